What follows belongs to an exercise in optimizing a design on an open flow for small area; a production flow would make more cautious choices.
At most, simulation tests tie the RTL to the original design; equivalence was not proved.
Runs are listed by start time; runs that overlapped did not see each other's results, and the first one shown may already differ from the original design.
Not every run is shown, and edits may drop behaviour that the tests do not exercise.
Only the layout flow was run in runs 2 to 4, 6 and 7; the RTL was not checked for function there.
Power figures rest on the tool's default switching activity, not on a simulated workload.

### flow/run.sh
#!/bin/bash
# synth_recipe.tcl (not shown) runs the flow's synth.tcl, then flattens the netlist and writes it again
# the make line also repeats each setting of config.mk as NAME=value (left out here)
make -C /OpenROAD-flow-scripts/flow DESIGN_CONFIG=/design/flow/config.mk WORK_HOME=/design/flow/orfs CLKGATE_MAP_FILE= SYNTH_SCRIPT=/design/flow/synth_recipe.tcl finish
### flow/config.mk
export PLATFORM = sky130hd
export DESIGN_NAME = FSd1
export DESIGN_NICKNAME = FSd1
export VERILOG_FILES = /design/flow/design.v
export SDC_FILE = /design/flow/constraint.sdc
export NUM_CORES = 4
export LEC_CHECK = 0
export CAP_MARGIN = 20
export CORE_MARGIN = 2
export CORE_UTILIZATION = 40
export SLEW_MARGIN = 20
### flow/constraint.sdc
create_clock -name core_clock -period 10.0 [get_ports {clk24M}]
set_input_delay 2.0000 -clock core_clock [delete_from_list [all_inputs] [get_ports {clk24M}]]
set_output_delay 2.0000 -clock core_clock [all_outputs]
set_load 0.01 [all_outputs]
### flow/design.v
module bin2bcd_unit(clk, rst, ModIn, ModOut, Q);
    input clk, rst, ModIn;
    output ModOut;
    output [3:0] Q;
    reg [3:0] bcd;
    assign Q = bcd;
    assign ModOut = (bcd >= 5)?(1'b1):(1'b0);
    always @(posedge clk) begin
        if (rst == 1'b1) bcd <= 4'b0000;
        else begin
            case (bcd) 
                4'b0000 : begin bcd <= {3'b000, ModIn}; end
                4'b0001 : begin bcd <= {3'b001, ModIn}; end
                4'b0010 : begin bcd <= {3'b010, ModIn}; end
                4'b0011 : begin bcd <= {3'b011, ModIn}; end
                4'b0100 : begin bcd <= {3'b100, ModIn}; end
                4'b0101 : begin bcd <= {3'b000, ModIn}; end
                4'b0110 : begin bcd <= {3'b001, ModIn}; end
                4'b0111 : begin bcd <= {3'b010, ModIn}; end
                4'b1000 : begin bcd <= {3'b011, ModIn}; end
                4'b1001 : begin bcd <= {3'b100, ModIn}; end
                default : begin bcd <= 4'b0000; end
            endcase
        end
    end
endmodule
module bin2bcd #(parameter Ndigit = 2)(clk, rst, in, out);
    input clk, rst;
    input in;
    output [Ndigit*4 - 1:0] out;
    wire [Ndigit:0] m;
    assign m[0] = in;
    generate
        genvar i;
        for (i = 0; i < Ndigit; i = i + 1) begin
            bin2bcd_unit d(clk, rst, m[i], m[i+1], out[i*4+3:i*4]);
        end
    endgenerate
endmodule
module TX8(clk, rst, data, txd, start, busy);
    input clk, rst, start;
    input [7:0] data;
    output      txd, busy;
    reg [11:0]   cnt;  
    reg [3:0]   n_bit;
    reg 	       r_busy;
    reg [10:0]   tdata;
    assign txd = tdata[0], busy = r_busy;
    always @(posedge clk) begin
        if (rst == 1'b1) begin
            cnt <= 0; n_bit <= 0;
            r_busy <= 0;
            tdata <= 11'b11111111111;   
        end
        else begin
            if (r_busy == 0 && start == 1) begin
                r_busy <= 1;
                tdata <= {2'b11, data, 1'b0};   
            end
            if (r_busy == 1) begin
                cnt <= cnt + 1;
                if (cnt == 208 - 1) begin
                    cnt <= 0;
                    n_bit <= n_bit + 1;
                    tdata[10:0] <= {1'b0, tdata[10:1]};   
                    if (n_bit == 10) begin   
                        r_busy <= 0;
                        n_bit <= 0;
                        cnt <= 0;
                        tdata <= 10'b1111111111;
                    end
                end
            end
        end
    end
endmodule
module RX8(clk, rst, rxd, data, ready);
    input clk, rst, rxd;
    output [7:0] data;
    output 	ready;
    reg [11:0]   cnt;  
    reg [3:0]   n_bit;
    reg [9:0]   rdata;
    reg [2:0]   rxdb0;  
    reg 	       rxdb;
    reg 	       r_ready;
    reg [7:0]   data;
    assign ready = r_ready;
    always @(rxdb0) begin
        case (rxdb0)
            3'b000 : rxdb <= 0;
            3'b001 : rxdb <= 0;
            3'b010 : rxdb <= 0;
            3'b011 : rxdb <= 1;
            3'b100 : rxdb <= 0;
            3'b101 : rxdb <= 1;
            3'b110 : rxdb <= 1;
            3'b111 : rxdb <= 1;
        endcase
    end
    always @(posedge clk) begin
        if (rst == 1'b1) begin
            cnt <= 0; n_bit <= 0;
            r_ready <= 0;
            rdata <= 0; rxdb0 <= 0;
            data <= 0;
        end
        else begin
            if (n_bit == 0 && rxd == 0) begin
                n_bit <= 1;
            end
            if (n_bit != 0) begin
                cnt <= cnt + 1;
                if (cnt == (208/4)-1) rxdb0[0] <= rxd;
                if (cnt == (208/2)-1) rxdb0[1] <= rxd;
                if (cnt == (208*3/4)-1) rxdb0[2] <= rxd;
                if (cnt == 208 - 1) begin
                    cnt <= 0;
                    n_bit <= n_bit + 1;
                    rdata[9:0] <= {rxdb, rdata[9:1]};
                    if (n_bit == 9) begin
                        r_ready <= 0;
                    end
                    if (n_bit == 10) begin
                        data <= rdata[9:2];
                        r_ready <= 1;
                        n_bit <= 0;
                        cnt <= 0;
                    end
                end
            end
        end
    end
endmodule
module FSd1 (clk24M, rst_n, mix_in, lo_out, mix_out, sig_in, TXD, RXD, led);
    input clk24M, rst_n;
    input [2:0] mix_in;
    input [2:0] sig_in;
    output[2:0] lo_out, mix_out;
    input RXD;
    output TXD;
    output [1:0] led;
    reg [11:0] lo_cnt[0:2];
    reg [11:0] lo_cycle[0:2];
    reg [2:0] r_lo;
    reg [11:0] raw_cnt[0:2], raw_cnt_work[0:2];
    reg [23:0] sig_cnt[0:2], sig_cnt_work[0:2];
    reg mix_in_p[0:2], sig_in_p[0:2];
    wire rst = ~rst_n;
    wire tx_busy, rx_ready;
    reg tx_start;
    wire [7:0] tx_data, rx_data;
    reg [7:0] tx_state;
    reg [4:0] data_b;
    reg [7:0] data_h;
    reg [1:0] rx_f_receiving;
    reg [5:0] rx_byte;
    reg [11:0] r_lo_cycle;
    reg [3:0] rx_data_b;
    reg f_send;
    reg [1:0] r_lo_channel;
    wire w_txd;
    reg f_tx_data_ready;
    reg [5:0] bcd_conversion_count;
    wire [31:0] bcd_out;
    reg [31:0] bcd_out_reg;
    reg bcd_in;
    reg f_bcd_data_ready, f_bcd_converting;
    reg [2:0] bcd_state;
    reg [23:0] bcd_in_data;
    wire bcd_rst;
    reg f_send_frame;
    RX8 irx8(clk24M, rst, RXD, rx_data, rx_ready);
    TX8 itx8(clk24M, rst, tx_data, w_txd, tx_start, tx_busy);
    assign TXD = (f_send_frame == 1)?(w_txd):(1'b1);
    bin2bcd #(.Ndigit(8)) i0(clk24M, bcd_rst, bcd_in, bcd_out);  
    assign bcd_rst = (f_bcd_converting == 1)?(0):(1);
    integer i;
    always @(posedge clk24M) begin
        for (i = 0; i < 3; i = i + 1) begin
            if (rst == 1'b1) begin
                lo_cnt[i] <= 0; lo_cycle[i] <= 100;
                raw_cnt[i] <= 0; raw_cnt_work[i] <= 0; mix_in_p[i] <= mix_in[i];
                sig_cnt[i] <= 0; sig_cnt_work[i] <= 0; sig_in_p[i] <= sig_in[i];
                r_lo[i] <= 1'b0;
            end
            else begin
                lo_cnt[i] <= lo_cnt[i] + 1;
                if (lo_cnt[i] == lo_cycle[i] - 1) begin  
                    r_lo[i] <= 1'b1; lo_cnt[i] <= 0;
                end
                else if (lo_cnt[i] == lo_cycle[i]/2 - 1) r_lo[i] <= 1'b0;
                if (mix_in_p[i] == 0 && mix_in[i] == 1) begin
                    raw_cnt[i] <= raw_cnt_work[i];
                    raw_cnt_work[i] <= 0;
                end
                else raw_cnt_work[i] <= raw_cnt_work[i] + 1;
                mix_in_p[i] <= mix_in[i];
                if (sig_in_p[i] == 0 && sig_in[i] == 1) begin
                    sig_cnt[i] <= sig_cnt_work[i];
                    sig_cnt_work[i] <= 0;
                end
                else sig_cnt_work[i] <= sig_cnt_work[i] + 1;
                sig_in_p[i] <= sig_in[i];
            end
        end
        if (rst == 1'b1) begin
            tx_start <= 0; tx_state <= 0; data_b <= 0;
            rx_f_receiving <= 0; rx_byte <= 0;
            f_send <= 0; f_send_frame <= 0;
            f_tx_data_ready <= 0; bcd_conversion_count <= 0;
            f_bcd_data_ready <= 0; bcd_state <= 0;
            bcd_in_data <= 0; f_bcd_converting <= 0;
            bcd_out_reg <= 0; bcd_in <= 0;
        end
        else begin  
        if (f_bcd_data_ready == 0 && f_bcd_converting == 0) begin
            f_bcd_converting <= 1;
            case (bcd_state)
                0  : bcd_in_data <= {12'h000, raw_cnt[0]};
                1  : bcd_in_data <= {12'h000, raw_cnt[1]};
                2  : bcd_in_data <= {12'h000, raw_cnt[2]};
                3  : bcd_in_data <= sig_cnt[0];
                4  : bcd_in_data <= sig_cnt[1];
                5  : bcd_in_data <= sig_cnt[2];
                default: bcd_in_data <= 0;
            endcase
        end
        else if (f_bcd_converting == 1) begin
            if (bcd_conversion_count <= 23) bcd_in <= bcd_in_data[23 - bcd_conversion_count];
            else bcd_in <= 0;
            if (bcd_conversion_count == 25) begin
                bcd_out_reg <= bcd_out;
                bcd_conversion_count <= 0;
                f_bcd_converting <= 0;
                f_bcd_data_ready <= 1; 
                if (bcd_state == 5) bcd_state <= 0;
                else bcd_state <= bcd_state + 1;
            end
            else bcd_conversion_count <= bcd_conversion_count + 1;
        end
        if (tx_busy == 0 && tx_start == 0 && f_bcd_data_ready == 1) begin
            case (tx_state) 
                0  : data_b <= bcd_out_reg[15:12];
                1  : data_b <= bcd_out_reg[11: 8];
                2  : data_b <= bcd_out_reg[ 7: 4];
                3  : begin data_b <= bcd_out_reg[ 3: 0]; f_bcd_data_ready <= 0; end
                4  : data_b <= 5'h12;
                5  : data_b <= bcd_out_reg[15:12];
                6  : data_b <= bcd_out_reg[11: 8];
                7  : data_b <= bcd_out_reg[ 7: 4];
                8  : begin data_b <= bcd_out_reg[ 3: 0]; f_bcd_data_ready <= 0; end
                9  : data_b <= 5'h12;
                10 : data_b <= bcd_out_reg[15:12];
                11 : data_b <= bcd_out_reg[11: 8];
                12 : data_b <= bcd_out_reg[ 7: 4];
                13 : begin data_b <= bcd_out_reg[ 3: 0]; f_bcd_data_ready <= 0; end
                14 : data_b <= 5'h12;
                15 : data_b <= bcd_out_reg[31:28];
                16 : data_b <= bcd_out_reg[27:24];
                17 : data_b <= bcd_out_reg[23:20];
                18 : data_b <= bcd_out_reg[19:16];
                19 : data_b <= bcd_out_reg[15:12];
                20 : data_b <= bcd_out_reg[11: 8];
                21 : data_b <= bcd_out_reg[ 7: 4];
                22 : begin data_b <= bcd_out_reg[ 3: 0]; f_bcd_data_ready <= 0; end
                23 : data_b <= 5'h12;
                24 : data_b <= bcd_out_reg[31:28];
                25 : data_b <= bcd_out_reg[27:24];
                26 : data_b <= bcd_out_reg[23:20];
                27 : data_b <= bcd_out_reg[19:16];
                28 : data_b <= bcd_out_reg[15:12];
                29 : data_b <= bcd_out_reg[11: 8];
                30 : data_b <= bcd_out_reg[ 7: 4];
                31 : begin data_b <= bcd_out_reg[ 3: 0]; f_bcd_data_ready <= 0; end
                32 : data_b <= 5'h12;
                33 : data_b <= bcd_out_reg[31:28];
                34 : data_b <= bcd_out_reg[27:24];
                35 : data_b <= bcd_out_reg[23:20];
                36 : data_b <= bcd_out_reg[19:16];
                37 : data_b <= bcd_out_reg[15:12];
                38 : data_b <= bcd_out_reg[11: 8];
                39 : data_b <= bcd_out_reg[ 7: 4];
                40 : begin data_b <= bcd_out_reg[ 3: 0]; f_bcd_data_ready <= 0; end
                41 : data_b <= 5'h10;
                42  : data_b <= 5'h11;
            endcase
            if (tx_state == 42) begin
                tx_state <= 0;
                f_send_frame <= f_send;
            end
            else tx_state <= tx_state + 1;
            tx_start <= 1;
        end
        else tx_start <= 0;
        if (rx_f_receiving == 0 && rx_ready == 1) rx_f_receiving <= 1;
        if (rx_f_receiving == 1) begin
            rx_f_receiving <= 2;
            rx_byte <= rx_byte + 1;
            if (rx_byte == 0) begin
                if (rx_data == 8'h20) begin
                    f_send <= ~f_send;
                    rx_byte <= 0;
                end
                else r_lo_channel <= rx_data_b[1:0];
            end
            if (rx_byte == 1) r_lo_cycle[11:8] <= rx_data_b;
            if (rx_byte == 2) r_lo_cycle[7:4] <= rx_data_b;
            if (rx_byte == 3) r_lo_cycle[3:0] <= rx_data_b;
            if (rx_byte == 4) begin
                lo_cycle[r_lo_channel] <= r_lo_cycle;
                rx_byte <= 0;
            end
        end
        if (rx_f_receiving == 2 && rx_ready == 0) rx_f_receiving <= 0;
        end  
    end
    assign led[0] = (rx_byte == 1)?(1'b0):(1'b1);  
    assign led[1] = (rx_byte == 0)?(1'b1):(1'b0);  
    assign tx_data = data_h;
    always @(data_b) begin
        case (data_b) 
            5'h0 : data_h <= 8'h30;
            5'h1 : data_h <= 8'h31;
            5'h2 : data_h <= 8'h32;
            5'h3 : data_h <= 8'h33;
            5'h4 : data_h <= 8'h34;
            5'h5 : data_h <= 8'h35;
            5'h6 : data_h <= 8'h36;
            5'h7 : data_h <= 8'h37;
            5'h8 : data_h <= 8'h38;
            5'h9 : data_h <= 8'h39;
            5'ha : data_h <= 8'h41;
            5'hb : data_h <= 8'h42;
            5'hc : data_h <= 8'h43;
            5'hd : data_h <= 8'h44;
            5'he : data_h <= 8'h45;
            5'hf : data_h <= 8'h46;
            5'h10 : data_h <= 8'h0d;  
            5'h11 : data_h <= 8'h0a;  
            5'h12 : data_h <= 8'h2c;  
            default: data_h <= 8'h20;  
        endcase
    end
    always @(rx_data) begin 
        case (rx_data)
            8'h30 : rx_data_b <= 4'h0;
            8'h31 : rx_data_b <= 4'h1;
            8'h32 : rx_data_b <= 4'h2;
            8'h33 : rx_data_b <= 4'h3;
            8'h34 : rx_data_b <= 4'h4;
            8'h35 : rx_data_b <= 4'h5;
            8'h36 : rx_data_b <= 4'h6;
            8'h37 : rx_data_b <= 4'h7;
            8'h38 : rx_data_b <= 4'h8;
            8'h39 : rx_data_b <= 4'h9;
            8'h41 : rx_data_b <= 4'ha;  
            8'h42 : rx_data_b <= 4'hb;
            8'h43 : rx_data_b <= 4'hc;
            8'h44 : rx_data_b <= 4'hd;
            8'h45 : rx_data_b <= 4'he;
            8'h46 : rx_data_b <= 4'hf;
            8'h61 : rx_data_b <= 4'ha;  
            8'h62 : rx_data_b <= 4'hb;
            8'h63 : rx_data_b <= 4'hc;
            8'h64 : rx_data_b <= 4'hd;
            8'h65 : rx_data_b <= 4'he;
            8'h66 : rx_data_b <= 4'hf;
            default : rx_data_b <= 0;
        endcase
    end
    wire [2:0] w_mix_sig, w_mix_lo, w_mix_out;
    assign w_mix_sig = mix_in;
    assign w_mix_lo = r_lo;
    assign w_mix_out = w_mix_sig ^ w_mix_lo;
    assign mix_out = w_mix_out;
    assign lo_out = r_lo;
endmodule
==> flow_results.org, run 1 <==
** Cells and area
- In the final layout, the share of cells above drive strength 1 is 0.0602.
- From synthesis to final layout, the design area changed by 10.5%.
- Post-layout net count :: 2776
- Commonest non-fill, non-tap cell in the layout :: sky130_fd_sc_hd__nand2_1
- ANT cells :: 0
- The top cell types in the final layout, fill and taps aside, are 463 x sky130_fd_sc_hd__nand2_1, 456 x sky130_fd_sc_hd__dfxtp_1, 332 x sky130_fd_sc_hd__nor2_1.
- Layout filler cell count :: 5737
- Largest registers :: sig_cnt x72, sig_cnt_work x72
- Post-route design area :: between 20000 and 30000 µm²

** Route
- Routed signal wires occupy layers up through met4.
- Vias per Instance :: 5.33
- Total number of vias :: 18903
- For this block, wires on met1 add up to between 20 and 30 mm.
- For this block, the initial DRC count from the detailed router was 1151.
- Pre-antenna DRT Iters :: 7
- In the final routed layout, each cell accounts on average for roughly 15 µm.
- Wire segments on met3 add up to 2.20 mm in the final route.
- Wire length after detailed routing :: 53.3 mm
- The detail route stage leaves a number of antenna-violating nets equal to 0.
- Met2 wirelength from detailed routing :: 24.9 mm
- For this run, design rule violations remaining after detail routing come to 0.

** Logic synthesis
- Synthesized area :: 23700 µm²
- After synthesis the netlist holds a flip-flop and latch count of slightly above 500.
- Of all flip-flops after synthesis, the portion carrying an async set or reset was 0.
- The biggest area contributor in the post-synthesis netlist is sky130_fd_sc_hd__dfxtp_1.
- Mean cell area of the mapped netlist :: 8.47 µm²
- Top-area cell type share of the netlist area :: 0.386
- For this run, the number of Yosys warnings is 11.
- Top cells by area in the synthesized netlist :: sky130_fd_sc_hd__dfxtp_1 39%, sky130_fd_sc_hd__nand2_1 7.3%, sky130_fd_sc_hd__edfxtp_1 6.3%
- Main flop type after synthesis :: sky130_fd_sc_hd__dfxtp_1
- For this run, the register share of the synthesized area comes to 0.449.
- The number of nets in the synthesized netlist is 2844.
- Synthesis produced 2795 cells.
- Number of flops mapped to enable cells by yosys :: 50
- Yosys mapped the design onto 89 distinct sky130hd cell types.

** Setup path
- CP Data Required Time :: around 8.0 ns
- Data on the critical path arrives at its endpoint at 3.29 ns.
- Largest stage delay on the critical path :: 0.57 ns
- The worst setup path is launched from an input port.
- Largest fanout of any net on the critical path :: 4
- Category of cells accounting for the largest share of critical-path delay :: buffers and inverters
- Walking the worst path, the cells encountered are clkdlybuf4s50_1 -> xor2_1 -> clkdlybuf4s50_1.
- The worst setup path is captured at an output port.
- Among the stages of the critical path, the cell type that occurs most often is sky130_fd_sc_hd__clkdlybuf4s50_1.
- The largest individual stage delay along the critical path comes from the cell sky130_fd_sc_hd__clkdlybuf4s50_1.
- Total buffers and inverters traversed by the critical path :: 2
- Critical path class :: input port to output port

** Timing
- For the pin with the worst max-slew slack, the measured transition is around 1.0 ns.
- Setup violations remaining at the end of the flow were counted as 0.
- Final Skew :: 0.0192 ns
- Timing would allow up to 189 MHz.
- Of the available clock period, the critical path in the final layout requires 0.529.
- Unrepaired setup endpoints after global routing :: no
- Total Neg Setup Slack :: 0 ns
- The final count of pins violating max slew is 0.
- Number of endpoints with negative hold slack in the final report :: 0
- Relative slew slack :: 0.299
- Subtracting the final worst setup slack from the clock period gives 5.29 ns.

** Run
- Max Cap Viol :: 0

** Floorplanning
- Die width :: 247 µm
- Core Rows :: 89
- The die covers 61100 µm².
- From bottom edge to top edge, the die measures 247 µm.
- Core area :: between 50000 and 60000 µm²
- Initial standard-cell utilization of the core :: 0.403
- IO Count :: 18

** Global routing
- The first global-routing pass estimated 88.5 mm of wire.
- GRT Total Usage :: 0.173
- Entering global routing, the biggest net connects 140 pins.
- Via count of the first global-routing pass :: 17851
- The number of antenna violations at the first check in global routing is 0.
- Overflow after GRT :: 0

** Power
- Comb pwr share :: 0.026
- The analysis attributes to net switching a power of between 0.0009 and 0.001 W.
- LEAKAGE :: 9.00 nW
- Portion of total power attributed to the clock network :: 0.486
- Internal power comes to approximately 0.0033 W.
- Dividing total power by cell area gives a power density of 164 nW/µm².
- Of the total power, the share spent switching nets is 0.220.
- Across the VDD grid, the largest voltage drop is 160 µV.
- The share of total power dissipated in sequential elements is 0.488.

** CTS
- Number of buffers between clock root and the deepest sink :: 3
- Post-CTS setup buffers :: 0
- Clock-pin slew was measured on the worst setup and hold paths at around 0.060 ns.
- Total number of clock tree sinks :: 506
- CTS tree :: yes
- Depth of the CTS H-tree :: 2
- Counting the buffers created by CTS gives 56.
- Clock latency (worst-skew pair) :: 0.61 ns
- Clock tree synthesis selected as its root buffer the cell sky130_fd_sc_hd__clkbuf_16.
- Number of hold-repair buffers added at the cts stage :: 0
- Once the clock tree was built, the resizer swapped 0 gates to a different size.

** Place
- The congestion estimate from routability-driven global placement came to 0.893.
- IO Port Bufs :: 17
- Detailed Place HPWL :: 36.9 mm
- After detailed placement, the total cell area comes to about 24000 µm².

** Status
- The run finished with no timing, DRC or antenna violations.

** Worst hold path
- Worst min-delay path category :: flop to flop
-- cell type report --
| cell class | instances | area (µm²) | area share |
|---|---|---|---|
| timing repair buffer | 29 | 255 | 0.00975 |
| clock buffer | 84 | 1680 | 0.0643 |
| clock inverter | 19 | 208 | 0.00794 |
| inverter | 61 | 234 | 0.00894 |
| multi-input combinational | 2073 | 12200 | 0.466 |
| tap | 773 | 967 | 0.0370 |
| sequential | 506 | 10600 | 0.406 |
-- cell families (layout without fill, tap and decap cells) --
family          after synthesis  after routing  synth area share
buf+inv                     216            193            0.0360
xor+xnor                    242            242            0.0895
simple gates               1251           1251             0.248
mux                          58             58            0.0324
flops                       506            506             0.449
fa+ha+maj                    40             40            0.0211
compound gates              482            482             0.124
-- path summary, 6_finish.rpt --
| path | startpoint | endpoint | slack, ns | cells after the start |
|---|---|---|---|---|
| max | mix_in[1] | mix_out[1] | 4.71 | 3 |
| min | sig_cnt[1][7] | sig_cnt[1][7] | 0.45 | 2 |
| min reg2reg | sig_cnt[1][7] | sig_cnt[1][7] | 0.45 | 2 |
| max reg2reg | tx_state[3] | itx8.data[0] | 5.91 | 13 |
-- through the flow --
| step | utilization | power [W] | hold WS (ns) | setup slack, ns | cells |
|---|---|---|---|---|---|
| 2_1_floorplan | - | 0.00221 | 0.432 | 5.78 | 2795 |
| 3_3_place_gp | 0.413 | 0.00224 | 0.443 | 4.72 | 3442 |
| 3_5_place_dp | 0.413 | 0.00224 | 0.447 | 4.71 | 3442 |
| 4_1_cts | 0.445 | 0.00434 | 0.456 | 4.71 | 3545 |
| 5_1_grt | 0.445 | 0.00443 | 0.473 | 4.67 | 3545 |
| 6_report | 0.445 | 0.00428 | 0.451 | 4.71 | 3545 |
-- power by group through the flow --
stage	combinational, W	sequential, W	clock (W)
floorplan	0.0000923	0.00212	0
global placement	0.000109	0.00213	0
detailed placement	0.000112	0.00213	0
CTS	0.000112	0.00209	0.00214
global route	0.000125	0.00209	0.00222
finish	0.000111	0.00209	0.00208
-- worst reg2reg max path, cell delays in order, from the launching register on --
cell and delay, ns:
sky130_fd_sc_hd__dfxtp_1 0.91, sky130_fd_sc_hd__mux2_2 0.48, sky130_fd_sc_hd__a32oi_1 0.35, sky130_fd_sc_hd__a21oi_2 0.15, sky130_fd_sc_hd__or4_4 0.57, sky130_fd_sc_hd__o21ai_2 0.20, sky130_fd_sc_hd__a22oi_1 0.22, sky130_fd_sc_hd__nor2_1 0.22
sky130_fd_sc_hd__inv_1 0.10, sky130_fd_sc_hd__ha_1 0.28, sky130_fd_sc_hd__inv_1 0.08, sky130_fd_sc_hd__a21oi_1 0.05, sky130_fd_sc_hd__a311oi_1 0.27, sky130_fd_sc_hd__o21ai_1 0.10
-- metal layers --
metal / vias to the layer above / GRT usage
li1: 9480 / -
met1: 9025 / 0.230
met2: 315 / 0.290
met3: 83 / 0.0287
met4: 0 / 0.0440
met5: - / 0
-- synth_stat cells (15+ instances only) --
master / count
sky130_fd_sc_hd__nand4_1: 37
sky130_fd_sc_hd__edfxtp_1: 50
sky130_fd_sc_hd__nor3_1: 48
sky130_fd_sc_hd__nor3b_1: 17
sky130_fd_sc_hd__a22oi_1: 20
sky130_fd_sc_hd__nand3_1: 102
sky130_fd_sc_hd__mux2i_1: 29
sky130_fd_sc_hd__dfxtp_1: 456
sky130_fd_sc_hd__nor4_1: 15
sky130_fd_sc_hd__mux2_2: 15
sky130_fd_sc_hd__o211ai_1: 15
sky130_fd_sc_hd__nor2_1: 333
sky130_fd_sc_hd__and4_1: 22
sky130_fd_sc_hd__xnor2_1: 107
sky130_fd_sc_hd__a222oi_1: 24
sky130_fd_sc_hd__a21oi_1: 247
sky130_fd_sc_hd__ha_1: 40
sky130_fd_sc_hd__nor2b_1: 23
sky130_fd_sc_hd__nand2b_1: 32
sky130_fd_sc_hd__o21ai_0: 83
sky130_fd_sc_hd__or3_1: 24
sky130_fd_sc_hd__xor2_1: 135
sky130_fd_sc_hd__clkbuf_1: 133
sky130_fd_sc_hd__inv_1: 61
sky130_fd_sc_hd__and2_1: 26
sky130_fd_sc_hd__nand2_1: 463
sky130_fd_sc_hd__and3_1: 53
==> run 2, diff against run 1 <==
==> flow/design.v (replaced) <==
module FSd1 (clk24M, rst_n, mix_in, lo_out, mix_out, sig_in, TXD, RXD, led);
    input clk24M, rst_n;
    input [2:0] mix_in;
    input [2:0] sig_in;
    output [2:0] lo_out, mix_out;
    input RXD;
    output TXD;
    output [1:0] led;
    wire rst = ~rst_n;
    reg [11:0] r_lo_cycle;
    reg [1:0]  r_lo_channel;
    reg [2:0]  rx_byte;
    wire       lo_wr;
    wire [11:0] rc0, rc1, rc2;
    wire [23:0] sc0, sc1, sc2;
    wire [2:0]  lo;
    genvar gi;
    generate
        for (gi = 0; gi < 3; gi = gi + 1) begin : ch
            reg [11:0] lo_cnt, lo_cyc;
            reg        r_lo;
            reg        mp, sp;
            reg [11:0] rw, rc;
            reg [23:0] sw, sc;
            wire [12:0] inc = {1'b0, lo_cnt} + 13'd1;
            wire m1 = (inc == {1'b0, lo_cyc});
            wire m2 = (inc == {2'b00, lo_cyc[11:1]});
            always @(posedge clk24M) begin
                mp <= mix_in[gi];
                sp <= sig_in[gi];
                if (rst) begin
                    lo_cnt <= 12'd0; lo_cyc <= 12'd100; r_lo <= 1'b0;
                    rw <= 12'd0; rc <= 12'd0;
                    sw <= 24'd0; sc <= 24'd0;
                end else begin
                    lo_cnt <= m1 ? 12'd0 : inc[11:0];
                    if (m1) r_lo <= 1'b1;
                    else if (m2) r_lo <= 1'b0;
                    if (lo_wr && r_lo_channel == gi) lo_cyc <= r_lo_cycle;
                    if (!mp && mix_in[gi]) begin rc <= rw; rw <= 12'd0; end
                    else rw <= rw + 12'd1;
                    if (!sp && sig_in[gi]) begin sc <= sw; sw <= 24'd0; end
                    else sw <= sw + 24'd1;
                end
            end
            assign lo[gi] = r_lo;
        end
    endgenerate
    assign rc0 = ch[0].rc; assign rc1 = ch[1].rc; assign rc2 = ch[2].rc;
    assign sc0 = ch[0].sc; assign sc1 = ch[1].sc; assign sc2 = ch[2].sc;
    assign lo_out = lo;
    assign mix_out = mix_in ^ lo;
    reg [31:0] R;
    reg        conv, ready;
    reg [7:0]  cnt;    
    reg [3:0]  tph;    
    reg [2:0]  g;      
    reg [3:0]  p;      
    reg [3:0]  db;     
    reg        f_send, f_send_frame;
    wire idle = (tph == 4'd11);
    wire busy = (tph <= 4'd10);
    wire fire = idle && ready;
    function [3:0] a3(input [3:0] d, input en);
        a3 = (en && d >= 4'd5) ? d + 4'd3 : d;
    endfunction
    wire [4:0] k = cnt[4:0];
    wire en23 = k[4] | k[3];
    wire en45 = k[4];
    wire en6  = k[4] & k[2];
    wire [31:0] Rc = {R[31:28],
                      a3(R[27:24], en6),
                      a3(R[23:20], en45), a3(R[19:16], en45),
                      a3(R[15:12], en23), a3(R[11:8], en23),
                      a3(R[7:4], 1'b1), a3(R[3:0], 1'b1)};
    reg [23:0] val;
    always @(*) begin
        case (g)
            3'd0: val = {12'd0, rc0};
            3'd1: val = {12'd0, rc1};
            3'd2: val = {12'd0, rc2};
            3'd3: val = sc0;
            3'd4: val = sc1;
            default: val = sc2;
        endcase
    end
    reg [3:0] digit;
    always @(*) begin
        case (p[2:0])
            3'd0: digit = R[3:0];
            3'd1: digit = R[7:4];
            3'd2: digit = R[11:8];
            3'd3: digit = R[15:12];
            3'd4: digit = R[19:16];
            3'd5: digit = R[23:20];
            3'd6: digit = R[27:24];
            default: digit = R[31:28];
        endcase
    end
    always @(posedge clk24M) begin
        if (rst) begin
            conv <= 1'b0; ready <= 1'b0; cnt <= 8'd0; tph <= 4'd11;
            g <= 3'd0; p <= 4'd3; f_send_frame <= 1'b0;
        end else begin
            if (!ready && !conv) begin
                conv <= 1'b1;
                R <= {val, 8'd0};
            end else if (conv) begin
                if (cnt <= 8'd23) R <= {Rc[30:0], Rc[31]};
                if (cnt == 8'd25) begin
                    conv <= 1'b0;
                    ready <= 1'b1;
                end
            end
            if (busy) cnt <= (cnt == 8'd207) ? 8'd0 : cnt + 8'd1;
            else if (conv) cnt <= (cnt == 8'd25) ? 8'd0 : cnt + 8'd1;
            else cnt <= 8'd0;
            if (fire) tph <= 4'd15;
            else if (tph == 4'd15 || (busy && cnt == 8'd207)) tph <= tph + 4'd1;
            if (fire) begin
                if (!p[3]) begin
                    db <= digit;
                    if (p[2:0] == 3'd0) begin
                        ready <= 1'b0;
                        g <= (g == 3'd5) ? 3'd0 : g + 3'd1;
                        p <= 4'd8;
                    end else p <= p - 4'd1;
                end else if (!p[0]) begin
                    if (g == 3'd0) begin
                        db <= 4'd13;             
                        p <= 4'd9;
                    end else begin
                        db <= 4'd12;             
                        p <= (g[2] | (g[1] & g[0])) ? 4'd7 : 4'd3;
                    end
                end else begin
                    db <= 4'd10;                 
                    p <= 4'd3;
                    f_send_frame <= f_send;
                end
            end
        end
    end
    wire isdig = ~db[3] | (~db[2] & ~db[1]);
    wire [7:0] ch_bits = {2'b00, isdig | (db[3] & db[2] & ~db[0]), isdig, db};
    reg txd;
    always @(*) begin
        case (tph)
            4'd0: txd = 1'b0;
            4'd1: txd = ch_bits[0];
            4'd2: txd = ch_bits[1];
            4'd3: txd = ch_bits[2];
            4'd4: txd = ch_bits[3];
            4'd5: txd = ch_bits[4];
            4'd6: txd = ch_bits[5];
            4'd7: txd = ch_bits[6];
            4'd8: txd = ch_bits[7];
            default: txd = 1'b1;
        endcase
    end
    assign TXD = f_send_frame ? txd : 1'b1;
    reg [7:0] rcnt;
    reg [3:0] rnb;
    reg [7:0] rdat;
    reg       rs;
    reg       st1, st2;
    wire      rlast = rnb[3] & rnb[1];       
    always @(posedge clk24M) begin
        if (rst) begin
            rcnt <= 8'd0; rnb <= 4'd0; st1 <= 1'b0; st2 <= 1'b0;
        end else begin
            st1 <= 1'b0;
            st2 <= st1;
            if (rnb == 4'd0) begin
                if (!RXD) rnb <= 4'd1;
            end else begin
                rcnt <= rcnt + 8'd1;
                if (!rlast) begin
                    if (rcnt == 8'd51) rdat <= {RXD, rdat[7:1]};
                    if (rcnt == 8'd103) rs <= RXD;
                    if (rcnt == 8'd155) rdat[7] <= (rdat[7] & rs) | (rdat[7] & RXD) | (rs & RXD);
                end
                if (rcnt == 8'd207) begin
                    rcnt <= 8'd0;
                    rnb <= rnb + 4'd1;
                    if (rlast) begin
                        rnb <= 4'd0;
                        st1 <= 1'b1;
                    end
                end
            end
        end
    end
    reg [3:0] hex;
    always @(*) begin
        case (rdat)
            8'h30: hex = 4'h0; 8'h31: hex = 4'h1; 8'h32: hex = 4'h2; 8'h33: hex = 4'h3;
            8'h34: hex = 4'h4; 8'h35: hex = 4'h5; 8'h36: hex = 4'h6; 8'h37: hex = 4'h7;
            8'h38: hex = 4'h8; 8'h39: hex = 4'h9;
            8'h41: hex = 4'ha; 8'h42: hex = 4'hb; 8'h43: hex = 4'hc;
            8'h44: hex = 4'hd; 8'h45: hex = 4'he; 8'h46: hex = 4'hf;
            8'h61: hex = 4'ha; 8'h62: hex = 4'hb; 8'h63: hex = 4'hc;
            8'h64: hex = 4'hd; 8'h65: hex = 4'he; 8'h66: hex = 4'hf;
            default: hex = 4'h0;
        endcase
    end
    assign lo_wr = st2 && (rx_byte == 3'd4);
    always @(posedge clk24M) begin
        if (rst) begin
            rx_byte <= 3'd0; f_send <= 1'b0;
        end else if (st2) begin
            case (rx_byte)
                3'd0: begin
                    if (rdat == 8'h20) f_send <= ~f_send;
                    else begin
                        r_lo_channel <= hex[1:0];
                        rx_byte <= 3'd1;
                    end
                end
                3'd4: rx_byte <= 3'd0;
                default: begin
                    r_lo_cycle <= {r_lo_cycle[7:0], hex};
                    rx_byte <= rx_byte + 3'd1;
                end
            endcase
        end
    end
    assign led[0] = (rx_byte == 3'd1) ? 1'b0 : 1'b1;
    assign led[1] = (rx_byte == 3'd0) ? 1'b1 : 1'b0;
endmodule
--- a/flow/config.mk
+++ b/flow/config.mk
@@ -5,6 +5,7 @@
 export SDC_FILE = /design/flow/constraint.sdc
 export NUM_CORES = 4
 export LEC_CHECK = 0
+export ABC_AREA = 1
 export CAP_MARGIN = 20
 export CORE_MARGIN = 2
 export CORE_UTILIZATION = 40
==> run 2 against run 1 <==
Compared with the run above: non-clock buffer count shrank 2; worst setup slack gained 0.062 ns; clock skew shrank 0.0022 ns; final cell count shrank 11%; global-route usage grew 1.5 points; sequential power shrank 19%; register-to-register slack gained 0.82 ns; first-iteration DRC count grew 19%; largest power group unchanged; highest routed layer unchanged.
==> flow_results.org, run 2 <==
** Status
- Run status :: no timing/DRC/antenna violations (unchanged)

** Cells and area
- The number of nets in the layout is 2567 (was 2776).
- The antenna diode instance count came to 0 (unchanged).
- The layout cell share with drive strength beyond 1 came to 0.0591 (was 0.0602).
- Layout filler cell count :: 4571 (was 5737)
- Non-filler cells in the finished layout :: 3161 (was 3545)
- Top library cells by usage in the layout, fill and taps aside: 464 x sky130_fd_sc_hd__nand2_1, 346 x sky130_fd_sc_hd__nor2_1, 337 x sky130_fd_sc_hd__dfxtp_1 (was 463 x sky130_fd_sc_hd__nand2_1, 456 x sky130_fd_sc_hd__dfxtp_1, 332 x sky130_fd_sc_hd__nor2_1).
- Largest registers: ch.sc x72, ch.sw x72 (was sig_cnt x72, sig_cnt_work x72).
- Area overhead of the layout relative to synthesis :: 11.9% (was 10.5%)
- The most frequent standard cell in the layout excluding fill and tap cells is sky130_fd_sc_hd__nand2_1 (unchanged).

** Floorplanning
- The y dimension of the die is 220 µm (was 247 µm).
- Die width :: 220 µm (was 247 µm)
- Core Rows :: 79 (was 89)
- The initial standard-cell utilization of the core is 0.402 (was 0.403).
- The die outline area came to 48200 µm² (was 61100 µm²).
- Core area :: 46300 µm² (was 58800 µm²)
- The number of I/O pins is 18 (unchanged).

** Setup path
- Setup slack on the worst flop-to-flop path :: 6.73 ns (was 5.91 ns)
- The kind of critical path is input port to output port (unchanged).
- The highest fanout seen on the critical path came to 3 (was 4).
- The required time of the critical path is 8.00 ns (about the same).
- The category of the worst setup path launch point was an input port (unchanged).
- The endpoint arrival time on the critical path was 3.22 ns (was 3.29 ns).
- Category of the worst setup path capture point :: output port (unchanged)

** Route
- The via density per instance was 5.13 (was 5.33).
- Pre-antenna DRT Iters :: 6 (was 7)
- The number of design rule violations left after detail routing was 0 (unchanged).
- The via count is 16210 (was 18903).
- Violation count after the first detailed-route iteration :: 1371 (was 1151)
- Post-route ant nets :: 0 (unchanged)
- Average detailed-routed wire length per instance :: 14.3 µm (was 15.0 µm)
- Wire length after detailed routing :: 45.1 mm (was 53.3 mm)

** CTS
- Clock slew at reported path FFs :: 0.06 ns (about the same)
- CTS tree :: yes (unchanged)
- Number of resized instances in the post-cts repair step :: 0 (unchanged)
- Clock tree root driver cell :: sky130_fd_sc_hd__clkbuf_16 (unchanged)
- The cts-stage hold buffer count is 0 (unchanged).
- The number of levels in the clock H-tree was 2 (unchanged).
- Post-CTS setup buffers :: 0 (unchanged)
- The clock insertion delay at the later pin of the skew report is 0.57 ns (was 0.61 ns).
- Number of CTS-inserted buffers :: 46 (was 56)
- Total number of clock tree sinks :: 396 (was 506)
- The buffer depth of the longest clock path is 3 (unchanged).

** Global routing
- The overall track demand over capacity in global routing is 0.187 (was 0.173).
- Number of antenna violations at the first check in global routing :: 0 (unchanged)
- The total overflow reported by the global router came to 0 (unchanged).
- Maximum number of pins on one net before global-route repair :: 89 (was 140)
- Wire length of the first global-routing pass :: 74.6 mm (was 88.5 mm)
- The number of global-route vias before repair was 15019 (was 17851).

** Power
- Total power divided by cell area :: 170 nW/µm² (was 164 nW/µm²)
- Total design power :: 0.00353 W (was 0.00428 W)
- IR Drop Worst-Case VDD :: 155 µV (was 160 µV)
- The total leakage power was 7.98 nW (was 9.00 nW).

** Logic synthesis
- Number of flip-flops and latches in the synthesized netlist :: 396 (was 506)
- Top cells by area in the synthesized netlist: sky130_fd_sc_hd__dfxtp_1 36%, sky130_fd_sc_hd__edfxtp_1 9.5%, sky130_fd_sc_hd__nand2_1 9.4% (was sky130_fd_sc_hd__dfxtp_1 39%, sky130_fd_sc_hd__nand2_1 7.3%, sky130_fd_sc_hd__edfxtp_1 6.3%).
- Synthesized area :: 18600 µm² (was 23700 µm²)
- Fraction of synthesized cell area in xor and xnor cells :: 0.0160 (was 0.0895)
- Sequential share of the synthesized area :: 0.458 (was 0.449)
- Cell type contributing the most total cell area after synthesis :: sky130_fd_sc_hd__dfxtp_1 (unchanged)
- The Yosys warning count is 1 (was 11).
- Fraction of the mapped netlist area in adder cells :: 0.0249 (was 0.0211)
- Top cell types by occurrence after synthesis: 464 x sky130_fd_sc_hd__nand2_1, 352 x sky130_fd_sc_hd__nor2_1, 337 x sky130_fd_sc_hd__dfxtp_1, 284 x sky130_fd_sc_hd__inv_1, 256 x sky130_fd_sc_hd__o21ai_0 (was 463 x sky130_fd_sc_hd__nand2_1, 456 x sky130_fd_sc_hd__dfxtp_1, 333 x sky130_fd_sc_hd__nor2_1, 247 x sky130_fd_sc_hd__a21oi_1, 135 x sky130_fd_sc_hd__xor2_1).
- The multiplexer area fraction after synthesis is 0.000538 (was 0.0324).
- The share of async-settable or async-resettable flops after synthesis was 0 (unchanged).
- Number of flops mapped to enable cells by yosys :: 59 (was 50)
- Synthesized Nets :: 2561 (was 2844)
- The share of Yosys cell area claimed by the top area cell type was 0.363 (was 0.386).
- The simple-gate share of the synthesized area came to 0.264 (was 0.248).
- Main flop type after synthesis :: sky130_fd_sc_hd__dfxtp_1 (unchanged)
- Cells after Synth :: 2515 (was 2795)
- The most common cell in the netlist was sky130_fd_sc_hd__nand2_1 (unchanged).
- The largest family of logic cells by synthesized area is simple AND/OR/NAND/NOR gates (unchanged).
- The post-synthesis compound-gate area fraction was 0.163 (was 0.124).
- Mean cell area of the mapped netlist :: 7.39 µm² (was 8.47 µm²)
- Distinct cell type count after synthesis :: 57 (was 89)

** Timing
- Total Neg Setup Slack :: 0 ns (unchanged)
- Slew of the pin with the lowest slew margin :: 1.10 ns (was 1.04 ns)
- Unrepaired setup endpoints after global routing :: no (unchanged)
- The hold violation total from the final report is 0 (unchanged).
- The worst-case headroom to the max-slew limit came to 0.267 (was 0.299).
- Final Skew :: 0.0170 ns (was 0.0192 ns)
- The shortest clock period the worst path allows after layout came to 5.22 ns (was 5.29 ns).
- The setup-violating endpoint count in the final report is 0 (unchanged).
- The final count of pins violating max slew came to 0 (unchanged).
- Achievable frequency :: 191 MHz (was 189 MHz)
- The worst path setup slack after routing came to 4.78 ns (was 4.71 ns).
- The part of the cycle the worst path needs was 0.522 (was 0.529).

** Place
- The final RePlAce weighted congestion was 0.886 (was 0.893).
- Worst setup slack before clock tree synthesis :: 4.78 ns (was 4.71 ns)
- The estimated wirelength of the detail-placed design is 32.3 mm (was 36.9 mm).
- The number of buffers inserted by port buffering was 17 (unchanged).
- Number of placed cells counting well taps :: 3080 (was 3442)

** Run
- The number of maximum-capacitance constraint violations is 0 (unchanged).

** Worst hold path
- Worst min-delay path category :: flop to flop (unchanged)
run 2: changes by cell type after synthesis, sizes merged, moves of 32 or more:
cell | previous run | this run
clkbuf | 133 | 59
nor2 | 334 | 373
nand3 | 103 | 163
dfxtp | 456 | 337
nand2b | 32 | 0
o21ai | 86 | 259
and3 | 53 | 0
xnor2 | 107 | 11
xor2 | 135 | 23
a21oi | 248 | 210
inv | 61 | 288
run 2: stage by stage:
step                      utilization  area [µm²]  hold slack, ns
final                           0.450       20800           0.428
after global routing            0.450       20800           0.441
after CTS                       0.450       20800           0.426
after detailed placement        0.418       19300           0.404
after global placement          0.418       19300           0.419
after floorplan                     -       18600           0.390
run 2: worst paths after layout:
kind	depth (start not counted)	start	end
min	2	st1	st2
max	3	mix_in[0]	mix_out[0]
min reg2reg	2	st1	st2
max reg2reg	5	g[2]	R[9]
run 2: cells by family (layout without fill, tap and decap cells):
group,count (synthesis),in the layout
buf+inv,358,397
simple gates,1133,1133
mux,1,1
compound gates,556,556
flops,396,396
fa+ha+maj,37,37
xor+xnor,34,34
run 2: power by group:
| group | switching (W) | leakage, nW | internal (W) |
|---|---|---|---|
| registers | 0.0000368 | 3.30 | 0.00167 |
| logic | 0.000128 | 3.96 | 0.0000623 |
| clock network | 0.000664 | 0.725 | 0.000973 |
| total | 0.000828 | 7.98 | 0.00270 |
run 2: cell type report:
type                            instances  area, µm²  share of cell area
Clock inverter                         18        153             0.00734
Multi-Input combinational cell       1761       8720               0.419
Tap cell                              607        759              0.0365
Timing Repair Buffer                   27        243              0.0117
Inverter                              289       1080              0.0522
Clock buffer                           63       1320              0.0634
Sequential cell                       396       8520               0.410
run 2: routing by layer:
metal  global-route usage  routed length [µm]  vias up
met5                    0                   0        -
met4               0.0535                1080        0
met3               0.0290                1980       77
met2                0.316               20700      341
met1                0.248               21300     7413
li1                     -                   -     8379
run 2: worst max-delay path: stages:
cell and delay (ns):
sky130_fd_sc_hd__clkdlybuf4s50_1 0.51, sky130_fd_sc_hd__xor2_1 0.16, sky130_fd_sc_hd__clkdlybuf4s50_1 0.55
==> run 3, diff against run 2 <==
--- a/flow/config.mk
+++ b/flow/config.mk
@@ -9,4 +9,6 @@
 export CAP_MARGIN = 20
 export CORE_MARGIN = 2
 export CORE_UTILIZATION = 40
+export CTS_BUF_LIST = sky130_fd_sc_hd__clkbuf_4
+export CTS_CLUSTER_SIZE = 30
 export SLEW_MARGIN = 20
==> run 3 against run 2 <==
Compared with the run above: largest cell class unchanged; non-clock buffer count did not move; first-iteration DRC count shrank 0.80%; clock skew grew 0.049 ns; maximum frequency hardly changed; critical endpoint unchanged; clock power shrank 12%; sequential share of layout area is 0.15 points higher; sequential power is essentially flat; utilization down 0.16 points; final area down 0.36%; hold slack improved by 0.0096 ns.
==> flow_results.org, run 3 <==
** Logic synthesis
- The post-synthesis cell area was 18600 µm² (unchanged).
- The Yosys warning count was 1 (unchanged).
- The share of Yosys cell area claimed by the top area cell type was 0.363 (unchanged).
- The prevailing post-synth register cell is sky130_fd_sc_hd__dfxtp_1 (unchanged).
- Share of flip-flops with an asynchronous set or reset after synthesis :: 0 (unchanged)
- The post-synthesis cell type with the largest combined area is sky130_fd_sc_hd__dfxtp_1 (unchanged).
- The number of instances in the synthesized netlist was 2515 (unchanged).
- The total nets after synthesis was 2561 (unchanged).
- The sequential element share of the synthesized area came to 0.458 (unchanged).
- The number of distinct library cells after synthesis came to 57 (unchanged).
- The number of register bits inferred by synthesis came to 396 (unchanged).
- The most common cell in the netlist was sky130_fd_sc_hd__nand2_1 (unchanged).
- The number of enable-type register cells in the synthesized netlist is 59 (unchanged).
- Mean cell area of the mapped netlist :: 7.39 µm² (unchanged)
- Top cells by area in the synthesized netlist :: sky130_fd_sc_hd__dfxtp_1 36%, sky130_fd_sc_hd__edfxtp_1 9.5%, sky130_fd_sc_hd__nand2_1 9.4% (unchanged)
- Top cell types by occurrence after synthesis :: 464 x sky130_fd_sc_hd__nand2_1, 352 x sky130_fd_sc_hd__nor2_1, 337 x sky130_fd_sc_hd__dfxtp_1, 284 x sky130_fd_sc_hd__inv_1, 256 x sky130_fd_sc_hd__o21ai_0 (unchanged)

** Cells and area
- The most frequent standard cell in the layout excluding fill and tap cells is sky130_fd_sc_hd__nand2_1 (unchanged).
- Fraction of final layout cells with drive strength greater than 1 :: 0.0971 (was 0.0591)
- Util after Layout :: 0.448 (was 0.450)
- Layout filler cell count :: 4684 (was 4571)
- Largest registers: ch.sc x72, ch.sw x72 (unchanged).
- Post-layout net count :: 2626 (was 2567)
- Area overhead of the layout relative to synthesis :: 11.5% (was 11.9%)
- Top library cells by usage in the layout, fill and taps aside :: 464 x sky130_fd_sc_hd__nand2_1, 346 x sky130_fd_sc_hd__nor2_1, 337 x sky130_fd_sc_hd__dfxtp_1 (unchanged)

** Route
- Average detailed-routed wire length per instance :: 13.7 µm (was 14.3 µm)
- Total number of vias :: 16498 (was 16210)
- The routed wire length came to 45.0 mm (was 45.1 mm).
- Violation count after the first detailed-route iteration :: 1360 (was 1371)
- The remaining antenna violation count after routing was 0 (unchanged).
- The via density per instance came to 5.04 (was 5.13).
- The detailed-routing iteration count for the pre-antenna-repair pass was 5 (was 6).
- Post-route DRC violation count :: 0 (unchanged)

** Timing
- The worst-case headroom to the max-slew limit is 0.260 (was 0.267).
- Clock period minus final worst setup slack :: 5.23 ns (was 5.22 ns)
- Achievable frequency :: 191 MHz (about the same)
- Unrepaired setup endpoints after global routing :: no (unchanged)
- The setup TNS after final layout is 0 ns (unchanged).
- The worst clock skew was 0.0661 ns (was 0.0170 ns).
- Max-slew violation count :: 0 (unchanged)
- The hold slack was 0.438 ns (was 0.428 ns).
- Slew of the pin with the lowest slew margin :: 1.11 ns (was 1.10 ns)
- Post-route clock period utilization :: 0.523 (was 0.522)
- Setup violators final :: 0 (unchanged)
- Number of endpoints with negative hold slack in the final report :: 0 (unchanged)

** CTS
- The cts-stage hold buffer count was 0 (unchanged).
- The number of sinks on the clock net is 396 (unchanged).
- Number of resized instances in the post-cts repair step :: 0 (unchanged)
- The post-CTS setup repair buffer count is 0 (unchanged).
- The clock-pin slew on the worst setup and hold paths came to 0.07 ns (was 0.06 ns).
- The CTS buffer count was 105 (was 46).
- Clock tree root driver cell :: sky130_fd_sc_hd__clkbuf_4 (was sky130_fd_sc_hd__clkbuf_16)
- CTS tree :: yes (unchanged)
- Clock latency (worst-skew pair) :: 0.82 ns (was 0.57 ns)
- Number of buffers between clock root and the deepest sink :: 3 (unchanged)
- The number of levels in the clock H-tree was 3 (was 2).

** Setup path
- Slowest-stage cell, CP :: sky130_fd_sc_hd__clkdlybuf4s50_1 (unchanged)
- Category of cells accounting for the largest share of critical-path delay :: buffers and inverters (unchanged)
- Cell seen most often among critical-path stages :: sky130_fd_sc_hd__clkdlybuf4s50_1 (unchanged)
- The kind of end point of the critical path was an output port (unchanged).
- Total buffers and inverters traversed by the critical path :: 2 (unchanged)
- Critical path class :: input port to output port (unchanged)
- Critical Path Start Type :: input port (unchanged)
- Largest fanout of any net on the critical path :: 3 (unchanged)
- Cell-by-cell listing of the critical path :: clkdlybuf4s50_1 -> xor2_1 -> clkdlybuf4s50_1 (unchanged)
- The required time of the critical path is 8.00 ns (about the same).
- Data arrival time at the worst-slack endpoint :: 3.23 ns (was 3.22 ns)
- Largest stage delay on the critical path :: 0.55 ns (about the same)

** Worst hold path
- The worst min-delay path class was flop to flop (unchanged).

** Global routing
- Wire length of the first global-routing pass :: 75.1 mm (was 74.6 mm)
- The number of antenna violations at the first check in global routing was 2 (was 0).
- The overall track demand over capacity in global routing is 0.189 (was 0.187).
- The total overflow reported by the global router came to 0 (unchanged).
- The number of global-route vias before repair came to 15468 (was 15019).
- The largest net degree at the start of global routing came to 89 (unchanged).

** Floorplanning
- The floorplan core area is 46300 µm² (unchanged).
- Initial standard-cell utilization of the core :: 0.402 (unchanged)
- The y dimension of the die came to 220 µm (unchanged).
- The die outline area was 48200 µm² (unchanged).
- IO Count :: 18 (unchanged)
- Die width :: 220 µm (unchanged)
- Core Rows :: 79 (unchanged)

** Status
- Run status: no timing/DRC/antenna violations (unchanged).

** Power
- The ratio of total power to cell area came to 161 nW/µm² (was 170 nW/µm²).
- The worst-case vdd ir drop is 87.9 µV (was 155 µV).
- The total power is 0.00334 W (was 0.00353 W).
- LEAKAGE :: 8.10 nW (was 7.98 nW)

** Place
- Detailed Place HPWL :: 32.3 mm (unchanged)
- IO Port Bufs :: 17 (unchanged)
- Gp weighted congestion :: 0.886 (unchanged)

** Run
- The number of maximum-capacitance constraint violations was 0 (unchanged).
## run 3: cells by family (layout without fill, tap and decap cells)
family                   count (synthesis)  in the layout  share of synthesized area
other                                    0              3                          0
AO/OA/AOI/OAI                          556            556                      0.163
adder cells (fa/ha/maj)                 37             37                     0.0249
XOR/XNOR                                34             34                     0.0160
buffers and inverters                  358            509                     0.0742
AND/OR/NAND/NOR                       1133           1133                      0.264
flip-flops                             396            396                      0.458
multiplexers                             1              1                   0.000538
## run 3: metal layers
layer | part of all wire | track usage | wire [µm] | vias to the layer above
li1 | - | - | - | 8590
met1 | 0.47 | 0.244 | 21200 | 7449
met2 | 0.46 | 0.311 | 20600 | 363
met3 | 0.043 | 0.0378 | 1950 | 96
met4 | 0.029 | 0.0743 | 1310 | 0
met5 | 0 | 0 | 0 | -
## run 3: layout make-up
cell class	instances	area (µm²)	share of cell area
Inverter	289	1080	0.0523
Timing Repair Buffer	27	243	0.0117
Clock buffer	168	1260	0.0609
Multi-Input combinational cell	1761	8720	0.421
Tap cell	607	759	0.0366
Clock inverter	25	128	0.00616
Sequential cell	396	8520	0.411
Antenna cell	3	7.51	0.000362
## run 3: worst paths after layout
| kind | startpoint | end | slack [ns] | cells after the start |
|---|---|---|---|---|
| hold reg to reg | st1 | st2 | 0.44 | 2 |
| setup reg to reg | g[2] | R[11] | 6.68 | 5 |
| setup / recovery | mix_in[0] | mix_out[0] | 4.77 | 3 |
| hold / removal | st1 | st2 | 0.44 | 2 |
## run 3: report_power, final
| group | internal [W] | switching [W] |
|---|---|---|
| Sequential | 0.00167 | 0.0000367 |
| Clock | 0.000783 | 0.000665 |
| Combinational | 0.0000623 | 0.000128 |
| Total | 0.00251 | 0.000830 |
## run 3: through the flow
stage	worst slack, ns	instances	instance area, µm²
6_report	4.77	3276	20700
5_1_grt	4.70	3276	20700
4_1_cts	4.78	3273	20700
3_5_place_dp	4.78	3080	19300
3_3_place_gp	4.77	3080	19300
2_1_floorplan	5.49	2515	18600
## run 3: worst reg2reg max path: cells and delay by family (launching register included)
kind,cells,cell delay (ns)
and+or+nand+nor,1,0.87
AOI/OAI and AO/OA,2,0.55
buffers and inverters,2,0.89
DFF,1,0.72
==> run 4, diff against run 3 <==
--- a/flow/config.mk
+++ b/flow/config.mk
@@ -8,7 +8,8 @@
 export ABC_AREA = 1
 export CAP_MARGIN = 20
 export CORE_MARGIN = 2
-export CORE_UTILIZATION = 40
-export CTS_BUF_LIST = sky130_fd_sc_hd__clkbuf_4
+export CORE_UTILIZATION = 60
+export CTS_BUF_LIST = sky130_fd_sc_hd__clkbuf_16
+export CTS_CLUSTER_DIAMETER = 120
 export CTS_CLUSTER_SIZE = 30
 export SLEW_MARGIN = 20
==> run 4 against run 3 <==
Compared with the run above: die area decreased by 33%; clock power decreased by 43%; hold slack got worse by 0.0065 ns; global-route usage increased by 7.0 points; maximum frequency about the same; via count decreased by 2.1%; sequential cell count unchanged; clock-buffer cell count decreased by 151; final area decreased by 5.5%; first-iteration DRC count decreased by 16%; largest power group unchanged.
==> flow_results.org, run 4 <==
** Route
- Pre-antenna DRT Iters :: 5 (unchanged)
- Total number of vias :: 16152 (was 16498)
- Vias per Instance :: 5.58 (was 5.04)
- The routed length on met2 was 20.4 mm (was 20.6 mm).
- The remaining antenna violation count after routing is 0 (unchanged).
- Violation count after the first detailed-route iteration :: 1138 (was 1360)
- The met3 routed wirelength came to 1.47 mm (was 1.95 mm).
- Top metal layer carrying routed signals :: met4 (unchanged)
- The routed wire length came to 42.8 mm (was 45.0 mm).
- The average wire per cell in the routed design came to 14.8 µm (was 13.7 µm).
- Post-route DRC violation count :: 0 (unchanged)
- Routed metal-1 wire length :: 19.9 mm (was 21.2 mm)

** CTS
- Post-CTS setup buffers :: 0 (unchanged)
- The clock-pin slew on the worst setup and hold paths came to 0.11 ns (was 0.07 ns).
- The clock insertion delay at the later pin of the skew report was 0.53 ns (was 0.82 ns).
- Clock tree root driver cell :: sky130_fd_sc_hd__clkbuf_16 (was sky130_fd_sc_hd__clkbuf_4)
- The number of sinks on the clock net is 396 (unchanged).
- The post-cts repair resize count is 0 (unchanged).
- Number of hold-repair buffers added at the cts stage :: 0 (unchanged)
- Depth of the CTS H-tree :: 1 (was 3)
- Number of CTS-inserted buffers :: 17 (was 105)
- Number of buffers between clock root and the deepest sink :: 3 (unchanged)
- The TritonCTS clock tree was yes (unchanged).

** Worst hold path
- The worst min-delay path class is flop to flop (unchanged).
- The source of the worst hold timing path is st1 (unchanged).

** Global routing
- The largest net degree at the start of global routing is 100 (was 89).
- Wire length of the first global-routing pass :: 71.4 mm (was 75.1 mm)
- Via count of the first global-routing pass :: 14851 (was 15468)
- GRT Total Usage :: 0.259 (was 0.189)
- The number of antenna violations at the first check in global routing was 0 (was 2).
- The total overflow reported by the global router is 0 (unchanged).

** Cells and area
- Area of combinational cells with multiple inputs :: 8720 µm² (about the same)
- Top library cells by usage in the layout, fill and taps aside: 464 x sky130_fd_sc_hd__nand2_1, 348 x sky130_fd_sc_hd__nor2_1, 337 x sky130_fd_sc_hd__dfxtp_1 (was 464 x sky130_fd_sc_hd__nand2_1, 346 x sky130_fd_sc_hd__nor2_1, 337 x sky130_fd_sc_hd__dfxtp_1).
- Largest registers :: ch.sc x72, ch.sw x72 (unchanged)
- Commonest non-fill, non-tap cell in the layout :: sky130_fd_sc_hd__nand2_1 (unchanged)
- The number of nets in the layout was 2540 (was 2626).
- Post-route design area :: 19600 µm² (was 20700 µm²)
- Area overhead of the layout relative to synthesis :: 5.28% (was 11.5%)
- Storage element area :: 8520 µm² (unchanged)
- The count of fill cells added during filler insertion came to 2788 (was 4684).
- The layout cell share with drive strength beyond 1 is 0.0404 (was 0.0971).
- Non-filler cells in the finished layout :: 2895 (was 3276)
- ANT cells :: 0 (was 3)

** Run
- The number of maximum-capacitance constraint violations is 0 (unchanged).

** Setup path
- Cell-by-cell listing of the critical path: clkdlybuf4s50_1 -> xor2_1 -> clkdlybuf4s50_1 (unchanged).
- Largest fanout of any net on the critical path :: 3 (unchanged)
- The worst reg2reg path startpoint is g[2] (unchanged).
- The slowest library cell on the worst path was sky130_fd_sc_hd__clkdlybuf4s50_1 (unchanged).
- Total buffers and inverters traversed by the critical path :: 2 (unchanged)
- First element of the critical path :: mix_in[2] (was mix_in[0])
- The biggest cell delay along the critical path came to 0.56 ns (was 0.55 ns).
- The endpoint arrival time on the critical path was 3.23 ns (about the same).
- Critical Path Start Type :: input port (unchanged)
- The kind of critical path is input port to output port (unchanged).
- Category of the worst setup path capture point :: output port (unchanged)
- Category of cells accounting for the largest share of critical-path delay :: buffers and inverters (unchanged)
- Cell seen most often among critical-path stages :: sky130_fd_sc_hd__clkdlybuf4s50_1 (unchanged)
- The required time of the critical path came to 8.00 ns (about the same).

** Floorplanning
- The die outline area was 32400 µm² (was 48200 µm²).
- The number of I/O pins came to 18 (unchanged).
- The floorplan core area is 30600 µm² (was 46300 µm²).
- The y dimension of the die was 180 µm (was 220 µm).
- The count of standard-cell rows was 64 (was 79).
- Die width :: 180 µm (was 220 µm)
- The initial standard-cell utilization of the core is 0.608 (was 0.402).

** Timing
- The setup-violating endpoint count in the final report is 0 (unchanged).
- The hold slack is 0.431 ns (was 0.438 ns).
- Achievable frequency :: 191 MHz (about the same)
- The worst-case headroom to the max-slew limit is 0.264 (was 0.260).
- Unrepaired setup endpoints after global routing: no (unchanged).
- The part of the cycle the worst path needs was 0.523 (about the same).
- The setup TNS after final layout is 0 ns (unchanged).
- The final count of pins violating max slew was 0 (unchanged).
- Final Skew :: 0.0294 ns (was 0.0661 ns)
- The transition time of the tightest slew-check pin came to 1.10 ns (was 1.11 ns).
- The hold violation total from the final report was 0 (unchanged).
- Clock period minus final worst setup slack :: 5.23 ns (about the same)

** Logic synthesis
- Top cells by area in the synthesized netlist: sky130_fd_sc_hd__dfxtp_1 36%, sky130_fd_sc_hd__edfxtp_1 9.5%, sky130_fd_sc_hd__nand2_1 9.4% (unchanged).
- Synthesized Nets :: 2561 (unchanged)
- Mean cell area of the mapped netlist :: 7.39 µm² (unchanged)
- Synthesized area :: 18600 µm² (unchanged)
- Most instantiated library cell after synthesis :: sky130_fd_sc_hd__nand2_1 (unchanged)
- Distinct cell type count after synthesis :: 57 (unchanged)
- The share of Yosys cell area claimed by the top area cell type was 0.363 (unchanged).
- The prevailing post-synth register cell is sky130_fd_sc_hd__dfxtp_1 (unchanged).
- The sequential element share of the synthesized area is 0.458 (unchanged).
- Top cell types by occurrence after synthesis :: 464 x sky130_fd_sc_hd__nand2_1, 352 x sky130_fd_sc_hd__nor2_1, 337 x sky130_fd_sc_hd__dfxtp_1, 284 x sky130_fd_sc_hd__inv_1, 256 x sky130_fd_sc_hd__o21ai_0 (unchanged)
- The post-synthesis cell type with the largest combined area is sky130_fd_sc_hd__dfxtp_1 (unchanged).
- Share of flip-flops with an asynchronous set or reset after synthesis :: 0 (unchanged)
- Number of flops mapped to enable cells by yosys :: 59 (unchanged)
- Cells after Synth :: 2515 (unchanged)
- Yosys warning total :: 1 (unchanged)
- The number of register bits inferred by synthesis is 396 (unchanged).

** Place
- The number of buffers inserted by port buffering came to 17 (unchanged).
- Cell area after placement :: 19100 µm² (was 19300 µm²)
- Detailed Place HPWL :: 31.4 mm (was 32.3 mm)
- Number of placed cells counting well taps :: 2870 (was 3080)
- Gp weighted congestion :: 0.896 (was 0.886)

** Status
- Run status: no timing/DRC/antenna violations (unchanged).

** Power
- IR Drop Worst-Case VDD :: 138 µV (was 87.9 µV)
- The total leakage power came to 7.53 nW (was 8.10 nW).
- The ratio of total power to cell area was 139 nW/µm² (was 161 nW/µm²).
- The total power came to 0.00271 W (was 0.00334 W).
==> run 4: final cells by class <==
type                    count  share of cell area
inverters                 289              0.0554
repair buffers             29              0.0142
clock inverters             7             0.00294
well taps                 396              0.0253
multi-input cells        1761               0.445
clock buffers              17              0.0217
flip-flops and latches    396               0.435
==> run 4: worst min-delay path, delay by kind of cell (launching register included) <==
family,cells,cell delay (ns)
buffers and inverters,1,0.03
AND/OR/NAND/NOR,1,0.05
flip-flops,1,0.32
==> run 4: worst paths after layout <==
check,end,slack (ns),depth (start not counted)
setup / recovery,mix_out[2],4.77,3
hold / removal,st2,0.43,2
setup reg to reg,R[19],6.72,5
hold reg to reg,st2,0.43,2
==> run 4: per-layer routing <==
metal / vias up / global-route usage
met5: - / 0
met4: 0 / 0.0668
met3: 60 / 0.0196
met2: 295 / 0.454
met1: 7478 / 0.348
li1: 8319 / -
==> run 4: cell families after synthesis <==
logic type,share of synthesized area
AO/OA/AOI/OAI,0.163
XOR/XNOR,0.0160
adder cells (fa/ha/maj),0.0249
buffers and inverters,0.0742
flip-flops,0.458
multiplexers,0.000538
AND/OR/NAND/NOR,0.264
==> run 4: where the power goes <==
part	internal, W	leakage [nW]	total [W]	switching (W)
clock	0.000321	0.252	0.000821	0.000500
sequential	0.00167	3.30	0.00170	0.0000368
combinational	0.0000639	3.97	0.000191	0.000127
==> run 4: metrics by stage <==
stage	setup WS, ns	util
after floorplan	5.49	-
after global placement	4.79	0.623
after detailed placement	4.76	0.623
after CTS	4.76	0.639
after global routing	4.68	0.640
final	4.77	0.640
==> run 5, diff against run 4 <==
--- a/flow/design.v
+++ b/flow/design.v
@@ -7,6 +7,9 @@
     output TXD;
     output [1:0] led;
     wire rst = ~rst_n;
+    reg rst_d;
+    always @(posedge clk24M) rst_d <= rst;
+    wire [11:0] lo_cyc_d = rst ? 12'd100 : r_lo_cycle;
     reg [11:0] r_lo_cycle;
     reg [1:0]  r_lo_channel;
     reg [2:0]  rx_byte;
@@ -28,18 +31,19 @@
             always @(posedge clk24M) begin
                 mp <= mix_in[gi];
                 sp <= sig_in[gi];
+                if (rst || (lo_wr && r_lo_channel == gi)) lo_cyc <= lo_cyc_d;
+                if (rst_d || (!mp && mix_in[gi])) rc <= rw;
+                if (rst_d || (!sp && sig_in[gi])) sc <= sw;
                 if (rst) begin
-                    lo_cnt <= 12'd0; lo_cyc <= 12'd100; r_lo <= 1'b0;
-                    rw <= 12'd0; rc <= 12'd0;
-                    sw <= 24'd0; sc <= 24'd0;
+                    lo_cnt <= 12'd0; r_lo <= 1'b0;
+                    rw <= 12'd0; sw <= 24'd0;
                 end else begin
                     lo_cnt <= m1 ? 12'd0 : inc[11:0];
                     if (m1) r_lo <= 1'b1;
                     else if (m2) r_lo <= 1'b0;
-                    if (lo_wr && r_lo_channel == gi) lo_cyc <= r_lo_cycle;
-                    if (!mp && mix_in[gi]) begin rc <= rw; rw <= 12'd0; end
+                    if (!mp && mix_in[gi]) rw <= 12'd0;
                     else rw <= rw + 12'd1;
-                    if (!sp && sig_in[gi]) begin sc <= sw; sw <= 24'd0; end
+                    if (!sp && sig_in[gi]) sw <= 24'd0;
                     else sw <= sw + 24'd1;
                 end
             end
@@ -50,7 +54,7 @@
     assign sc0 = ch[0].sc; assign sc1 = ch[1].sc; assign sc2 = ch[2].sc;
     assign lo_out = lo;
     assign mix_out = mix_in ^ lo;
-    reg [31:0] R;
+    reg [28:0] R;
     reg        conv, ready;
     reg [7:0]  cnt;    
     reg [3:0]  tph;    
@@ -65,18 +69,18 @@
         a3 = (en && d >= 4'd5) ? d + 4'd3 : d;
     endfunction
     wire [4:0] k = cnt[4:0];
-    wire en23 = k[4] | k[3];
-    wire en45 = k[4];
-    wire en6  = k[4] & k[2];
-    wire [31:0] Rc = {R[31:28],
-                      a3(R[27:24], en6),
-                      a3(R[23:20], en45), a3(R[19:16], en45),
-                      a3(R[15:12], en23), a3(R[11:8], en23),
-                      a3(R[7:4], 1'b1), a3(R[3:0], 1'b1)};
+    wire [28:0] Rc = {R[28],
+                      a3(R[27:24], k[4] & k[2] & k[1] & k[0]),    
+                      a3(R[23:20], k[4] & (k[2] | (k[1] & k[0]))),  
+                      a3(R[19:16], k[4]),                         
+                      a3(R[15:12], k[4] | (k[3] & k[2])),         
+                      a3(R[11:8], k[4] | k[3]),                   
+                      a3(R[7:4], k[4] | k[3] | k[2]),             
+                      a3(R[3:0], 1'b1)};
     reg [23:0] val;
     always @(*) begin
         case (g)
-            3'd0: val = {12'd0, rc0};
+            3'd0: val = rst_d ? 24'd0 : {12'd0, rc0};
             3'd1: val = {12'd0, rc1};
             3'd2: val = {12'd0, rc2};
             3'd3: val = sc0;
@@ -94,7 +98,7 @@
             3'd4: digit = R[19:16];
             3'd5: digit = R[23:20];
             3'd6: digit = R[27:24];
-            default: digit = R[31:28];
+            default: digit = {3'd0, R[28]};
         endcase
     end
     always @(posedge clk24M) begin
@@ -104,9 +108,9 @@
         end else begin
             if (!ready && !conv) begin
                 conv <= 1'b1;
-                R <= {val, 8'd0};
+                R <= {val, 5'd0};
             end else if (conv) begin
-                if (cnt <= 8'd23) R <= {Rc[30:0], Rc[31]};
+                if (cnt <= 8'd23) R <= {Rc[27:0], Rc[28]};
                 if (cnt == 8'd25) begin
                     conv <= 1'b0;
                     ready <= 1'b1;
@@ -166,22 +170,21 @@
     reg       st1, st2;
     wire      rlast = rnb[3] & rnb[1];       
     always @(posedge clk24M) begin
+        rcnt <= (rst || rnb == 4'd0 || rcnt == 8'd207) ? 8'd0 : rcnt + 8'd1;
         if (rst) begin
-            rcnt <= 8'd0; rnb <= 4'd0; st1 <= 1'b0; st2 <= 1'b0;
+            rnb <= 4'd0; st1 <= 1'b0; st2 <= 1'b0;
         end else begin
             st1 <= 1'b0;
             st2 <= st1;
             if (rnb == 4'd0) begin
                 if (!RXD) rnb <= 4'd1;
             end else begin
-                rcnt <= rcnt + 8'd1;
                 if (!rlast) begin
                     if (rcnt == 8'd51) rdat <= {RXD, rdat[7:1]};
                     if (rcnt == 8'd103) rs <= RXD;
                     if (rcnt == 8'd155) rdat[7] <= (rdat[7] & rs) | (rdat[7] & RXD) | (rs & RXD);
                 end
                 if (rcnt == 8'd207) begin
-                    rcnt <= 8'd0;
                     rnb <= rnb + 4'd1;
                     if (rlast) begin
                         rnb <= 4'd0;
==> flow/flow/run.sh (new file) <==
#!/bin/bash
# Layout flow: the standard flow (standard.sh), with two synthesis changes
# that leave the registers as the standard synthesis makes them:
#  - ABC maps the logic with the area script in flow/abc_area.script
#    (a scripts folder that links every ORFS script but that one);
#  - adders are left to ABC as plain logic (ADDER_MAP_FILE empty).
set -euo pipefail
W=$PWD
mkdir -p "$W/scripts"
for f in "$FLOW_HOME"/scripts/*; do
  ln -sfn "$f" "$W/scripts/$(basename "$f")"
done
rm -f "$W/scripts/abc_area.script"
cp "$W/flow/abc_area.script" "$W/scripts/abc_area.script"
export SCRIPTS_DIR="$W/scripts"
bash standard.sh ADDER_MAP_FILE= synth > "$W/synth.log" 2>&1
bash standard.sh ADDER_MAP_FILE= finish > "$W/layout.log" 2>&1
==> flow/flow/abc_area.script (new file) <==
strash
&get -n
&deepsyn -T 30
&put
dch -f
amap
topo
dnsize -c
==> flow/standard.sh (new file) <==
#!/bin/bash
# synth_recipe.tcl (not shown) runs the flow's synth.tcl, then flattens the netlist and writes it again
# the make line also repeats each setting of config.mk as NAME=value (left out here)
make -C /OpenROAD-flow-scripts/flow DESIGN_CONFIG=/design/flow/config.mk WORK_HOME=/design/flow/orfs CLKGATE_MAP_FILE= SYNTH_SCRIPT=/design/flow/synth_recipe.tcl "${@:-finish}"
removed: flow/run.sh
==> run 5 against run 4 <==
Compared with the run above: clock power fell by 1%; worst setup slack got worse by 0.020 ns; largest cell class is now flip-flops and latches; register-to-register slack got worse by 0.47 ns; clock-buffer cell count did not move; highest routed layer unchanged.
==> flow_results.org, run 5 <==
** Status
- Run status :: no timing/DRC/antenna violations (unchanged)

** Setup path
- The kind of critical path is input port to output port (unchanged).
- The highest fanout seen on the critical path was 4 (was 3).
- The worst reg2reg path startpoint was ch[2].lo_cnt[0] (was g[2]).
- Worst r2r dst :: ch[2].lo_cnt[3] (was R[19])
- Critical Path Start Type :: input port (unchanged)
- Category of the worst setup path capture point :: output port (unchanged)
- CP Data Required Time :: 8.00 ns (about the same)
- The flop-to-flop setup slack is 6.25 ns (was 6.72 ns).
- The endpoint arrival time on the critical path was 3.25 ns (was 3.23 ns).
- The number of cells traversed by the worst register-to-register path was 19 (was 5).

** Floorplanning
- The number of I/O pins is 18 (unchanged).
- Core area :: 25300 µm² (was 30600 µm²)
- Die outline area :: 27100 µm² (was 32400 µm²)
- Core Rows :: 58 (was 64)
- The y dimension of the die is 165 µm (was 180 µm).
- The width of the chip came to 165 µm (was 180 µm).
- Initial standard-cell utilization of the core :: 0.614 (was 0.608)

** Logic synthesis
- Top cell types by occurrence after synthesis: 272 x sky130_fd_sc_hd__nor2_1, 200 x sky130_fd_sc_hd__edfxtp_1, 194 x sky130_fd_sc_hd__dfxtp_1, 157 x sky130_fd_sc_hd__clkinv_1, 135 x sky130_fd_sc_hd__nor3_1 (was 464 x sky130_fd_sc_hd__nand2_1, 352 x sky130_fd_sc_hd__nor2_1, 337 x sky130_fd_sc_hd__dfxtp_1, 284 x sky130_fd_sc_hd__inv_1, 256 x sky130_fd_sc_hd__o21ai_0).
- The total nets after synthesis is 1516 (was 2561).
- Sequential share of the synthesized area :: 0.638 (was 0.458)
- Top-area cell type share of the netlist area :: 0.387 (was 0.363)
- The most common cell in the netlist is sky130_fd_sc_hd__nor2_1 (was sky130_fd_sc_hd__nand2_1).
- The prevailing post-synth register cell is sky130_fd_sc_hd__edfxtp_1 (was sky130_fd_sc_hd__dfxtp_1).
- Cells after Synth :: 1507 (was 2515)
- The number of enable-type register cells in the synthesized netlist is 200 (was 59).
- The share of async-settable or async-resettable flops after synthesis came to 0 (unchanged).
- The Yosys warning count is 1 (unchanged).
- Synthesized area :: 15500 µm² (was 18600 µm²)
- Distinct cell type count after synthesis :: 43 (was 57)
- Top cells by area in the synthesized netlist :: sky130_fd_sc_hd__edfxtp_1 39%, sky130_fd_sc_hd__dfxtp_1 25%, sky130_fd_sc_hd__nor2_1 6.6% (was sky130_fd_sc_hd__dfxtp_1 36%, sky130_fd_sc_hd__edfxtp_1 9.5%, sky130_fd_sc_hd__nand2_1 9.4%)
- Mean cell area of the mapped netlist :: 10.3 µm² (was 7.39 µm²)
- The post-synthesis cell type with the largest combined area is sky130_fd_sc_hd__edfxtp_1 (was sky130_fd_sc_hd__dfxtp_1).
- The number of register bits inferred by synthesis was 394 (was 396).

** Route
- Violation count after the first detailed-route iteration :: 1184 (was 1138)
- The via density per instance is 5.87 (was 5.58).
- The routed wire length came to 31.3 mm (was 42.8 mm).
- The via count is 11150 (was 16152).
- The average wire per cell in the routed design came to 16.5 µm (was 14.8 µm).
- The number of design rule violations left after detail routing was 0 (unchanged).
- The remaining antenna violation count after routing is 0 (unchanged).
- Pre-antenna DRT Iters :: 7 (was 5)

** Run
- The number of maximum-capacitance constraint violations came to 0 (unchanged).

** Timing
- The part of the cycle the worst path needs is 0.525 (was 0.523).
- The worst-case headroom to the max-slew limit came to 0.277 (was 0.264).
- Final Skew :: 0.0367 ns (was 0.0294 ns)
- Number of endpoints with negative hold slack in the final report :: 0 (unchanged)
- Smallest hold slack :: 0.440 ns (was 0.431 ns)
- The fmax came to 190 MHz (was 191 MHz).
- Unrepaired setup endpoints after global routing :: no (unchanged)
- The transition time of the tightest slew-check pin came to 1.08 ns (was 1.10 ns).
- Setup violators final :: 0 (unchanged)
- The setup TNS after final layout was 0 ns (unchanged).
- Clock period minus final worst setup slack :: 5.25 ns (was 5.23 ns)
- Max-slew violation count :: 0 (unchanged)

** Cells and area
- Fraction of final layout cells with drive strength greater than 1 :: 0.0281 (was 0.0404)
- Post-route design area :: 16700 µm² (was 19600 µm²)
- Storage element area :: 9890 µm² (was 8520 µm²)
- The number of cells in the finished layout apart from fillers is 1898 (was 2895).
- The most frequent standard cell in the layout excluding fill and tap cells is sky130_fd_sc_hd__nor2_1 (was sky130_fd_sc_hd__nand2_1).
- Top library cells by usage in the layout, fill and taps aside: 271 x sky130_fd_sc_hd__nor2_1, 200 x sky130_fd_sc_hd__edfxtp_1, 194 x sky130_fd_sc_hd__dfxtp_1 (was 464 x sky130_fd_sc_hd__nand2_1, 348 x sky130_fd_sc_hd__nor2_1, 337 x sky130_fd_sc_hd__dfxtp_1).
- Layout filler cell count :: 2023 (was 2788)
- Area of combinational cells with multiple inputs :: 5050 µm² (was 8720 µm²)
- Util after Layout :: 0.663 (was 0.640)
- The antenna diode instance count came to 0 (unchanged).
- The synthesis-to-layout area growth was 8.00% (was 5.28%).
- The number of nets in the layout is 1566 (was 2540).
- Largest registers :: ch.sc x72, ch.sw x72 (unchanged)

** Place
- IO Port Bufs :: 17 (unchanged)
- The estimated wirelength of the detail-placed design was 22.4 mm (was 31.4 mm).
- The final RePlAce weighted congestion is 0.925 (was 0.896).
- Cell area after placement :: 16200 µm² (was 19100 µm²)
- The post-placement cell count was 1868 (was 2870).

** CTS
- The clock root buffer was sky130_fd_sc_hd__clkbuf_16 (unchanged).
- The post-CTS setup repair buffer count is 0 (unchanged).
- Total number of clock tree sinks :: 394 (was 396)
- The clock insertion delay at the later pin of the skew report came to 0.53 ns (about the same).
- The TritonCTS clock tree is yes (unchanged).
- Number of resized instances in the post-cts repair step :: 0 (unchanged)
- The buffer depth of the longest clock path is 3 (unchanged).
- The cts-stage hold buffer count was 0 (unchanged).
- The CTS buffer count came to 17 (unchanged).
- Clock slew at reported path FFs :: 0.11 ns (about the same)
- Depth of the CTS H-tree :: 1 (unchanged)

** Worst hold path
- The worst min-delay path class is flop to flop (unchanged).
- Worst min-delay path endpoint :: rcnt[0] (was st2)
- Hold path startpoint :: rcnt[0] (was st1)
- Worst hold path cell count :: 1 (was 2)

** Global routing
- GRT Total Usage :: 0.233 (was 0.259)
- Via count of the first global-routing pass :: 9954 (was 14851)
- The number of antenna violations at the first check in global routing came to 1 (was 0).
- The wire length of the first global-routing pass was 49.8 mm (was 71.4 mm).
- Overflow after GRT :: 0 (unchanged)
- Maximum number of pins on one net before global-route repair :: 40 (was 100)

** Power
- The worst-case vdd ir drop was 173 µV (was 138 µV).
- The ratio of total power to cell area is 176 nW/µm² (was 139 nW/µm²).
- LEAKAGE :: 5.86 nW (was 7.53 nW)
## run 5: cell count changes in the layout (fill, tap and decap cells not counted), sizes merged, moves of 89 or more
cell,delta
nor3,+93
clkinv,+156
a21oi,-177
nand3,-150
o21ai,-172
inv,-282
nand2,-383
edfxtp,+141
nor2,-101
and3,+89
dfxtp,-143
## run 5: worst max-delay path, cell delays in order
cell and delay, ns:
sky130_fd_sc_hd__clkdlybuf4s50_1 0.54, sky130_fd_sc_hd__nor2_1 0.05, sky130_fd_sc_hd__a21oi_1 0.11, sky130_fd_sc_hd__clkdlybuf4s50_1 0.54
## run 5: worst max-delay path by stage
stage	startpoint	endpoint	slack (ns)	depth (start not counted)
after floorplan	rst_n	R[0]	5.42	2
after global placement	mix_in[0]	mix_out[0]	4.77	4
after detailed placement	mix_in[1]	mix_out[1]	4.74	4
after CTS	mix_in[1]	mix_out[1]	4.74	4
after global routing	mix_in[0]	mix_out[0]	4.66	4
final	mix_in[1]	mix_out[1]	4.75	4
## run 5: kinds of logic (layout without fill, tap and decap cells)
| kind of cell | after synthesis | count (layout) | share of synthesized area |
|---|---|---|---|
| flops | 394 | 394 | 0.638 |
| buf+inv | 160 | 221 | 0.0395 |
| compound gates | 293 | 293 | 0.126 |
| simple gates | 659 | 659 | 0.196 |
| xor+xnor | 1 | 1 | 0.000565 |
## run 5: area by class of cell
| cell class | count | share of cell area |
|---|---|---|
| Clock inverter | 13 | 0.00478 |
| Timing Repair Buffer | 34 | 0.0178 |
| Inverter | 157 | 0.0352 |
| Sequential cell | 394 | 0.591 |
| Multi-Input combinational cell | 953 | 0.302 |
| Tap cell | 330 | 0.0247 |
| Clock buffer | 17 | 0.0254 |
## run 5: metrics by stage
stage | setup slack (ns) | total power, W
floorplan | 5.42 | 0.00207
global placement | 4.77 | 0.00216
detailed placement | 4.74 | 0.00217
CTS | 4.74 | 0.00296
global route | 4.66 | 0.00306
finish | 4.75 | 0.00295
## run 5: report_power, final
part	leakage (nW)	switching [W]	internal [W]	total, W
combinational	1.96	0.000188	0.0000951	0.000283
sequential	3.61	0.0000657	0.00179	0.00185
clock	0.284	0.000487	0.000323	0.000810
## run 5: metal layers
metal | global-route usage | vias to the layer above | part of all wire
li1 | - | 5606 | -
met1 | 0.357 | 5250 | 0.49
met2 | 0.360 | 261 | 0.43
met3 | 0.0309 | 33 | 0.059
met4 | 0.0455 | 0 | 0.015
met5 | 0 | - | 0
==> run 6, diff against run 5 <==
--- a/flow/design.v
+++ b/flow/design.v
@@ -65,18 +65,26 @@
     wire idle = (tph == 4'd11);
     wire busy = (tph <= 4'd10);
     wire fire = idle && ready;
-    function [3:0] a3(input [3:0] d, input en);
-        a3 = (en && d >= 4'd5) ? d + 4'd3 : d;
+    function [3:0] dd(input [3:0] d, input en);
+        reg g;
+        begin
+            g = en & (d[3] | (d[2] & (d[1] | d[0])));
+            dd = {g | d[3],
+                  g ? (d[3] & d[0]) : d[2],
+                  d[1] ^ (g & ~d[0]),
+                  d[0] ^ g};
+        end
     endfunction
     wire [4:0] k = cnt[4:0];
-    wire [28:0] Rc = {R[28],
-                      a3(R[27:24], k[4] & k[2] & k[1] & k[0]),    
-                      a3(R[23:20], k[4] & (k[2] | (k[1] & k[0]))),  
-                      a3(R[19:16], k[4]),                         
-                      a3(R[15:12], k[4] | (k[3] & k[2])),         
-                      a3(R[11:8], k[4] | k[3]),                   
-                      a3(R[7:4], k[4] | k[3] | k[2]),             
-                      a3(R[3:0], 1'b1)};
+    wire crot = conv && cnt <= 8'd23;    
+    wire [3:0] c0 = dd(R[3:0], crot);
+    wire [3:0] c1 = dd(R[7:4], crot & (k[4] | k[3] | k[2]));              
+    wire [3:0] c2 = dd(R[11:8], crot & (k[4] | k[3]));                   
+    wire [3:0] c3 = dd(R[15:12], crot & (k[4] | (k[3] & k[2])));         
+    wire [3:0] c4 = dd(R[19:16], crot & k[4]);                           
+    wire [3:0] c5 = dd(R[23:20], crot & k[4] & (k[2] | (k[1] & k[0])));  
+    wire [3:0] c6 = dd(R[27:24], crot & k[4] & k[2] & k[1] & k[0]);      
+    wire [28:0] Rn = {c6, c5, c4, c3, c2, c1, c0, R[28]};
     reg [23:0] val;
     always @(*) begin
         case (g)
@@ -88,19 +96,10 @@
             default: val = sc2;
         endcase
     end
-    reg [3:0] digit;
-    always @(*) begin
-        case (p[2:0])
-            3'd0: digit = R[3:0];
-            3'd1: digit = R[7:4];
-            3'd2: digit = R[11:8];
-            3'd3: digit = R[15:12];
-            3'd4: digit = R[19:16];
-            3'd5: digit = R[23:20];
-            3'd6: digit = R[27:24];
-            default: digit = {3'd0, R[28]};
-        endcase
-    end
+    wire raw = !g[2] && !(g[1] & g[0]);
+    wire [3:0] digit = raw ? R[15:12] : {R[2:0] & {3{p[2:0] != 3'd7}}, R[28]};
+    wire isdig = ~db[3] | (~db[2] & ~db[1]);
+    wire drot = tph == 4'd0 && cnt <= 8'd3 && isdig;
     always @(posedge clk24M) begin
         if (rst) begin
             conv <= 1'b0; ready <= 1'b0; cnt <= 8'd0; tph <= 4'd11;
@@ -109,8 +108,10 @@
             if (!ready && !conv) begin
                 conv <= 1'b1;
                 R <= {val, 5'd0};
-            end else if (conv) begin
-                if (cnt <= 8'd23) R <= {Rc[27:0], Rc[28]};
+            end else if (crot || drot) begin
+                R <= Rn;
+            end
+            if (conv) begin
                 if (cnt == 8'd25) begin
                     conv <= 1'b0;
                     ready <= 1'b1;
@@ -145,7 +146,6 @@
             end
         end
     end
-    wire isdig = ~db[3] | (~db[2] & ~db[1]);
     wire [7:0] ch_bits = {2'b00, isdig | (db[3] & db[2] & ~db[0]), isdig, db};
     reg txd;
     always @(*) begin
--- a/flow/flow/run.sh
+++ b/flow/flow/run.sh
@@ -3,7 +3,8 @@
 # that leave the registers as the standard synthesis makes them:
 #  - ABC maps the logic with the area script in flow/abc_area.script
 #    (a scripts folder that links every ORFS script but that one);
-#  - adders are left to ABC as plain logic (ADDER_MAP_FILE empty).
+#  - adders are left to ABC as plain logic (ADDER_MAP_FILE empty);
+# and the port buffers are the smallest buffer, sky130_fd_sc_hd__buf_1.
 set -euo pipefail
 W=$PWD
 mkdir -p "$W/scripts"
@@ -13,5 +14,6 @@
 rm -f "$W/scripts/abc_area.script"
 cp "$W/flow/abc_area.script" "$W/scripts/abc_area.script"
 export SCRIPTS_DIR="$W/scripts"
+export BUFFER_PORTS_ARGS="-buffer_cell sky130_fd_sc_hd__buf_1"
 bash standard.sh ADDER_MAP_FILE= synth > "$W/synth.log" 2>&1
 bash standard.sh ADDER_MAP_FILE= finish > "$W/layout.log" 2>&1
==> flow/config.mk (replaced) <==
export PLATFORM = sky130hd
export DESIGN_NAME = FSd1
export DESIGN_NICKNAME = FSd1
export VERILOG_FILES = /design/flow/design.v
export SDC_FILE = /design/flow/constraint.sdc
export NUM_CORES = 4
export LEC_CHECK = 0
export ABC_AREA = 1
export CAP_MARGIN = 0
export CORE_MARGIN = 2
export CORE_UTILIZATION = 60
export CTS_BUF_LIST = sky130_fd_sc_hd__clkbuf_8
export CTS_CLUSTER_DIAMETER = 100
export CTS_CLUSTER_SIZE = 16
export SLEW_MARGIN = 0
==> run 6 against run 5 <==
Compared with the run above: worst setup slack gained 0.68 ns; synthesized area shrank 0.73%; die area shrank 0.71%; critical endpoint is now mix_out[2].
==> flow_results.org, run 6 <==
** Status
- Run status :: no timing/DRC/antenna violations (unchanged)

** Setup path
- The required time of the critical path is 8.00 ns (about the same).
- The number of cells traversed by the worst register-to-register path came to 13 (was 19).
- Worst r2r dst :: ch[2].lo_cnt[7] (was ch[2].lo_cnt[3])
- Total buffers and inverters traversed by the critical path :: 2 (unchanged)
- The kind of critical path is input port to output port (unchanged).
- The kind of end point of the critical path was an output port (unchanged).
- The highest fanout seen on the critical path is 4 (unchanged).
- Cell-by-cell listing of the critical path: buf_1 -> nor2_1 -> a21oi_1 -> buf_1 (was clkdlybuf4s50_1 -> nor2_1 -> a21oi_1 -> clkdlybuf4s50_1).
- The biggest cell delay along the critical path came to 0.18 ns (was 0.54 ns).
- Worst R2R Start :: ch[2].lo_cnt[0] (unchanged)
- Critical Path Start Type :: input port (unchanged)
- The flop-to-flop setup slack is 6.05 ns (was 6.25 ns).
- The slowest library cell on the worst path is sky130_fd_sc_hd__a21oi_1 (was sky130_fd_sc_hd__clkdlybuf4s50_1).
- Category of cells accounting for the largest share of critical-path delay :: buffers and inverters (unchanged)
- Data arrival time at the worst-slack endpoint :: 2.57 ns (was 3.25 ns)
- The cell type with the highest occurrence count on the critical path is sky130_fd_sc_hd__buf_1 (was sky130_fd_sc_hd__clkdlybuf4s50_1).

** Logic synthesis
- The number of register bits inferred by synthesis came to 394 (unchanged).
- Top cells by area in the synthesized netlist: sky130_fd_sc_hd__edfxtp_1 39%, sky130_fd_sc_hd__dfxtp_1 25%, sky130_fd_sc_hd__nor2_1 6.3% (was sky130_fd_sc_hd__edfxtp_1 39%, sky130_fd_sc_hd__dfxtp_1 25%, sky130_fd_sc_hd__nor2_1 6.6%).
- The most common cell in the netlist is sky130_fd_sc_hd__nor2_1 (unchanged).
- The share of async-settable or async-resettable flops after synthesis came to 0 (unchanged).
- The number of distinct library cells after synthesis was 43 (unchanged).
- Cell type contributing the most total cell area after synthesis :: sky130_fd_sc_hd__edfxtp_1 (unchanged)
- The number of instances in the synthesized netlist came to 1477 (was 1507).
- The share of Yosys cell area claimed by the top area cell type is 0.390 (was 0.387).
- Number of flops mapped to enable cells by yosys :: 200 (unchanged)
- The total nets after synthesis is 1486 (was 1516).
- Yosys warning total :: 1 (unchanged)
- The average cell area after synthesis came to 10.4 µm² (was 10.3 µm²).
- Top cell types by occurrence after synthesis :: 257 x sky130_fd_sc_hd__nor2_1, 200 x sky130_fd_sc_hd__edfxtp_1, 194 x sky130_fd_sc_hd__dfxtp_1, 153 x sky130_fd_sc_hd__clkinv_1, 124 x sky130_fd_sc_hd__nor3_1 (was 272 x sky130_fd_sc_hd__nor2_1, 200 x sky130_fd_sc_hd__edfxtp_1, 194 x sky130_fd_sc_hd__dfxtp_1, 157 x sky130_fd_sc_hd__clkinv_1, 135 x sky130_fd_sc_hd__nor3_1)
- The sequential element share of the synthesized area is 0.642 (was 0.638).
- Main flop type after synthesis :: sky130_fd_sc_hd__edfxtp_1 (unchanged)
- Synthesized area :: 15400 µm² (was 15500 µm²)

** Timing
- The fmax came to 219 MHz (was 190 MHz).
- Relative slew slack :: 0.232 (was 0.277)
- The shortest clock period the worst path allows after layout was 4.57 ns (was 5.25 ns).
- Smallest hold slack :: 0.443 ns (was 0.440 ns)
- The transition time of the tightest slew-check pin was 1.14 ns (was 1.08 ns).
- Unrepaired setup endpoints after global routing: no (unchanged).
- The worst clock skew was 0.0230 ns (was 0.0367 ns).
- The setup TNS after final layout is 0 ns (unchanged).
- Post-route clock period utilization :: 0.457 (was 0.525)
- Number of endpoints with negative hold slack in the final report :: 0 (unchanged)
- Worst path setup slack after routing :: 5.43 ns (was 4.75 ns)
- The setup-violating endpoint count in the final report came to 0 (unchanged).
- The final count of pins violating max slew came to 0 (unchanged).

** Cells and area
- ANT cells :: 0 (unchanged)
- The number of cells in the finished layout apart from fillers came to 1895 (was 1898).
- The count of fill cells added during filler insertion was 2012 (was 2023).
- Top library cells by usage in the layout, fill and taps aside :: 257 x sky130_fd_sc_hd__nor2_1, 200 x sky130_fd_sc_hd__edfxtp_1, 194 x sky130_fd_sc_hd__dfxtp_1 (was 271 x sky130_fd_sc_hd__nor2_1, 200 x sky130_fd_sc_hd__edfxtp_1, 194 x sky130_fd_sc_hd__dfxtp_1)
- Area overhead of the layout relative to synthesis :: 7.38% (was 8.00%)
- Largest registers :: ch.sc x72, ch.sw x72 (unchanged)
- The layout cell share with drive strength beyond 1 was 0.0358 (was 0.0281).
- The number of nets in the layout came to 1552 (was 1566).
- Commonest non-fill, non-tap cell in the layout :: sky130_fd_sc_hd__nor2_1 (unchanged)

** Global routing
- GRT Total Usage :: 0.229 (was 0.233)
- The met3 capacity usage during global routing came to 0.0247 (was 0.0309).
- The met1 layer usage reported by global route was 0.327 (was 0.357).
- Number of antenna violations at the first check in global routing :: 0 (was 1)
- Wire length of the first global-routing pass :: 49.4 mm (was 49.8 mm)
- Overflow after GRT :: 0 (unchanged)
- The global routing met2 resource utilization came to 0.380 (was 0.360).
- Maximum number of pins on one net before global-route repair :: 38 (was 40)
- The global-route layer with the greatest usage is met2 (unchanged).
- The number of global-route vias before repair came to 10116 (was 9954).

** Floorplanning
- Die width :: 164 µm (was 165 µm)
- The initial standard-cell utilization of the core is 0.611 (was 0.614).
- Height of the chip :: 164 µm (was 165 µm)
- The number of I/O pins came to 18 (unchanged).
- Core area :: 25200 µm² (was 25300 µm²)
- Core Rows :: 58 (unchanged)
- The die outline area came to 27000 µm² (was 27100 µm²).

** CTS
- Post-CTS setup buffers :: 0 (unchanged)
- The cts-stage hold buffer count came to 0 (unchanged).
- Clock slew at reported path FFs :: 0.08 ns (was 0.11 ns)
- The CTS buffer count came to 28 (was 17).
- Depth of the CTS H-tree :: 1 (unchanged)
- The TritonCTS clock tree is yes (unchanged).
- The clock root buffer was sky130_fd_sc_hd__clkbuf_8 (was sky130_fd_sc_hd__clkbuf_16).
- Number of resized instances in the post-cts repair step :: 0 (unchanged)
- Clock latency (worst-skew pair) :: 0.59 ns (was 0.53 ns)
- The buffer depth of the longest clock path is 3 (unchanged).
- The number of sinks on the clock net is 394 (unchanged).

** Worst hold path
- The worst min-delay path class was flop to flop (unchanged).
- The hold-critical path endpoint is rcnt[0] (unchanged).
- Hold path startpoint :: rcnt[0] (unchanged)
- Worst hold path cell count :: 1 (unchanged)

** Power
- Total power divided by cell area :: 173 nW/µm² (was 176 nW/µm²)
- IR Drop Worst-Case VDD :: 136 µV (was 173 µV)
- The total power was 0.00285 W (was 0.00295 W).
- The total leakage power came to 5.88 nW (was 5.86 nW).

** Route
- Pre-antenna DRT Iters :: 5 (was 7)
- Total number of vias :: 10795 (was 11150)
- Post-route DRC violation count :: 0 (unchanged)
- Post-route ant nets :: 0 (unchanged)
- The average wire per cell in the routed design was 15.9 µm (was 16.5 µm).
- Violation count after the first detailed-route iteration :: 1047 (was 1184)
- Vias per Instance :: 5.70 (was 5.87)
- The routed wire length was 30.0 mm (was 31.3 mm).

** Place
- Number of placed cells counting well taps :: 1843 (was 1868)
- Worst setup slack before clock tree synthesis :: 5.46 ns (was 4.74 ns)
- IO Port Bufs :: 17 (unchanged)
- The estimated wirelength of the detail-placed design came to 21.5 mm (was 22.4 mm).
- Gp weighted congestion :: 0.827 (was 0.925)

** Run
- Max Cap Viol :: 0 (unchanged)
[run 6: worst max path at each step]
stage            endpoint       from  cells past startpoint  slack, ns
2_1_floorplan        R[0]      rst_n                      2       5.34
3_3_place_gp   mix_out[2]  mix_in[2]                      4       5.47
3_5_place_dp   mix_out[2]  mix_in[2]                      4       5.46
6_report       mix_out[2]  mix_in[2]                      4       5.43
4_1_cts        mix_out[2]  mix_in[2]                      4       5.46
5_1_grt        mix_out[2]  mix_in[2]                      4       5.39
[run 6: power by group]
part	leakage, nW	switching [W]	internal [W]
logic	1.94	0.000161	0.0000839
clock network	0.330	0.000493	0.000272
registers	3.61	0.0000585	0.00179
[run 6: kinds of logic (layout without fill, tap and decap cells)]
family	count (synthesis)	count (layout)	synth area share
AOI/OAI and AO/OA	275	275	0.120
xor gates and xnor gates	1	1	0.000569
buffers and inverters	156	244	0.0388
DFF	394	394	0.642
and+or+nand+nor	651	651	0.199
[run 6: routing by layer]
metal	part of all wire	vias up	routed length, µm
met1	0.47	5014	14000
met2	0.46	242	13800
li1	-	5503	-
met3	0.054	36	1620
met5	0	-	0
met4	0.022	0	647
[run 6: cell type report]
cell class	count	area, µm²	share of cell area
Clock buffer	29	399	0.0241
Clock inverter	23	91.3	0.00553
Inverter	153	574	0.0347
Multi-Input combinational cell	927	4930	0.298
Sequential cell	394	9890	0.598
Tap cell	330	413	0.0250
Timing Repair Buffer	39	229	0.0139
[run 6: stage by stage]
step	cell area, µm²	utilization
floorplan	15400	-
global placement	16000	0.637
detailed placement	16000	0.637
CTS	16500	0.656
global route	16500	0.656
finish	16500	0.656
==> run 7, diff against run 6 <==
--- a/flow/config.mk
+++ b/flow/config.mk
@@ -9,7 +9,7 @@
 export CAP_MARGIN = 0
 export CORE_MARGIN = 2
 export CORE_UTILIZATION = 60
-export CTS_BUF_LIST = sky130_fd_sc_hd__clkbuf_8
-export CTS_CLUSTER_DIAMETER = 100
-export CTS_CLUSTER_SIZE = 16
+export CTS_BUF_LIST = sky130_fd_sc_hd__clkbuf_16
+export CTS_CLUSTER_DIAMETER = 120
+export CTS_CLUSTER_SIZE = 30
 export SLEW_MARGIN = 0
==> run 7 against run 6 <==
Compared with the run above: via count down 0.42%; final area about the same; global-route usage down 0.22 points; clock power up 4.2%; register-to-register slack worse by 0.04 ns; combinational power about the same; hold slack worse by 0.020 ns; sequential share of layout area about the same; die area unchanged; critical path depth unchanged; worst setup slack better by 0.00076 ns; synthesized area unchanged; critical path type unchanged.
==> flow_results.org, run 7 <==
** Status
- Run status: no timing/DRC/antenna violations (unchanged).

** Setup path
- The slowest library cell on the worst path was sky130_fd_sc_hd__a21oi_1 (unchanged).
- The endpoint arrival time on the critical path is 2.57 ns (about the same).
- The cell type with the highest occurrence count on the critical path is sky130_fd_sc_hd__buf_1 (unchanged).
- The category of the worst setup path launch point was an input port (unchanged).
- The highest fanout seen on the critical path was 4 (unchanged).
- Cell-by-cell listing of the critical path :: buf_1 -> nor2_1 -> a21oi_1 -> buf_1 (unchanged)
- The biggest cell delay along the critical path is 0.18 ns (about the same).
- The top cell family by delay on the critical path was buffers and inverters (unchanged).
- CP Data Required Time :: 8.00 ns (about the same)
- The number of buffer and inverter instances along the worst setup path was 2 (unchanged).
- First element of the critical path :: mix_in[2] (unchanged)
- The kind of end point of the critical path is an output port (unchanged).
- The worst reg2reg path startpoint is ch[2].lo_cnt[0] (unchanged).
- The kind of critical path is input port to output port (unchanged).

** Route
- The via density per instance is 5.75 (was 5.70).
- Violation count after the first detailed-route iteration :: 999 (was 1047)
- The average wire per cell in the routed design is 16.0 µm (was 15.9 µm).
- Pre-antenna DRT Iters :: 7 (was 5)
- Post-route DRC violation count :: 0 (unchanged)
- The remaining antenna violation count after routing came to 0 (unchanged).
- Total number of vias :: 10750 (was 10795)
- Wire length after detailed routing :: 29.8 mm (was 30.0 mm)

** Logic synthesis
- Top cells by area in the synthesized netlist :: sky130_fd_sc_hd__edfxtp_1 39%, sky130_fd_sc_hd__dfxtp_1 25%, sky130_fd_sc_hd__nor2_1 6.3% (unchanged)
- Mean cell area of the mapped netlist :: 10.4 µm² (unchanged)
- The share of async-settable or async-resettable flops after synthesis came to 0 (unchanged).
- Synthesized area :: 15400 µm² (unchanged)
- The prevailing post-synth register cell was sky130_fd_sc_hd__edfxtp_1 (unchanged).
- Most instantiated library cell after synthesis :: sky130_fd_sc_hd__nor2_1 (unchanged)
- The post-synthesis cell type with the largest combined area is sky130_fd_sc_hd__edfxtp_1 (unchanged).
- Cells after Synth :: 1477 (unchanged)
- Yosys warning total :: 1 (unchanged)
- Top-area cell type share of the netlist area :: 0.390 (unchanged)
- The sequential element share of the synthesized area is 0.642 (unchanged).
- The total nets after synthesis was 1486 (unchanged).
- The number of enable-type register cells in the synthesized netlist was 200 (unchanged).
- The number of register bits inferred by synthesis came to 394 (unchanged).
- Top cell types by occurrence after synthesis :: 257 x sky130_fd_sc_hd__nor2_1, 200 x sky130_fd_sc_hd__edfxtp_1, 194 x sky130_fd_sc_hd__dfxtp_1, 153 x sky130_fd_sc_hd__clkinv_1, 124 x sky130_fd_sc_hd__nor3_1 (unchanged)
- The number of distinct library cells after synthesis is 43 (unchanged).

** CTS
- Number of hold-repair buffers added at the cts stage :: 0 (unchanged)
- Clock slew at reported path FFs :: 0.10 ns (was 0.08 ns)
- The post-CTS setup repair buffer count came to 0 (unchanged).
- The CTS buffer count is 17 (was 28).
- The clock insertion delay at the later pin of the skew report was 0.52 ns (was 0.59 ns).
- The post-cts repair resize count came to 0 (unchanged).
- The buffer depth of the longest clock path is 3 (unchanged).
- The number of sinks on the clock net was 394 (unchanged).
- CTS tree :: yes (unchanged)
- Clock tree root driver cell :: sky130_fd_sc_hd__clkbuf_16 (was sky130_fd_sc_hd__clkbuf_8)
- The number of levels in the clock H-tree came to 1 (unchanged).

** Global routing
- GRT Total Usage :: 0.227 (was 0.229)
- Maximum number of pins on one net before global-route repair :: 38 (unchanged)
- Overflow after GRT :: 0 (unchanged)
- The number of antenna violations at the first check in global routing came to 0 (unchanged).
- Wire length of the first global-routing pass :: 48.8 mm (was 49.4 mm)
- The number of global-route vias before repair is 9979 (was 10116).

** Cells and area
- Largest registers: ch.sc x72, ch.sw x72 (unchanged).
- ANT cells :: 0 (unchanged)
- The most frequent standard cell in the layout excluding fill and tap cells is sky130_fd_sc_hd__nor2_1 (unchanged).
- The synthesis-to-layout area growth is 7.35% (was 7.38%).
- Top library cells by usage in the layout, fill and taps aside :: 257 x sky130_fd_sc_hd__nor2_1, 200 x sky130_fd_sc_hd__edfxtp_1, 194 x sky130_fd_sc_hd__dfxtp_1 (unchanged)
- The number of nets in the layout was 1541 (was 1552).
- The count of fill cells added during filler insertion is 2003 (was 2012).
- The layout cell share with drive strength beyond 1 was 0.0286 (was 0.0358).

** Timing
- The setup-violating endpoint count in the final report was 0 (unchanged).
- Max-slew violation count :: 0 (unchanged)
- The fmax was 219 MHz (about the same).
- The hold slack was 0.423 ns (was 0.443 ns).
- Unrepaired setup endpoints after global routing: no (unchanged).
- The worst clock skew was 0.0344 ns (was 0.0230 ns).
- The setup TNS after final layout is 0 ns (unchanged).
- Slew of the pin with the lowest slew margin :: 1.13 ns (was 1.14 ns)
- The hold violation total from the final report came to 0 (unchanged).
- Post-route clock period utilization :: 0.457 (about the same)
- The shortest clock period the worst path allows after layout came to 4.57 ns (about the same).
- The worst-case headroom to the max-slew limit is 0.241 (was 0.232).

** Floorplanning
- Core Rows :: 58 (unchanged)
- The die outline area came to 27000 µm² (unchanged).
- The number of I/O pins came to 18 (unchanged).
- Die width :: 164 µm (unchanged)
- The y dimension of the die is 164 µm (unchanged).
- Core area :: 25200 µm² (unchanged)
- Initial standard-cell utilization of the core :: 0.611 (unchanged)

** Power
- The ratio of total power to cell area was 175 nW/µm² (was 173 nW/µm²).
- IR Drop Worst-Case VDD :: 165 µV (was 136 µV)
- LEAKAGE :: 5.81 nW (was 5.88 nW)

** Place
- The number of buffers inserted by port buffering was 17 (unchanged).
- Gp weighted congestion :: 0.827 (unchanged)
- The estimated wirelength of the detail-placed design is 21.5 mm (unchanged).

** Run
- Max Cap Viol :: 0 (unchanged)

** Worst hold path
- The worst min-delay path class is flop to flop (unchanged).
- The source of the worst hold timing path was ch[2].sw[22] (was rcnt[0]).
==> run 7: layout make-up <==
class | count | area, µm² | share of cell area
Inverter | 153 | 574 | 0.0348
Multi-Input combinational cell | 927 | 4930 | 0.299
Sequential cell | 394 | 9890 | 0.598
Clock inverter | 9 | 60.1 | 0.00363
Tap cell | 330 | 413 | 0.0250
Clock buffer | 17 | 425 | 0.0257
Timing Repair Buffer | 39 | 229 | 0.0139
==> run 7: cell families (layout without fill, tap and decap cells) <==
kind of cell | after synthesis | after routing | synth area share
AO/OA/AOI/OAI | 275 | 275 | 0.120
XOR/XNOR | 1 | 1 | 0.000569
buffers and inverters | 156 | 218 | 0.0388
flip-flops | 394 | 394 | 0.642
AND/OR/NAND/NOR | 651 | 651 | 0.199
==> run 7: per-layer routing <==
metal  track usage  vias to the layer above  share of wire
met5             0                        -              0
met4        0.0482                        0          0.019
met3        0.0215                       26          0.047
met2         0.379                      213           0.47
met1         0.325                     5036           0.47
li1              -                     5475              -
==> run 7: through the flow <==
step | instance area [µm²] | power [W] | cells | util | worst slack (ns)
2_1_floorplan | 15400 | 0.00204 | 1477 | - | 5.34
3_3_place_gp | 16000 | 0.00212 | 1843 | 0.637 | 5.47
3_5_place_dp | 16000 | 0.00212 | 1843 | 0.637 | 5.46
4_1_cts | 16500 | 0.00291 | 1869 | 0.656 | 5.46
5_1_grt | 16500 | 0.00301 | 1869 | 0.656 | 5.39
6_report | 16500 | 0.00289 | 1869 | 0.656 | 5.43
==> run 7: path summary, 6_finish.rpt <==
check / cells after the start / slack [ns] / to
setup / recovery: 4 / 5.43 / mix_out[2]
hold / removal: 0 / 0.42 / ch[2].sc[22]
setup reg to reg: 13 / 6.01 / ch[2].lo_cnt[7]
hold reg to reg: 0 / 0.42 / ch[2].sc[22]
==> run 7: power breakdown <==
group | total [W] | switching [W] | internal [W]
Sequential | 0.00184 | 0.0000584 | 0.00179
Clock | 0.000797 | 0.000478 | 0.000319
Combinational | 0.000246 | 0.000162 | 0.0000840
==> run 8, diff against run 7 <==
--- a/flow/design.v
+++ b/flow/design.v
@@ -55,7 +55,7 @@
     assign lo_out = lo;
     assign mix_out = mix_in ^ lo;
     reg [28:0] R;
-    reg        conv, ready;
+    reg        conv;
     reg [7:0]  cnt;    
     reg [3:0]  tph;    
     reg [2:0]  g;      
@@ -64,6 +64,8 @@
     reg        f_send, f_send_frame;
     wire idle = (tph == 4'd11);
     wire busy = (tph <= 4'd10);
+    wire start = rst_d || (tph == 4'd15 && p == 4'd8);
+    wire ready = !conv && !start;
     wire fire = idle && ready;
     function [3:0] dd(input [3:0] d, input en);
         reg g;
@@ -100,33 +102,28 @@
     wire [3:0] digit = raw ? R[15:12] : {R[2:0] & {3{p[2:0] != 3'd7}}, R[28]};
     wire isdig = ~db[3] | (~db[2] & ~db[1]);
     wire drot = tph == 4'd0 && cnt <= 8'd3 && isdig;
+    always @(posedge clk24M)
+        cnt <= (cnt == 8'd207 || (!busy && !conv)) ? 8'd0 : cnt + 8'd1;
     always @(posedge clk24M) begin
         if (rst) begin
-            conv <= 1'b0; ready <= 1'b0; cnt <= 8'd0; tph <= 4'd11;
+            conv <= 1'b0; tph <= 4'd11;
             g <= 3'd0; p <= 4'd3; f_send_frame <= 1'b0;
         end else begin
-            if (!ready && !conv) begin
+            if (start) begin
                 conv <= 1'b1;
                 R <= {val, 5'd0};
             end else if (crot || drot) begin
                 R <= Rn;
             end
             if (conv) begin
-                if (cnt == 8'd25) begin
-                    conv <= 1'b0;
-                    ready <= 1'b1;
-                end
-            end
-            if (busy) cnt <= (cnt == 8'd207) ? 8'd0 : cnt + 8'd1;
-            else if (conv) cnt <= (cnt == 8'd25) ? 8'd0 : cnt + 8'd1;
-            else cnt <= 8'd0;
+                if (cnt == 8'd25) conv <= 1'b0;
+            end
             if (fire) tph <= 4'd15;
             else if (tph == 4'd15 || (busy && cnt == 8'd207)) tph <= tph + 4'd1;
             if (fire) begin
                 if (!p[3]) begin
                     db <= digit;
                     if (p[2:0] == 3'd0) begin
-                        ready <= 1'b0;
                         g <= (g == 3'd5) ? 3'd0 : g + 3'd1;
                         p <= 4'd8;
                     end else p <= p - 4'd1;
@@ -163,34 +160,30 @@
         endcase
     end
     assign TXD = f_send_frame ? txd : 1'b1;
+    localparam [7:0] R0 = 8'h01, R51 = 8'h0a, R103 = 8'h86, R155 = 8'h77, R207 = 8'hab;
     reg [7:0] rcnt;
     reg [3:0] rnb;
     reg [7:0] rdat;
     reg       rs;
-    reg       st1, st2;
-    wire      rlast = rnb[3] & rnb[1];       
+    reg       st2;
+    wire      ridle = (rnb == 4'd0) || (rnb == 4'd11);
+    wire      rlast = (rnb == 4'd10);
     always @(posedge clk24M) begin
-        rcnt <= (rst || rnb == 4'd0 || rcnt == 8'd207) ? 8'd0 : rcnt + 8'd1;
+        rcnt <= (rst || ridle || rcnt == R207) ? R0 :
+                {rcnt[6:0], rcnt[7] ^ rcnt[5] ^ rcnt[4] ^ rcnt[3]};
         if (rst) begin
-            rnb <= 4'd0; st1 <= 1'b0; st2 <= 1'b0;
+            rnb <= 4'd0; st2 <= 1'b0;
         end else begin
-            st1 <= 1'b0;
-            st2 <= st1;
-            if (rnb == 4'd0) begin
-                if (!RXD) rnb <= 4'd1;
+            st2 <= (rnb == 4'd11);
+            if (ridle) begin
+                rnb <= RXD ? 4'd0 : 4'd1;
             end else begin
                 if (!rlast) begin
-                    if (rcnt == 8'd51) rdat <= {RXD, rdat[7:1]};
-                    if (rcnt == 8'd103) rs <= RXD;
-                    if (rcnt == 8'd155) rdat[7] <= (rdat[7] & rs) | (rdat[7] & RXD) | (rs & RXD);
-                end
-                if (rcnt == 8'd207) begin
-                    rnb <= rnb + 4'd1;
-                    if (rlast) begin
-                        rnb <= 4'd0;
-                        st1 <= 1'b1;
-                    end
-                end
+                    if (rcnt == R51) rdat <= {RXD, rdat[7:1]};
+                    if (rcnt == R103) rs <= RXD;
+                    if (rcnt == R155) rdat[7] <= (rdat[7] & rs) | (rdat[7] & RXD) | (rs & RXD);
+                end
+                if (rcnt == R207) rnb <= rnb + 4'd1;
             end
         end
     end
==> run 8 against run 7 <==
Compared with the run above: utilization is 0.10 points higher; die area hardly changed; non-clock buffer count is 2 higher; combinational power is 8.9% lower; total power is 1.6% lower; hold slack better by 0.0053 ns; first-iteration DRC count is 4.2% lower; via count is 1.6% lower; maximum frequency is 1.6% higher; sequential power hardly changed; largest power group unchanged; highest routed layer unchanged.
==> flow_results.org, run 8 <==
** Setup path
- The flop-to-flop setup slack came to 5.98 ns (was 6.01 ns).
- Category of the worst setup path capture point :: output port (unchanged)
- The required time of the critical path came to 8.00 ns (about the same).
- Largest stage delay on the critical path :: 0.17 ns (was 0.18 ns)
- The highest fanout seen on the critical path is 3 (was 4).
- Cell seen most often among critical-path stages :: sky130_fd_sc_hd__buf_1 (unchanged)
- Critical path class :: input port to output port (unchanged)
- Cell-by-cell listing of the critical path: buf_1 -> clkinv_1 -> o22ai_1 -> buf_1 (was buf_1 -> nor2_1 -> a21oi_1 -> buf_1).
- The endpoint arrival time on the critical path was 2.50 ns (was 2.57 ns).
- Critical Path Start Type :: input port (unchanged)
- Slowest-stage cell, CP :: sky130_fd_sc_hd__buf_1 (was sky130_fd_sc_hd__a21oi_1)

** Global routing
- The largest net degree at the start of global routing came to 33 (was 38).
- Number of antenna violations at the first check in global routing :: 0 (unchanged)
- Overflow after GRT :: 0 (unchanged)
- The number of global-route vias before repair is 9546 (was 9979).
- GRT Total Usage :: 0.221 (was 0.227)
- Wire length of the first global-routing pass :: 47.5 mm (was 48.8 mm)

** Logic synthesis
- The sequential element share of the synthesized area came to 0.640 (was 0.642).
- The share of Yosys cell area claimed by the top area cell type came to 0.390 (about the same).
- Yosys warning total :: 1 (unchanged)
- Top cell types by occurrence after synthesis: 265 x sky130_fd_sc_hd__nor2_1, 200 x sky130_fd_sc_hd__edfxtp_1, 192 x sky130_fd_sc_hd__dfxtp_1, 149 x sky130_fd_sc_hd__clkinv_1, 122 x sky130_fd_sc_hd__nor3_1 (was 257 x sky130_fd_sc_hd__nor2_1, 200 x sky130_fd_sc_hd__edfxtp_1, 194 x sky130_fd_sc_hd__dfxtp_1, 153 x sky130_fd_sc_hd__clkinv_1, 124 x sky130_fd_sc_hd__nor3_1).
- The number of distinct library cells after synthesis was 48 (was 43).
- Cell type contributing the most total cell area after synthesis :: sky130_fd_sc_hd__edfxtp_1 (unchanged)
- The number of register bits inferred by synthesis is 392 (was 394).
- Main flop type after synthesis :: sky130_fd_sc_hd__edfxtp_1 (unchanged)
- Cells after Synth :: 1475 (was 1477)
- Mean cell area of the mapped netlist :: 10.4 µm² (about the same)
- Share of flip-flops with an asynchronous set or reset after synthesis :: 0 (unchanged)
- Synthesized Nets :: 1484 (was 1486)
- Top cells by area in the synthesized netlist: sky130_fd_sc_hd__edfxtp_1 39%, sky130_fd_sc_hd__dfxtp_1 25%, sky130_fd_sc_hd__nor2_1 6.5% (was sky130_fd_sc_hd__edfxtp_1 39%, sky130_fd_sc_hd__dfxtp_1 25%, sky130_fd_sc_hd__nor2_1 6.3%).
- The most common cell in the netlist is sky130_fd_sc_hd__nor2_1 (unchanged).
- Number of flops mapped to enable cells by yosys :: 200 (unchanged)
- Synthesized area :: 15400 µm² (about the same)

** Power
- The ratio of total power to cell area came to 172 nW/µm² (was 175 nW/µm²).
- IR Drop Worst-Case VDD :: 155 µV (was 165 µV)
- LEAKAGE :: 5.87 nW (was 5.81 nW)

** Cells and area
- The synthesis-to-layout area growth came to 7.55% (was 7.35%).
- Largest registers :: ch.sc x72, ch.sw x72 (unchanged)
- Top library cells by usage in the layout, fill and taps aside: 265 x sky130_fd_sc_hd__nor2_1, 200 x sky130_fd_sc_hd__edfxtp_1, 192 x sky130_fd_sc_hd__dfxtp_1 (was 257 x sky130_fd_sc_hd__nor2_1, 200 x sky130_fd_sc_hd__edfxtp_1, 194 x sky130_fd_sc_hd__dfxtp_1).
- Post-layout net count :: 1541 (unchanged)
- Commonest non-fill, non-tap cell in the layout :: sky130_fd_sc_hd__nor2_1 (unchanged)
- Layout filler cell count :: 2064 (was 2003)
- The layout cell share with drive strength beyond 1 was 0.0311 (was 0.0286).
- The antenna diode instance count came to 0 (unchanged).

** Route
- The remaining antenna violation count after routing was 0 (unchanged).
- Violation count after the first detailed-route iteration :: 957 (was 999)
- Pre-antenna DRT Iters :: 7 (unchanged)
- Vias per Instance :: 5.65 (was 5.75)
- The average wire per cell in the routed design came to 15.8 µm (was 16.0 µm).
- Wire length after detailed routing :: 29.6 mm (was 29.8 mm)
- Total number of vias :: 10582 (was 10750)
- Post-route DRC violation count :: 0 (unchanged)

** Status
- Run status :: no timing/DRC/antenna violations (unchanged)

** Floorplanning
- The width of the chip is 164 µm (about the same).
- The count of standard-cell rows was 58 (unchanged).
- Die outline area :: 26900 µm² (was 27000 µm²)
- Initial standard-cell utilization of the core :: 0.611 (about the same)
- Height of the chip :: 164 µm (about the same)
- The number of I/O pins came to 18 (unchanged).
- Core area :: 25200 µm² (unchanged)

** Timing
- The setup TNS after final layout was 0 ns (unchanged).
- Slew of the pin with the lowest slew margin :: 1.24 ns (was 1.13 ns)
- Unrepaired setup endpoints after global routing: no (unchanged).
- Setup violators final :: 0 (unchanged)
- Number of endpoints with negative hold slack in the final report :: 0 (unchanged)
- Achievable frequency :: 222 MHz (was 219 MHz)
- The hold slack was 0.428 ns (was 0.423 ns).
- The shortest clock period the worst path allows after layout came to 4.50 ns (was 4.57 ns).
- Max-slew violation count :: 0 (unchanged)
- The worst clock skew came to 0.0392 ns (was 0.0344 ns).
- The part of the cycle the worst path needs came to 0.450 (was 0.457).
- Relative slew slack :: 0.170 (was 0.241)

** CTS
- The post-CTS setup repair buffer count came to 0 (unchanged).
- Clock tree root driver cell :: sky130_fd_sc_hd__clkbuf_16 (unchanged)
- The CTS buffer count was 17 (unchanged).
- Clock slew at reported path FFs :: 0.11 ns (was 0.10 ns)
- Depth of the CTS H-tree :: 1 (unchanged)
- Total number of clock tree sinks :: 392 (was 394)
- CTS tree :: yes (unchanged)
- Number of buffers between clock root and the deepest sink :: 3 (unchanged)
- The cts-stage hold buffer count came to 0 (unchanged).
- Clock latency (worst-skew pair) :: 0.52 ns (about the same)
- The post-cts repair resize count was 0 (unchanged).

** Place
- The final RePlAce weighted congestion is 0.810 (was 0.827).
- The number of buffers inserted by port buffering is 17 (unchanged).
- Detailed Place HPWL :: 21.3 mm (was 21.5 mm)

** Worst hold path
- Worst min-delay path category :: flop to flop (unchanged)

** Run
- The number of maximum-capacitance constraint violations was 0 (unchanged).
==> run 8: cell count changes after synthesis, moves of 4 or more <==
cell	before	now
sky130_fd_sc_hd__o22ai_1	33	22
sky130_fd_sc_hd__a22o_1	2	6
sky130_fd_sc_hd__nor2_1	257	265
sky130_fd_sc_hd__a22oi_1	11	3
sky130_fd_sc_hd__nand2_1	85	77
sky130_fd_sc_hd__o21ai_0	84	94
sky130_fd_sc_hd__a2111oi_0	19	13
sky130_fd_sc_hd__clkinv_1	153	149
==> run 8: cells by family after synthesis <==
kind of cell / count (synthesis) / synth area share
AO/OA/AOI/OAI: 281 / 0.123
XOR/XNOR: 5 / 0.00285
buffers and inverters: 152 / 0.0378
flip-flops: 392 / 0.640
AND/OR/NAND/NOR: 645 / 0.196
==> run 8: worst paths after layout <==
| path | cells after the start | startpoint | end |
|---|---|---|---|
| worst max-delay path | 4 | mix_in[1] | mix_out[1] |
| worst min-delay path | 0 | ch[1].rw[6] | ch[1].rc[6] |
| worst max register to register | 11 | tph[0] | g[2] |
| worst min register to register | 0 | ch[1].rw[6] | ch[1].rc[6] |
==> run 8: cell type report <==
type | instances | area (µm²) | area share
Clock buffer | 17 | 425 | 0.0257
Clock inverter | 13 | 80.1 | 0.00484
Inverter | 149 | 559 | 0.0338
Multi-Input combinational cell | 931 | 4980 | 0.301
Sequential cell | 392 | 9850 | 0.595
Tap cell | 330 | 413 | 0.0249
Timing Repair Buffer | 41 | 244 | 0.0147
==> run 8: power by group <==
part	switching [W]	internal [W]
sequential	0.0000506	0.00176
combinational	0.000151	0.0000728
clock	0.000482	0.000323
==> run 8: critical path: cells and delay by family <==
family                 cells  cell delay [ns]
buffers and inverters      3             0.39
AOI/OAI and AO/OA          1             0.11
==> run 8: through the flow <==
step           instance area, µm²   util  total power (W)  worst slack, ns  std cells
2_1_floorplan               15400      -          0.00200             5.47       1475
3_3_place_gp                16000  0.637          0.00207             5.52       1843
3_5_place_dp                16000  0.637          0.00207             5.49       1843
4_1_cts                     16600  0.657          0.00286             5.48       1873
5_1_grt                     16600  0.657          0.00295             5.43       1873
6_report                    16600  0.657          0.00284             5.50       1873
==> run 8: routing by layer <==
metal,share of wire,GRT usage,vias up
met3,0.040,0.0225,35
met2,0.46,0.367,186
met5,0,0,-
met4,0.016,0.0443,0
met1,0.48,0.319,4867
li1,-,-,5494
==> run 9, diff against run 8 <==
==> flow/flow/abc_area.script (replaced) <==
strash
&get -n
&deepsyn -T 30
&put
dch -f
amap
topo
stime -c
buffer -c
upsize -c
dnsize -c
==> run 9 against run 8 <==
Compared with the run above: still clean; maximum frequency shrank 3.1%; synthesized cell count rose by 2.2%; via count is 1.5% higher; critical path depth did not move; register-to-register slack improved by 0.50 ns; sequential cell count is the same; die area increased by 1.2%; total power grew 0.59%; clock power up 1%; worst setup slack got worse by 0.15 ns; sequential power hardly changed; critical path type unchanged.
==> flow_results.org, run 9 <==
** Cells and area
- The combined area of the multi-input logic cells was 5030 µm² (was 4980 µm²).
- The antenna diode instance count is 0 (unchanged).
- The post-route core utilization was 0.655 (was 0.657).
- Area overhead of the layout relative to synthesis :: 6.41% (was 7.55%)
- Largest registers: ch.sc x72, ch.sw x72 (unchanged).
- The number of cells in the finished layout apart from fillers was 1870 (was 1873).
- The number of nets in the layout was 1538 (was 1541).
- Layout filler cell count :: 2020 (was 2064)
- The most frequent standard cell in the layout excluding fill and tap cells is sky130_fd_sc_hd__nor2_1 (unchanged).
- Top library cells by usage in the layout, fill and taps aside: 265 x sky130_fd_sc_hd__nor2_1, 200 x sky130_fd_sc_hd__edfxtp_1, 192 x sky130_fd_sc_hd__dfxtp_1 (unchanged).
- Storage element area :: 9850 µm² (unchanged)
- Fraction of final layout cells with drive strength greater than 1 :: 0.0552 (was 0.0311)

** Route
- Total number of vias :: 10737 (was 10582)
- The number of design-rule violations left by the first detailed-router iteration came to 871 (was 957).
- The average wire per cell in the routed design is 16.7 µm (was 15.8 µm).
- The routed wire length was 31.3 mm (was 29.6 mm).
- The remaining antenna violation count after routing was 0 (unchanged).
- The via density per instance is 5.74 (was 5.65).
- Pre-antenna DRT Iters :: 6 (was 7)
- Post-route DRC violation count :: 0 (unchanged)

** Setup path
- The kind of critical path was input port to output port (unchanged).
- The biggest cell delay along the critical path was 0.30 ns (was 0.17 ns).
- Total buffers and inverters traversed by the critical path :: 2 (was 3)
- Slowest-stage cell, CP :: sky130_fd_sc_hd__buf_1 (unchanged)
- The number of cells on the critical path was 4 (unchanged).
- The highest fanout seen on the critical path is 4 (was 3).
- The required time of the critical path came to 8.00 ns (about the same).
- Cell-by-cell listing of the critical path :: buf_1 -> nor2_1 -> a21oi_1 -> buf_1 (was buf_1 -> clkinv_1 -> o22ai_1 -> buf_1)
- The endpoint arrival time on the critical path was 2.65 ns (was 2.50 ns).
- Cell seen most often among critical-path stages :: sky130_fd_sc_hd__buf_1 (unchanged)
- Worst R2R Start :: tph[0] (unchanged)
- First element of the critical path :: mix_in[0] (was mix_in[1])
- Setup slack on the worst flop-to-flop path :: 6.48 ns (was 5.98 ns)
- Category of the worst setup path capture point :: output port (unchanged)
- The top cell family by delay on the critical path is buffers and inverters (unchanged).
- The category of the worst setup path launch point is an input port (unchanged).
- Number of cells traversed by the worst register-to-register path :: 12 (was 11)

** Logic synthesis
- The number of enable-type register cells in the synthesized netlist was 200 (unchanged).
- The post-synthesis cell area was 15600 µm² (was 15400 µm²).
- The number of instances in the synthesized netlist was 1507 (was 1475).
- The share of async-settable or async-resettable flops after synthesis is 0 (unchanged).
- Yosys warning total :: 1 (unchanged)
- The average cell area after synthesis was 10.3 µm² (was 10.4 µm²).
- Top-area cell type share of the netlist area :: 0.385 (was 0.390)
- The total nets after synthesis was 1516 (was 1484).
- Distinct cell type count after synthesis :: 64 (was 48)
- Sequential share of the synthesized area :: 0.632 (was 0.640)
- Top cell types by occurrence after synthesis :: 265 x sky130_fd_sc_hd__nor2_1, 200 x sky130_fd_sc_hd__edfxtp_1, 192 x sky130_fd_sc_hd__dfxtp_1, 133 x sky130_fd_sc_hd__inv_1, 122 x sky130_fd_sc_hd__nor3_1 (was 265 x sky130_fd_sc_hd__nor2_1, 200 x sky130_fd_sc_hd__edfxtp_1, 192 x sky130_fd_sc_hd__dfxtp_1, 149 x sky130_fd_sc_hd__clkinv_1, 122 x sky130_fd_sc_hd__nor3_1)
- Cell type contributing the most total cell area after synthesis :: sky130_fd_sc_hd__edfxtp_1 (unchanged)
- Number of flip-flops and latches in the synthesized netlist :: 392 (unchanged)
- The prevailing post-synth register cell is sky130_fd_sc_hd__edfxtp_1 (unchanged).
- Top cells by area in the synthesized netlist :: sky130_fd_sc_hd__edfxtp_1 39%, sky130_fd_sc_hd__dfxtp_1 25%, sky130_fd_sc_hd__nor2_1 6.4% (was sky130_fd_sc_hd__edfxtp_1 39%, sky130_fd_sc_hd__dfxtp_1 25%, sky130_fd_sc_hd__nor2_1 6.5%)
- Most instantiated library cell after synthesis :: sky130_fd_sc_hd__nor2_1 (unchanged)

** Run
- Max Cap Viol :: 0 (unchanged)

** Place
- Gp weighted congestion :: 0.836 (was 0.810)
- The number of buffers inserted by port buffering is 17 (unchanged).
- Detailed Place HPWL :: 22.6 mm (was 21.3 mm)
- Number of placed cells counting well taps :: 1840 (was 1843)

** Global routing
- The number of antenna violations at the first check in global routing was 0 (unchanged).
- Maximum number of pins on one net before global-route repair :: 34 (was 33)
- Wire length of the first global-routing pass :: 50.7 mm (was 47.5 mm)
- Overflow after GRT :: 0 (unchanged)
- The number of global-route vias before repair is 9972 (was 9546).
- The overall track demand over capacity in global routing came to 0.235 (was 0.221).

** Power
- Switching power summed over all nets :: 0.000699 W (was 0.000684 W)
- Total design power :: 0.00286 W (was 0.00284 W)
- The clock network fraction of design power was 0.285 (was 0.284).
- LEAKAGE :: 6.49 nW (was 5.87 nW)
- The ratio of total power to cell area was 172 nW/µm² (about the same).
- The share of power burned in combinational logic was 0.081 (was 0.079).
- IR Drop Worst-Case VDD :: 136 µV (was 155 µV)
- Cell Int Power :: 0.00216 W (about the same)
- The power share of the sequential group is 0.635 (was 0.638).
- The switching share of total power was 0.245 (was 0.241).

** Timing
- The setup TNS after final layout is 0 ns (unchanged).
- The final count of pins violating max slew is 0 (unchanged).
- The setup-violating endpoint count in the final report is 0 (unchanged).
- Relative slew slack :: 0.230 (was 0.170)
- Unrepaired setup endpoints after global routing: no (unchanged).
- Final Skew :: 0.0381 ns (was 0.0392 ns)
- The hold violation total from the final report came to 0 (unchanged).
- Achievable frequency :: 215 MHz (was 222 MHz)
- The shortest clock period the worst path allows after layout was 4.65 ns (was 4.50 ns).
- Smallest hold slack :: 0.455 ns (was 0.428 ns)
- The transition time of the tightest slew-check pin was 1.16 ns (was 1.24 ns).
- The part of the cycle the worst path needs is 0.465 (was 0.450).

** CTS
- The clock-pin slew on the worst setup and hold paths was 0.11 ns (about the same).
- The buffer depth of the longest clock path came to 3 (unchanged).
- The number of levels in the clock H-tree is 1 (unchanged).
- CTS tree :: yes (unchanged)
- The CTS buffer count came to 17 (unchanged).
- The clock insertion delay at the later pin of the skew report came to 0.53 ns (was 0.52 ns).
- Clock tree root driver cell :: sky130_fd_sc_hd__clkbuf_16 (unchanged)
- The cts-stage hold buffer count is 0 (unchanged).
- Number of resized instances in the post-cts repair step :: 0 (unchanged)
- Post-CTS setup buffers :: 0 (unchanged)
- Total number of clock tree sinks :: 392 (unchanged)

** Floorplanning
- The number of I/O pins came to 18 (unchanged).
- The y dimension of the die came to 165 µm (was 164 µm).
- The count of standard-cell rows came to 58 (unchanged).
- The die outline area came to 27300 µm² (was 26900 µm²).
- The floorplan core area is 25300 µm² (was 25200 µm²).
- The width of the chip was 165 µm (was 164 µm).
- The initial standard-cell utilization of the core is 0.615 (was 0.611).

** Worst hold path
- The source of the worst hold timing path was r_lo_cycle[5] (was ch[1].rw[6]).
- The worst hold path stage count is 0 (unchanged).
- Worst min-delay path category :: flop to flop (unchanged)

** Status
- Run status :: no timing/DRC/antenna violations (unchanged)
[run 9: cells by family after synthesis]
| family | count (synthesis) | synth area share |
|---|---|---|
| buffers and inverters | 184 | 0.0459 |
| AND/OR/NAND/NOR | 645 | 0.195 |
| XOR/XNOR | 5 | 0.00281 |
| flip-flops | 392 | 0.632 |
| AO/OA/AOI/OAI | 281 | 0.124 |
[run 9: power by group through the flow]
| stage | Clock (W) | Sequential (W) | Combinational (W) |
|---|---|---|---|
| final | 0.000813 | 0.00181 | 0.000230 |
| after global routing | 0.000887 | 0.00182 | 0.000261 |
| after CTS | 0.000836 | 0.00181 | 0.000229 |
| after detailed placement | 0 | 0.00185 | 0.000228 |
| after global placement | 0 | 0.00185 | 0.000223 |
| after floorplan | 0 | 0.00183 | 0.000172 |
[run 9: path summary, 6_finish.rpt]
| path | to |
|---|---|
| max | mix_out[0] |
| min | r_lo_cycle[9] |
| max reg2reg | g[1] |
| min reg2reg | r_lo_cycle[9] |
[run 9: per-layer routing]
metal  track usage  up-vias  share of wire
met5             0        -              0
met4        0.0585        0          0.022
met2         0.380      199           0.45
met1         0.340     5050           0.48
met3        0.0317       42          0.055
li1              -     5446              -
[run 9: stage by stage]
| step | setup slack [ns] | area [µm²] |
|---|---|---|
| after floorplan | 5.66 | 15600 |
| after global placement | 5.30 | 16100 |
| after detailed placement | 5.31 | 16100 |
| after CTS | 5.31 | 16600 |
| after global routing | 5.18 | 16600 |
| final | 5.35 | 16600 |
[run 9: layout make-up]
cell class,count,share of cell area
clock inverter,13,0.00483
timing repair buffer,38,0.0134
inverter,149,0.0338
tap,330,0.0249
sequential,392,0.594
clock buffer,17,0.0257
multi-input combinational,931,0.304
==> run 10, diff against run 9 <==
==> flow/flow/abc_area.script (replaced) <==
strash
&get -n
&deepsyn -T 30
&dch -f
&nf -R 1000 -p -F 8 -C 32
&put
topo
dnsize -c
--- a/flow/config.mk
+++ b/flow/config.mk
@@ -9,7 +9,7 @@
 export CAP_MARGIN = 0
 export CORE_MARGIN = 2
 export CORE_UTILIZATION = 60
-export CTS_BUF_LIST = sky130_fd_sc_hd__clkbuf_16
-export CTS_CLUSTER_DIAMETER = 120
-export CTS_CLUSTER_SIZE = 30
+export CTS_BUF_LIST = sky130_fd_sc_hd__clkbuf_4
+export CTS_CLUSTER_DIAMETER = 60
+export CTS_CLUSTER_SIZE = 10
 export SLEW_MARGIN = 0
==> run 10 against run 9 <==
Compared with the run above: register-to-register slack worse by 0.50 ns; routed wire length fell by 3.6%; maximum frequency is 4.6% higher; synthesized cell count is 16% lower; clock skew increased by 0.035 ns; sequential share of layout area increased by 1.1 points; die area is 3.2% lower; highest routed layer unchanged.
==> flow_results.org, run 10 <==
** Place
- The estimated wirelength of the detail-placed design was 20.6 mm (was 22.6 mm).
- Cell area after placement :: 15600 µm² (was 16100 µm²)
- The placement-stage worst setup slack is 5.55 ns (was 5.31 ns).
- The final RePlAce weighted congestion was 0.804 (was 0.836).
- IO Port Bufs :: 17 (unchanged)

** Logic synthesis
- Top cells by area in the synthesized netlist: sky130_fd_sc_hd__edfxtp_1 40%, sky130_fd_sc_hd__dfxtp_1 26%, sky130_fd_sc_hd__a21oi_1 3.8% (was sky130_fd_sc_hd__edfxtp_1 39%, sky130_fd_sc_hd__dfxtp_1 25%, sky130_fd_sc_hd__nor2_1 6.4%).
- The average cell area after synthesis was 11.9 µm² (was 10.3 µm²).
- The number of enable-type register cells in the synthesized netlist was 200 (unchanged).
- The post-synthesis cell area was 15100 µm² (was 15600 µm²).
- The prevailing post-synth register cell is sky130_fd_sc_hd__edfxtp_1 (unchanged).
- The post-synthesis cell type with the largest combined area is sky130_fd_sc_hd__edfxtp_1 (unchanged).
- Distinct cell type count after synthesis :: 48 (was 64)
- The most common cell in the netlist is sky130_fd_sc_hd__edfxtp_1 (was sky130_fd_sc_hd__nor2_1).
- The number of register bits inferred by synthesis was 392 (unchanged).
- Synthesized Nets :: 1278 (was 1516)
- Sequential share of the synthesized area :: 0.654 (was 0.632)
- Share of flip-flops with an asynchronous set or reset after synthesis :: 0 (unchanged)
- Cells after Synth :: 1269 (was 1507)
- The Yosys warning count came to 1 (unchanged).
- Top-area cell type share of the netlist area :: 0.399 (was 0.385)
- Top cell types by occurrence after synthesis :: 200 x sky130_fd_sc_hd__edfxtp_1, 192 x sky130_fd_sc_hd__dfxtp_1, 123 x sky130_fd_sc_hd__nor2_1, 114 x sky130_fd_sc_hd__a21oi_1, 86 x sky130_fd_sc_hd__o21ai_0 (was 265 x sky130_fd_sc_hd__nor2_1, 200 x sky130_fd_sc_hd__edfxtp_1, 192 x sky130_fd_sc_hd__dfxtp_1, 133 x sky130_fd_sc_hd__inv_1, 122 x sky130_fd_sc_hd__nor3_1)

** Route
- The average wire per cell in the routed design was 17.7 µm (was 16.7 µm).
- The number of design-rule violations left by the first detailed-router iteration came to 972 (was 871).
- Post-route DRC violation count :: 0 (unchanged)
- Vias per Instance :: 5.89 (was 5.74)
- The routed wire length was 30.2 mm (was 31.3 mm).
- The detailed-routing iteration count for the pre-antenna-repair pass is 7 (was 6).
- The remaining antenna violation count after routing was 0 (unchanged).
- Total number of vias :: 10035 (was 10737)

** Power
- The total internal power came to 0.00222 W (was 0.00216 W).
- The share of power burned in combinational logic was 0.074 (was 0.081).
- Portion of total power attributed to the clock network :: 0.303 (was 0.285)
- Total power divided by cell area :: 180 nW/µm² (was 172 nW/µm²)
- The total leakage power is 5.76 nW (was 6.49 nW).
- The power share of the sequential group was 0.623 (was 0.635).
- Switching power summed over all nets :: 0.000709 W (was 0.000699 W)
- IR Drop Worst-Case VDD :: 128 µV (was 136 µV)
- The switching share of total power was 0.242 (was 0.245).

** Timing
- The setup-violating endpoint count in the final report came to 0 (unchanged).
- The shortest clock period the worst path allows after layout is 4.44 ns (was 4.65 ns).
- The worst-case headroom to the max-slew limit is 0.239 (was 0.230).
- The part of the cycle the worst path needs is 0.444 (was 0.465).
- The setup TNS after final layout came to 0 ns (unchanged).
- The worst clock skew was 0.0734 ns (was 0.0381 ns).
- The final count of pins violating max slew came to 0 (unchanged).
- Smallest hold slack :: 0.443 ns (was 0.455 ns)
- Worst path setup slack after routing :: 5.56 ns (was 5.35 ns)
- Number of endpoints with negative hold slack in the final report :: 0 (unchanged)
- Achievable frequency :: 225 MHz (was 215 MHz)
- Unrepaired setup endpoints after global routing: no (unchanged).
- Slew of the pin with the lowest slew margin :: 1.14 ns (was 1.16 ns)

** Global routing
- Met2 Track Usage GR :: 0.362 (was 0.380)
- Number of antenna violations at the first check in global routing :: 1 (was 0)
- Maximum number of pins on one net before global-route repair :: 54 (was 34)
- The met3 capacity usage during global routing was 0.0321 (was 0.0317).
- Overflow after GRT :: 0 (unchanged)
- The number of global-route vias before repair was 9202 (was 9972).
- The global-route layer with the greatest usage is met2 (unchanged).
- Wire length of the first global-routing pass :: 48.6 mm (was 50.7 mm)
- The overall track demand over capacity in global routing came to 0.233 (was 0.235).
- Met1 demand-to-capacity share in global routing :: 0.350 (was 0.340)

** CTS
- The post-cts repair resize count was 0 (unchanged).
- Number of buffers between clock root and the deepest sink :: 3 (unchanged)
- Number of hold-repair buffers added at the cts stage :: 0 (unchanged)
- The post-CTS setup repair buffer count came to 0 (unchanged).
- Total number of clock tree sinks :: 392 (unchanged)
- Depth of the CTS H-tree :: 2 (was 1)
- Clock slew at reported path FFs :: 0.11 ns (about the same)
- CTS tree :: yes (unchanged)
- The clock root buffer was sky130_fd_sc_hd__clkbuf_4 (was sky130_fd_sc_hd__clkbuf_16).
- The clock insertion delay at the later pin of the skew report was 0.70 ns (was 0.53 ns).
- Number of CTS-inserted buffers :: 45 (was 17)

** Floorplanning
- The number of I/O pins came to 18 (unchanged).
- Initial standard-cell utilization of the core :: 0.616 (was 0.615)
- The y dimension of the die came to 162 µm (was 165 µm).
- The die outline area was 26400 µm² (was 27300 µm²).
- The count of standard-cell rows came to 57 (was 58).
- The width of the chip was 162 µm (was 165 µm).
- Core area :: 24500 µm² (was 25300 µm²)

** Cells and area
- Post-layout net count :: 1354 (was 1538)
- Top library cells by usage in the layout, fill and taps aside :: 200 x sky130_fd_sc_hd__edfxtp_1, 192 x sky130_fd_sc_hd__dfxtp_1, 122 x sky130_fd_sc_hd__nor2_1 (was 265 x sky130_fd_sc_hd__nor2_1, 200 x sky130_fd_sc_hd__edfxtp_1, 192 x sky130_fd_sc_hd__dfxtp_1)
- Largest registers: ch.sc x72, ch.sw x72 (unchanged).
- The synthesis-to-layout area growth was 8.06% (was 6.41%).
- The combined area of the multi-input logic cells was 5180 µm² (was 5030 µm²).
- Commonest non-fill, non-tap cell in the layout :: sky130_fd_sc_hd__edfxtp_1 (was sky130_fd_sc_hd__nor2_1)
- The register area is 9850 µm² (unchanged).
- The layout cell share with drive strength beyond 1 was 0.0739 (was 0.0552).
- Layout filler cell count :: 1876 (was 2020)
- The cell area after layout came to 16300 µm² (was 16600 µm²).

** Setup path
- Slowest-stage cell, CP :: sky130_fd_sc_hd__xor2_1 (was sky130_fd_sc_hd__buf_1)
- Cell-by-cell listing of the critical path: buf_1 -> xor2_1 -> buf_1 (was buf_1 -> nor2_1 -> a21oi_1 -> buf_1).
- Worst R2R Start :: ch[1].sw[0] (was tph[0])
- The kind of critical path was input port to output port (unchanged).
- First element of the critical path :: mix_in[2] (was mix_in[0])
- Data arrival time at the worst-slack endpoint :: 2.44 ns (was 2.65 ns)
- The top cell family by delay on the critical path was buffers and inverters (unchanged).
- The required time of the critical path is 8.00 ns (about the same).
- Total buffers and inverters traversed by the critical path :: 2 (unchanged)
- Largest stage delay on the critical path :: 0.16 ns (was 0.30 ns)
- The category of the worst setup path launch point was an input port (unchanged).
- The kind of end point of the critical path was an output port (unchanged).
- The cell type with the highest occurrence count on the critical path is sky130_fd_sc_hd__buf_1 (unchanged).
- The highest fanout seen on the critical path is 3 (was 4).

** Run
- Max Cap Viol :: 0 (unchanged)

** Worst hold path
- Hold path startpoint :: ch[2].rw[3] (was r_lo_cycle[5])
- Worst min-delay path category :: flop to flop (unchanged)

** Status
- Run status :: no timing/DRC/antenna violations (unchanged)
run 10: path summary, 6_finish.rpt:
path             endpoint  slack, ns  cells past startpoint
max            mix_out[2]       5.56                      3
min           ch[2].rc[3]       0.44                      0
max reg2reg  ch[1].sw[23]       5.98                     16
min reg2reg   ch[2].rc[3]       0.44                      0
run 10: cell families (layout without fill, tap and decap cells):
| group | Yosys count | count (layout) | synth area share |
|---|---|---|---|
| flops | 392 | 392 | 0.654 |
| other cells | 0 | 1 | 0 |
| simple gates | 442 | 442 | 0.148 |
| mux | 2 | 2 | 0.00133 |
| compound gates | 317 | 317 | 0.132 |
| buf+inv | 11 | 122 | 0.00349 |
| xor+xnor | 105 | 105 | 0.0610 |
run 10: cell type report:
type	instances	share of cell area
Sequential cell	392	0.605
Multi-Input combinational cell	866	0.318
Clock buffer	79	0.0364
Antenna cell	1	0.000154
Timing Repair Buffer	32	0.0109
Tap cell	324	0.0249
Clock inverter	3	0.00254
Inverter	8	0.00184
run 10: power groups by stage:
stage / clock network [W] / registers [W] / logic, W
after global routing: 0.000980 / 0.00184 / 0.000244
final: 0.000889 / 0.00182 / 0.000215
after detailed placement: 0 / 0.00186 / 0.000214
after CTS: 0.000914 / 0.00182 / 0.000216
after global placement: 0 / 0.00186 / 0.000211
after floorplan: 0 / 0.00184 / 0.000157
run 10: through the flow:
stage / util / cells / power, W
2_1_floorplan: - / 1269 / 0.00200
3_3_place_gp: 0.640 / 1622 / 0.00207
3_5_place_dp: 0.640 / 1622 / 0.00207
4_1_cts: 0.665 / 1704 / 0.00295
5_1_grt: 0.666 / 1705 / 0.00306
6_report: 0.666 / 1705 / 0.00293
run 10: metal layers:
metal | part of all wire | vias to the layer above | routed length (µm)
met1 | 0.49 | 4813 | 14700
met3 | 0.045 | 38 | 1350
met5 | 0 | - | 0
li1 | - | 4966 | -
met4 | 0.014 | 0 | 425
met2 | 0.45 | 218 | 13700
==> run 11, diff against run 10 <==
--- a/flow/config.mk
+++ b/flow/config.mk
@@ -9,7 +9,7 @@
 export CAP_MARGIN = 0
 export CORE_MARGIN = 2
 export CORE_UTILIZATION = 60
-export CTS_BUF_LIST = sky130_fd_sc_hd__clkbuf_4
-export CTS_CLUSTER_DIAMETER = 60
-export CTS_CLUSTER_SIZE = 10
+export CTS_BUF_LIST = sky130_fd_sc_hd__clkbuf_16
+export CTS_CLUSTER_DIAMETER = 120
+export CTS_CLUSTER_SIZE = 30
 export SLEW_MARGIN = 0
==> run 11 against run 10 <==
Compared with the run above: via count is 2.5% lower; first-iteration DRC count increased by 15%; sequential share of layout area increased by 0.53 points; final cell count shrank 3.2%; hold slack better by 0.012 ns; critical path depth did not move; worst setup slack got worse by 0.018 ns; die area stayed put.
==> flow_results.org, run 11 <==
** Status
- Run status :: no timing/DRC/antenna violations (unchanged)

** Cells and area
- Post-layout net count :: 1326 (was 1354)
- Largest registers: ch.sc x72, ch.sw x72 (unchanged).
- Fraction of final layout cells with drive strength greater than 1 :: 0.0286 (was 0.0739)
- Area overhead of the layout relative to synthesis :: 7.13% (was 8.06%)
- The post-route core utilization was 0.660 (was 0.666).
- The antenna diode instance count was 0 (was 1).
- Commonest non-fill, non-tap cell in the layout :: sky130_fd_sc_hd__edfxtp_1 (unchanged)
- Top library cells by usage in the layout, fill and taps aside :: 200 x sky130_fd_sc_hd__edfxtp_1, 192 x sky130_fd_sc_hd__dfxtp_1, 122 x sky130_fd_sc_hd__nor2_1 (unchanged)

** Logic synthesis
- Synthesized Nets :: 1278 (unchanged)
- The number of register bits inferred by synthesis came to 392 (unchanged).
- Top cells by area in the synthesized netlist: sky130_fd_sc_hd__edfxtp_1 40%, sky130_fd_sc_hd__dfxtp_1 26%, sky130_fd_sc_hd__a21oi_1 3.8% (unchanged).
- Top cell types by occurrence after synthesis: 200 x sky130_fd_sc_hd__edfxtp_1, 192 x sky130_fd_sc_hd__dfxtp_1, 123 x sky130_fd_sc_hd__nor2_1, 114 x sky130_fd_sc_hd__a21oi_1, 86 x sky130_fd_sc_hd__o21ai_0 (unchanged).
- The most common cell in the netlist is sky130_fd_sc_hd__edfxtp_1 (unchanged).
- Top-area cell type share of the netlist area :: 0.399 (unchanged)
- The post-synthesis cell type with the largest combined area is sky130_fd_sc_hd__edfxtp_1 (unchanged).
- The number of enable-type register cells in the synthesized netlist came to 200 (unchanged).
- Main flop type after synthesis :: sky130_fd_sc_hd__edfxtp_1 (unchanged)
- The sequential element share of the synthesized area is 0.654 (unchanged).
- Cells after Synth :: 1269 (unchanged)
- The number of distinct library cells after synthesis came to 48 (unchanged).
- The post-synthesis cell area came to 15100 µm² (unchanged).
- Yosys warning total :: 1 (unchanged)
- Share of flip-flops with an asynchronous set or reset after synthesis :: 0 (unchanged)
- Mean cell area of the mapped netlist :: 11.9 µm² (unchanged)

** Global routing
- The number of antenna violations at the first check in global routing was 0 (was 1).
- GRT Total Usage :: 0.227 (was 0.233)
- Maximum number of pins on one net before global-route repair :: 54 (unchanged)
- The total overflow reported by the global router is 0 (unchanged).
- Wire length of the first global-routing pass :: 47.6 mm (was 48.6 mm)
- Via count of the first global-routing pass :: 8878 (was 9202)

** Power
- LEAKAGE :: 5.65 nW (was 5.76 nW)
- The worst-case vdd ir drop is 181 µV (was 128 µV).
- The clock network fraction of design power came to 0.282 (was 0.303).
- Total power divided by cell area :: 176 nW/µm² (was 180 nW/µm²)
- Comb pwr share :: 0.076 (was 0.074)
- The switching component of the power is 0.000681 W (was 0.000709 W).
- The switching share of total power is 0.240 (was 0.242).
- Cell Int Power :: 0.00216 W (was 0.00222 W)
- Sequential cell fraction of total power :: 0.642 (was 0.623)

** Floorplanning
- IO Count :: 18 (unchanged)
- Die outline area :: 26400 µm² (unchanged)
- The count of standard-cell rows was 57 (unchanged).
- The initial standard-cell utilization of the core came to 0.616 (unchanged).
- The width of the chip was 162 µm (unchanged).
- Core area :: 24500 µm² (unchanged)
- Height of the chip :: 162 µm (unchanged)

** Timing
- Clock period minus final worst setup slack :: 4.46 ns (was 4.44 ns)
- Post-route clock period utilization :: 0.446 (was 0.444)
- Relative slew slack :: 0.231 (was 0.239)
- The transition time of the tightest slew-check pin is 1.15 ns (was 1.14 ns).
- Setup violators final :: 0 (unchanged)
- The hold violation total from the final report was 0 (unchanged).
- Unrepaired setup endpoints after global routing: no (unchanged).
- The final count of pins violating max slew was 0 (unchanged).
- Achievable frequency :: 224 MHz (was 225 MHz)
- The setup TNS after final layout came to 0 ns (unchanged).
- The worst clock skew is 0.0414 ns (was 0.0734 ns).

** CTS
- Number of CTS-inserted buffers :: 17 (was 45)
- The TritonCTS clock tree is yes (unchanged).
- The post-CTS setup repair buffer count came to 0 (unchanged).
- The clock root buffer is sky130_fd_sc_hd__clkbuf_16 (was sky130_fd_sc_hd__clkbuf_4).
- Total number of clock tree sinks :: 392 (unchanged)
- Clock slew at reported path FFs :: 0.12 ns (was 0.11 ns)
- The post-cts repair resize count came to 0 (unchanged).
- Clock latency (worst-skew pair) :: 0.52 ns (was 0.70 ns)
- The cts-stage hold buffer count is 0 (unchanged).
- The number of levels in the clock H-tree was 1 (was 2).
- Number of buffers between clock root and the deepest sink :: 3 (unchanged)

** Worst hold path
- The worst min-delay path class is flop to flop (unchanged).

** Setup path
- Critical path class :: input port to output port (unchanged)
- CP Data Required Time :: 8.00 ns (about the same)
- Critical Path Start Type :: input port (unchanged)
- The kind of end point of the critical path is an output port (unchanged).
- The highest fanout seen on the critical path is 3 (unchanged).
- Data arrival time at the worst-slack endpoint :: 2.46 ns (was 2.44 ns)

** Route
- The detailed-routing iteration count for the pre-antenna-repair pass came to 6 (was 7).
- The number of design rule violations left after detail routing is 0 (unchanged).
- Vias per Instance :: 5.92 (was 5.89)
- Post-route ant nets :: 0 (unchanged)
- Average detailed-routed wire length per instance :: 18.0 µm (was 17.7 µm)
- Total number of vias :: 9781 (was 10035)
- The routed wire length was 29.7 mm (was 30.2 mm).
- The number of design-rule violations left by the first detailed-router iteration came to 1119 (was 972).

** Place
- The final RePlAce weighted congestion came to 0.804 (unchanged).
- The estimated wirelength of the detail-placed design came to 20.6 mm (unchanged).
- IO Port Bufs :: 17 (unchanged)

** Run
- The number of maximum-capacitance constraint violations came to 0 (unchanged).
[run 11: cell counts after synthesis]
Identical to the previous run, type by type.
[run 11: layer usage]
| metal | vias to the layer above | wire, µm | GRT usage |
|---|---|---|---|
| li1 | 4875 | - | - |
| met1 | 4690 | 14600 | 0.346 |
| met2 | 182 | 13400 | 0.356 |
| met3 | 34 | 1190 | 0.0283 |
| met4 | 0 | 475 | 0.0438 |
| met5 | - | 0 | 0 |
[run 11: stage by stage]
step / power, W / instances / instance area [µm²] / hold slack [ns] / setup WS (ns)
detailed placement: 0.00207 / 1622 / 15600 / 0.427 / 5.55
global placement: 0.00207 / 1622 / 15600 / 0.422 / 5.56
CTS: 0.00286 / 1651 / 16100 / 0.455 / 5.53
floorplan: 0.00200 / 1269 / 15100 / 0.416 / 5.78
finish: 0.00284 / 1651 / 16100 / 0.455 / 5.54
global route: 0.00296 / 1651 / 16100 / 0.467 / 5.50
[run 11: power by group through the flow]
stage               clock [W]  sequential, W  combinational (W)
floorplan                   0        0.00184           0.000157
global placement            0        0.00186           0.000211
detailed placement          0        0.00186           0.000214
CTS                  0.000823        0.00182           0.000216
global route         0.000876        0.00184           0.000244
finish               0.000802        0.00182           0.000215
[run 11: worst max-delay path, cell delays in order]
cell and delay (ns):
sky130_fd_sc_hd__buf_1 0.13, sky130_fd_sc_hd__xor2_1 0.17, sky130_fd_sc_hd__buf_1 0.16
[run 11: final timing paths]
kind | from | endpoint | slack [ns] | cells past startpoint
hold reg to reg | r_lo_cycle[6] | r_lo_cycle[10] | 0.45 | 0
setup reg to reg | ch[1].sw[0] | ch[1].sw[23] | 5.98 | 16
hold / removal | r_lo_cycle[6] | r_lo_cycle[10] | 0.45 | 0
setup / recovery | mix_in[2] | mix_out[2] | 5.54 | 3
[run 11: cell type report]
cell class | instances | area [µm²]
clock inverters | 12 | 71.3
clock buffers | 17 | 425
inverters | 8 | 30.0
multi-input cells | 866 | 5180
fillers | 1860 | 8320
flip-flops and latches | 392 | 9850
well taps | 324 | 405
repair buffers | 32 | 178
[run 11: cell families after synthesis]
logic type	Yosys count	share of synthesized area
AOI/OAI and AO/OA	317	0.132
xor gates and xnor gates	105	0.0610
buffers and inverters	11	0.00349
DFF	392	0.654
muxes	2	0.00133
and+or+nand+nor	442	0.148
==> run 12, diff against run 11 <==
--- a/flow/flow/run.sh
+++ b/flow/flow/run.sh
@@ -15,5 +15,6 @@
 cp "$W/flow/abc_area.script" "$W/scripts/abc_area.script"
 export SCRIPTS_DIR="$W/scripts"
 export BUFFER_PORTS_ARGS="-buffer_cell sky130_fd_sc_hd__buf_1"
+export CTS_ARGS="-sink_clustering_enable -repair_clock_nets -sink_clustering_size 30 -sink_clustering_max_diameter 120 -buf_list sky130_fd_sc_hd__clkbuf_16 -dont_use_dummy_load"
 bash standard.sh ADDER_MAP_FILE= synth > "$W/synth.log" 2>&1
 bash standard.sh ADDER_MAP_FILE= finish > "$W/layout.log" 2>&1
--- a/flow/config.mk
+++ b/flow/config.mk
@@ -12,4 +12,5 @@
 export CTS_BUF_LIST = sky130_fd_sc_hd__clkbuf_16
 export CTS_CLUSTER_DIAMETER = 120
 export CTS_CLUSTER_SIZE = 30
+export GPL_TIMING_DRIVEN = 0
 export SLEW_MARGIN = 0
==> run 12 against run 11 <==
Compared with the run above: still clean; hold slack got worse by 0.024 ns; non-clock buffer count down 6; worst setup slack worse by 0.084 ns; critical path depth unchanged; combinational power fell by 2%; sequential power hardly changed; die area unchanged; critical path type unchanged.
==> flow_results.org, run 12 <==
** Status
- Run status: no timing/DRC/antenna violations (unchanged).

** Logic synthesis
- Top cell types by occurrence after synthesis: 200 x sky130_fd_sc_hd__edfxtp_1, 192 x sky130_fd_sc_hd__dfxtp_1, 123 x sky130_fd_sc_hd__nor2_1, 114 x sky130_fd_sc_hd__a21oi_1, 86 x sky130_fd_sc_hd__o21ai_0 (unchanged).
- The number of distinct library cells after synthesis came to 48 (unchanged).
- The share of async-settable or async-resettable flops after synthesis came to 0 (unchanged).
- Top-area cell type share of the netlist area :: 0.399 (unchanged)
- Yosys warning total :: 1 (unchanged)
- Top cells by area in the synthesized netlist: sky130_fd_sc_hd__edfxtp_1 40%, sky130_fd_sc_hd__dfxtp_1 26%, sky130_fd_sc_hd__a21oi_1 3.8% (unchanged).
- The total nets after synthesis is 1278 (unchanged).
- Cells after Synth :: 1269 (unchanged)
- The post-synthesis cell type with the largest combined area was sky130_fd_sc_hd__edfxtp_1 (unchanged).
- Main flop type after synthesis :: sky130_fd_sc_hd__edfxtp_1 (unchanged)
- The most common cell in the netlist is sky130_fd_sc_hd__edfxtp_1 (unchanged).
- The sequential element share of the synthesized area came to 0.654 (unchanged).
- The post-synthesis cell area is 15100 µm² (unchanged).
- Number of flops mapped to enable cells by yosys :: 200 (unchanged)
- The average cell area after synthesis was 11.9 µm² (unchanged).
- Number of flip-flops and latches in the synthesized netlist :: 392 (unchanged)

** Route
- Total number of vias :: 9813 (was 9781)
- Wire length after detailed routing :: 29.6 mm (was 29.7 mm)
- The average wire per cell in the routed design is 18.1 µm (was 18.0 µm).
- The number of design-rule violations left by the first detailed-router iteration was 903 (was 1119).
- The remaining antenna violation count after routing is 0 (unchanged).
- The via density per instance came to 6.01 (was 5.92).
- The number of design rule violations left after detail routing was 0 (unchanged).
- The detailed-routing iteration count for the pre-antenna-repair pass came to 6 (unchanged).

** Power
- Total power divided by cell area :: 174 nW/µm² (was 176 nW/µm²)
- Cell Int Power :: 0.00214 W (was 0.00216 W)
- The switching component of the power came to 0.000652 W (was 0.000681 W).
- Net Sw Frac :: 0.233 (was 0.240)
- Comb pwr share :: 0.075 (was 0.076)
- The clock network fraction of design power was 0.272 (was 0.282).
- LEAKAGE :: 5.57 nW (was 5.65 nW)
- The worst-case vdd ir drop is 202 µV (was 181 µV).
- Sequential cell fraction of total power :: 0.653 (was 0.642)

** Cells and area
- Layout filler cell count :: 1912 (was 1860)
- The synthesis-to-layout area growth is 6.65% (was 7.13%).
- The most frequent standard cell in the layout excluding fill and tap cells is sky130_fd_sc_hd__edfxtp_1 (unchanged).
- Post-route design area :: 16100 µm² (about the same)
- The post-route core utilization was 0.657 (was 0.660).
- Storage element area :: 9850 µm² (unchanged)
- ANT cells :: 0 (unchanged)
- The layout cell share with drive strength beyond 1 came to 0.0260 (was 0.0286).
- Largest registers :: ch.sc x72, ch.sw x72 (unchanged)
- Top library cells by usage in the layout, fill and taps aside :: 200 x sky130_fd_sc_hd__edfxtp_1, 192 x sky130_fd_sc_hd__dfxtp_1, 122 x sky130_fd_sc_hd__nor2_1 (unchanged)
- Area of combinational cells with multiple inputs :: 5200 µm² (was 5180 µm²)
- Post-layout net count :: 1320 (was 1326)

** Setup path
- The category of the worst setup path launch point is an input port (unchanged).
- The number of cells traversed by the worst register-to-register path was 16 (unchanged).
- Category of the worst setup path capture point :: output port (unchanged)
- The endpoint arrival time on the critical path is 2.55 ns (was 2.46 ns).
- The kind of critical path was input port to output port (unchanged).
- Largest stage delay on the critical path :: 0.22 ns (was 0.17 ns)
- Setup slack on the worst flop-to-flop path :: 5.82 ns (was 5.98 ns)
- Largest fanout of any net on the critical path :: 3 (unchanged)
- Cell seen most often among critical-path stages :: sky130_fd_sc_hd__buf_1 (unchanged)
- Cell-by-cell listing of the critical path: buf_1 -> xor2_1 -> buf_1 (unchanged).
- CP Data Required Time :: 8.00 ns (about the same)
- Slowest-stage cell, CP :: sky130_fd_sc_hd__buf_1 (was sky130_fd_sc_hd__xor2_1)
- The endpoint of the most critical register-to-register path is ch[0].sw[23] (was ch[1].sw[23]).
- The worst reg2reg path startpoint is ch[0].sw[0] (was ch[1].sw[0]).

** CTS
- Clock tree root driver cell :: sky130_fd_sc_hd__clkbuf_16 (unchanged)
- Number of hold-repair buffers added at the cts stage :: 0 (unchanged)
- CTS tree :: yes (unchanged)
- Number of CTS-inserted buffers :: 17 (unchanged)
- Clock slew at reported path FFs :: 0.10 ns (was 0.12 ns)
- The buffer depth of the longest clock path is 3 (unchanged).
- The number of levels in the clock H-tree is 1 (unchanged).
- The post-cts repair resize count was 0 (unchanged).
- Total number of clock tree sinks :: 392 (unchanged)
- Clock latency (worst-skew pair) :: 0.53 ns (was 0.52 ns)
- Post-CTS setup buffers :: 0 (unchanged)

** Timing
- Number of endpoints with negative hold slack in the final report :: 0 (unchanged)
- Slew of the pin with the lowest slew margin :: 1.34 ns (was 1.15 ns)
- Setup violators final :: 0 (unchanged)
- The setup TNS after final layout was 0 ns (unchanged).
- Max-slew violation count :: 0 (unchanged)
- The part of the cycle the worst path needs came to 0.455 (was 0.446).
- Achievable frequency :: 220 MHz (was 224 MHz)
- The worst clock skew was 0.0727 ns (was 0.0414 ns).
- Unrepaired setup endpoints after global routing :: no (unchanged)
- Relative slew slack :: 0.105 (was 0.231)
- Clock period minus final worst setup slack :: 4.55 ns (was 4.46 ns)

** Worst hold path
- The worst hold path stage count was 0 (unchanged).
- Worst min-delay path category :: flop to flop (unchanged)
- Hold path startpoint :: ch[0].rw[6] (was r_lo_cycle[6])
- Worst min-delay path endpoint :: ch[0].rc[6] (was r_lo_cycle[10])

** Place
- The placed standard-cell area is 15600 µm² (unchanged).
- The final RePlAce weighted congestion was 0.805 (was 0.804).
- The estimated wirelength of the detail-placed design came to 20.8 mm (was 20.6 mm).
- IO Port Bufs :: 17 (unchanged)

** Floorplanning
- Die width :: 162 µm (unchanged)
- The die outline area was 26400 µm² (unchanged).
- The y dimension of the die came to 162 µm (unchanged).
- IO Count :: 18 (unchanged)
- The floorplan core area is 24500 µm² (unchanged).
- The count of standard-cell rows came to 57 (unchanged).
- The initial standard-cell utilization of the core is 0.616 (unchanged).

** Global routing
- Wire length of the first global-routing pass :: 47.5 mm (was 47.6 mm)
- Number of antenna violations at the first check in global routing :: 0 (unchanged)
- The total overflow reported by the global router came to 0 (unchanged).
- GRT Total Usage :: 0.228 (was 0.227)
- The number of global-route vias before repair was 9167 (was 8878).
- The largest net degree at the start of global routing was 36 (was 54).

** Run
- Max Cap Viol :: 0 (unchanged)
[run 12: layout make-up]
class                      count  share of cell area
buffer                         3             0.00140
timing repair buffer          23             0.00833
inverter                       8             0.00187
multi-input combinational    866               0.324
clock buffer                  17              0.0265
tap                          324              0.0252
sequential                   392               0.613
[run 12: stage by stage]
step / total power (W) / instances / hold slack [ns] / setup slack [ns]
finish: 0.00280 / 1633 / 0.431 / 5.45
global placement: 0.00206 / 1610 / 0.421 / 2.25
floorplan: 0.00200 / 1269 / 0.416 / 5.78
detailed placement: 0.00207 / 1616 / 0.423 / 5.45
CTS: 0.00281 / 1633 / 0.427 / 5.45
global route: 0.00290 / 1633 / 0.431 / 5.36
[run 12: routing by layer]
layer,GRT usage,share of wire,up-vias
met5,0,0,-
li1,-,-,4853
met1,0.338,0.48,4684
met4,0.0611,0.026,0
met3,0.0362,0.058,55
met2,0.353,0.44,221
[run 12: cells by family after synthesis]
group | after synthesis | synth area share
compound gates | 317 | 0.132
xor+xnor | 105 | 0.0610
buf+inv | 11 | 0.00349
flops | 392 | 0.654
mux | 2 | 0.00133
simple gates | 442 | 0.148
[run 12: worst max path at each step]
stage | cells after the start | startpoint | endpoint
floorplan | 1 | mix_in[0] | mix_out[0]
global placement | 3 | rst_n | R[5]
detailed placement | 3 | mix_in[0] | mix_out[0]
CTS | 3 | mix_in[0] | mix_out[0]
global route | 16 | ch[0].sw[0] | ch[0].sw[23]
finish | 3 | mix_in[0] | mix_out[0]
[run 12: worst max-delay path: cells and delay by family]
| family | cells | cell delay, ns |
|---|---|---|
| xor+xnor | 1 | 0.17 |
| buf+inv | 2 | 0.38 |
[run 12: power groups by stage]
stage | clock (W) | combinational [W] | sequential, W
5_1_grt | 0.000826 | 0.000238 | 0.00184
3_3_place_gp | 0 | 0.000204 | 0.00186
6_report | 0.000760 | 0.000210 | 0.00183
3_5_place_dp | 0 | 0.000211 | 0.00186
4_1_cts | 0.000776 | 0.000212 | 0.00183
2_1_floorplan | 0 | 0.000157 | 0.00184
==> run 13, diff against run 12 <==
--- a/flow/flow/run.sh
+++ b/flow/flow/run.sh
@@ -15,6 +15,6 @@
 cp "$W/flow/abc_area.script" "$W/scripts/abc_area.script"
 export SCRIPTS_DIR="$W/scripts"
 export BUFFER_PORTS_ARGS="-buffer_cell sky130_fd_sc_hd__buf_1"
-export CTS_ARGS="-sink_clustering_enable -repair_clock_nets -sink_clustering_size 30 -sink_clustering_max_diameter 120 -buf_list sky130_fd_sc_hd__clkbuf_16 -dont_use_dummy_load"
+export CTS_ARGS="-sink_clustering_enable -repair_clock_nets -sink_clustering_size 32 -sink_clustering_max_diameter 120 -buf_list sky130_fd_sc_hd__clkbuf_16 -root_buf sky130_fd_sc_hd__clkbuf_8 -tree_buf sky130_fd_sc_hd__clkbuf_8 -sink_clustering_buffer sky130_fd_sc_hd__clkbuf_16 -dont_use_dummy_load"
 bash standard.sh ADDER_MAP_FILE= synth > "$W/synth.log" 2>&1
 bash standard.sh ADDER_MAP_FILE= finish > "$W/layout.log" 2>&1
--- a/flow/config.mk
+++ b/flow/config.mk
@@ -8,7 +8,7 @@
 export ABC_AREA = 1
 export CAP_MARGIN = 0
 export CORE_MARGIN = 2
-export CORE_UTILIZATION = 60
+export CORE_UTILIZATION = 70
 export CTS_BUF_LIST = sky130_fd_sc_hd__clkbuf_16
 export CTS_CLUSTER_DIAMETER = 120
 export CTS_CLUSTER_SIZE = 30
==> run 13 against run 12 <==
Compared with the run above: non-clock buffer count unchanged; utilization increased by 10 points; sequential power about the same; synthesized cell count unchanged; final cell count decreased by 3.1%; register-to-register slack improved by 0.03 ns; routed wire length about the same; sequential cell count unchanged; sequential share of layout area increased by 0.40 points; clock skew decreased by 0.015 ns; maximum frequency increased by 0.34%; critical endpoint is now mix_out[1].
==> flow_results.org, run 13 <==
** Setup path
- The slowest library cell on the worst path is sky130_fd_sc_hd__buf_1 (unchanged).
- The number of buffer and inverter instances along the worst setup path came to 2 (unchanged).
- Stages on worst setup path :: 3 (unchanged)
- Critical path destination :: mix_out[1] (was mix_out[0])
- CP Data Required Time :: 8.00 ns (about the same)
- The worst setup path startpoint was mix_in[1] (was mix_in[0]).
- The biggest cell delay along the critical path was 0.20 ns (was 0.22 ns).
- The flop-to-flop setup slack was 5.85 ns (was 5.82 ns).
- Category of the worst setup path capture point :: output port (unchanged)
- The endpoint arrival time on the critical path came to 2.53 ns (was 2.55 ns).
- Critical Path Start Type :: input port (unchanged)
- Cell seen most often among critical-path stages :: sky130_fd_sc_hd__buf_1 (unchanged)
- The kind of critical path is input port to output port (unchanged).
- Largest fanout of any net on the critical path :: 3 (unchanged)
- Number of cells traversed by the worst register-to-register path :: 16 (unchanged)
- The top cell family by delay on the critical path is buffers and inverters (unchanged).
- Cell-by-cell listing of the critical path: buf_1 -> xor2_1 -> buf_1 (unchanged).
- The worst reg2reg path startpoint was ch[0].sw[0] (unchanged).
- Worst r2r dst :: ch[0].sw[23] (unchanged)

** Timing
- Post-route clock period utilization :: 0.453 (was 0.455)
- Total Neg Setup Slack :: 0 ns (unchanged)
- Setup violators final :: 0 (unchanged)
- Relative slew slack :: 0.148 (was 0.105)
- Slew of the pin with the lowest slew margin :: 1.28 ns (was 1.34 ns)
- The worst clock skew came to 0.0581 ns (was 0.0727 ns).
- Achievable frequency :: 221 MHz (was 220 MHz)
- Unrepaired setup endpoints after global routing :: no (unchanged)
- The shortest clock period the worst path allows after layout is 4.53 ns (was 4.55 ns).
- The hold violation total from the final report came to 0 (unchanged).
- Max-slew violation count :: 0 (unchanged)

** CTS
- Clock tree root driver cell :: sky130_fd_sc_hd__clkbuf_8 (was sky130_fd_sc_hd__clkbuf_16)
- The buffer depth of the longest clock path is 3 (unchanged).
- The post-cts repair resize count is 0 (unchanged).
- Number of hold-repair buffers added at the cts stage :: 0 (unchanged)
- The clock-pin slew on the worst setup and hold paths was 0.11 ns (was 0.10 ns).
- The post-CTS setup repair buffer count came to 0 (unchanged).
- The clock insertion delay at the later pin of the skew report was 0.57 ns (was 0.53 ns).
- The number of sinks on the clock net came to 392 (unchanged).
- Depth of the CTS H-tree :: 1 (unchanged)
- Number of CTS-inserted buffers :: 16 (was 17)
- The TritonCTS clock tree was yes (unchanged).

** Route
- Total number of vias :: 10027 (was 9813)
- The number of design rule violations left after detail routing was 0 (unchanged).
- Post-route ant nets :: 0 (unchanged)
- Vias per Instance :: 6.33 (was 6.01)
- Average detailed-routed wire length per instance :: 18.7 µm (was 18.1 µm)
- The routed wire length came to 29.6 mm (about the same).
- The detailed-routing iteration count for the pre-antenna-repair pass was 7 (was 6).
- Violation count after the first detailed-route iteration :: 1032 (was 903)

** Logic synthesis
- Top cell types by occurrence after synthesis: 200 x sky130_fd_sc_hd__edfxtp_1, 192 x sky130_fd_sc_hd__dfxtp_1, 123 x sky130_fd_sc_hd__nor2_1, 114 x sky130_fd_sc_hd__a21oi_1, 86 x sky130_fd_sc_hd__o21ai_0 (unchanged).
- Number of flops mapped to enable cells by yosys :: 200 (unchanged)
- Share of flip-flops with an asynchronous set or reset after synthesis :: 0 (unchanged)
- Synthesized Nets :: 1278 (unchanged)
- Top cells by area in the synthesized netlist :: sky130_fd_sc_hd__edfxtp_1 40%, sky130_fd_sc_hd__dfxtp_1 26%, sky130_fd_sc_hd__a21oi_1 3.8% (unchanged)
- Most instantiated library cell after synthesis :: sky130_fd_sc_hd__edfxtp_1 (unchanged)
- The number of distinct library cells after synthesis came to 48 (unchanged).
- Mean cell area of the mapped netlist :: 11.9 µm² (unchanged)
- The number of register bits inferred by synthesis came to 392 (unchanged).
- Cell type contributing the most total cell area after synthesis :: sky130_fd_sc_hd__edfxtp_1 (unchanged)
- The sequential element share of the synthesized area came to 0.654 (unchanged).
- The prevailing post-synth register cell was sky130_fd_sc_hd__edfxtp_1 (unchanged).
- The number of instances in the synthesized netlist came to 1269 (unchanged).
- The post-synthesis cell area is 15100 µm² (unchanged).
- The share of Yosys cell area claimed by the top area cell type is 0.399 (unchanged).
- The Yosys warning count came to 1 (unchanged).

** Cells and area
- ANT cells :: 0 (unchanged)
- Largest registers: ch.sc x72, ch.sw x72 (unchanged).
- Top library cells by usage in the layout, fill and taps aside :: 200 x sky130_fd_sc_hd__edfxtp_1, 192 x sky130_fd_sc_hd__dfxtp_1, 122 x sky130_fd_sc_hd__nor2_1 (unchanged)
- The count of fill cells added during filler insertion is 1408 (was 1912).
- The layout cell share with drive strength beyond 1 was 0.0252 (was 0.0260).
- The number of nets in the layout came to 1319 (was 1320).
- The most frequent standard cell in the layout excluding fill and tap cells is sky130_fd_sc_hd__edfxtp_1 (unchanged).
- Non-filler cells in the finished layout :: 1583 (was 1633)
- Area overhead of the layout relative to synthesis :: 5.95% (was 6.65%)

** Global routing
- The number of global-route vias before repair came to 9118 (was 9167).
- The overall track demand over capacity in global routing came to 0.267 (was 0.228).
- Wire length of the first global-routing pass :: 47.1 mm (was 47.5 mm)
- The total overflow reported by the global router is 0 (unchanged).
- Number of antenna violations at the first check in global routing :: 0 (unchanged)
- The largest net degree at the start of global routing is 36 (unchanged).

** Floorplanning
- The initial standard-cell utilization of the core came to 0.714 (was 0.616).
- IO Count :: 18 (unchanged)
- The width of the chip came to 151 µm (was 162 µm).
- The y dimension of the die was 151 µm (was 162 µm).
- Core Rows :: 53 (was 57)
- Core area :: 21100 µm² (was 24500 µm²)
- The die outline area is 22700 µm² (was 26400 µm²).

** Run
- Max Cap Viol :: 0 (unchanged)

** Place
- Number of placed cells counting well taps :: 1567 (was 1616)
- The estimated wirelength of the detail-placed design was 20.9 mm (was 20.8 mm).
- Gp weighted congestion :: 0.861 (was 0.805)
- The number of buffers inserted by port buffering is 17 (unchanged).

** Power
- Total power divided by cell area :: 172 nW/µm² (was 174 nW/µm²)
- The worst-case vdd ir drop came to 145 µV (was 202 µV).
- The total leakage power came to 5.55 nW (was 5.57 nW).

** Status
- Run status: no timing/DRC/antenna violations (unchanged).

** Worst hold path
- The worst min-delay path class was flop to flop (unchanged).
==> run 13: changes by cell type in the layout (fill, tap and decap cells not counted) <==
| cell | previous run | this run |
|---|---|---|
| sky130_fd_sc_hd__clkbuf_16 | 17 | 13 |
| sky130_fd_sc_hd__clkbuf_8 | 0 | 3 |
| sky130_fd_sc_hd__nor2_2 | 0 | 1 |
| sky130_fd_sc_hd__buf_16 | 0 | 1 |
| sky130_fd_sc_hd__buf_4 | 6 | 5 |
| sky130_fd_sc_hd__nor2_4 | 1 | 0 |
==> run 13: worst min path at each step <==
| stage | from | cells past startpoint | slack, ns | to |
|---|---|---|---|---|
| floorplan | f_send | 1 | 0.42 | f_send |
| global placement | r_lo_cycle[5] | 0 | 0.42 | r_lo_cycle[9] |
| detailed placement | r_lo_cycle[5] | 0 | 0.43 | r_lo_cycle[9] |
| CTS | r_lo_cycle[5] | 0 | 0.45 | r_lo_cycle[9] |
| global route | ch[1].rw[3] | 0 | 0.47 | ch[1].rc[3] |
| finish | r_lo_cycle[5] | 0 | 0.45 | r_lo_cycle[9] |
==> run 13: power by group <==
group / total, W / internal, W / switching [W]
clock: 0.000706 / 0.000263 / 0.000444
sequential: 0.00183 / 0.00176 / 0.0000676
combinational: 0.000213 / 0.0000775 / 0.000135
total: 0.00275 / 0.00210 / 0.000647
==> run 13: layout make-up <==
cell class | instances | area (µm²) | share of cell area
plain buffers | 3 | 22.5 | 0.00141
clock buffers | 16 | 367 | 0.0230
inverters | 8 | 30.0 | 0.00188
multi-input cells | 866 | 5200 | 0.326
flip-flops and latches | 392 | 9850 | 0.617
well taps | 275 | 344 | 0.0216
repair buffers | 23 | 154 | 0.00964
==> run 13: metal layers <==
layer / global-route usage / vias to the layer above / routed length (µm)
li1: - / 4846 / -
met5: 0 / - / 0
met1: 0.404 / 4818 / 13600
met2: 0.416 / 323 / 13300
met3: 0.0358 / 40 / 2070
met4: 0.0598 / 0 / 612
==> run 13: cells by family (layout without fill, tap and decap cells) <==
kind of cell,Yosys count,count (layout),share of synthesized area
buffers and inverters,11,50,0.00349
DFF,392,392,0.654
and+or+nand+nor,442,442,0.148
muxes,2,2,0.00133
AOI/OAI and AO/OA,317,317,0.132
xor gates and xnor gates,105,105,0.0610
==> run 13: through the flow <==
| stage | utilization | hold WS, ns | power [W] | setup slack, ns | cell area [µm²] |
|---|---|---|---|---|---|
| finish | 0.757 | 0.450 | 0.00275 | 5.47 | 16000 |
| detailed placement | 0.739 | 0.427 | 0.00207 | 5.48 | 15600 |
| global route | 0.757 | 0.467 | 0.00284 | 5.41 | 16000 |
| global placement | 0.734 | 0.420 | 0.00206 | 2.34 | 15500 |
| floorplan | - | 0.416 | 0.00200 | 5.78 | 15100 |
| CTS | 0.757 | 0.452 | 0.00275 | 5.48 | 16000 |
==> run 14, diff against run 13 <==
--- a/flow/flow/run.sh
+++ b/flow/flow/run.sh
@@ -15,6 +15,6 @@
 cp "$W/flow/abc_area.script" "$W/scripts/abc_area.script"
 export SCRIPTS_DIR="$W/scripts"
 export BUFFER_PORTS_ARGS="-buffer_cell sky130_fd_sc_hd__buf_1"
-export CTS_ARGS="-sink_clustering_enable -repair_clock_nets -sink_clustering_size 32 -sink_clustering_max_diameter 120 -buf_list sky130_fd_sc_hd__clkbuf_16 -root_buf sky130_fd_sc_hd__clkbuf_8 -tree_buf sky130_fd_sc_hd__clkbuf_8 -sink_clustering_buffer sky130_fd_sc_hd__clkbuf_16 -dont_use_dummy_load"
+export CTS_ARGS="-sink_clustering_enable -repair_clock_nets -sink_clustering_size 30 -sink_clustering_max_diameter 120 -buf_list sky130_fd_sc_hd__clkbuf_16 -dont_use_dummy_load"
 bash standard.sh ADDER_MAP_FILE= synth > "$W/synth.log" 2>&1
 bash standard.sh ADDER_MAP_FILE= finish > "$W/layout.log" 2>&1
==> run 14 against run 13 <==
Compared with the run above: register-to-register slack about the same; critical endpoint unchanged; first-iteration DRC count up 2.9%; critical path depth unchanged; largest power group unchanged; clock-buffer cell count up 1; clock power up 7.1%; sequential cell count unchanged.
==> flow_results.org, run 14 <==
** Floorplanning
- The initial standard-cell utilization of the core was 0.714 (unchanged).
- Core area :: 21100 µm² (unchanged)
- The count of standard-cell rows came to 53 (unchanged).
- The y dimension of the die came to 151 µm (unchanged).
- IO Count :: 18 (unchanged)
- Die width :: 151 µm (unchanged)
- Die outline area :: 22700 µm² (unchanged)

** Route
- The via density per instance is 6.28 (was 6.33).
- The number of design-rule violations left by the first detailed-router iteration was 1062 (was 1032).
- Wire length after detailed routing :: 29.6 mm (about the same)
- The highest signal layer in the routed design is met4 (unchanged).
- Routed metal-1 wire length :: 13.6 mm (about the same)
- Post-route DRC violation count :: 0 (unchanged)
- Detailed route wirelength on metal3 :: 2.20 mm (was 2.07 mm)
- The detailed-routing iteration count for the pre-antenna-repair pass is 8 (was 7).
- The remaining antenna violation count after routing came to 0 (unchanged).
- Average detailed-routed wire length per instance :: 18.7 µm (about the same)
- The via count is 9940 (was 10027).
- The routed length on met2 came to 13.3 mm (about the same).

** Power
- The total leakage power was 5.57 nW (was 5.55 nW).
- Total power divided by cell area :: 175 nW/µm² (was 172 nW/µm²)
- The worst-case vdd ir drop came to 168 µV (was 145 µV).

** Place
- The post-placement cell count was 1567 (unchanged).
- The estimated wirelength of the detail-placed design was 20.9 mm (unchanged).
- The placed standard-cell area came to 15600 µm² (unchanged).
- The placement-stage worst setup slack was 5.48 ns (unchanged).
- The final RePlAce weighted congestion is 0.861 (unchanged).
- The number of buffers inserted by port buffering is 17 (unchanged).

** Cells and area
- Area of combinational cells with multiple inputs :: 5200 µm² (unchanged)
- Largest registers: ch.sc x72, ch.sw x72 (unchanged).
- ANT cells :: 0 (unchanged)
- Non-filler cells in the finished layout :: 1584 (was 1583)
- The number of nets in the layout was 1320 (was 1319).
- Top library cells by usage in the layout, fill and taps aside :: 200 x sky130_fd_sc_hd__edfxtp_1, 192 x sky130_fd_sc_hd__dfxtp_1, 122 x sky130_fd_sc_hd__nor2_1 (unchanged)
- The register area came to 9850 µm² (unchanged).
- The count of fill cells added during filler insertion was 1409 (was 1408).
- The synthesis-to-layout area growth came to 6.34% (was 5.95%).
- The most frequent standard cell in the layout excluding fill and tap cells was sky130_fd_sc_hd__edfxtp_1 (unchanged).
- The cell area after layout is 16000 µm² (about the same).
- The layout cell share with drive strength beyond 1 was 0.0260 (was 0.0252).

** Setup path
- The endpoint arrival time on the critical path was 2.53 ns (about the same).
- Critical path class :: input port to output port (unchanged)
- Worst R2R Start :: ch[0].sw[0] (unchanged)
- The required time of the critical path is 8.00 ns (about the same).
- Largest fanout of any net on the critical path :: 3 (unchanged)
- Critical Path Start Type :: input port (unchanged)
- Category of the worst setup path capture point :: output port (unchanged)
- First element of the critical path :: mix_in[1] (unchanged)

** Logic synthesis
- Top cells by area in the synthesized netlist :: sky130_fd_sc_hd__edfxtp_1 40%, sky130_fd_sc_hd__dfxtp_1 26%, sky130_fd_sc_hd__a21oi_1 3.8% (unchanged)
- The number of enable-type register cells in the synthesized netlist came to 200 (unchanged).
- Top cell types by occurrence after synthesis :: 200 x sky130_fd_sc_hd__edfxtp_1, 192 x sky130_fd_sc_hd__dfxtp_1, 123 x sky130_fd_sc_hd__nor2_1, 114 x sky130_fd_sc_hd__a21oi_1, 86 x sky130_fd_sc_hd__o21ai_0 (unchanged)
- The sequential element share of the synthesized area is 0.654 (unchanged).
- Mean cell area of the mapped netlist :: 11.9 µm² (unchanged)
- Top-area cell type share of the netlist area :: 0.399 (unchanged)
- Distinct cell type count after synthesis :: 48 (unchanged)
- Share of flip-flops with an asynchronous set or reset after synthesis :: 0 (unchanged)
- Main flop type after synthesis :: sky130_fd_sc_hd__edfxtp_1 (unchanged)
- The number of register bits inferred by synthesis is 392 (unchanged).
- Cell type contributing the most total cell area after synthesis :: sky130_fd_sc_hd__edfxtp_1 (unchanged)
- Yosys warning total :: 1 (unchanged)
- The most common cell in the netlist is sky130_fd_sc_hd__edfxtp_1 (unchanged).
- The total nets after synthesis is 1278 (unchanged).
- Cells after Synth :: 1269 (unchanged)
- The post-synthesis cell area was 15100 µm² (unchanged).

** Timing
- The shortest clock period the worst path allows after layout is 4.53 ns (about the same).
- The fmax is 221 MHz (about the same).
- The worst clock skew is 0.0678 ns (was 0.0581 ns).
- Total Neg Setup Slack :: 0 ns (unchanged)
- Unrepaired setup endpoints after global routing: no (unchanged).
- Post-route clock period utilization :: 0.453 (about the same)
- The worst-case headroom to the max-slew limit is 0.173 (was 0.148).
- The hold violation total from the final report was 0 (unchanged).
- Worst path setup slack after routing :: 5.47 ns (about the same)
- The transition time of the tightest slew-check pin is 1.24 ns (was 1.28 ns).
- Setup violators final :: 0 (unchanged)
- The final count of pins violating max slew is 0 (unchanged).

** Run
- The number of maximum-capacitance constraint violations is 0 (unchanged).

** Global routing
- GRT Total Usage :: 0.267 (about the same)
- Overflow after GRT :: 0 (unchanged)
- Wire length of the first global-routing pass :: 46.9 mm (was 47.1 mm)
- Via count of the first global-routing pass :: 9115 (was 9118)
- Maximum number of pins on one net before global-route repair :: 36 (unchanged)
- The number of antenna violations at the first check in global routing came to 0 (unchanged).

** Worst hold path
- Hold path startpoint :: r_lo_cycle[5] (unchanged)
- The worst min-delay path class was flop to flop (unchanged).

** CTS
- Number of hold-repair buffers added at the cts stage :: 0 (unchanged)
- Clock tree root driver cell :: sky130_fd_sc_hd__clkbuf_16 (was sky130_fd_sc_hd__clkbuf_8)
- Total number of clock tree sinks :: 392 (unchanged)
- CTS tree :: yes (unchanged)
- The number of levels in the clock H-tree came to 1 (unchanged).
- Number of buffers between clock root and the deepest sink :: 3 (unchanged)
- Number of CTS-inserted buffers :: 17 (was 16)
- Post-CTS setup buffers :: 0 (unchanged)
- Number of resized instances in the post-cts repair step :: 0 (unchanged)
- The clock insertion delay at the later pin of the skew report came to 0.51 ns (was 0.57 ns).
- Clock slew at reported path FFs :: 0.10 ns (was 0.11 ns)

** Status
- Run status :: no timing/DRC/antenna violations (unchanged)
## run 14: cell counts after synthesis
Identical to the previous run, type by type.
## run 14: worst max-delay path: stages
cell and delay [ns]:
sky130_fd_sc_hd__buf_1 0.20, sky130_fd_sc_hd__xor2_1 0.17, sky130_fd_sc_hd__buf_1 0.16
## run 14: stage by stage
| stage | util | power (W) | hold slack [ns] |
|---|---|---|---|
| 2_1_floorplan | - | 0.00200 | 0.416 |
| 3_3_place_gp | 0.734 | 0.00206 | 0.420 |
| 3_5_place_dp | 0.739 | 0.00207 | 0.427 |
| 4_1_cts | 0.760 | 0.00281 | 0.447 |
| 5_1_grt | 0.760 | 0.00289 | 0.463 |
| 6_report | 0.760 | 0.00280 | 0.449 |
## run 14: layout make-up
type / instances / share of cell area
Buffer: 3 / 0.00141
Clock buffer: 17 / 0.0266
Inverter: 8 / 0.00187
Multi-Input combinational cell: 866 / 0.324
Sequential cell: 392 / 0.615
Tap cell: 275 / 0.0215
Timing Repair Buffer: 23 / 0.00960
## run 14: kinds of logic (layout without fill, tap and decap cells)
| kind of cell | count (synthesis) | after routing | share of synthesized area |
|---|---|---|---|
| XOR/XNOR | 105 | 105 | 0.0610 |
| buffers and inverters | 11 | 51 | 0.00349 |
| flip-flops | 392 | 392 | 0.654 |
| AO/OA/AOI/OAI | 317 | 317 | 0.132 |
| AND/OR/NAND/NOR | 442 | 442 | 0.148 |
| multiplexers | 2 | 2 | 0.00133 |
## run 14: per-layer routing
metal | global-route usage | up-vias
li1 | - | 4843
met1 | 0.401 | 4750
met2 | 0.416 | 311
met3 | 0.0358 | 36
met4 | 0.0682 | 0
met5 | 0 | -
## run 14: where the power goes
| group | switching [W] | internal, W | total [W] |
|---|---|---|---|
| sequential | 0.0000673 | 0.00176 | 0.00183 |
| combinational | 0.000136 | 0.0000775 | 0.000213 |
| clock | 0.000448 | 0.000308 | 0.000756 |
| total | 0.000651 | 0.00215 | 0.00280 |
## run 14: worst paths after layout
path,end,slack (ns),cells after the start
worst max register to register,ch[0].sw[23],5.86,16
worst min-delay path,r_lo_cycle[9],0.45,0
worst max-delay path,mix_out[1],5.47,3
worst min register to register,r_lo_cycle[9],0.45,0
==> run 15, diff against run 14 <==
--- a/flow/design.v
+++ b/flow/design.v
@@ -55,6 +55,7 @@
     assign lo_out = lo;
     assign mix_out = mix_in ^ lo;
     reg [28:0] R;
+    reg        cy;
     reg        conv;
     reg [7:0]  cnt;    
     reg [3:0]  tph;    
@@ -77,16 +78,23 @@
                   d[0] ^ g};
         end
     endfunction
-    wire [4:0] k = cnt[4:0];
-    wire crot = conv && cnt <= 8'd23;    
-    wire [3:0] c0 = dd(R[3:0], crot);
-    wire [3:0] c1 = dd(R[7:4], crot & (k[4] | k[3] | k[2]));              
-    wire [3:0] c2 = dd(R[11:8], crot & (k[4] | k[3]));                   
-    wire [3:0] c3 = dd(R[15:12], crot & (k[4] | (k[3] & k[2])));         
-    wire [3:0] c4 = dd(R[19:16], crot & k[4]);                           
-    wire [3:0] c5 = dd(R[23:20], crot & k[4] & (k[2] | (k[1] & k[0])));  
-    wire [3:0] c6 = dd(R[27:24], crot & k[4] & k[2] & k[1] & k[0]);      
-    wire [28:0] Rn = {c6, c5, c4, c3, c2, c1, c0, R[28]};
+    wire sconv = p == 4'd8 && tph == 4'd0 && cnt < 8'd192 && cnt[2:0] != 3'd7;
+    wire [2:0] j = cnt[2:0];
+    wire [4:0] k = cnt[7:3];
+    reg en;
+    always @(*) begin
+        case (j)
+            3'd0: en = 1'b1;
+            3'd1: en = k[4] | k[3] | k[2];               
+            3'd2: en = k[4] | k[3];                      
+            3'd3: en = k[4] | (k[3] & k[2]);             
+            3'd4: en = k[4];                             
+            3'd5: en = k[4] & (k[2] | (k[1] & k[0]));    
+            default: en = k[4] & k[2] & k[1] & k[0];     
+        endcase
+    end
+    wire [3:0] c = dd(R[3:0], en);
+    wire cin = (j == 3'd0) ? R[28] : cy;
     reg [23:0] val;
     always @(*) begin
         case (g)
@@ -99,9 +107,9 @@
         endcase
     end
     wire raw = !g[2] && !(g[1] & g[0]);
-    wire [3:0] digit = raw ? R[15:12] : {R[2:0] & {3{p[2:0] != 3'd7}}, R[28]};
+    wire [3:0] digit = raw ? R[15:12] : (p[2:0] == 3'd7) ? {3'd0, R[28]} : R[27:24];
     wire isdig = ~db[3] | (~db[2] & ~db[1]);
-    wire drot = tph == 4'd0 && cnt <= 8'd3 && isdig;
+    wire drot = tph == 4'd0 && cnt <= 8'd5 && isdig && !p[3] && p != 4'd6;
     always @(posedge clk24M)
         cnt <= (cnt == 8'd207 || (!busy && !conv)) ? 8'd0 : cnt + 8'd1;
     always @(posedge clk24M) begin
@@ -112,8 +120,11 @@
             if (start) begin
                 conv <= 1'b1;
                 R <= {val, 5'd0};
-            end else if (crot || drot) begin
-                R <= Rn;
+            end else if (sconv) begin
+                R <= {(j == 3'd6) ? c[3] : R[28], c[2:0], cin, R[27:4]};
+                cy <= c[3];
+            end else if (drot) begin
+                R[27:0] <= {R[3:0], R[27:4]};
             end
             if (conv) begin
                 if (cnt == 8'd25) conv <= 1'b0;
--- a/flow/flow/run.sh
+++ b/flow/flow/run.sh
@@ -15,6 +15,6 @@
 cp "$W/flow/abc_area.script" "$W/scripts/abc_area.script"
 export SCRIPTS_DIR="$W/scripts"
 export BUFFER_PORTS_ARGS="-buffer_cell sky130_fd_sc_hd__buf_1"
-export CTS_ARGS="-sink_clustering_enable -repair_clock_nets -sink_clustering_size 30 -sink_clustering_max_diameter 120 -buf_list sky130_fd_sc_hd__clkbuf_16 -dont_use_dummy_load"
+export CTS_ARGS="-sink_clustering_enable -repair_clock_nets -sink_clustering_size 32 -sink_clustering_max_diameter 120 -buf_list sky130_fd_sc_hd__clkbuf_16 -root_buf sky130_fd_sc_hd__clkbuf_8 -tree_buf sky130_fd_sc_hd__clkbuf_8 -sink_clustering_buffer sky130_fd_sc_hd__clkbuf_16 -dont_use_dummy_load"
 bash standard.sh ADDER_MAP_FILE= synth > "$W/synth.log" 2>&1
 bash standard.sh ADDER_MAP_FILE= finish > "$W/layout.log" 2>&1
==> run 15 against run 14 <==
Compared with the run above: critical endpoint unchanged; routed wire length shrank 2.8%; sequential power hardly changed; largest cell class unchanged; non-clock buffer count rose by 1; final area shrank 0.73%; maximum frequency shrank 0.27%; total power shrank 0.94%; critical path type unchanged.
==> flow_results.org, run 15 <==
** Place
- Detailed Place HPWL :: 20.0 mm (was 20.9 mm)
- The number of buffers inserted by port buffering was 17 (unchanged).
- The placement-stage worst setup slack came to 5.47 ns (was 5.48 ns).
- The final RePlAce weighted congestion came to 0.853 (was 0.861).

** CTS
- Number of hold-repair buffers added at the cts stage :: 0 (unchanged)
- CTS tree :: yes (unchanged)
- Clock latency (worst-skew pair) :: 0.58 ns (was 0.51 ns)
- Clock tree root driver cell :: sky130_fd_sc_hd__clkbuf_8 (was sky130_fd_sc_hd__clkbuf_16)
- Number of buffers between clock root and the deepest sink :: 3 (unchanged)
- The post-cts repair resize count is 0 (unchanged).
- The clock-pin slew on the worst setup and hold paths is 0.11 ns (was 0.10 ns).
- Depth of the CTS H-tree :: 1 (unchanged)
- Post-CTS setup buffers :: 0 (unchanged)
- The number of sinks on the clock net was 393 (was 392).
- Number of CTS-inserted buffers :: 16 (was 17)

** Route
- Total number of vias :: 9676 (was 9940)
- Post-route ant nets :: 0 (unchanged)
- The detailed-routing iteration count for the pre-antenna-repair pass was 8 (unchanged).
- The number of design-rule violations left by the first detailed-router iteration was 972 (was 1062).
- The average wire per cell in the routed design was 18.3 µm (was 18.7 µm).
- Post-route DRC violation count :: 0 (unchanged)
- Wire length after detailed routing :: 28.8 mm (was 29.6 mm)
- The via density per instance was 6.15 (was 6.28).

** Setup path
- The top cell family by delay on the critical path was buffers and inverters (unchanged).
- The highest fanout seen on the critical path is 3 (unchanged).
- The number of cells traversed by the worst register-to-register path came to 16 (unchanged).
- CP Data Required Time :: 8.00 ns (about the same)
- Category of the worst setup path capture point :: output port (unchanged)
- The worst reg2reg path startpoint is ch[1].sw[0] (was ch[0].sw[0]).
- The cell type with the highest occurrence count on the critical path was sky130_fd_sc_hd__buf_1 (unchanged).
- The category of the worst setup path launch point was an input port (unchanged).
- The kind of critical path is input port to output port (unchanged).
- The endpoint arrival time on the critical path was 2.55 ns (was 2.53 ns).
- Largest stage delay on the critical path :: 0.22 ns (was 0.20 ns)
- Total buffers and inverters traversed by the critical path :: 2 (unchanged)
- Slowest-stage cell, CP :: sky130_fd_sc_hd__buf_1 (unchanged)
- Cell-by-cell listing of the critical path :: buf_1 -> xor2_1 -> buf_1 (unchanged)
- The endpoint of the most critical register-to-register path is ch[1].sw[23] (was ch[0].sw[23]).
- Setup slack on the worst flop-to-flop path :: 5.86 ns (about the same)

** Timing
- Clock period minus final worst setup slack :: 4.55 ns (was 4.53 ns)
- Setup violators final :: 0 (unchanged)
- The final count of pins violating max slew is 0 (unchanged).
- The part of the cycle the worst path needs was 0.455 (was 0.453).
- Unrepaired setup endpoints after global routing: no (unchanged).
- The setup TNS after final layout is 0 ns (unchanged).
- The worst path setup slack after routing came to 5.45 ns (was 5.47 ns).
- The worst clock skew came to 0.0554 ns (was 0.0678 ns).
- The transition time of the tightest slew-check pin came to 1.34 ns (was 1.24 ns).
- The worst-case headroom to the max-slew limit came to 0.109 (was 0.173).
- Achievable frequency :: 220 MHz (was 221 MHz)
- The hold violation total from the final report is 0 (unchanged).

** Floorplanning
- The number of I/O pins is 18 (unchanged).
- Initial standard-cell utilization of the core :: 0.714 (about the same)
- The width of the chip was 150 µm (was 151 µm).
- Core area :: 21000 µm² (was 21100 µm²)
- Die outline area :: 22600 µm² (was 22700 µm²)
- The count of standard-cell rows was 53 (unchanged).
- Height of the chip :: 150 µm (was 151 µm)

** Cells and area
- The register area is 9880 µm² (was 9850 µm²).
- Fraction of final layout cells with drive strength greater than 1 :: 0.0262 (was 0.0260)
- Post-layout net count :: 1310 (was 1320)
- Layout filler cell count :: 1413 (was 1409)
- Area of combinational cells with multiple inputs :: 5100 µm² (was 5200 µm²)
- The synthesis-to-layout area growth was 6.04% (was 6.34%).
- Largest registers: ch.sc x72, ch.sw x72 (unchanged).
- The most frequent standard cell in the layout excluding fill and tap cells is sky130_fd_sc_hd__edfxtp_1 (unchanged).
- Top library cells by usage in the layout, fill and taps aside: 201 x sky130_fd_sc_hd__edfxtp_1, 192 x sky130_fd_sc_hd__dfxtp_1, 126 x sky130_fd_sc_hd__nor2_1 (was 200 x sky130_fd_sc_hd__edfxtp_1, 192 x sky130_fd_sc_hd__dfxtp_1, 122 x sky130_fd_sc_hd__nor2_1).
- The antenna diode instance count was 0 (unchanged).

** Global routing
- The number of antenna violations at the first check in global routing came to 0 (unchanged).
- Via count of the first global-routing pass :: 8986 (was 9115)
- Maximum number of pins on one net before global-route repair :: 49 (was 36)
- GRT Total Usage :: 0.259 (was 0.267)
- Wire length of the first global-routing pass :: 45.7 mm (was 46.9 mm)
- The total overflow reported by the global router was 0 (unchanged).

** Logic synthesis
- Combinational family with the most area after synthesis :: simple AND/OR/NAND/NOR gates (unchanged)
- Number of flip-flops and latches in the synthesized netlist :: 393 (was 392)
- Synthesized area :: 15000 µm² (was 15100 µm²)
- The most common cell in the netlist is sky130_fd_sc_hd__edfxtp_1 (unchanged).
- The adder and majority cell fraction of the synthesized area came to 0 (unchanged).
- The prevailing post-synth register cell is sky130_fd_sc_hd__edfxtp_1 (unchanged).
- The multiplexer area fraction after synthesis was 0.00275 (was 0.00133).
- The number of enable-type register cells in the synthesized netlist came to 201 (was 200).
- Top cells by area in the synthesized netlist :: sky130_fd_sc_hd__edfxtp_1 40%, sky130_fd_sc_hd__dfxtp_1 26%, sky130_fd_sc_hd__a21oi_1 4.0% (was sky130_fd_sc_hd__edfxtp_1 40%, sky130_fd_sc_hd__dfxtp_1 26%, sky130_fd_sc_hd__a21oi_1 3.8%)
- The post-synthesis compound-gate area fraction is 0.124 (was 0.132).
- Synthesized Nets :: 1268 (was 1278)
- The share of async-settable or async-resettable flops after synthesis was 0 (unchanged).
- Fraction of synthesized cell area in xor and xnor cells :: 0.0590 (was 0.0610)
- The sequential element share of the synthesized area is 0.659 (was 0.654).
- Top cell types by occurrence after synthesis: 201 x sky130_fd_sc_hd__edfxtp_1, 192 x sky130_fd_sc_hd__dfxtp_1, 126 x sky130_fd_sc_hd__nor2_1, 119 x sky130_fd_sc_hd__a21oi_1, 78 x sky130_fd_sc_hd__o21ai_0 (was 200 x sky130_fd_sc_hd__edfxtp_1, 192 x sky130_fd_sc_hd__dfxtp_1, 123 x sky130_fd_sc_hd__nor2_1, 114 x sky130_fd_sc_hd__a21oi_1, 86 x sky130_fd_sc_hd__o21ai_0).
- Mean cell area of the mapped netlist :: 11.9 µm² (about the same)
- The post-synthesis cell type with the largest combined area was sky130_fd_sc_hd__edfxtp_1 (unchanged).
- Top-area cell type share of the netlist area :: 0.402 (was 0.399)
- The Yosys warning count was 1 (unchanged).
- The number of instances in the synthesized netlist is 1259 (was 1269).
- The simple-gate share of the synthesized area is 0.153 (was 0.148).
- Distinct cell type count after synthesis :: 46 (was 48)

** Power
- Total power divided by cell area :: 174 nW/µm² (was 175 nW/µm²)
- The worst-case vdd ir drop was 135 µV (was 168 µV).
- LEAKAGE :: 5.55 nW (was 5.57 nW)

** Run
- Max Cap Viol :: 0 (unchanged)

** Worst hold path
- Hold path startpoint :: ch[0].sw[3] (was r_lo_cycle[5])
- Worst hold path cell count :: 0 (unchanged)
- The hold-critical path endpoint is ch[0].sc[3] (was r_lo_cycle[9]).
- The worst min-delay path class is flop to flop (unchanged).

** Status
- Run status: no timing/DRC/antenna violations (unchanged).
## run 15: layout make-up
type,count,area share
multi-input combinational,856,0.321
timing repair buffer,24,0.0103
sequential,393,0.621
buffer,3,0.00142
inverter,7,0.00165
clock buffer,16,0.0230
tap,275,0.0216
## run 15: logic make-up (layout without fill, tap and decap cells)
| group | after synthesis | count (layout) |
|---|---|---|
| AOI/OAI and AO/OA | 300 | 300 |
| xor gates and xnor gates | 101 | 101 |
| buffers and inverters | 10 | 50 |
| DFF | 393 | 393 |
| muxes | 4 | 4 |
| and+or+nand+nor | 451 | 451 |
## run 15: worst register-to-register path, cell delays in order (launching register included)
cell and delay, ns:
sky130_fd_sc_hd__dfxtp_1 0.43, sky130_fd_sc_hd__and3_1 0.22, sky130_fd_sc_hd__and2_0 0.26, sky130_fd_sc_hd__and3_1 0.27
sky130_fd_sc_hd__and3_1 0.21, sky130_fd_sc_hd__and2_0 0.24, sky130_fd_sc_hd__and3_1 0.25, sky130_fd_sc_hd__and2_0 0.25
sky130_fd_sc_hd__and3_1 0.23, sky130_fd_sc_hd__and2_0 0.29, sky130_fd_sc_hd__and3_1 0.23, sky130_fd_sc_hd__and2_0 0.27
sky130_fd_sc_hd__and3_1 0.24, sky130_fd_sc_hd__and2_0 0.27, sky130_fd_sc_hd__nand3_1 0.14, sky130_fd_sc_hd__xor2_1 0.15
sky130_fd_sc_hd__nor2_1 0.05
## run 15: report_power, final
| part | switching [W] | internal [W] | leakage [nW] |
|---|---|---|---|
| combinational | 0.000142 | 0.0000881 | 1.76 |
| clock | 0.000442 | 0.000263 | 0.182 |
| sequential | 0.0000711 | 0.00176 | 3.61 |
## run 15: how the worst max path moves through the flow
| stage | start | to | slack [ns] | cells past startpoint |
|---|---|---|---|---|
| after global placement | rst_n | R[19] | 2.57 | 3 |
| after floorplan | rst_n | R[0] | 5.43 | 2 |
| after detailed placement | mix_in[1] | mix_out[1] | 5.47 | 3 |
| after global routing | mix_in[1] | mix_out[1] | 5.42 | 3 |
| after CTS | mix_in[1] | mix_out[1] | 5.46 | 3 |
| final | mix_in[1] | mix_out[1] | 5.45 | 3 |
## run 15: per-layer routing
layer | GRT usage | routed length (µm)
met1 | 0.383 | 13300
met2 | 0.401 | 12900
met5 | 0 | 0
met3 | 0.0464 | 1860
met4 | 0.0693 | 669
## run 15: stage by stage
step | total power [W] | std cells | instance area, µm² | hold WS (ns) | util
2_1_floorplan | 0.00202 | 1259 | 15000 | 0.414 | -
3_3_place_gp | 0.00208 | 1551 | 15400 | 0.420 | 0.733
3_5_place_dp | 0.00210 | 1558 | 15500 | 0.431 | 0.739
4_1_cts | 0.00278 | 1574 | 15900 | 0.448 | 0.757
5_1_grt | 0.00287 | 1574 | 15900 | 0.460 | 0.757
6_report | 0.00277 | 1574 | 15900 | 0.445 | 0.757
==> run 16, diff against run 15 <==
--- a/flow/flow/run.sh
+++ b/flow/flow/run.sh
@@ -4,7 +4,10 @@
 #  - ABC maps the logic with the area script in flow/abc_area.script
 #    (a scripts folder that links every ORFS script but that one);
 #  - adders are left to ABC as plain logic (ADDER_MAP_FILE empty);
-# and the port buffers are the smallest buffer, sky130_fd_sc_hd__buf_1.
+# and two layout changes: the port buffers are the smallest buffer,
+# sky130_fd_sc_hd__buf_1, and clock tree synthesis gets its own arguments
+# (CTS_ARGS: clusters of up to 32 sinks under clkbuf_16, clkbuf_8 above
+# them, no dummy loads).
 set -euo pipefail
 W=$PWD
 mkdir -p "$W/scripts"
--- a/flow/config.mk
+++ b/flow/config.mk
@@ -9,8 +9,5 @@
 export CAP_MARGIN = 0
 export CORE_MARGIN = 2
 export CORE_UTILIZATION = 70
-export CTS_BUF_LIST = sky130_fd_sc_hd__clkbuf_16
-export CTS_CLUSTER_DIAMETER = 120
-export CTS_CLUSTER_SIZE = 30
 export GPL_TIMING_DRIVEN = 0
 export SLEW_MARGIN = 0
==> run 16 against run 15 <==
Compared with the run above: synthesized cell count did not move; utilization did not move; final cell count did not move.
==> flow_results.org, run 16 <==
** Global routing
- Wire length of the first global-routing pass :: 45.7 mm (unchanged)
- Via count of the first global-routing pass :: 8986 (unchanged)
- Number of antenna violations at the first check in global routing :: 0 (unchanged)
- Maximum number of pins on one net before global-route repair :: 49 (unchanged)
- GRT Total Usage :: 0.259 (unchanged)
- The total overflow reported by the global router is 0 (unchanged).

** Place
- The placement-stage worst setup slack is 5.47 ns (unchanged).
- The estimated wirelength of the detail-placed design came to 20.0 mm (unchanged).
- IO Port Bufs :: 17 (unchanged)
- The final RePlAce weighted congestion is 0.853 (unchanged).

** Floorplanning
- The die outline area came to 22600 µm² (unchanged).
- Core Rows :: 53 (unchanged)
- Height of the chip :: 150 µm (unchanged)
- The floorplan core area is 21000 µm² (unchanged).
- The initial standard-cell utilization of the core is 0.714 (unchanged).
- IO Count :: 18 (unchanged)
- The width of the chip is 150 µm (unchanged).

** Timing
- The fmax is 220 MHz (unchanged).
- The part of the cycle the worst path needs is 0.455 (unchanged).
- Setup violators final :: 0 (unchanged)
- Total Neg Setup Slack :: 0 ns (unchanged)
- Smallest hold slack :: 0.445 ns (unchanged)
- Max-slew violation count :: 0 (unchanged)
- Unrepaired setup endpoints after global routing: no (unchanged).
- The worst clock skew came to 0.0554 ns (unchanged).
- Relative slew slack :: 0.109 (unchanged)
- The worst path setup slack after routing is 5.45 ns (unchanged).
- Clock period minus final worst setup slack :: 4.55 ns (unchanged)
- The hold violation total from the final report is 0 (unchanged).
- The transition time of the tightest slew-check pin is 1.34 ns (unchanged).

** CTS
- The clock-pin slew on the worst setup and hold paths is 0.11 ns (about the same).
- The buffer depth of the longest clock path is 3 (unchanged).
- The clock insertion delay at the later pin of the skew report was 0.58 ns (about the same).
- Clock tree root driver cell :: sky130_fd_sc_hd__clkbuf_8 (unchanged)
- The post-cts repair resize count is 0 (unchanged).
- Total number of clock tree sinks :: 393 (unchanged)
- The cts-stage hold buffer count is 0 (unchanged).
- The post-CTS setup repair buffer count came to 0 (unchanged).
- CTS tree :: yes (unchanged)
- Number of CTS-inserted buffers :: 16 (unchanged)
- Depth of the CTS H-tree :: 1 (unchanged)

** Setup path
- Largest fanout of any net on the critical path :: 3 (unchanged)
- Total buffers and inverters traversed by the critical path :: 2 (unchanged)
- First element of the critical path :: mix_in[1] (unchanged)
- Cell-by-cell listing of the critical path: buf_1 -> xor2_1 -> buf_1 (unchanged).
- Worst R2R Start :: ch[1].sw[0] (unchanged)
- The category of the worst setup path launch point is an input port (unchanged).
- Category of the worst setup path capture point :: output port (unchanged)
- Critical path class :: input port to output port (unchanged)
- Slowest-stage cell, CP :: sky130_fd_sc_hd__buf_1 (unchanged)
- Category of cells accounting for the largest share of critical-path delay :: buffers and inverters (unchanged)
- The endpoint arrival time on the critical path was 2.55 ns (about the same).
- The required time of the critical path was 8.00 ns (about the same).
- Cell seen most often among critical-path stages :: sky130_fd_sc_hd__buf_1 (unchanged)
- Largest stage delay on the critical path :: 0.22 ns (about the same)

** Cells and area
- The most frequent standard cell in the layout excluding fill and tap cells is sky130_fd_sc_hd__edfxtp_1 (unchanged).
- Largest registers: ch.sc x72, ch.sw x72 (unchanged).
- Util after Layout :: 0.757 (unchanged)
- Fraction of final layout cells with drive strength greater than 1 :: 0.0262 (unchanged)
- The antenna diode instance count was 0 (unchanged).
- Top library cells by usage in the layout, fill and taps aside: 201 x sky130_fd_sc_hd__edfxtp_1, 192 x sky130_fd_sc_hd__dfxtp_1, 126 x sky130_fd_sc_hd__nor2_1 (unchanged).
- Area overhead of the layout relative to synthesis :: 6.04% (unchanged)
- Post-layout net count :: 1310 (unchanged)

** Power
- Portion of total power attributed to the clock network :: 0.255 (about the same)
- Total power divided by cell area :: 174 nW/µm² (unchanged)
- The share of power burned in combinational logic was 0.083 (about the same).
- Switching power summed over all nets :: 0.000655 W (unchanged)
- Cell Int Power :: 0.00211 W (unchanged)
- LEAKAGE :: 5.55 nW (unchanged)
- Net Sw Frac :: 0.236 (unchanged)
- The worst-case vdd ir drop came to 135 µV (unchanged).
- The power share of the sequential group came to 0.662 (about the same).

** Logic synthesis
- The number of instances in the synthesized netlist came to 1259 (unchanged).
- Number of flops mapped to enable cells by yosys :: 201 (unchanged)
- The share of Yosys cell area claimed by the top area cell type was 0.402 (unchanged).
- Fraction of the mapped netlist area in adder cells :: 0 (unchanged)
- Mean cell area of the mapped netlist :: 11.9 µm² (unchanged)
- The most common cell in the netlist is sky130_fd_sc_hd__edfxtp_1 (unchanged).
- Top cells by area in the synthesized netlist :: sky130_fd_sc_hd__edfxtp_1 40%, sky130_fd_sc_hd__dfxtp_1 26%, sky130_fd_sc_hd__a21oi_1 4.0% (unchanged)
- The largest family of logic cells by synthesized area was simple AND/OR/NAND/NOR gates (unchanged).
- The post-synthesis cell type with the largest combined area was sky130_fd_sc_hd__edfxtp_1 (unchanged).
- The Yosys warning count came to 1 (unchanged).
- Number of flip-flops and latches in the synthesized netlist :: 393 (unchanged)
- Distinct cell type count after synthesis :: 46 (unchanged)
- Synthesized Nets :: 1268 (unchanged)
- Synthesized area :: 15000 µm² (unchanged)
- Top cell types by occurrence after synthesis :: 201 x sky130_fd_sc_hd__edfxtp_1, 192 x sky130_fd_sc_hd__dfxtp_1, 126 x sky130_fd_sc_hd__nor2_1, 119 x sky130_fd_sc_hd__a21oi_1, 78 x sky130_fd_sc_hd__o21ai_0 (unchanged)
- Main flop type after synthesis :: sky130_fd_sc_hd__edfxtp_1 (unchanged)
- Sequential share of the synthesized area :: 0.659 (unchanged)
- The multiplexer area fraction after synthesis was 0.00275 (unchanged).
- The simple-gate share of the synthesized area came to 0.153 (unchanged).
- The share of async-settable or async-resettable flops after synthesis was 0 (unchanged).
- Synthesized-area fraction occupied by ao, oa, aoi and oai cells :: 0.124 (unchanged)
- The parity-gate share of the synthesized area counting xor and xnor cells came to 0.0590 (unchanged).

** Status
- Run status :: no timing/DRC/antenna violations (unchanged)

** Worst hold path
- The worst min-delay path class was flop to flop (unchanged).
- Hold path startpoint :: ch[0].sw[3] (unchanged)

** Route
- Post-route ant nets :: 0 (unchanged)
- Violation count after the first detailed-route iteration :: 972 (unchanged)
- Average detailed-routed wire length per instance :: 18.3 µm (unchanged)
- The detailed-routing iteration count for the pre-antenna-repair pass is 8 (unchanged).
- The via density per instance is 6.15 (unchanged).
- Post-route DRC violation count :: 0 (unchanged)
- The routed wire length was 28.8 mm (unchanged).
- The via count was 9676 (unchanged).

** Run
- Max Cap Viol :: 0 (unchanged)
==> run 16: cell counts after synthesis <==
No cell type changed its count.
==> run 16: area by class of cell <==
| class | instances | area [µm²] |
|---|---|---|
| Sequential cell | 393 | 9880 |
| Fill cell | 1413 | 5110 |
| Multi-Input combinational cell | 856 | 5100 |
| Clock buffer | 16 | 367 |
| Tap cell | 275 | 344 |
| Timing Repair Buffer | 24 | 164 |
| Inverter | 7 | 26.3 |
| Buffer | 3 | 22.5 |
==> run 16: path summary, 6_finish.rpt <==
path	end	depth (start not counted)	slack, ns
setup / recovery	mix_out[1]	3	5.45
hold / removal	ch[0].sc[3]	0	0.44
setup reg to reg	ch[1].sw[23]	16	5.86
hold reg to reg	ch[0].sc[3]	0	0.44
==> run 16: metrics by stage <==
| step | cells | instance area, µm² | power [W] |
|---|---|---|---|
| after floorplan | 1259 | 15000 | 0.00202 |
| after global placement | 1551 | 15400 | 0.00208 |
| after detailed placement | 1558 | 15500 | 0.00210 |
| after CTS | 1574 | 15900 | 0.00278 |
| after global routing | 1574 | 15900 | 0.00287 |
| final | 1574 | 15900 | 0.00277 |
==> run 16: worst reg2reg max path: cells and delay by family, from the launching register on <==
kind,cells,cell delay (ns)
AND/OR/NAND/NOR,15,3.42
XOR/XNOR,1,0.15
flip-flops,1,0.43
==> run 16: kinds of logic after synthesis <==
logic type	after synthesis
buffers and inverters	10
multiplexers	4
AO/OA/AOI/OAI	300
XOR/XNOR	101
flip-flops	393
AND/OR/NAND/NOR	451
==> run 16: layer usage <==
layer,up-vias,wire length [µm],GRT usage
met5,-,0,0
met4,0,669,0.0693
met3,44,1860,0.0464
met2,247,12900,0.401
met1,4601,13300,0.383
li1,4784,-,-
==> run 16: power by group through the flow <==
stage | registers, W | logic, W | clock network, W
CTS | 0.00183 | 0.000229 | 0.000714
finish | 0.00184 | 0.000230 | 0.000705
global placement | 0.00187 | 0.000216 | 0
global route | 0.00185 | 0.000257 | 0.000767
floorplan | 0.00185 | 0.000172 | 0
detailed placement | 0.00187 | 0.000227 | 0
==> run 17, diff against run 16 <==
--- a/flow/config.mk
+++ b/flow/config.mk
@@ -8,6 +8,6 @@
 export ABC_AREA = 1
 export CAP_MARGIN = 0
 export CORE_MARGIN = 2
-export CORE_UTILIZATION = 70
+export CORE_UTILIZATION = 80
 export GPL_TIMING_DRIVEN = 0
 export SLEW_MARGIN = 0
==> run 17 against run 16 <==
Compared with the run above: still clean on timing, DRC and antenna; register-to-register slack lost 0.15 ns; combinational power is essentially flat; sequential power is essentially flat; clock-buffer cell count is the same; clock power grew 0.6%; critical path depth is the same; final cell count shrank 2.5%; critical endpoint unchanged.
==> flow_results.org, run 17 <==
** Timing
- Setup violators final :: 0 (unchanged)
- Relative slew slack :: 0.114 (was 0.109)
- The hold violation total from the final report was 0 (unchanged).
- The shortest clock period the worst path allows after layout came to 4.48 ns (was 4.55 ns).
- The transition time of the tightest slew-check pin was 1.33 ns (was 1.34 ns).
- Achievable frequency :: 223 MHz (was 220 MHz)
- Unrepaired setup endpoints after global routing: no (unchanged).
- Post-route clock period utilization :: 0.448 (was 0.455)
- The final count of pins violating max slew came to 0 (unchanged).
- Final Skew :: 0.0569 ns (was 0.0554 ns)
- The hold slack is 0.444 ns (was 0.445 ns).
- The worst path setup slack after routing came to 5.52 ns (was 5.45 ns).
- Total Neg Setup Slack :: 0 ns (unchanged)

** Power
- The worst-case vdd ir drop came to 163 µV (was 135 µV).
- LEAKAGE :: 5.56 nW (was 5.55 nW)
- Total power divided by cell area :: 175 nW/µm² (was 174 nW/µm²)

** Setup path
- The slowest library cell on the worst path is sky130_fd_sc_hd__buf_1 (unchanged).
- Critical Path Start Type :: input port (unchanged)
- The worst reg2reg path startpoint is ch[1].sw[1] (was ch[1].sw[0]).
- Cell seen most often among critical-path stages :: sky130_fd_sc_hd__buf_1 (unchanged)
- The flop-to-flop setup slack was 5.71 ns (was 5.86 ns).
- Cell-by-cell listing of the critical path: buf_1 -> xor2_1 -> buf_1 (unchanged).
- Data arrival time at the worst-slack endpoint :: 2.48 ns (was 2.55 ns)
- The highest fanout seen on the critical path was 3 (unchanged).
- CP Data Required Time :: 8.00 ns (about the same)
- Critical path class :: input port to output port (unchanged)
- Number of cells traversed by the worst register-to-register path :: 16 (unchanged)
- Worst r2r dst :: ch[1].sw[23] (unchanged)
- The biggest cell delay along the critical path came to 0.17 ns (was 0.22 ns).
- The kind of end point of the critical path is an output port (unchanged).
- Category of cells accounting for the largest share of critical-path delay :: buffers and inverters (unchanged)
- Total buffers and inverters traversed by the critical path :: 2 (unchanged)

** Floorplanning
- Die width :: 141 µm (was 150 µm)
- Core Rows :: 50 (was 53)
- Initial standard-cell utilization of the core :: 0.807 (was 0.714)
- The number of I/O pins came to 18 (unchanged).
- Die outline area :: 19900 µm² (was 22600 µm²)
- The floorplan core area came to 18600 µm² (was 21000 µm²).
- The y dimension of the die is 141 µm (was 150 µm).

** Cells and area
- The register area was 9880 µm² (unchanged).
- Fraction of final layout cells with drive strength greater than 1 :: 0.0262 (unchanged)
- Area of combinational cells with multiple inputs :: 5100 µm² (unchanged)
- Largest registers: ch.sc x72, ch.sw x72 (unchanged).
- Area overhead of the layout relative to synthesis :: 5.74% (was 6.04%)
- Post-route design area :: 15900 µm² (about the same)
- Top library cells by usage in the layout, fill and taps aside :: 201 x sky130_fd_sc_hd__edfxtp_1, 192 x sky130_fd_sc_hd__dfxtp_1, 126 x sky130_fd_sc_hd__nor2_1 (unchanged)
- The number of nets in the layout is 1310 (unchanged).
- Commonest non-fill, non-tap cell in the layout :: sky130_fd_sc_hd__edfxtp_1 (unchanged)
- Layout filler cell count :: 984 (was 1413)

** CTS
- CTS tree :: yes (unchanged)
- The number of levels in the clock H-tree came to 1 (unchanged).
- The clock root buffer was sky130_fd_sc_hd__clkbuf_8 (unchanged).
- Number of CTS-inserted buffers :: 16 (unchanged)
- The post-cts repair resize count came to 0 (unchanged).
- The clock-pin slew on the worst setup and hold paths was 0.12 ns (was 0.11 ns).
- Post-CTS setup buffers :: 0 (unchanged)
- Number of hold-repair buffers added at the cts stage :: 0 (unchanged)
- The number of sinks on the clock net is 393 (unchanged).
- Number of buffers between clock root and the deepest sink :: 3 (unchanged)
- The clock insertion delay at the later pin of the skew report was 0.56 ns (was 0.58 ns).

** Logic synthesis
- Cells after Synth :: 1259 (unchanged)
- Number of flip-flops and latches in the synthesized netlist :: 393 (unchanged)
- Share of flip-flops with an asynchronous set or reset after synthesis :: 0 (unchanged)
- The prevailing post-synth register cell is sky130_fd_sc_hd__edfxtp_1 (unchanged).
- Top cell types by occurrence after synthesis: 201 x sky130_fd_sc_hd__edfxtp_1, 192 x sky130_fd_sc_hd__dfxtp_1, 126 x sky130_fd_sc_hd__nor2_1, 119 x sky130_fd_sc_hd__a21oi_1, 78 x sky130_fd_sc_hd__o21ai_0 (unchanged).
- The most common cell in the netlist is sky130_fd_sc_hd__edfxtp_1 (unchanged).
- Sequential share of the synthesized area :: 0.659 (unchanged)
- The average cell area after synthesis came to 11.9 µm² (unchanged).
- The number of distinct library cells after synthesis is 46 (unchanged).
- The post-synthesis cell type with the largest combined area is sky130_fd_sc_hd__edfxtp_1 (unchanged).
- The post-synthesis cell area was 15000 µm² (unchanged).
- Yosys warning total :: 1 (unchanged)
- Top cells by area in the synthesized netlist: sky130_fd_sc_hd__edfxtp_1 40%, sky130_fd_sc_hd__dfxtp_1 26%, sky130_fd_sc_hd__a21oi_1 4.0% (unchanged).
- The number of enable-type register cells in the synthesized netlist is 201 (unchanged).
- Top-area cell type share of the netlist area :: 0.402 (unchanged)
- The total nets after synthesis was 1268 (unchanged).

** Global routing
- Overflow after GRT :: 0 (unchanged)
- GRT Total Usage :: 0.312 (was 0.259)
- The wire length of the first global-routing pass is 48.8 mm (was 45.7 mm).
- The number of antenna violations at the first check in global routing is 0 (unchanged).
- The number of global-route vias before repair was 9456 (was 8986).
- The largest net degree at the start of global routing is 43 (was 49).

** Worst hold path
- Worst min-delay path category :: flop to flop (unchanged)
- The hold-critical path endpoint is f_send_frame (was ch[0].sc[3]).
- The worst hold path stage count was 2 (was 0).
- The source of the worst hold timing path was f_send_frame (was ch[0].sw[3]).

** Route
- Average detailed-routed wire length per instance :: 20.0 µm (was 18.3 µm)
- Total number of vias :: 10146 (was 9676)
- The routed wire length came to 30.7 mm (was 28.8 mm).
- Post-route ant nets :: 0 (unchanged)
- The number of design rule violations left after detail routing is 0 (unchanged).
- The number of design-rule violations left by the first detailed-router iteration was 1116 (was 972).
- Vias per Instance :: 6.61 (was 6.15)
- Pre-antenna DRT Iters :: 9 (was 8)

** Place
- The final RePlAce weighted congestion came to 0.862 (was 0.853).
- The placed standard-cell area was 15500 µm² (about the same).
- The number of buffers inserted by port buffering is 17 (unchanged).
- Detailed Place HPWL :: 21.0 mm (was 20.0 mm)
- Worst setup slack before clock tree synthesis :: 5.52 ns (was 5.47 ns)

** Status
- Run status: no timing/DRC/antenna violations (unchanged).

** Run
- The number of maximum-capacitance constraint violations was 0 (unchanged).
==> run 17: changes by cell type in the layout (fill, tap and decap cells not counted) <==
cell	change
sky130_fd_sc_hd__buf_8	-3
sky130_fd_sc_hd__diode_2	+2
sky130_fd_sc_hd__buf_16	+1
sky130_fd_sc_hd__buf_4	+1
sky130_fd_sc_hd__buf_6	+1
==> run 17: worst max path at each step <==
stage / startpoint / endpoint / slack [ns] / cells after the start
after global placement: rst_n / R[21] / 2.60 / 3
final: mix_in[1] / mix_out[1] / 5.52 / 3
after floorplan: rst_n / R[0] / 5.43 / 2
after CTS: mix_in[1] / mix_out[1] / 5.52 / 3
after global routing: ch[1].sw[1] / ch[1].sw[23] / 5.37 / 16
after detailed placement: mix_in[1] / mix_out[1] / 5.52 / 3
==> run 17: cell type report <==
type,instances,area share
Inverter,7,0.00166
Clock buffer,16,0.0231
Multi-Input combinational cell,856,0.322
Tap cell,234,0.0185
Antenna cell,2,0.000316
Sequential cell,393,0.623
Buffer,3,0.00142
Timing Repair Buffer,24,0.0104
==> run 17: where the power goes <==
group / switching [W] / internal (W)
registers: 0.0000735 / 0.00176
clock network: 0.000446 / 0.000263
logic: 0.000142 / 0.0000880
total: 0.000661 / 0.00212
==> run 17: kinds of logic (layout without fill, tap and decap cells) <==
group | after synthesis | in the layout | synth area share
and+or+nand+nor | 451 | 451 | 0.153
DFF | 393 | 393 | 0.659
AOI/OAI and AO/OA | 300 | 300 | 0.124
xor gates and xnor gates | 101 | 101 | 0.0590
buffers and inverters | 10 | 50 | 0.00325
muxes | 4 | 4 | 0.00275
other | 0 | 2 | 0
==> run 17: tightest hold or removal path: stages (launching register included) <==
cell and delay (ns):
sky130_fd_sc_hd__dfxtp_1 0.33, sky130_fd_sc_hd__clkinv_1 0.04, sky130_fd_sc_hd__a21oi_1 0.05
==> run 17: routing by layer <==
layer | GRT usage | routed length (µm) | part of all wire | vias up
li1 | - | - | - | 4784
met2 | 0.516 | 15000 | 0.49 | 403
met5 | 0 | 0 | 0 | -
met4 | 0.0700 | 475 | 0.015 | 0
met1 | 0.440 | 12500 | 0.41 | 4916
met3 | 0.0588 | 2710 | 0.088 | 43
==> run 17: stage by stage <==
step                      power, W  instances   util
after floorplan            0.00202       1259      -
after global placement     0.00208       1510  0.827
after detailed placement   0.00210       1517  0.834
after CTS                  0.00277       1533  0.853
after global routing       0.00286       1533  0.853
final                      0.00278       1535  0.854
==> run 18, diff against run 17 <==
--- a/flow/config.mk
+++ b/flow/config.mk
@@ -8,6 +8,7 @@
 export ABC_AREA = 1
 export CAP_MARGIN = 0
 export CORE_MARGIN = 2
-export CORE_UTILIZATION = 80
+export CORE_UTILIZATION = 70
 export GPL_TIMING_DRIVEN = 0
+export PLACE_DENSITY = 0.9
 export SLEW_MARGIN = 0
==> run 18 against run 17 <==
Compared with the run above: routed wire length increased by 2.0%; final cell count grew 2.4%; critical path depth unchanged; worst setup slack worse by 0.045 ns; utilization down 9.8 points; die area grew 14%; synthesized area unchanged; still clean; register-to-register slack improved by 0.17 ns; total power fell by 0.13%; sequential share of layout area decreased by 0.059 points.
==> flow_results.org, run 18 <==
** Route
- The via density per instance is 6.55 (was 6.61).
- The via count came to 10290 (was 10146).
- Wire length after detailed routing :: 31.3 mm (was 30.7 mm)
- The detailed-routing iteration count for the pre-antenna-repair pass is 7 (was 9).
- Post-route DRC violation count :: 0 (unchanged)
- The number of design-rule violations left by the first detailed-router iteration is 1429 (was 1116).
- The remaining antenna violation count after routing is 0 (unchanged).
- The average wire per cell in the routed design is 19.9 µm (was 20.0 µm).

** Timing
- Achievable frequency :: 221 MHz (was 223 MHz)
- The transition time of the tightest slew-check pin is 1.27 ns (was 1.33 ns).
- The hold slack was 0.389 ns (was 0.444 ns).
- The setup-violating endpoint count in the final report came to 0 (unchanged).
- Relative slew slack :: 0.157 (was 0.114)
- Total Neg Setup Slack :: 0 ns (unchanged)
- Max-slew violation count :: 0 (unchanged)
- Clock period minus final worst setup slack :: 4.53 ns (was 4.48 ns)
- Number of endpoints with negative hold slack in the final report :: 0 (unchanged)
- Final Skew :: 0.0625 ns (was 0.0569 ns)
- The worst path setup slack after routing came to 5.47 ns (was 5.52 ns).
- Unrepaired setup endpoints after global routing :: no (unchanged)
- The part of the cycle the worst path needs came to 0.453 (was 0.448).

** Setup path
- Critical path class :: input port to output port (unchanged)
- The top cell family by delay on the critical path was buffers and inverters (unchanged).
- Cell-by-cell listing of the critical path: buf_1 -> xor2_1 -> buf_1 (unchanged).
- The flop-to-flop setup slack came to 5.88 ns (was 5.71 ns).
- Data arrival time at the worst-slack endpoint :: 2.53 ns (was 2.48 ns)
- The biggest cell delay along the critical path was 0.19 ns (was 0.17 ns).
- Total buffers and inverters traversed by the critical path :: 2 (unchanged)
- The highest fanout seen on the critical path came to 3 (unchanged).
- Critical Path Start Type :: input port (unchanged)
- The kind of end point of the critical path is an output port (unchanged).
- The cell type with the highest occurrence count on the critical path is sky130_fd_sc_hd__buf_1 (unchanged).
- CP Data Required Time :: 8.00 ns (about the same)
- Slowest-stage cell, CP :: sky130_fd_sc_hd__buf_1 (unchanged)

** Logic synthesis
- Most instantiated library cell after synthesis :: sky130_fd_sc_hd__edfxtp_1 (unchanged)
- Yosys warning total :: 1 (unchanged)
- Top cells by area in the synthesized netlist: sky130_fd_sc_hd__edfxtp_1 40%, sky130_fd_sc_hd__dfxtp_1 26%, sky130_fd_sc_hd__a21oi_1 4.0% (unchanged).
- Top cell types by occurrence after synthesis :: 201 x sky130_fd_sc_hd__edfxtp_1, 192 x sky130_fd_sc_hd__dfxtp_1, 126 x sky130_fd_sc_hd__nor2_1, 119 x sky130_fd_sc_hd__a21oi_1, 78 x sky130_fd_sc_hd__o21ai_0 (unchanged)
- Main flop type after synthesis :: sky130_fd_sc_hd__edfxtp_1 (unchanged)
- Synthesized area :: 15000 µm² (unchanged)
- The post-synthesis cell type with the largest combined area is sky130_fd_sc_hd__edfxtp_1 (unchanged).
- The total nets after synthesis was 1268 (unchanged).
- The share of async-settable or async-resettable flops after synthesis is 0 (unchanged).
- The number of distinct library cells after synthesis was 46 (unchanged).
- Top-area cell type share of the netlist area :: 0.402 (unchanged)
- Sequential share of the synthesized area :: 0.659 (unchanged)
- Number of flops mapped to enable cells by yosys :: 201 (unchanged)
- The number of register bits inferred by synthesis came to 393 (unchanged).
- Cells after Synth :: 1259 (unchanged)
- Mean cell area of the mapped netlist :: 11.9 µm² (unchanged)

** CTS
- Clock tree root driver cell :: sky130_fd_sc_hd__clkbuf_8 (unchanged)
- Depth of the CTS H-tree :: 1 (unchanged)
- The cts-stage hold buffer count came to 0 (unchanged).
- Number of CTS-inserted buffers :: 16 (unchanged)
- Clock latency (worst-skew pair) :: 0.57 ns (was 0.56 ns)
- Clock slew at reported path FFs :: 0.12 ns (about the same)
- Post-CTS setup buffers :: 0 (unchanged)
- Total number of clock tree sinks :: 393 (unchanged)
- The TritonCTS clock tree is yes (unchanged).
- Number of buffers between clock root and the deepest sink :: 3 (unchanged)
- The post-cts repair resize count was 0 (unchanged).

** Global routing
- The total overflow reported by the global router came to 0 (unchanged).
- Maximum number of pins on one net before global-route repair :: 51 (was 43)
- The number of global-route vias before repair came to 9720 (was 9456).
- Wire length of the first global-routing pass :: 50.0 mm (was 48.8 mm)
- The overall track demand over capacity in global routing was 0.281 (was 0.312).
- Number of antenna violations at the first check in global routing :: 0 (unchanged)

** Floorplanning
- The width of the chip came to 150 µm (was 141 µm).
- Core area :: 21000 µm² (was 18600 µm²)
- IO Count :: 18 (unchanged)
- Height of the chip :: 150 µm (was 141 µm)
- Die outline area :: 22600 µm² (was 19900 µm²)
- Core Rows :: 53 (was 50)
- The initial standard-cell utilization of the core is 0.714 (was 0.807).

** Cells and area
- The synthesis-to-layout area growth is 5.84% (was 5.74%).
- Largest registers :: ch.sc x72, ch.sw x72 (unchanged)
- Util after Layout :: 0.755 (was 0.854)
- Top library cells by usage in the layout, fill and taps aside :: 201 x sky130_fd_sc_hd__edfxtp_1, 192 x sky130_fd_sc_hd__dfxtp_1, 126 x sky130_fd_sc_hd__nor2_1 (unchanged)
- Commonest non-fill, non-tap cell in the layout :: sky130_fd_sc_hd__edfxtp_1 (unchanged)
- ANT cells :: 0 (was 2)
- Layout filler cell count :: 1281 (was 984)
- The layout cell share with drive strength beyond 1 came to 0.0247 (was 0.0262).
- Post-layout net count :: 1308 (was 1310)

** Status
- Run status: no timing/DRC/antenna violations (unchanged).

** Worst hold path
- The worst min-delay path class was flop to flop (unchanged).

** Place
- The estimated wirelength of the detail-placed design is 21.9 mm (was 21.0 mm).
- IO Port Bufs :: 17 (unchanged)
- The placement-stage worst setup slack was 5.13 ns (was 5.52 ns).
- Gp weighted congestion :: 0.861 (was 0.862)

** Power
- The ratio of total power to cell area came to 175 nW/µm² (about the same).
- IR Drop Worst-Case VDD :: 129 µV (was 163 µV)
- LEAKAGE :: 5.54 nW (was 5.56 nW)
- Total design power :: 0.00277 W (was 0.00278 W)

** Run
- The number of maximum-capacitance constraint violations is 0 (unchanged).
[run 18: cells by family (layout without fill, tap and decap cells)]
| kind of cell | Yosys count | after routing | share of synthesized area |
|---|---|---|---|
| mux | 4 | 4 | 0.00275 |
| xor+xnor | 101 | 101 | 0.0590 |
| compound gates | 300 | 300 | 0.124 |
| flops | 393 | 393 | 0.659 |
| simple gates | 451 | 451 | 0.153 |
| buf+inv | 10 | 48 | 0.00325 |
[run 18: stage by stage]
step	cell area, µm²	std cells
global placement	15400	1551
floorplan	15000	1259
finish	15900	1572
CTS	15900	1572
global route	15900	1572
detailed placement	15500	1556
[run 18: layer usage]
layer	track usage	vias up	routed length, µm
met1	0.385	4948	12400
met3	0.0264	75	2480
met5	0	-	0
li1	-	4779	-
met4	0.103	0	994
met2	0.473	488	15400
[run 18: cell type report]
cell class / instances / area [µm²] / share of cell area
clock buffer: 16 / 367 / 0.0231
timing repair buffer: 22 / 134 / 0.00843
tap: 275 / 344 / 0.0217
multi-input combinational: 856 / 5100 / 0.321
buffer: 3 / 22.5 / 0.00142
sequential: 393 / 9880 / 0.622
inverter: 7 / 26.3 / 0.00165
[run 18: worst register-to-register path: stages (launching register included)]
cell                      delay (ns)
sky130_fd_sc_hd__dfxtp_1        0.42
sky130_fd_sc_hd__and3_1         0.23
sky130_fd_sc_hd__and2_0         0.24
sky130_fd_sc_hd__and3_1         0.27
sky130_fd_sc_hd__and3_1         0.21
sky130_fd_sc_hd__and2_0         0.26
sky130_fd_sc_hd__and3_1         0.29
sky130_fd_sc_hd__and2_0         0.27
sky130_fd_sc_hd__and3_1         0.23
sky130_fd_sc_hd__and2_0         0.25
sky130_fd_sc_hd__and3_1         0.24
sky130_fd_sc_hd__and2_0         0.26
sky130_fd_sc_hd__and3_1         0.23
sky130_fd_sc_hd__and2_0         0.27
sky130_fd_sc_hd__nand3_1        0.14
sky130_fd_sc_hd__xor2_1         0.14
sky130_fd_sc_hd__nor2_1         0.05
[run 18: path summary, 6_finish.rpt]
kind	cells after the start	startpoint	endpoint
worst max-delay path	3	mix_in[1]	mix_out[1]
worst min-delay path	0	ch[0].rw[10]	ch[0].rc[10]
worst max register to register	16	ch[1].sw[0]	ch[1].sw[23]
worst min register to register	0	ch[0].rw[10]	ch[0].rc[10]
[run 18: where the power goes]
part	switching [W]	total [W]	internal [W]
clock	0.000441	0.000704	0.000263
combinational	0.000143	0.000230	0.0000873
sequential	0.0000744	0.00184	0.00176
total	0.000658	0.00277	0.00211
==> run 19, diff against run 18 <==
--- a/flow/flow/run.sh
+++ b/flow/flow/run.sh
@@ -18,6 +18,6 @@
 cp "$W/flow/abc_area.script" "$W/scripts/abc_area.script"
 export SCRIPTS_DIR="$W/scripts"
 export BUFFER_PORTS_ARGS="-buffer_cell sky130_fd_sc_hd__buf_1"
-export CTS_ARGS="-sink_clustering_enable -repair_clock_nets -sink_clustering_size 32 -sink_clustering_max_diameter 120 -buf_list sky130_fd_sc_hd__clkbuf_16 -root_buf sky130_fd_sc_hd__clkbuf_8 -tree_buf sky130_fd_sc_hd__clkbuf_8 -sink_clustering_buffer sky130_fd_sc_hd__clkbuf_16 -dont_use_dummy_load"
+export CTS_ARGS="-sink_clustering_enable -repair_clock_nets -sink_clustering_size 18 -sink_clustering_max_diameter 80 -buf_list sky130_fd_sc_hd__clkbuf_8 -root_buf sky130_fd_sc_hd__clkbuf_8 -tree_buf sky130_fd_sc_hd__clkbuf_8 -sink_clustering_buffer sky130_fd_sc_hd__clkbuf_8 -dont_use_dummy_load"
 bash standard.sh ADDER_MAP_FILE= synth > "$W/synth.log" 2>&1
 bash standard.sh ADDER_MAP_FILE= finish > "$W/layout.log" 2>&1
--- a/flow/config.mk
+++ b/flow/config.mk
@@ -10,5 +10,4 @@
 export CORE_MARGIN = 2
 export CORE_UTILIZATION = 70
 export GPL_TIMING_DRIVEN = 0
-export PLACE_DENSITY = 0.9
 export SLEW_MARGIN = 0
==> run 19 against run 18 <==
Compared with the run above: still clean on timing, DRC and antenna; worst setup slack worse by 0.022 ns; sequential cell count stayed put; global-route usage is 2.1 points lower; total power is 1.4% lower; routed wire length is 8.3% lower; synthesized cell count stayed put; largest cell class unchanged; largest power group unchanged.
==> flow_results.org, run 19 <==
** Timing
- Smallest hold slack :: 0.449 ns (was 0.389 ns)
- The fmax is 220 MHz (was 221 MHz).
- The hold violation total from the final report was 0 (unchanged).
- Setup violators final :: 0 (unchanged)
- Final Skew :: 0.0251 ns (was 0.0625 ns)
- Max-slew violation count :: 0 (unchanged)
- The setup TNS after final layout came to 0 ns (unchanged).
- The worst-case headroom to the max-slew limit was 0.115 (was 0.157).
- Post-route clock period utilization :: 0.455 (was 0.453)
- The transition time of the tightest slew-check pin was 1.33 ns (was 1.27 ns).
- The shortest clock period the worst path allows after layout came to 4.55 ns (was 4.53 ns).
- Unrepaired setup endpoints after global routing: no (unchanged).

** Logic synthesis
- Synthesized area :: 15000 µm² (unchanged)
- Cells after Synth :: 1259 (unchanged)
- Mean cell area of the mapped netlist :: 11.9 µm² (unchanged)
- Share of flip-flops with an asynchronous set or reset after synthesis :: 0 (unchanged)
- The sequential element share of the synthesized area came to 0.659 (unchanged).
- Most instantiated library cell after synthesis :: sky130_fd_sc_hd__edfxtp_1 (unchanged)
- Number of flops mapped to enable cells by yosys :: 201 (unchanged)
- Top cells by area in the synthesized netlist :: sky130_fd_sc_hd__edfxtp_1 40%, sky130_fd_sc_hd__dfxtp_1 26%, sky130_fd_sc_hd__a21oi_1 4.0% (unchanged)
- Number of flip-flops and latches in the synthesized netlist :: 393 (unchanged)
- Cell type contributing the most total cell area after synthesis :: sky130_fd_sc_hd__edfxtp_1 (unchanged)
- Synthesized Nets :: 1268 (unchanged)
- Top cell types by occurrence after synthesis: 201 x sky130_fd_sc_hd__edfxtp_1, 192 x sky130_fd_sc_hd__dfxtp_1, 126 x sky130_fd_sc_hd__nor2_1, 119 x sky130_fd_sc_hd__a21oi_1, 78 x sky130_fd_sc_hd__o21ai_0 (unchanged).
- Distinct cell type count after synthesis :: 46 (unchanged)
- Main flop type after synthesis :: sky130_fd_sc_hd__edfxtp_1 (unchanged)
- Top-area cell type share of the netlist area :: 0.402 (unchanged)
- The Yosys warning count came to 1 (unchanged).

** Place
- The estimated wirelength of the detail-placed design is 20.0 mm (was 21.9 mm).
- IO Port Bufs :: 17 (unchanged)
- Cell area after placement :: 15500 µm² (about the same)
- Gp weighted congestion :: 0.853 (was 0.861)

** Cells and area
- Top library cells by usage in the layout, fill and taps aside: 201 x sky130_fd_sc_hd__edfxtp_1, 192 x sky130_fd_sc_hd__dfxtp_1, 126 x sky130_fd_sc_hd__nor2_1 (unchanged).
- The layout cell share with drive strength beyond 1 was 0.0329 (was 0.0247).
- The synthesis-to-layout area growth was 5.89% (was 5.84%).
- Post-route design area :: 15900 µm² (about the same)
- Util after Layout :: 0.756 (was 0.755)
- Layout filler cell count :: 1427 (was 1281)
- Largest registers :: ch.sc x72, ch.sw x72 (unchanged)
- Commonest non-fill, non-tap cell in the layout :: sky130_fd_sc_hd__edfxtp_1 (unchanged)
- Post-layout net count :: 1319 (was 1308)
- The antenna diode instance count came to 0 (unchanged).

** CTS
- The CTS buffer count came to 25 (was 16).
- The clock-pin slew on the worst setup and hold paths came to 0.11 ns (was 0.12 ns).
- Number of buffers between clock root and the deepest sink :: 3 (unchanged)
- The post-CTS setup repair buffer count came to 0 (unchanged).
- The number of sinks on the clock net is 393 (unchanged).
- CTS tree :: yes (unchanged)
- The clock insertion delay at the later pin of the skew report is 0.57 ns (about the same).
- The cts-stage hold buffer count was 0 (unchanged).
- The post-cts repair resize count came to 0 (unchanged).
- The number of levels in the clock H-tree came to 1 (unchanged).
- The clock root buffer was sky130_fd_sc_hd__clkbuf_8 (unchanged).

** Global routing
- The number of antenna violations at the first check in global routing is 0 (unchanged).
- The largest net degree at the start of global routing is 49 (was 51).
- GRT Total Usage :: 0.260 (was 0.281)
- The total overflow reported by the global router is 0 (unchanged).
- Via count of the first global-routing pass :: 8971 (was 9720)
- The wire length of the first global-routing pass came to 45.8 mm (was 50.0 mm).

** Setup path
- The highest fanout seen on the critical path is 3 (unchanged).
- The kind of critical path is input port to output port (unchanged).
- CP Data Required Time :: 8.00 ns (about the same)
- Category of the worst setup path capture point :: output port (unchanged)
- Critical Path Start Type :: input port (unchanged)
- The endpoint arrival time on the critical path is 2.55 ns (was 2.53 ns).

** Route
- The remaining antenna violation count after routing is 0 (unchanged).
- Violation count after the first detailed-route iteration :: 939 (was 1429)
- Total number of vias :: 9730 (was 10290)
- Average detailed-routed wire length per instance :: 18.1 µm (was 19.9 µm)
- The routed wire length came to 28.7 mm (was 31.3 mm).
- Pre-antenna DRT Iters :: 8 (was 7)
- Vias per Instance :: 6.15 (was 6.55)
- Post-route DRC violation count :: 0 (unchanged)

** Power
- IR Drop Worst-Case VDD :: 124 µV (was 129 µV)
- The ratio of total power to cell area is 172 nW/µm² (was 175 nW/µm²).
- The total power is 0.00273 W (was 0.00277 W).
- LEAKAGE :: 5.55 nW (was 5.54 nW)

** Floorplanning
- Core area :: 21000 µm² (unchanged)
- The die outline area came to 22600 µm² (unchanged).
- Core Rows :: 53 (unchanged)
- Height of the chip :: 150 µm (unchanged)
- The initial standard-cell utilization of the core is 0.714 (unchanged).
- Die width :: 150 µm (unchanged)
- IO Count :: 18 (unchanged)

** Worst hold path
- The worst min-delay path class was flop to flop (unchanged).

** Status
- Run status :: no timing/DRC/antenna violations (unchanged)

** Run
- The number of maximum-capacitance constraint violations was 0 (unchanged).
==> run 19: cell counts after synthesis <==
No cell type changed its count.
==> run 19: cell families (layout without fill, tap and decap cells) <==
group                  after synthesis  after routing  synth area share
buffers and inverters               10             59           0.00325
AND/OR/NAND/NOR                    451            451             0.153
flip-flops                         393            393             0.659
multiplexers                         4              4           0.00275
XOR/XNOR                           101            101            0.0590
AO/OA/AOI/OAI                      300            300             0.124
==> run 19: final timing paths <==
path,startpoint,end,slack [ns],cells after the start
setup / recovery,mix_in[1],mix_out[1],5.45,3
hold / removal,f_send_frame,f_send_frame,0.45,2
setup reg to reg,ch[1].sw[0],ch[1].sw[23],5.87,16
hold reg to reg,f_send_frame,f_send_frame,0.45,2
==> run 19: layout make-up <==
class / instances / area (µm²) / share of cell area
plain buffers: 3 / 22.5 / 0.00142
repair buffers: 24 / 164 / 0.0103
well taps: 275 / 344 / 0.0217
flip-flops and latches: 393 / 9880 / 0.622
inverters: 7 / 26.3 / 0.00165
multi-input cells: 856 / 5100 / 0.321
clock buffers: 25 / 344 / 0.0217
==> run 19: worst max-delay path: stages <==
cell and delay (ns):
sky130_fd_sc_hd__buf_1 0.22, sky130_fd_sc_hd__xor2_1 0.17, sky130_fd_sc_hd__buf_1 0.16
==> run 19: layer usage <==
layer | vias to the layer above | GRT usage | wire, µm
li1 | 4798 | - | -
met4 | 0 | 0.0651 | 596
met5 | - | 0 | 0
met1 | 4651 | 0.384 | 13200
met2 | 248 | 0.398 | 12800
met3 | 33 | 0.0530 | 2030
==> run 19: through the flow <==
step	setup slack [ns]	std cells
2_1_floorplan	5.43	1259
6_report	5.45	1583
5_1_grt	5.42	1583
3_3_place_gp	2.57	1551
3_5_place_dp	5.47	1558
4_1_cts	5.46	1583
==> run 19: report_power, final <==
part | switching [W] | internal (W)
Sequential | 0.0000709 | 0.00176
Combinational | 0.000141 | 0.0000881
Clock | 0.000445 | 0.000226
==> run 20, diff against run 19 <==
--- a/flow/flow/run.sh
+++ b/flow/flow/run.sh
@@ -6,8 +6,8 @@
 #  - adders are left to ABC as plain logic (ADDER_MAP_FILE empty);
 # and two layout changes: the port buffers are the smallest buffer,
 # sky130_fd_sc_hd__buf_1, and clock tree synthesis gets its own arguments
-# (CTS_ARGS: clusters of up to 32 sinks under clkbuf_16, clkbuf_8 above
-# them, no dummy loads).
+# (CTS_ARGS: clusters of up to 18 sinks, clkbuf_8 throughout, no dummy
+# loads).
 set -euo pipefail
 W=$PWD
 mkdir -p "$W/scripts"
--- a/flow/config.mk
+++ b/flow/config.mk
@@ -10,4 +10,5 @@
 export CORE_MARGIN = 2
 export CORE_UTILIZATION = 70
 export GPL_TIMING_DRIVEN = 0
+export PLACE_DENSITY = 0.9
 export SLEW_MARGIN = 0
==> run 20 against run 19 <==
Compared with the run above: still clean on timing, DRC and antenna; final cell count shrank 0.13%; die area is the same; hold slack lost 0.00094 ns; first-iteration DRC count grew 32%; global-route usage grew 2.0 points; clock-buffer cell count is the same; via count grew 5.5%; combinational power is essentially flat; critical path type unchanged; highest routed layer unchanged.
==> flow_results.org, run 20 <==
** Status
- Run status :: no timing/DRC/antenna violations (unchanged)

** Cells and area
- Area of combinational cells with multiple inputs :: 5100 µm² (unchanged)
- Layout filler cell count :: 1287 (was 1427)
- The layout cell share with drive strength beyond 1 was 0.0314 (was 0.0329).
- The synthesis-to-layout area growth is 5.69% (was 5.89%).
- ANT cells :: 0 (unchanged)
- Top library cells by usage in the layout, fill and taps aside: 201 x sky130_fd_sc_hd__edfxtp_1, 192 x sky130_fd_sc_hd__dfxtp_1, 126 x sky130_fd_sc_hd__nor2_1 (unchanged).
- Storage element area :: 9880 µm² (unchanged)
- Largest registers: ch.sc x72, ch.sw x72 (unchanged).
- Commonest non-fill, non-tap cell in the layout :: sky130_fd_sc_hd__edfxtp_1 (unchanged)
- The number of nets in the layout came to 1317 (was 1319).

** Logic synthesis
- Number of flops mapped to enable cells by yosys :: 201 (unchanged)
- The number of register bits inferred by synthesis came to 393 (unchanged).
- Fraction of the mapped netlist area in adder cells :: 0 (unchanged)
- Fraction of synthesized cell area in xor and xnor cells :: 0.0590 (unchanged)
- Sequential share of the synthesized area :: 0.659 (unchanged)
- Top cells by area in the synthesized netlist :: sky130_fd_sc_hd__edfxtp_1 40%, sky130_fd_sc_hd__dfxtp_1 26%, sky130_fd_sc_hd__a21oi_1 4.0% (unchanged)
- The total nets after synthesis is 1268 (unchanged).
- The post-synthesis compound-gate area fraction came to 0.124 (unchanged).
- Top-area cell type share of the netlist area :: 0.402 (unchanged)
- The multiplexer area fraction after synthesis came to 0.00275 (unchanged).
- Synthesized area :: 15000 µm² (unchanged)
- Cell type contributing the most total cell area after synthesis :: sky130_fd_sc_hd__edfxtp_1 (unchanged)
- The most common cell in the netlist is sky130_fd_sc_hd__edfxtp_1 (unchanged).
- The simple-gate share of the synthesized area is 0.153 (unchanged).
- Distinct cell type count after synthesis :: 46 (unchanged)
- The average cell area after synthesis is 11.9 µm² (unchanged).
- The prevailing post-synth register cell is sky130_fd_sc_hd__edfxtp_1 (unchanged).
- The Yosys warning count is 1 (unchanged).
- Top cell types by occurrence after synthesis :: 201 x sky130_fd_sc_hd__edfxtp_1, 192 x sky130_fd_sc_hd__dfxtp_1, 126 x sky130_fd_sc_hd__nor2_1, 119 x sky130_fd_sc_hd__a21oi_1, 78 x sky130_fd_sc_hd__o21ai_0 (unchanged)
- The number of instances in the synthesized netlist came to 1259 (unchanged).
- The largest family of logic cells by synthesized area was simple AND/OR/NAND/NOR gates (unchanged).
- The share of async-settable or async-resettable flops after synthesis was 0 (unchanged).

** CTS
- The TritonCTS clock tree is yes (unchanged).
- Number of hold-repair buffers added at the cts stage :: 0 (unchanged)
- Total number of clock tree sinks :: 393 (unchanged)
- The number of levels in the clock H-tree is 1 (unchanged).
- The post-CTS setup repair buffer count came to 0 (unchanged).
- The post-cts repair resize count is 0 (unchanged).
- The clock insertion delay at the later pin of the skew report came to 0.58 ns (was 0.57 ns).
- Clock tree root driver cell :: sky130_fd_sc_hd__clkbuf_8 (unchanged)
- The buffer depth of the longest clock path was 3 (unchanged).
- The CTS buffer count is 25 (unchanged).
- The clock-pin slew on the worst setup and hold paths was 0.10 ns (was 0.11 ns).

** Worst hold path
- Worst min-delay path category :: flop to flop (unchanged)

** Setup path
- The cell type with the highest occurrence count on the critical path is sky130_fd_sc_hd__buf_1 (unchanged).
- Number of cells traversed by the worst register-to-register path :: 16 (unchanged)
- Category of the worst setup path capture point :: output port (unchanged)
- Cell-by-cell listing of the critical path: buf_1 -> xor2_1 -> buf_1 (unchanged).
- CP Data Required Time :: 8.00 ns (about the same)
- The endpoint arrival time on the critical path came to 2.53 ns (was 2.55 ns).
- The biggest cell delay along the critical path came to 0.19 ns (was 0.22 ns).
- The slowest library cell on the worst path was sky130_fd_sc_hd__buf_1 (unchanged).
- The category of the worst setup path launch point was an input port (unchanged).
- The worst setup path startpoint is mix_in[1] (unchanged).
- Total buffers and inverters traversed by the critical path :: 2 (unchanged)
- The top cell family by delay on the critical path is buffers and inverters (unchanged).
- Critical path class :: input port to output port (unchanged)
- Setup slack on the worst flop-to-flop path :: 5.82 ns (was 5.87 ns)
- Worst R2R Start :: ch[1].sw[0] (unchanged)
- The endpoint of the most critical register-to-register path is ch[1].sw[23] (unchanged).
- The number of cells on the critical path came to 3 (unchanged).
- The highest fanout seen on the critical path is 3 (unchanged).
- The endpoint of the worst setup timing path is mix_out[1] (unchanged).

** Timing
- The worst path setup slack after routing is 5.47 ns (was 5.45 ns).
- Setup violators final :: 0 (unchanged)
- Max-slew violation count :: 0 (unchanged)
- Unrepaired setup endpoints after global routing: no (unchanged).
- The fmax was 221 MHz (was 220 MHz).
- The worst-case headroom to the max-slew limit is 0.120 (was 0.115).
- Final Skew :: 0.0286 ns (was 0.0251 ns)
- Post-route clock period utilization :: 0.453 (was 0.455)
- Clock period minus final worst setup slack :: 4.53 ns (was 4.55 ns)
- The transition time of the tightest slew-check pin came to 1.32 ns (was 1.33 ns).
- The setup TNS after final layout is 0 ns (unchanged).
- The hold violation total from the final report was 0 (unchanged).

** Global routing
- Wire length of the first global-routing pass :: 49.7 mm (was 45.8 mm)
- The largest net degree at the start of global routing was 51 (was 49).
- The number of antenna violations at the first check in global routing was 0 (unchanged).
- Via count of the first global-routing pass :: 9867 (was 8971)
- Global route hottest layer :: met2 (unchanged)
- Met2 Track Usage GR :: 0.463 (was 0.398)
- Met3 global-route usage :: 0.0467 (was 0.0530)
- Met1 demand-to-capacity share in global routing :: 0.372 (was 0.384)
- Overflow after GRT :: 0 (unchanged)
- GRT Total Usage :: 0.280 (was 0.260)

** Run
- The number of maximum-capacitance constraint violations was 0 (unchanged).

** Floorplanning
- The y dimension of the die was 150 µm (unchanged).
- The width of the chip came to 150 µm (unchanged).
- Core area :: 21000 µm² (unchanged)
- Die outline area :: 22600 µm² (unchanged)
- The initial standard-cell utilization of the core was 0.714 (unchanged).
- IO Count :: 18 (unchanged)
- The count of standard-cell rows came to 53 (unchanged).

** Place
- The placement-stage worst setup slack came to 5.13 ns (was 5.47 ns).
- The estimated wirelength of the detail-placed design came to 21.9 mm (was 20.0 mm).
- Gp weighted congestion :: 0.861 (was 0.853)
- IO Port Bufs :: 17 (unchanged)

** Route
- Total number of vias :: 10268 (was 9730)
- Wire length after detailed routing :: 31.2 mm (was 28.7 mm)
- Post-route ant nets :: 0 (unchanged)
- Post-route DRC violation count :: 0 (unchanged)
- Average detailed-routed wire length per instance :: 19.7 µm (was 18.1 µm)
- The via density per instance was 6.49 (was 6.15).
- Pre-antenna DRT Iters :: 10 (was 8)
- Violation count after the first detailed-route iteration :: 1236 (was 939)

** Power
- IR Drop Worst-Case VDD :: 114 µV (was 124 µV)
- The ratio of total power to cell area is 173 nW/µm² (was 172 nW/µm²).
- The total leakage power came to 5.54 nW (was 5.55 nW).
run 20: changes by cell type in the layout (fill, tap and decap cells not counted), sizes merged:
cell	before	now
buf	27	25
run 20: per-layer routing:
| metal | vias up | wire length (µm) |
|---|---|---|
| met3 | 110 | 2540 |
| met1 | 4905 | 12400 |
| met2 | 470 | 15000 |
| li1 | 4783 | - |
| met5 | - | 0 |
| met4 | 0 | 1280 |
run 20: power breakdown:
part / total (W) / switching [W] / leakage, nW / internal, W
logic: 0.000229 / 0.000141 / 1.75 / 0.0000873
clock network: 0.000679 / 0.000453 / 0.180 / 0.000225
registers: 0.00184 / 0.0000743 / 3.61 / 0.00176
run 20: area by class of cell:
type                            instances  share of cell area
Inverter                                7             0.00166
Tap cell                              275              0.0217
Buffer                                  3             0.00142
Multi-Input combinational cell        856               0.322
Timing Repair Buffer                   22             0.00844
Sequential cell                       393               0.623
Clock buffer                           25              0.0217
run 20: cell families after synthesis:
logic type	Yosys count
buffers and inverters	10
muxes	4
AOI/OAI and AO/OA	300
DFF	393
xor gates and xnor gates	101
and+or+nand+nor	451
run 20: through the flow:
| step | hold WS [ns] | cell area [µm²] | power [W] | utilization | cells |
|---|---|---|---|---|---|
| final | 0.448 | 15900 | 0.00275 | 0.754 | 1581 |
| after global routing | 0.466 | 15900 | 0.00284 | 0.754 | 1581 |
| after CTS | 0.453 | 15900 | 0.00275 | 0.754 | 1581 |
| after detailed placement | 0.428 | 15500 | 0.00210 | 0.738 | 1556 |
| after global placement | 0.419 | 15400 | 0.00208 | 0.733 | 1551 |
| after floorplan | 0.414 | 15000 | 0.00202 | - | 1259 |
run 20: worst min-delay path by stage:
stage	start	end	slack, ns	cells past startpoint
floorplan	f_send_frame	f_send_frame	0.41	2
global placement	r_lo_cycle[5]	r_lo_cycle[9]	0.42	0
detailed placement	ch[1].sw[17]	ch[1].sc[17]	0.43	0
CTS	f_send_frame	f_send_frame	0.45	2
global route	ch[1].rw[3]	ch[1].rc[3]	0.47	0
finish	f_send_frame	f_send_frame	0.45	2
run 20: worst reg2reg max path: stages, from the launching register on:
cell,delay [ns]
sky130_fd_sc_hd__dfxtp_1,0.43
sky130_fd_sc_hd__and3_1,0.23
sky130_fd_sc_hd__and2_0,0.24
sky130_fd_sc_hd__and3_1,0.27
sky130_fd_sc_hd__and3_1,0.21
sky130_fd_sc_hd__and2_0,0.26
sky130_fd_sc_hd__and3_1,0.28
sky130_fd_sc_hd__and2_0,0.27
sky130_fd_sc_hd__and3_1,0.23
sky130_fd_sc_hd__and2_0,0.26
sky130_fd_sc_hd__and3_1,0.24
sky130_fd_sc_hd__and2_0,0.27
sky130_fd_sc_hd__and3_1,0.25
sky130_fd_sc_hd__and2_0,0.29
sky130_fd_sc_hd__nand3_1,0.15
sky130_fd_sc_hd__xor2_1,0.14
sky130_fd_sc_hd__nor2_1,0.05

==> what the ideal ports hide <==
The flow's constraints put no driver on any port. The routed layouts listed below were extracted and timed again, unchanged, in two steps.
Step 1 (the two cells are an assumption about what drives the block):
set clk [get_ports {clk24M}]
set_driving_cell -lib_cell sky130_fd_sc_hd__clkbuf_16 $clk
set_driving_cell -lib_cell sky130_fd_sc_hd__buf_2 [delete_from_list [all_inputs] $clk]
Step 2 also shifts input and output timing later by t, the mid clock arrival at the registers, as if the neighbouring blocks saw the same clock.
Three values: no drivers, after step 1, after step 2; two values: the first two.
run | t (ns) | setup slack, ns | hold WS [ns] | latest minus earliest clock arrival (ns) | worst register clock-pin slew, ns
run 1 | 0.654 | 4.714 / 4.684 / 4.684 | 0.451 / 0.451 / 0.451 | 0.024 / 0.024 | 0.07 / 0.07
run 2 | 0.621 | 4.777 / 4.750 / 4.750 | 0.428 / 0.428 / 0.428 | 0.021 / 0.020 | 0.06 / 0.06
run 3 | 0.839 | 4.774 / 4.747 / 4.747 | 0.438 / 0.438 / 0.438 | 0.066 / 0.067 | 0.08 / 0.08
run 4 | 0.573 | 4.770 / 4.747 / 4.747 | 0.431 / 0.431 / 0.431 | 0.034 / 0.034 | 0.12 / 0.12
run 5 | 0.566 | 4.750 / 4.721 / 4.721 | 0.440 / 0.440 / 0.440 | 0.040 / 0.040 | 0.12 / 0.12
run 6 | 0.625 | 5.426 / 5.384 / 5.384 | 0.443 / 0.443 / 0.443 | 0.023 / 0.023 | 0.11 / 0.11
run 7 | 0.556 | 5.427 / 5.383 / 5.383 | 0.423 / 0.423 / 0.423 | 0.034 / 0.034 | 0.12 / 0.12
run 8 | 0.555 | 5.498 / 5.475 / 5.475 | 0.428 / 0.428 / 0.428 | 0.042 / 0.041 | 0.12 / 0.12
run 9 | 0.563 | 5.353 / 5.322 / 5.322 | 0.455 / 0.455 / 0.455 | 0.044 / 0.044 | 0.12 / 0.12
run 10 | 0.711 | 5.555 / 5.534 / 5.534 | 0.443 / 0.443 / 0.443 | 0.074 / 0.074 | 0.12 / 0.12
run 11 | 0.554 | 5.538 / 5.517 / 5.517 | 0.455 / 0.455 / 0.455 | 0.043 / 0.043 | 0.12 / 0.12
run 12 | 0.542 | 5.454 / 5.433 / 5.433 | 0.431 / 0.431 / 0.431 | 0.073 / 0.073 | 0.11 / 0.11
run 13 | 0.585 | 5.469 / 5.411 / 5.411 | 0.450 / 0.450 / 0.450 | 0.061 / 0.060 | 0.12 / 0.12
run 14 | 0.536 | 5.467 / 5.404 / 5.404 | 0.449 / 0.449 / 0.449 | 0.078 / 0.078 | 0.11 / 0.11
run 15 | 0.592 | 5.455 / 5.426 / 5.426 | 0.445 / 0.445 / 0.445 | 0.055 / 0.056 | 0.12 / 0.12
run 16 | 0.592 | 5.455 / 5.426 / 5.426 | 0.445 / 0.445 / 0.445 | 0.055 / 0.056 | 0.12 / 0.12
run 17 | 0.583 | 5.520 / 5.498 / 5.498 | 0.444 / 0.444 / 0.444 | 0.065 / 0.065 | 0.12 / 0.12
run 18 | 0.579 | 5.475 / 5.452 / 5.156 | 0.389 / 0.389 / 0.389 | 0.063 / 0.062 | 0.12 / 0.12
run 19 | 0.605 | 5.453 / 5.424 / 5.424 | 0.449 / 0.449 / 0.449 | 0.027 / 0.027 | 0.11 / 0.11
run 20 | 0.611 | 5.470 / 5.446 / 5.144 | 0.448 / 0.448 / 0.448 | 0.030 / 0.031 | 0.11 / 0.11
After both steps every run listed still meets setup and hold. For run 20, which loses most, drivers alone change the setup slack by -0.024 ns; drivers and shift together by -0.326 ns.
